This is an optimization exercise on Yosys and OpenROAD, whose aim is a short achievable clock period and few clock cycles, not a production implementation. Function was checked by simulation only, so behaviour that the tests miss may differ from the original. Runs are listed by start time; runs that overlapped did not see each other's results, and the first one shown may already differ from the original design. Not every run is shown, and edits may drop behaviour that the tests do not exercise. Power and IR drop assume default switching activity.

**config.mk**
```make
export PLATFORM = sky130hd
export DESIGN_NAME = pipelined
export DESIGN_NICKNAME = pipelined
export VERILOG_FILES = /design/flow/design.v
export SDC_FILE = /design/flow/constraint.sdc
export NUM_CORES = 4
export LEC_CHECK = 0
export CAP_MARGIN = 20
export CELL_PAD_IN_SITES_DETAIL_PLACEMENT = 1
export CELL_PAD_IN_SITES_GLOBAL_PLACEMENT = 2
export CORE_MARGIN = 2
export CORE_UTILIZATION = 30
export PLACE_DENSITY = 0.45
export SLEW_MARGIN = 20
```
**constraint.sdc**
```tcl
create_clock -name core_clock -period 12.0 [get_ports {clk_i}]
set_input_delay 2.4000 -clock core_clock [delete_from_list [all_inputs] [get_ports {clk_i}]]
set_output_delay 2.4000 -clock core_clock [all_outputs]
set_load 0.01 [all_outputs]
```
**design.v**
```verilog
module saturated_adder #(parameter WIDTH = 4) (
  input      [WIDTH-1:0] val_i,
  input                  taken,
  output reg [WIDTH-1:0] val_o
);
  always_comb begin
    if((val_i == {WIDTH{1'd1}} & taken) | (val_i == {WIDTH{1'd0}} & ~taken)) begin
      val_o = val_i;
    end else begin
      if(taken) begin
        val_o = val_i + 'd1;
      end else begin
        val_o = val_i - 'd1;
      end
    end
  end
endmodule
module bimodal #(
  parameter WIDTH      = 2,
  parameter INDEX_BITS = 4
) (
  input        clk, reset_n ,
  input        enable, stall,
  input  [7:0] pc_share_rd, pc_share_wr,
  input        taken        ,
  output       predict_taken
);
  reg [WIDTH-1:0] bht[2**INDEX_BITS];
  wire [INDEX_BITS-1:0] bht_addr_rd, bht_addr_wr;
  wire [WIDTH-1:0] counter_val_rd, counter_val_wr;
  wire [WIDTH-1:0] next_val_counter;
  assign bht_addr_rd = pc_share_rd[INDEX_BITS-1:0];
  assign bht_addr_wr = pc_share_wr[INDEX_BITS-1:0];
  assign counter_val_rd = bht[bht_addr_rd];
  assign counter_val_wr = bht[bht_addr_wr];
  assign predict_taken  = counter_val_rd[WIDTH-1];
  saturated_adder #(WIDTH) saturated_adder (
    .val_i(counter_val_wr  ),
    .taken(taken           ),
    .val_o(next_val_counter)
  );
  always @(posedge clk or negedge reset_n) begin
    if(~reset_n) begin
      for (int i = 0; i < 2**INDEX_BITS; i = i + 1) begin
        bht[i] <= {1'b1, {(WIDTH-1){1'b0}}};   
      end
    end else begin
      if(enable & ~stall) begin
        bht[bht_addr_wr] <= next_val_counter;
      end
    end
  end
endmodule
module btb #(
  parameter IDX_BITS = 4
) (
  input                   clk      ,
  input                   reset_n  ,
  input  [IDX_BITS-1:0]   addr_rd_i, addr_wr_i,
  input  [31:0]           pc_i     ,
  input  [29-IDX_BITS:0]  tag_i    ,
  input                   enable   ,
  output [31:0]           pc_o     ,
  output [29-IDX_BITS:0]  tag_o    ,
  output                  used_o
);
  localparam ENTRIES = 2**IDX_BITS;
  reg  [59-IDX_BITS:0] buffer[ENTRIES];
  reg  [ENTRIES-1:0]   valid          ;
  wire [29:0] pc          ;
  assign pc_o = {pc, 2'd0};
  always_ff @(posedge clk) begin
    if(enable) begin
      buffer[addr_wr_i] <= {tag_i, pc_i[31:2]};
    end
  end
  always_ff @(posedge clk or negedge reset_n) begin
    if(~reset_n) begin
      valid <= {ENTRIES{1'b0}};
    end else if(enable) begin
      valid[addr_wr_i] <= 1'b1;
    end
  end
  assign {tag_o, pc} = buffer[addr_rd_i];
  assign used_o      = valid[addr_rd_i];
endmodule
module branch_prediction (
  input         clk, reset_n,
  input  [31:0] PC_i        ,
  input  [31:0] PC_ID_i, PC_EX_i, br_PC,
  input  [31:0] inst_EX_i, inst_IF_i,
  input         branch_taken,
  input         stall       ,
  output [31:0] next_pc     ,
  output        br_flush
);
  localparam BTB_IDX_BITS = 4;
  wire [29-BTB_IDX_BITS:0] PC_tag    ;
  wire [BTB_IDX_BITS-1:0]  table_addr;
  wire [31:0] predicted_pc ;
  wire [29-BTB_IDX_BITS:0] predicted_tag;
  wire        hit          ;
  wire        used         ;
  wire        predict_taken;
  wire [31:0] expected_pc, predict_new_pc;
  wire        is_br_IF, is_br_EX, is_jump_IF, is_jump_EX;
  wire [29-BTB_IDX_BITS:0] PC_EX_i_tag  ;
  wire [BTB_IDX_BITS-1:0]  table_addr_EX;
  assign PC_tag     = PC_i[31:BTB_IDX_BITS+2];
  assign table_addr = PC_i[BTB_IDX_BITS+1:2];
  assign hit = (PC_tag == predicted_tag);
  assign PC_EX_i_tag   = PC_EX_i[31:BTB_IDX_BITS+2];
  assign table_addr_EX = PC_EX_i[BTB_IDX_BITS+1:2];
  assign is_br_IF   = (inst_IF_i[6:2] == 5'b11000);
  assign is_br_EX   = (inst_EX_i[6:2] == 5'b11000);
  assign is_jump_IF = (inst_IF_i[6:2] == 5'b11011 | inst_IF_i[6:2] == 5'b11001);
  assign is_jump_EX = (inst_EX_i[6:2] == 5'b11011 | inst_EX_i[6:2] == 5'b11001);
  assign br_flush = (is_br_EX | is_jump_EX) & (PC_ID_i != expected_pc);
  assign expected_pc    = branch_taken ? br_PC : PC_EX_i + 4;
  assign predict_new_pc = (((is_br_IF & predict_taken) | is_jump_IF) & hit & used) ? predicted_pc : PC_i + 4;
  assign next_pc = br_flush ? expected_pc : predict_new_pc;
  bimodal #(.INDEX_BITS(4), .WIDTH(2)) bimodal (
    .clk          (clk          ),
    .reset_n      (reset_n      ),
    .enable       (is_br_EX     ),
    .stall        (stall        ),
    .pc_share_rd  (PC_i[9:2]    ),
    .pc_share_wr  (PC_EX_i[9:2] ),
    .taken        (branch_taken ),
    .predict_taken(predict_taken)
  );
  btb #(.IDX_BITS(BTB_IDX_BITS)) btb (
    .clk      (clk                  ),
    .reset_n  (reset_n              ),
    .addr_rd_i(table_addr           ),
    .addr_wr_i(table_addr_EX        ),
    .pc_i     (br_PC                ),
    .tag_i    (PC_EX_i_tag          ),
    .enable   (is_br_EX | is_jump_EX),
    .pc_o     (predicted_pc         ),
    .tag_o    (predicted_tag        ),
    .used_o   (used                 )
  );
endmodule
module IF (
  input         clk, reset_n, enable,
  input  [31:0] alu_out_i ,
  input  [31:0] PC_ID_i, PC_EX_i,
  input  [31:0] inst_EX_i ,
  input         branch_taken,
  input  [31:0] imem_rdata_i,
  output [31:0] PC_o      ,
  output [31:0] instr_o   ,
  output        br_flush
);
  reg  [31:0] PC     ;
  wire [31:0] next_pc;
  branch_prediction branch_prediction (
    .clk       (clk       ),
    .reset_n   (reset_n   ),
    .PC_i      (PC        ),
    .PC_EX_i   (PC_EX_i   ),
    .PC_ID_i   (PC_ID_i   ),
    .br_PC     (alu_out_i ),
    .inst_IF_i (instr_o   ),
    .inst_EX_i (inst_EX_i ),
    .stall     (1'b0   ),
    .branch_taken(branch_taken),
    .next_pc   (next_pc   ),
    .br_flush  (br_flush  )
  );
  assign instr_o = imem_rdata_i;
  assign PC_o = PC;
  always_ff @( posedge clk or negedge reset_n ) begin
    if(~reset_n) begin
      PC <= 32'd0;
    end else begin
      if(enable) begin
        PC <= next_pc;
      end else begin
        PC <= PC;
      end
    end
  end
endmodule
module IF_ID_regs (
  input             clk, reset_n, enable, flush,
  input      [31:0] PC_i, inst_i,
  output reg [31:0] PC_o, inst_o
);
  always_ff @(posedge clk or negedge reset_n) begin
    if(~reset_n) begin
      PC_o   <= 32'd0;
      inst_o <= 32'd0;
    end else if(enable & flush) begin
      PC_o   <= 32'd0;
      inst_o <= 32'd0;
    end else if(enable) begin
      PC_o   <= PC_i;
      inst_o <= inst_i;
    end
  end
endmodule
module RegFile #(parameter SP_RESET = 32'd2048) (
  input         clk_i   ,  
  input         reset_n ,
  input  [ 4:0] rsW_i, rsR1_i, rsR2_i,  
  input  [31:0] dataW_i ,  
  input         regWEn_i,
  output [31:0] dataR1_o, dataR2_o   
);
  reg [31:0] RegArray[1:31];  
  always @(negedge clk_i or negedge reset_n) begin
    if(~reset_n) begin
      for (int i = 1; i <= 31; i = i + 1) begin
        RegArray[i] <= 32'b0;
      end
      RegArray[2] <= SP_RESET;
    end else if(regWEn_i & (|rsW_i)) begin
      RegArray[rsW_i] <= dataW_i;
    end
  end
  assign dataR1_o = |rsR1_i ? RegArray[rsR1_i] : 32'b0;
  assign dataR2_o = |rsR2_i ? RegArray[rsR2_i] : 32'b0;
endmodule
module immgen (
  input  [31:7] instr  ,
  input  [ 4:0] imm_sel,
  output reg [31:0] imm
);
  logic [31:11] signxt;
  always_comb begin
    if (instr[31])
      signxt = {21{1'b1}};
    else
      signxt = 0;
    if(imm_sel[0])                                                     
      imm = {signxt[31:11],instr[30:20]};
    else if (imm_sel[1])                                               
      imm = {signxt[31:11],instr[30:25],instr[11:7]};
    else if (imm_sel[2])                                               
      imm = {signxt[31:12],instr[7],instr[30:25],instr[11:8],1'b0};
    else if(imm_sel[3])                                                
      imm = {instr[31:12],12'h0};
    else if (imm_sel[4])                                               
      imm = {signxt[31:20],instr[19:12],instr[20],instr[30:21],1'b0};
    else
      imm = 32'd0;
  end
endmodule
/*verilator lint_off UNUSEDSIGNAL*/
module control_logic (
  input  [31:0] inst_i     ,
  output [ 4:0] imm_sel_o  ,
  output [ 3:0] alu_sel_o  ,
  output        regWEn_o, BrUn_o, b_sel_o, a_sel_o, memRW_o,
  output [ 1:0] wb_sel_o   ,
  output [ 2:0] ld_st_sel_o
);
  wire [4:0] opcode = inst_i[6:2]  ;
  wire [2:0] funct3 = inst_i[14:12];
  wire       funct7 = inst_i[30]   ;
  wire Rtype, Itype, Stype, Btype, Jtype, JItype, Utype, Ltype;  
  assign Rtype  = (opcode == 5'b01100);
  assign Itype  = ({opcode[4:3], opcode[1:0]} == 4'b0000);
  assign Stype  = (opcode == 5'b01000);
  assign Btype  = (opcode == 5'b11000);
  assign Utype  = ({opcode[4], opcode[2:0]} == 4'b0101);      
  assign Jtype  = (opcode == 5'b11011);                       
  assign JItype = (opcode == 5'b11001);                       
  assign Ltype  = ~(|opcode);                                 
  assign imm_sel_o = {Jtype, Utype, Btype, Stype, Itype | JItype};
  assign BrUn_o    = funct3[1];
  assign a_sel_o   = Btype | Jtype | Utype;
  assign b_sel_o   = ~Rtype;
  assign memRW_o   = Stype;
  assign regWEn_o  = ~Btype & ~Stype;
  assign wb_sel_o  = Ltype ? 2'b00 : (Jtype | JItype) ? 2'b10 : 2'b01;
  assign ld_st_sel_o = funct3;
  assign alu_sel_o = (Rtype) ? {funct7, funct3} :
    ((Itype & ~Ltype) ? ((funct3 == 3'b101) ? {funct7, funct3} : {1'b0, funct3}) :
      ((opcode == 5'b01101) ? 4'b1001 : 4'b0000));
endmodule
/*verilator lint_on UNUSEDSIGNAL*/
module ID (
  input         clk_i, reset_n,
  input  [31:0] inst_i     ,
  input  [ 4:0] rsW_i      ,
  input  [31:0] dataW_i    ,
  input         regWEn_WB_i,
  output        a_sel_o, b_sel_o,
  output [ 3:0] alu_sel_o  ,
  output        regWEn_o   ,
  output        BrUn_o     ,
  output        memRW_o    ,
  output [ 1:0] wb_sel_o   ,
  output [ 2:0] ld_st_sel_o,
  output [31:0] dataR1_o, dataR2_o,
  output [31:0] imm_o
);
  wire [4:0] imm_sel_w;
  RegFile RegFile_module (
    .clk_i   (clk_i        ),  
    .reset_n (reset_n      ),
    .rsW_i   (rsW_i        ),
    .rsR1_i  (inst_i[19:15]),
    .rsR2_i  (inst_i[24:20]),  
    .dataW_i (dataW_i      ),  
    .regWEn_i(regWEn_WB_i  ),
    .dataR1_o(dataR1_o     ),
    .dataR2_o(dataR2_o     )   
  );
  immgen immgen_module (
    .instr  (inst_i[31:7]),
    .imm_sel(imm_sel_w   ),
    .imm    (imm_o       )
  );
  control_logic control_logic_module (
    .inst_i     (inst_i     ),
    .imm_sel_o  (imm_sel_w  ),
    .alu_sel_o  (alu_sel_o  ),
    .regWEn_o   (regWEn_o   ),
    .BrUn_o     (BrUn_o     ),
    .a_sel_o    (a_sel_o    ),
    .b_sel_o    (b_sel_o    ),
    .memRW_o    (memRW_o    ),
    .wb_sel_o   (wb_sel_o   ),
    .ld_st_sel_o(ld_st_sel_o)
  );
endmodule
module ID_EX_regs (
  input             clk, reset_n, flush,
  input      [31:0] PC_i, inst_i,
  input      [31:0] dataR1_i, dataR2_i, imm_i,
  input             a_sel_i, b_sel_i,
  input             BrUn_i     ,
  input      [ 3:0] alu_sel_i  ,
  input             regWEn_i   ,
  input             memRW_i    ,
  input      [ 1:0] wb_sel_i   ,
  input      [ 2:0] ld_st_sel_i,
  output reg [31:0] PC_o, inst_o,
  output reg [31:0] dataR1_o, dataR2_o, imm_o,
  output reg        a_sel_o, b_sel_o,
  output reg        BrUn_o     ,
  output reg [ 3:0] alu_sel_o  ,
  output reg        regWEn_o   ,
  output reg        memRW_o    ,
  output reg [ 1:0] wb_sel_o   ,
  output reg [ 2:0] ld_st_sel_o
);
  always_ff @(posedge clk or negedge reset_n) begin
    if(~reset_n) begin
      PC_o        <= 32'd0;
      inst_o      <= 32'd0;
      dataR1_o    <= 32'd0;
      dataR2_o    <= 32'd0;
      imm_o       <= 32'd0;
      a_sel_o     <= 1'd0;
      b_sel_o     <= 1'd0;
      BrUn_o      <= 1'd0;
      alu_sel_o   <= 4'd0;
      regWEn_o    <= 1'd0;
      memRW_o     <= 1'd0;
      wb_sel_o    <= 2'd0;
      ld_st_sel_o <= 3'd0;
    end else if(flush) begin
      PC_o        <= 32'd0;
      inst_o      <= 32'd0;
      dataR1_o    <= 32'd0;
      dataR2_o    <= 32'd0;
      imm_o       <= 32'd0;
      a_sel_o     <= 1'd0;
      b_sel_o     <= 1'd0;
      BrUn_o      <= 1'd0;
      alu_sel_o   <= 4'd0;
      regWEn_o    <= 1'd0;
      memRW_o     <= 1'd0;
      wb_sel_o    <= 2'd0;
      ld_st_sel_o <= 3'd0;
    end else begin
      PC_o        <= PC_i;
      inst_o      <= inst_i;
      dataR1_o    <= dataR1_i;
      dataR2_o    <= dataR2_i;
      imm_o       <= imm_i;
      a_sel_o     <= a_sel_i;
      b_sel_o     <= b_sel_i;
      BrUn_o      <= BrUn_i;
      alu_sel_o   <= alu_sel_i;
      regWEn_o    <= regWEn_i;
      memRW_o     <= memRW_i;
      wb_sel_o    <= wb_sel_i;
      ld_st_sel_o <= ld_st_sel_i;
    end
  end
endmodule
/*verilator lint_off DECLFILENAME*/
module addsub (
  input  [31:0] inA         ,
  input  [31:0] inB         ,
  input         neg_sel     ,
  input         unsigned_sel,
  output [31:0] result      ,
  output        less_than   ,
  output        equal
);
  wire [32:0] extendedA, extendedB;
  assign extendedA = unsigned_sel ? {1'b0, inA} : {1'(inA[31]), inA};
  assign extendedB = unsigned_sel ? {1'b0, inB} : {1'(inB[31]), inB};
  wire [32:0] newB;
  assign newB = neg_sel ? (~extendedB + 1'b1) : extendedB;
  assign {less_than, result} = extendedA + newB;
  assign equal = (result == 32'd0);
endmodule
/*verilator lint_on DECLFILENAME*/
module alu (
  input      [31:0] inA ,
  input      [31:0] inB ,
  input      [ 3:0] sel ,
  output reg [31:0] data
);
  wire [31:0] addsub_result;
  wire        less_than    ;
  addsub addsubcomp (
    .inA         (inA            ),
    .inB         (inB            ),
    .neg_sel     (sel[3] | sel[1]),
    .unsigned_sel(sel[0]         ),
    .result      (addsub_result  ),
    .less_than   (less_than      ),
    .equal       (               )
  );
  wire [31:0] AxorB, AorB, AandB, AsllB, AsrlB, AsraB;
  assign AxorB = inA ^ inB;
  assign AorB  = inA | inB;
  assign AandB = inA & inB;
  assign AsllB = inA << inB[4:0];
  assign AsrlB = inA >> inB[4:0];
  assign AsraB = (inA >> inB[4:0]) | ~(32'hFFFFFFFF >> (inA[31] ? inB[4:0] : 0));
  always_comb begin
    case (sel)
      4'b0000 : data =  addsub_result;
      4'b1000 : data =  addsub_result;
      4'b0010 : data = {31'd0, less_than};
      4'b0011 : data = {31'd0, less_than};
      4'b0100 : data = AxorB;
      4'b0110 : data = AorB;
      4'b0111 : data = AandB;
      4'b0001 : data = AsllB;
      4'b0101 : data = AsrlB;
      4'b1001 : data = inB;
      4'b1101 : data = AsraB;
      default : data = 0;
    endcase
  end
endmodule
/*verilator lint_off DECLFILENAME*/
module brcomp (
  input  logic [31:0] rs1_data, rs2_data,
  input  logic        br_unsigned,
  output logic        br_less, br_equal
);
  addsub addsubcomp (
    .inA         (rs1_data   ),
    .inB         (rs2_data   ),
    .neg_sel     (1'b1       ),
    .unsigned_sel(br_unsigned),
    .result      (           ),
    .less_than   (br_less    ),
    .equal       (br_equal   )
  );
endmodule
module EX (
  input  [ 3:0] alu_sel_i          ,
  input  [31:0] PC_i               ,
  input  [31:0] imm_i              ,
  input         BrUn_i             ,
  input         A_sel, B_sel       ,
  input  [31:0] rs1_data, rs2_data ,
  input  [ 1:0] forward_sel_A_i, forward_sel_B_i,
  input         pc_plus_four_selA_i, pc_plus_four_selB_i,
  input  [31:0] pc_plus_four_MEM_i, pc_plus_four_WB_i,
  input  [31:0] alu_out_MEM_i, dataW_WB,
  input  [31:0] inst_EX_i          ,
  output [31:0] forwardB_o         ,
  output [31:0] alu_out_o          ,
  output [31:0] pc_plus_four_o     ,
  output        branch_taken
);
  assign pc_plus_four_o = PC_i + 32'd4;
  wire [31:0] inA, inB;
  wire [31:0] forwardA, forwardB;
  wire [31:0] pc_plus_fourA, pc_plus_fourB;
  assign pc_plus_fourA = pc_plus_four_selA_i ? pc_plus_four_WB_i : pc_plus_four_MEM_i;
  assign pc_plus_fourB = pc_plus_four_selB_i ? pc_plus_four_WB_i : pc_plus_four_MEM_i;
  wire BrEq, BrLT;
  assign forwardA = (forward_sel_A_i == 2'b11) ? pc_plus_fourA : (forward_sel_A_i == 2'b10) ? alu_out_MEM_i : (forward_sel_A_i == 2'b01) ? dataW_WB : rs1_data;
  assign forwardB = (forward_sel_B_i == 2'b11) ? pc_plus_fourB : (forward_sel_B_i == 2'b10) ? alu_out_MEM_i : (forward_sel_B_i == 2'b01) ? dataW_WB : rs2_data;
  assign inA = A_sel ? PC_i : forwardA;
  assign inB = B_sel ? imm_i : forwardB;
  wire [2:0] funct3 = inst_EX_i[14:12];
  wire       Btype, Jtype;
  assign Btype        = (inst_EX_i[6:2] == 5'b11000);
  assign Jtype        = (inst_EX_i[6:4] == 3'b110) & inst_EX_i[2];                       
  assign branch_taken = Jtype | (Btype & ((funct3 == 3'b000 & BrEq) | (funct3 == 3'b001 & ~BrEq) | ({funct3[2], funct3[0]} == 2'b10 & BrLT) | ({funct3[2], funct3[0]} == 2'b11 & ~BrLT)));
  alu alu_module (
    .inA (inA      ),
    .inB (inB      ),
    .sel (alu_sel_i),
    .data(alu_out_o)
  );
  brcomp brcomp_module (
    .rs1_data   (forwardA),
    .rs2_data   (forwardB),
    .br_unsigned(BrUn_i  ),
    .br_less    (BrLT    ),
    .br_equal   (BrEq    )
  );
  assign forwardB_o = forwardB;
endmodule
module EX_MEM_regs (
  input             clk, reset_n  ,
  input      [31:0] PC_i, inst_i  ,
  input      [31:0] alu_out_i, dataR2_i,
  input             regWEn_i      ,
  input             memRW_i       ,
  input      [ 1:0] wb_sel_i      ,
  input      [ 2:0] ld_st_sel_i   ,
  input      [31:0] pc_plus_four_i,
  output reg [31:0] PC_o, inst_o  ,
  output reg [31:0] alu_out_o, dataR2_o,
  output reg        regWEn_o      ,
  output reg        memRW_o       ,
  output reg [ 1:0] wb_sel_o      ,
  output reg [ 2:0] ld_st_sel_o   ,
  output reg [31:0] pc_plus_four_o
);
  always_ff @(posedge clk or negedge reset_n) begin
    if(~reset_n) begin
      PC_o           <= 32'd0;
      inst_o         <= 32'd0;
      alu_out_o      <= 32'd0;
      regWEn_o       <= 1'd0;
      memRW_o        <= 1'd0;
      wb_sel_o       <= 2'd0;
      ld_st_sel_o    <= 3'd0;
      dataR2_o       <= 32'd0;
      pc_plus_four_o <= 32'd0;
    end else begin
      PC_o           <= PC_i;
      inst_o         <= inst_i;
      alu_out_o      <= alu_out_i;
      regWEn_o       <= regWEn_i;
      memRW_o        <= memRW_i;
      wb_sel_o       <= wb_sel_i;
      ld_st_sel_o    <= ld_st_sel_i;
      dataR2_o       <= dataR2_i;
      pc_plus_four_o <= pc_plus_four_i;
    end
  end
endmodule
/*verilator lint_off UNUSEDSIGNAL*/
module lsu (
  input             clk         ,
  input             reset_n     ,
  input      [31:0] addr_i      ,
  input      [31:0] st_data_i   ,
  input             st_en_i     ,
  input      [ 2:0] ld_st_sel_i ,
  input      [31:0] dmem_rdata_i,
  output     [31:0] dmem_addr_o ,
  output reg [31:0] dmem_wdata_o,
  output reg [ 3:0] dmem_be_o   ,
  output            dmem_we_o   ,
  output reg [31:0] ld_data_o
);
  wire [31:0] data_o;
  assign data_o      = dmem_rdata_i;
  assign dmem_addr_o = addr_i;
  assign dmem_we_o   = st_en_i;
  reg [31:0] lane_data;
  always_comb begin
    case (addr_i[1:0])
      2'b01   : lane_data = {8'd0, data_o[31:8]};
      2'b10   : lane_data = {16'd0, data_o[31:16]};
      2'b11   : lane_data = {24'd0, data_o[31:24]};
      default : lane_data = data_o;
    endcase
  end
  always_comb begin
    casez(ld_st_sel_i)
      3'b000  : ld_data_o = {{24{lane_data[7]}}, lane_data[7:0]};  
      3'b001  : ld_data_o = {{16{lane_data[15]}}, lane_data[15:0]};  
      3'b010  : ld_data_o = lane_data;  
      3'b100  : ld_data_o = {24'd0, lane_data[7:0]};  
      3'b101  : ld_data_o = {16'd0, lane_data[15:0]};  
      default : ld_data_o = 32'd0;
    endcase
  end
  always_comb begin
    casez(ld_st_sel_i)
      3'b000  : begin dmem_wdata_o = {4{st_data_i[7:0]}};  dmem_be_o = 4'b0001 << addr_i[1:0]; end  
      3'b001  : begin dmem_wdata_o = {2{st_data_i[15:0]}}; dmem_be_o = addr_i[1] ? 4'b1100 : 4'b0011; end  
      3'b010  : begin dmem_wdata_o = st_data_i;            dmem_be_o = 4'b1111; end  
      default : begin dmem_wdata_o = 32'd0;                dmem_be_o = 4'b0000; end
    endcase
  end
endmodule
/*verilator lint_on UNUSEDSIGNAL*/
module MEM (
  input         clk           ,
  input         reset_n       ,
  input  [31:0] addr_i        ,
  input  [31:0] rs2_i         ,
  input         st_en_i       ,
  input  [ 2:0] ld_st_sel_i   ,
  input  [31:0] PC_i          ,
  input  [31:0] dmem_rdata_i  ,
  output [31:0] dmem_addr_o   ,
  output [31:0] dmem_wdata_o  ,
  output [ 3:0] dmem_be_o     ,
  output        dmem_we_o     ,
  output [31:0] ld_data_o
);
  lsu lsu_module (
    .clk         (clk         ),
    .reset_n     (reset_n     ),
    .addr_i      (addr_i      ),
    .st_data_i   (rs2_i       ),
    .st_en_i     (st_en_i     ),
    .ld_st_sel_i (ld_st_sel_i ),
    .dmem_rdata_i(dmem_rdata_i),
    .dmem_addr_o (dmem_addr_o ),
    .dmem_wdata_o(dmem_wdata_o),
    .dmem_be_o   (dmem_be_o   ),
    .dmem_we_o   (dmem_we_o   ),
    .ld_data_o   (ld_data_o   )
  );
endmodule
module MEM_WB_regs (
  input             clk, reset_n  ,
  input      [31:0] mem_i         ,
  input      [31:0] pc_plus_four_i, inst_i,
  input      [31:0] alu_out_i     ,
  input      [ 1:0] wb_sel_i      ,
  input             regWEn_i      ,
  output reg [31:0] mem_o         ,
  output reg [31:0] pc_plus_four_o, inst_o,
  output reg [31:0] alu_out_o     ,
  output reg [ 1:0] wb_sel_o      ,
  output reg        regWEn_o
);
  always_ff @(posedge clk or negedge reset_n) begin
    if(~reset_n) begin
      mem_o          <= 32'd0;
      regWEn_o       <= 1'd0;
      pc_plus_four_o <= 32'd0;
      alu_out_o      <= 32'd0;
      wb_sel_o       <= 2'd0;
      inst_o         <= 32'd0;
    end else begin
      mem_o          <= mem_i;
      regWEn_o       <= regWEn_i;
      pc_plus_four_o <= pc_plus_four_i;
      alu_out_o      <= alu_out_i;
      wb_sel_o       <= wb_sel_i;
      inst_o         <= inst_i;
    end
  end
endmodule
module WB (
  input  [31:0] pc_plus_four_i,
  input  [31:0] alu_i         ,
  input  [31:0] mem_i         ,
  input  [ 1:0] WB_sel_i         ,
  output [31:0] dataW_o
);
  assign dataW_o = (WB_sel_i == 2'b01) ? alu_i : (WB_sel_i == 2'b10) ? pc_plus_four_i : mem_i;
endmodule
module forwarding_unit (
  input      [31:0] inst_EX_i, inst_MEM_i, inst_WB_i,
  input             regWEn_MEM_i, regWEn_WB_i,
  output reg [ 1:0] forward_sel_A_o, forward_sel_B_o,
  output reg        pc_plus_four_selA, pc_plus_four_selB
);
  wire [4:0] rs1_EX, rs2_EX, rsW_MEM, rsW_WB;
  assign rs1_EX  = inst_EX_i[19:15];
  assign rs2_EX  = inst_EX_i[24:20];
  assign rsW_MEM = inst_MEM_i[11:7];
  assign rsW_WB  = inst_WB_i[11:7];
  wire [4:0] opcode_MEM, opcode_WB;
  assign opcode_MEM = inst_MEM_i[6:2];
  assign opcode_WB  = inst_WB_i[6:2];
  wire is_jump_MEM, is_jump_WB;
  assign is_jump_MEM = (opcode_MEM == 5'b11011) | (opcode_MEM == 5'b11001);
  assign is_jump_WB  = (opcode_WB == 5'b11011) | (opcode_WB == 5'b11001);
  always_comb begin
    forward_sel_A_o   = 2'b00;
    forward_sel_B_o   = 2'b00;
    pc_plus_four_selA = 1'b0;
    pc_plus_four_selB = 1'b0;
    if(regWEn_MEM_i & (rsW_MEM != 5'd0) & (rsW_MEM == rs1_EX)) begin
      if(is_jump_MEM) begin
        forward_sel_A_o   = 2'b11;
        pc_plus_four_selA = 1'b0;
      end else begin
        forward_sel_A_o = 2'b10;
      end
    end else if(regWEn_WB_i & (rsW_WB != 5'd0) & (rsW_WB == rs1_EX)) begin
      if(is_jump_WB) begin
        forward_sel_A_o   = 2'b11;
        pc_plus_four_selA = 1'b1;
      end else begin
        forward_sel_A_o = 2'b01;
      end
    end
    if(regWEn_MEM_i & (rsW_MEM != 5'd0) & (rsW_MEM == rs2_EX)) begin
      if(is_jump_MEM) begin
        forward_sel_B_o   = 2'b11;
        pc_plus_four_selB = 1'b0;
      end else begin
        forward_sel_B_o = 2'b10;
      end
    end else if(regWEn_WB_i & (rsW_WB != 5'd0) & (rsW_WB == rs2_EX)) begin
      if(is_jump_WB) begin
        forward_sel_B_o   = 2'b11;
        pc_plus_four_selB = 1'b1;
      end else begin
        forward_sel_B_o = 2'b01;
      end
    end
  end
endmodule
module hazard_detection (
  input      [31:0] inst_ID_i, inst_EX_i,
  output reg        ID_EX_flush ,
  output reg        pc_en, IF_ID_en
);
  wire [4:0] rs1_ID, rs2_ID, rsW_EX;
  wire [4:0] opcode_EX;
  wire       isload_EX;
  assign opcode_EX = inst_EX_i[6:2];
  assign isload_EX = ~(|opcode_EX);                                 
  assign rs1_ID    = inst_ID_i[19:15];
  assign rs2_ID    = inst_ID_i[24:20];
  assign rsW_EX    = inst_EX_i[11:7];
  always_comb begin
    if(isload_EX & (rsW_EX != 5'd0) & (rsW_EX == rs1_ID | rsW_EX == rs2_ID)) begin
      ID_EX_flush = 1'b1;
      IF_ID_en    = 1'b0;
      pc_en       = 1'b0;
    end else begin
      ID_EX_flush = 1'b0;
      IF_ID_en    = 1'b1;
      pc_en       = 1'b1;
    end
  end
endmodule
module pipelined (
  input         clk_i, rst_ni,
  output [31:0] imem_addr_o ,
  input  [31:0] imem_rdata_i,
  output [31:0] dmem_addr_o ,
  output [31:0] dmem_wdata_o,
  output [ 3:0] dmem_be_o   ,
  output        dmem_we_o   ,
  input  [31:0] dmem_rdata_i
);
assign imem_addr_o = PC_IF_o;
wire [31:0] PC_IF_o, inst_IF_o;
wire [31:0] PC_ID_i, inst_ID_i;
wire [31:0] dataR1_ID_o, dataR2_ID_o;
wire [31:0] imm_ID_o      ;
wire        a_sel_ID_o, b_sel_ID_o;
wire        BrUn_ID_o     ;
wire [ 3:0] alu_sel_ID_o  ;
wire        regWEn_ID_o   ;
wire        memRW_ID_o    ;
wire [ 1:0] wb_sel_ID_o   ;
wire [ 2:0] ld_st_sel_ID_o;
wire [31:0] PC_EX_i, inst_EX_i;
wire [31:0] dataR1_EX_i, dataR2_EX_i;
wire [31:0] imm_EX_i      ;
wire        a_sel_EX_i, b_sel_EX_i;
wire        BrUn_EX_i     ;
wire [ 3:0] alu_sel_EX_i  ;
wire        regWEn_EX_i   ;
wire        memRW_EX_i    ;
wire [ 1:0] wb_sel_EX_i   ;
wire [ 2:0] ld_st_sel_EX_i;
wire [31:0] alu_out_EX_o     ;
wire [31:0] pc_plus_four_EX_o;
wire [31:0] forwardB_EX_o;
wire [31:0] alu_out_MEM_i     ;
wire [31:0] PC_MEM_i, inst_MEM_i;
wire [31:0] dataR2_MEM_i      ;
wire        regWEn_MEM_i      ;
wire        memRW_MEM_i       ;
wire [ 1:0] wb_sel_MEM_i      ;
wire [ 2:0] ld_st_sel_MEM_i   ;
wire [31:0] pc_plus_four_MEM_i;
wire [31:0] mem_MEM_o;
wire [31:0] pc_plus_four_WB_i, inst_WB_i;
wire [31:0] alu_out_WB_i     ;
wire        regWEn_WB_i      ;
wire [31:0] mem_WB_i         ;
wire [ 1:0] wb_sel_WB_i      ;
wire [31:0] dataW_WB;
wire [1:0] forward_sel_A_w, forward_sel_B_w;
wire       pc_plus_four_selA_w, pc_plus_four_selB_w;
wire       pc_en, IF_ID_en, ID_EX_flush;
wire branch_taken;
wire br_flush    ;
IF IF (
  .clk         (clk_i       ),
  .reset_n     (rst_ni      ),
  .enable      (pc_en       ),
  .alu_out_i   (alu_out_EX_o),
  .PC_ID_i     (PC_ID_i     ),
  .PC_EX_i     (PC_EX_i     ),
  .inst_EX_i   (inst_EX_i   ),
  .branch_taken(branch_taken),
  .PC_o        (PC_IF_o     ),
  .imem_rdata_i(imem_rdata_i),
  .instr_o     (inst_IF_o   ),
  .br_flush    (br_flush    )
);
IF_ID_regs IF_ID_regs (
  .clk    (clk_i    ),
  .reset_n(rst_ni   ),
  .PC_i   (PC_IF_o  ),
  .PC_o   (PC_ID_i  ),
  .inst_i (inst_IF_o),
  .inst_o (inst_ID_i),
  .enable (IF_ID_en ),
  .flush  (br_flush )
);
ID ID (
  .clk_i      (clk_i          ),
  .reset_n    (rst_ni         ),
  .inst_i     (inst_ID_i      ),
  .dataW_i    (dataW_WB       ),
  .dataR1_o   (dataR1_ID_o    ),
  .dataR2_o   (dataR2_ID_o    ),
  .imm_o      (imm_ID_o       ),
  .regWEn_WB_i(regWEn_WB_i    ),
  .BrUn_o     (BrUn_ID_o      ),
  .a_sel_o    (a_sel_ID_o     ),
  .b_sel_o    (b_sel_ID_o     ),
  .alu_sel_o  (alu_sel_ID_o   ),
  .regWEn_o   (regWEn_ID_o    ),
  .memRW_o    (memRW_ID_o     ),
  .wb_sel_o   (wb_sel_ID_o    ),
  .ld_st_sel_o(ld_st_sel_ID_o ),
  .rsW_i      (inst_WB_i[11:7])
);
ID_EX_regs ID_EX_regs (
  .clk        (clk_i                 ),
  .reset_n    (rst_ni                ),
  .PC_i       (PC_ID_i               ),
  .inst_i     (inst_ID_i             ),
  .dataR1_i   (dataR1_ID_o           ),
  .dataR2_i   (dataR2_ID_o           ),
  .imm_i      (imm_ID_o              ),
  .a_sel_i    (a_sel_ID_o            ),
  .b_sel_i    (b_sel_ID_o            ),
  .BrUn_i     (BrUn_ID_o             ),
  .alu_sel_i  (alu_sel_ID_o          ),
  .regWEn_i   (regWEn_ID_o           ),
  .memRW_i    (memRW_ID_o            ),
  .wb_sel_i   (wb_sel_ID_o           ),
  .ld_st_sel_i(ld_st_sel_ID_o        ),
  .PC_o       (PC_EX_i               ),
  .inst_o     (inst_EX_i             ),
  .dataR1_o   (dataR1_EX_i           ),
  .dataR2_o   (dataR2_EX_i           ),
  .imm_o      (imm_EX_i              ),
  .a_sel_o    (a_sel_EX_i            ),
  .b_sel_o    (b_sel_EX_i            ),
  .BrUn_o     (BrUn_EX_i             ),
  .alu_sel_o  (alu_sel_EX_i          ),
  .regWEn_o   (regWEn_EX_i           ),
  .memRW_o    (memRW_EX_i            ),
  .wb_sel_o   (wb_sel_EX_i           ),
  .ld_st_sel_o(ld_st_sel_EX_i        ),
  .flush      (br_flush | ID_EX_flush)
);
EX EX (
  .alu_sel_i          (alu_sel_EX_i       ),
  .PC_i               (PC_EX_i            ),
  .rs1_data           (dataR1_EX_i        ),
  .rs2_data           (dataR2_EX_i        ),
  .imm_i              (imm_EX_i           ),
  .BrUn_i             (BrUn_EX_i          ),
  .A_sel              (a_sel_EX_i         ),
  .B_sel              (b_sel_EX_i         ),
  .inst_EX_i          (inst_EX_i          ),
  .forward_sel_A_i    (forward_sel_A_w    ),
  .forward_sel_B_i    (forward_sel_B_w    ),
  .pc_plus_four_selA_i(pc_plus_four_selA_w),
  .pc_plus_four_selB_i(pc_plus_four_selB_w),
  .pc_plus_four_MEM_i (pc_plus_four_MEM_i ),
  .pc_plus_four_WB_i  (pc_plus_four_WB_i  ),
  .forwardB_o         (forwardB_EX_o      ),
  .alu_out_o          (alu_out_EX_o       ),
  .alu_out_MEM_i      (alu_out_MEM_i      ),
  .dataW_WB           (dataW_WB           ),
  .branch_taken       (branch_taken       ),
  .pc_plus_four_o     (pc_plus_four_EX_o  )
);
EX_MEM_regs EX_MEM_regs (
  .clk           (clk_i             ),
  .reset_n       (rst_ni            ),
  .PC_i          (PC_EX_i           ),
  .inst_i        (inst_EX_i         ),
  .alu_out_i     (alu_out_EX_o      ),
  .dataR2_i      (forwardB_EX_o     ),
  .regWEn_i      (regWEn_EX_i       ),
  .memRW_i       (memRW_EX_i        ),
  .wb_sel_i      (wb_sel_EX_i       ),
  .ld_st_sel_i   (ld_st_sel_EX_i    ),
  .pc_plus_four_i(pc_plus_four_EX_o ),
  .alu_out_o     (alu_out_MEM_i     ),
  .dataR2_o      (dataR2_MEM_i      ),
  .regWEn_o      (regWEn_MEM_i      ),
  .memRW_o       (memRW_MEM_i       ),
  .wb_sel_o      (wb_sel_MEM_i      ),
  .ld_st_sel_o   (ld_st_sel_MEM_i   ),
  .PC_o          (PC_MEM_i          ),
  .inst_o        (inst_MEM_i        ),
  .pc_plus_four_o(pc_plus_four_MEM_i)
);
MEM MEM (
  .clk        (clk_i          ),
  .reset_n    (rst_ni         ),
  .addr_i     (alu_out_MEM_i  ),
  .rs2_i      (dataR2_MEM_i   ),
  .st_en_i    (memRW_MEM_i    ),
  .ld_st_sel_i(ld_st_sel_MEM_i),
  .PC_i       (PC_MEM_i       ),
  .dmem_rdata_i(dmem_rdata_i  ),
  .dmem_addr_o(dmem_addr_o    ),
  .dmem_wdata_o(dmem_wdata_o  ),
  .dmem_be_o  (dmem_be_o      ),
  .dmem_we_o  (dmem_we_o      ),
  .ld_data_o  (mem_MEM_o      )
);
MEM_WB_regs MEM_WB_regs (
  .clk           (clk_i             ),
  .reset_n       (rst_ni            ),
  .mem_i         (mem_MEM_o         ),
  .pc_plus_four_i(pc_plus_four_MEM_i),
  .inst_i        (inst_MEM_i        ),
  .alu_out_i     (alu_out_MEM_i     ),
  .wb_sel_i      (wb_sel_MEM_i      ),
  .regWEn_i      (regWEn_MEM_i      ),
  .mem_o         (mem_WB_i          ),
  .pc_plus_four_o(pc_plus_four_WB_i ),
  .alu_out_o     (alu_out_WB_i      ),
  .wb_sel_o      (wb_sel_WB_i       ),
  .regWEn_o      (regWEn_WB_i       ),
  .inst_o        (inst_WB_i         )
);
WB WB (
  .pc_plus_four_i(pc_plus_four_WB_i),
  .alu_i         (alu_out_WB_i     ),
  .mem_i         (mem_WB_i         ),
  .WB_sel_i      (wb_sel_WB_i      ),
  .dataW_o       (dataW_WB         )
);
forwarding_unit forwarding_unit (
  .inst_EX_i        (inst_EX_i          ),
  .inst_MEM_i       (inst_MEM_i         ),
  .inst_WB_i        (inst_WB_i          ),
  .regWEn_MEM_i     (regWEn_MEM_i       ),
  .regWEn_WB_i      (regWEn_WB_i        ),
  .forward_sel_A_o  (forward_sel_A_w    ),
  .forward_sel_B_o  (forward_sel_B_w    ),
  .pc_plus_four_selA(pc_plus_four_selA_w),
  .pc_plus_four_selB(pc_plus_four_selB_w)
);
hazard_detection hazard_detection (
  .inst_ID_i  (inst_ID_i  ),
  .inst_EX_i  (inst_EX_i  ),
  .ID_EX_flush(ID_EX_flush),
  .pc_en      (pc_en      ),
  .IF_ID_en   (IF_ID_en   )
);
endmodule
```
**run.sh**
```bash
#!/bin/bash
# synth_recipe.tcl (not shown) runs the flow's synth.tcl, then flattens the netlist and writes it again
# the make line also repeats each setting of config.mk as NAME=value (left out here)
make -C /OpenROAD-flow-scripts/flow DESIGN_CONFIG=/design/flow/config.mk WORK_HOME=/design/flow/orfs CLKGATE_MAP_FILE= SYNTH_SCRIPT=/design/flow/synth_recipe.tcl finish
```
==> results of run 1 <==
-- logic make-up after synthesis --
kind of cell	after synthesis	synth area share, %
fa+ha+maj	142	1.53
simple gates	2880	11.0
xor+xnor	213	1.59
flops	2411	55.3
compound gates	3286	18.7
buf+inv	1064	3.53
mux	611	8.38
-- power by group through the flow --
| stage | Combinational [mW] | Sequential, mW | Clock, mW |
|---|---|---|---|
| after CTS | 13.7 | 13.8 | 9.36 |
| after detailed placement | 13.7 | 13.9 | 0.00104 |
| after global routing | 14.7 | 14.0 | 9.65 |
| after floorplan | 7.41 | 12.5 | 0.00104 |
| final | 13.9 | 13.8 | 9.20 |
| after global placement | 13.5 | 13.9 | 0.00104 |
-- worst max-delay path, delay by kind of cell, from the launching register on --
family	cells	cell delay (ps)
AOI/OAI and AO/OA	7	2570
xor gates and xnor gates	3	570
adders and majority gates	1	400
buffers and inverters	4	740
DFF	1	640
muxes	1	330
and+or+nand+nor	17	5570
-- cells in the mapped netlist (143+ instances only) --
cell type	count	area share, %
nor3_1	221	0.94
nor2_1	411	1.3
xnor2_1	143	1.1
edfxtp_1	896	23
a22oi_1	377	2.4
nand2_1	1505	4.8
inv_1	171	0.55
clkbuf_1	717	2.3
a21oi_1	307	1.3
nand3_1	183	0.78
mux4_2	288	5.5
a221oi_1	367	2.7
mux2i_1	232	2.0
dfrtp_1	507	11
dfrtn_1	991	21
a22o_1	325	2.4
nand4_1	180	0.96
o21ai_0	1297	5.5
-- metrics by stage --
step                hold slack (ps)  util [%]  cells
finish                          350      35.2  16100
global route                    376      35.2  16100
CTS                             349      35.2  16100
detailed placement              337      32.6  15600
global placement                341      32.6  15600
floorplan                       331         -  10600
-- worst max path at each step --
| stage | end | startpoint | slack, ps |
|---|---|---|---|
| 6_report | ID_EX_regs.dataR2_o[29] | MEM_WB_regs.inst_o[7] | 990 |
| 5_1_grt | ID_EX_regs.dataR2_o[29] | MEM_WB_regs.inst_o[7] | 510 |
| 4_1_cts | ID_EX_regs.dataR2_o[29] | MEM_WB_regs.inst_o[7] | 1080 |
| 3_5_place_dp | ID_EX_regs.dataR2_o[29] | MEM_WB_regs.inst_o[7] | 1140 |
| 3_3_place_gp | ID_EX_regs.dataR2_o[4] | MEM_WB_regs.inst_o[7] | 1200 |
| 2_1_floorplan | IF.PC[14] | MEM_WB_regs.inst_o[7] | 3540 |
-- area by class of cell --
class | count | area [um^2]
well taps | 5197 | 6500
inverters | 181 | 679
diodes | 27 | 67.6
flip-flops and latches | 2411 | 64900
repair buffers | 632 | 5470
clock buffers | 415 | 8510
fillers | 42100 | 252000
multi-input cells | 7132 | 49500
clock inverters | 132 | 1250
-- metal layers --
| metal | up-vias | share of wire, % | GRT usage [%] | routed length, um |
|---|---|---|---|---|
| met4 | 18 | 4.4 | 12.9 | 30400 |
| li1 | 40200 | - | - | - |
| met5 | - | 0.017 | 0 | 116 |
| met2 | 4404 | 42 | 49.7 | 290000 |
| met3 | 1109 | 6.8 | 5.25 | 46700 |
| met1 | 53600 | 47 | 50.3 | 322000 |
==> impl_results.md, run 1 <==
- Post-route ant nets: 0
- Flop pwr share: about 37%
- Core area: 389000 um^2
- Critical path arrival: between 10000 and 15000 ps
- First-pass GRT wire length: roughly 920 mm
- Top reg by flops: ID.RegFile_module.RegArray
- CP Max Fanout: 64
- Vias: a little under 100k
- #FFs+latches synth: 2411
- Clock-pin slew on the worst setup and hold paths: 60 ps
- Die Y: between 600 and 700 um
- Post-synth EDFFs: between 800 and 900
- Psw: approximately 16 mW
- Tmin final: between 10000 and 15000 ps
- # H-tree levels: 5
- Final period util: between 90% and 100%
- Peak supply drop: 152 uV
- Max_slew headroom: 4.74%
- Worst Hold Class: reg2reg
- Biggest regs: ID.RegFile_module.RegArray x992, IF.branch_prediction.btb.buffer x896
- Placed standard-cell area: between 100000 and 150000 um^2
- Commonest non-fill, non-tap cells in the layout: nand2_1 (1480), o21ai_0 (1294), dfrtn_1 (991), edfxtp_1 (896), dfrtp_1 (496)
- Synth Net Count: 10800
- Starting DRT DRC Count: about 12000
- Setup Viol. Count Final: 0
- Max Cap Viol: 0
- Placer Congestion: a little over 0.9
- GRT overflow: 0
- Cts-stage hold buffer count: 0
- Initial antenna violation count: between 80 and 90
- R2r worst-path depth: 33
- Required @ worst endpoint: 12770 ps
- Worst Setup End Kind: register
- Worst Clk Skew: 100 ps
- Non-Filler Cell Area, Final: approximately 140000 um^2
- Share of cells above drive strength 1: between 10% and 20%
- Fin. max-slew vios: 0
- Reg2reg setup slack: between 900 and 1000 ps
- Post-Route Setup TNS: 0 ps
- Largest net degree at the start of global routing: 155
- Fraction of registers with async set/reset: a little over three fifths
- Max reg flops: about 990
- Port Buffer Count: 164
- Cts repair resizes: 0
- Num CTS Buffers: ~300
- Fin. Hold Viols: 0
- CTS Buffer Depth: 4
- Reg2reg start: MEM_WB_regs.inst_o[7]
- Synth Flop Type: dfrtn_1
- Layout Area Growth over Synthesis: 16.7%
- Synthesized area per cell: 11.1 um^2
- Clock share of power: between 20% and 30%
- Hold path depth: 0
- Max incr delay on CP: around 760 ps
- Post-Route WL: slightly below 700 mm
- CP most frequent cell: nor3_1
- Tot Pwr: between 30 and 40 mW
- Switching share of total power: a little over two fifths
- PD cells: 269 nW/um^2
- Synth cell types: approximately 110
- Comb pwr share: roughly 38%
- # clock sinks: 2411
- Worst slew pin tran: 1390 ps
- Sequential element share of the synthesized area: 55.3%
- Residual DRC: 0
- Slowest cell on crit path: or4_1
- Pre-CTS WS: 1140 ps
- 1st-pass router iterations: 6
- Setup CP Type: reg2reg
- Final worst slack: 992 ps
- Total track usage: 34.0%
- Achievable Freq: between 90 and 100 MHz
- I/O pin total: 167
- Root buffer cell: clkbuf_16
- Worst r2r dst: ID_EX_regs.dataR2_o[29]
- Commonest non-fill, non-tap cell in the layout: nand2_1
- Clock latency (worst-skew pair): between 900 and 1000 ps
- Synth warnings: 16
- Die width: 629 um
- Post-synthesis cell count: ~11000
- Routed vias/inst: 6.16
- Post-Syn Area: approximately 120000 um^2
- Int Pwr: ~21 mW
- Worst hold endpoint: EX_MEM_regs.regWEn_o
- Hpwl dp: 455 mm
- Drt wl/cell: about 43 um
- Vias in the first global route: ~100000
- Die ar.: slightly below 400000 um^2
- Status: timing/DRC/antenna clean
- Hold Startpoint: ID_EX_regs.regWEn_o
- Std-Cell Rows: 229
- Crit path launch type: register
- CTS tree: built
- Setup repair bufs after CTS: 0
- Layout Nets: around 11000
- Initial core utilization: slightly above 30%
- RSZ-0062 raised after global routing: no
- Pleak: 53.7 nW
Testbench counts, summed over its fixed seeds: cycles 258,478.
==> run 2: changes to the inputs <==
==> design.v (replaced) <==
module pipelined (
  input         clk_i, rst_ni,
  output [31:0] imem_addr_o ,
  input  [31:0] imem_rdata_i,
  output [31:0] dmem_addr_o ,
  output [31:0] dmem_wdata_o,
  output [ 3:0] dmem_be_o   ,
  output        dmem_we_o   ,
  input  [31:0] dmem_rdata_i
);
  localparam int NB = 32;    
  localparam int NR = 4;     
  logic [31:0] pc_q;
  logic        d_valid;
  logic [31:0] d_pc, d_inst;
  logic        d_pt;                  
  logic        d_hit;                 
  logic [31:0] d_ptgt;                
  logic        e_valid;
  logic [31:0] e_a, e_b, e_s;         
  logic        e_fa, e_fb, e_fs;      
  logic [ 4:0] e_rd;
  logic        e_we, e_load, e_store, e_br, e_jal, e_jalr, e_call, e_ret;
  logic [ 2:0] e_f3;
  logic        e_sub, e_sra, e_ltu;
  logic        e_r_add, e_r_lt, e_r_xor, e_r_or, e_r_and, e_r_sll, e_r_sr, e_r_link;
  logic        e_pt;
  logic [31:0] e_alt;                 
  logic [31:0] e_exp;                 
  logic [31:0] e_link, e_bt, e_pc;
  logic        m_valid, m_we, m_load, m_store;
  logic [ 4:0] m_rd;
  logic [ 2:0] m_f3;
  logic [31:0] m_res;
  logic [31:0] m_wdata;
  logic [ 3:0] m_be;
  logic        m_redir;               
  logic [31:0] m_tgt;
  logic        u_valid, u_taken, u_cond, u_call, u_ret;
  logic [31:0] u_pc, u_tgt, u_link;
  logic [31:0][31:0] rf;
  logic [NB-1:0]            bt_v, bt_cond, bt_ret;
  logic [NB-1:0][10:0]      bt_tag, bt_tgt;
  logic [NB-1:0][3:0]       bt_h;
  logic [NB-1:0][15:0][1:0] bt_c;
  logic [4:0]               bt_ptr;    
  logic [NR-1:0][10:0]      ras;
  logic          pc_ok;
  logic [NB-1:0] hit, take;
  logic          p_taken, p_ret;
  logic [10:0]   p_btgt, p_tgt;
  logic [31:0]   pc_plus4, p_next;
  assign imem_addr_o = pc_q;
  assign pc_ok       = (pc_q[31:13] == 19'd0) & (pc_q[1:0] == 2'd0);
  always_comb begin
    p_btgt = '0;
    for (int e = 0; e < NB; e++) begin
      hit[e]  = bt_v[e] & (bt_tag[e] == pc_q[12:2]) & pc_ok;
      take[e] = hit[e] & (~bt_cond[e] | bt_c[e][bt_h[e]][1]);
      p_btgt  = p_btgt | ({11{hit[e]}} & bt_tgt[e]);
    end
  end
  assign p_taken  = |take;
  assign p_ret    = |(hit & bt_ret);
  assign p_tgt    = p_ret ? ras[0] : p_btgt;
  assign pc_plus4 = pc_q + 32'd4;
  assign p_next   = p_taken ? {19'd0, p_tgt, 2'd0} : pc_plus4;
  wire [4:0] op  = d_inst[6:2];
  wire [2:0] f3  = d_inst[14:12];
  wire       f7b = d_inst[30];
  wire [4:0] rd  = d_inst[11:7];
  wire [4:0] rs1 = d_inst[19:15];
  wire [4:0] rs2 = d_inst[24:20];
  wire is_lui   = (op == 5'b01101);
  wire is_auipc = (op == 5'b00101);
  wire is_jal   = (op == 5'b11011);
  wire is_jalr  = (op == 5'b11001);
  wire is_br    = (op == 5'b11000);
  wire is_load  = (op == 5'b00000);
  wire is_store = (op == 5'b01000);
  wire is_opimm = (op == 5'b00100);
  wire is_op    = (op == 5'b01100);
  wire writes   = is_lui | is_auipc | is_jal | is_jalr | is_load | is_opimm | is_op;
  wire d_we     = writes & (rd != 5'd0);
  wire uses_rs1 = is_jalr | is_br | is_load | is_store | is_opimm | is_op;
  wire uses_rs2 = is_br | is_store | is_op;
  wire use_imm  = ~(is_op | is_br);
  wire [31:0] imm_i = {{20{d_inst[31]}}, d_inst[31:20]};
  wire [31:0] imm_s = {{20{d_inst[31]}}, d_inst[31:25], d_inst[11:7]};
  wire [31:0] imm_b = {{19{d_inst[31]}}, d_inst[31], d_inst[7], d_inst[30:25], d_inst[11:8], 1'b0};
  wire [31:0] imm_u = {d_inst[31:12], 12'd0};
  wire [31:0] imm_j = {{11{d_inst[31]}}, d_inst[31], d_inst[19:12], d_inst[20], d_inst[30:21], 1'b0};
  logic [31:0] imm;
  always_comb begin
    if (is_store)              imm = imm_s;
    else if (is_lui | is_auipc) imm = imm_u;
    else                       imm = imm_i;
  end
  wire [31:0] d_bt   = d_pc + (is_jal ? imm_j : imm_b);
  wire [31:0] d_link = d_pc + 32'd4;
  wire [31:0] d_exp  = d_ptgt - imm_i;
  logic [31:0] ld_data, wb_res;
  wire         w_en = m_we;
  wire [31:0]  w_sel = 32'd1 << m_rd;
  wire [31:0] rf1 = (rs1 == 5'd0) ? 32'd0 : rf[rs1];
  wire [31:0] rf2 = (rs2 == 5'd0) ? 32'd0 : rf[rs2];
  wire [31:0] rv1 = (w_en & (m_rd == rs1)) ? wb_res : rf1;
  wire [31:0] rv2 = (w_en & (m_rd == rs2)) ? wb_res : rf2;
  wire ex_w   = e_valid & e_we;
  wire fwd1   = ex_w & (e_rd == rs1);
  wire fwd2   = ex_w & (e_rd == rs2);
  wire stall  = d_valid & e_valid & e_load & e_we &
                ((uses_rs1 & (e_rd == rs1)) | (uses_rs2 & (e_rd == rs2)));
  wire id_redirect = d_valid & ~stall & ~d_hit & (is_jal | (is_br & d_inst[31]));
  wire d_call = (is_jal | is_jalr) & (rd == 5'd1);
  wire d_ret  = is_jalr & (rd == 5'd0) & (rs1 == 5'd1);
  wire [31:0] A = e_fa ? m_res : e_a;
  wire [31:0] B = e_fb ? m_res : e_b;
  wire [31:0] S = e_fs ? m_res : e_s;
  wire [31:0] sum = A + (e_sub ? ~B : B) + {31'd0, e_sub};
  wire        eq  = (A == B);
  wire        lt  = ({A[31] ^ ~e_ltu, A[30:0]} < {B[31] ^ ~e_ltu, B[30:0]});
  wire [31:0] sll = A << B[4:0];
  wire [31:0] sr  = (A >> B[4:0]) | ({32{e_sra & A[31]}} & ~(32'hFFFFFFFF >> B[4:0]));
  wire [31:0] res = ({32{e_r_add }} & sum)
                  | ({32{e_r_lt  }} & {31'd0, lt})
                  | ({32{e_r_xor }} & (A ^ B))
                  | ({32{e_r_or  }} & (A | B))
                  | ({32{e_r_and }} & (A & B))
                  | ({32{e_r_sll }} & sll)
                  | ({32{e_r_sr  }} & sr)
                  | ({32{e_r_link}} & e_link);
  wire taken       = e_f3[2] ? (lt ^ e_f3[0]) : (eq ^ e_f3[0]);
  wire ex_redirect = e_valid & e_br & (taken ^ e_pt);
  wire jalr_miss   = e_valid & e_jalr & (~e_pt | (A != e_exp));
  wire ex_flush    = ex_redirect | jalr_miss;
  logic [3:0]  be;
  logic [31:0] wdata;
  always_comb begin
    case (e_f3[1:0])
      2'b00:   begin wdata = {4{S[7:0]}};  be = 4'b0001 << sum[1:0]; end
      2'b01:   begin wdata = {2{S[15:0]}}; be = sum[1] ? 4'b1100 : 4'b0011; end
      default: begin wdata = S;            be = 4'b1111; end
    endcase
  end
  assign dmem_addr_o  = m_res;
  assign dmem_wdata_o = m_wdata;
  assign dmem_be_o    = m_be;
  assign dmem_we_o    = m_store;
  wire [31:0] lane = dmem_rdata_i >> {m_res[1:0], 3'b000};
  always_comb begin
    case (m_f3)
      3'b000:  ld_data = {{24{lane[7]}}, lane[7:0]};
      3'b001:  ld_data = {{16{lane[15]}}, lane[15:0]};
      3'b100:  ld_data = {24'd0, lane[7:0]};
      3'b101:  ld_data = {16'd0, lane[15:0]};
      default: ld_data = lane;
    endcase
  end
  assign wb_res = m_load ? ld_data : m_res;
  logic [31:0] npc;
  always_comb begin
    if (m_redir)          npc = m_tgt;
    else if (ex_redirect) npc = e_alt;
    else if (id_redirect) npc = d_bt;
    else if (stall)       npc = pc_q;
    else                  npc = p_next;
  end
  always_ff @(posedge clk_i or negedge rst_ni) begin
    if (~rst_ni) pc_q <= 32'd0;
    else         pc_q <= npc;
  end
  wire kill_d = m_redir | ex_flush | id_redirect;
  wire kill_e = m_redir | ex_flush | stall;
  always_ff @(posedge clk_i or negedge rst_ni) begin
    if (~rst_ni) begin
      d_valid <= 1'b0;
      e_valid <= 1'b0;
      m_valid <= 1'b0;
      m_we    <= 1'b0;
      m_store <= 1'b0;
      m_redir <= 1'b0;
      u_valid <= 1'b0;
    end else begin
      if (kill_d)      d_valid <= 1'b0;
      else if (~stall) d_valid <= 1'b1;
      e_valid <= d_valid & ~kill_e;
      m_valid <= e_valid;
      m_we    <= e_valid & e_we;
      m_store <= e_valid & e_store;
      m_redir <= jalr_miss;
      u_valid <= e_valid & (e_br | e_jal | e_jalr);
    end
  end
  always_ff @(posedge clk_i) begin
    if (~stall) begin
      d_pc   <= pc_q;
      d_inst <= imem_rdata_i;
      d_pt   <= p_taken;
      d_hit  <= |hit;
      d_ptgt <= {19'd0, p_tgt, 2'd0};
    end
    e_a      <= is_lui ? 32'd0 : is_auipc ? d_pc : rv1;
    e_b      <= use_imm ? imm : rv2;
    e_s      <= rv2;
    e_fa     <= fwd1 & uses_rs1;
    e_fb     <= fwd2 & ~use_imm;
    e_fs     <= fwd2;
    e_rd     <= rd;
    e_we     <= d_we;
    e_load   <= is_load;
    e_store  <= is_store;
    e_br     <= is_br;
    e_jal    <= is_jal;
    e_jalr   <= is_jalr;
    e_call   <= d_call;
    e_ret    <= d_ret;
    e_f3     <= f3;
    e_sub    <= is_op & (f3 == 3'b000) & f7b;
    e_sra    <= f7b;
    e_ltu    <= (is_op | is_opimm) ? f3[0] : f3[1];
    e_r_add  <= ((is_op | is_opimm) & (f3 == 3'b000)) | is_load | is_store | is_lui | is_auipc;
    e_r_lt   <= (is_op | is_opimm) & (f3[2:1] == 2'b01);
    e_r_xor  <= (is_op | is_opimm) & (f3 == 3'b100);
    e_r_or   <= (is_op | is_opimm) & (f3 == 3'b110);
    e_r_and  <= (is_op | is_opimm) & (f3 == 3'b111);
    e_r_sll  <= (is_op | is_opimm) & (f3 == 3'b001);
    e_r_sr   <= (is_op | is_opimm) & (f3 == 3'b101);
    e_r_link <= is_jal | is_jalr;
    e_pt     <= d_pt | id_redirect;
    e_alt    <= (d_pt | id_redirect) ? d_link : d_bt;
    e_exp    <= d_exp;
    e_link   <= d_link;
    e_bt     <= d_bt;
    e_pc     <= d_pc;
    m_rd     <= e_rd;
    m_load   <= e_load;
    m_f3     <= e_f3;
    m_res    <= res;
    m_wdata  <= wdata;
    m_be     <= be;
    m_tgt    <= sum;
    u_taken  <= e_br ? taken : 1'b1;
    u_cond   <= e_br;
    u_call   <= e_call;
    u_ret    <= e_ret;
    u_pc     <= e_pc;
    u_tgt    <= e_jalr ? sum : e_bt;
    u_link   <= e_link;
  end
  always_ff @(posedge clk_i or negedge rst_ni) begin
    if (~rst_ni) begin
      for (int i = 0; i < 32; i++) rf[i] <= (i == 2) ? 32'h800 : 32'd0;
    end else begin
      for (int i = 1; i < 32; i++)
        if (w_en & w_sel[i]) rf[i] <= wb_res;
    end
  end
  wire          u_pc_ok  = (u_pc[31:13] == 19'd0);
  wire          u_tgt_ok = (u_tgt[31:13] == 19'd0) & (u_tgt[1:0] == 2'd0);
  logic [NB-1:0] um;
  always_comb
    for (int e = 0; e < NB; e++)
      um[e] = bt_v[e] & (bt_tag[e] == u_pc[12:2]) & u_pc_ok;
  wire u_any   = |um;
  wire u_alloc = u_valid & ~u_any & u_taken & u_pc_ok & u_tgt_ok;
  always_ff @(posedge clk_i or negedge rst_ni) begin
    if (~rst_ni) begin
      bt_v   <= '0;
      bt_ptr <= '0;
      ras    <= '0;
    end else begin
      if (u_alloc) begin
        bt_v[bt_ptr] <= 1'b1;
        bt_ptr       <= bt_ptr + 1'b1;
      end
      for (int e = 0; e < NB; e++)
        if (u_valid & um[e] & u_taken & ~u_tgt_ok) bt_v[e] <= 1'b0;
      if (u_valid) begin
        if (u_ret & u_call)  ras[0] <= u_link[12:2];
        else if (u_call)     ras    <= {ras[NR-2:0], u_link[12:2]};
        else if (u_ret)      ras    <= {11'd0, ras[NR-1:1]};
      end
    end
  end
  always_ff @(posedge clk_i) begin
    for (int e = 0; e < NB; e++) begin
      if (u_alloc & (bt_ptr == e)) begin
        bt_tag[e]  <= u_pc[12:2];
        bt_tgt[e]  <= u_tgt[12:2];
        bt_cond[e] <= u_cond;
        bt_ret[e]  <= u_ret;
        bt_h[e]    <= 4'd1;
        bt_c[e]    <= {16{2'b10}};
      end else if (u_valid & um[e]) begin
        if (u_taken & u_tgt_ok) bt_tgt[e] <= u_tgt[12:2];
        if (u_cond) begin
          bt_h[e] <= {bt_h[e][2:0], u_taken};
          if (u_taken & (bt_c[e][bt_h[e]] != 2'b11))  bt_c[e][bt_h[e]] <= bt_c[e][bt_h[e]] + 2'b01;
          if (~u_taken & (bt_c[e][bt_h[e]] != 2'b00)) bt_c[e][bt_h[e]] <= bt_c[e][bt_h[e]] - 2'b01;
        end
      end
    end
  end
endmodule
--- a/config.mk
+++ b/config.mk
@@ -5,10 +5,13 @@
 export SDC_FILE = /design/flow/constraint.sdc
 export NUM_CORES = 4
 export LEC_CHECK = 0
+export ABC_CLOCK_PERIOD_IN_PS = 4000
 export CAP_MARGIN = 20
 export CELL_PAD_IN_SITES_DETAIL_PLACEMENT = 1
 export CELL_PAD_IN_SITES_GLOBAL_PLACEMENT = 2
 export CORE_MARGIN = 2
 export CORE_UTILIZATION = 30
 export PLACE_DENSITY = 0.45
+export SETUP_SLACK_MARGIN = 5
 export SLEW_MARGIN = 20
+export TNS_END_PERCENT = 100
==> run 2 against run 1 <==
Against the previous run: still clean on timing, DRC and antenna; core utilization fell by 0.74 points; sequential power is 15% higher; die area is 70% higher; critical path depth shrank 13; worst hold slack lost 26 ps; first-iteration DRC count grew 46%; setup slack improved by 4500 ps; routed wire length is 54% higher; combinational power down 44%; critical endpoint is now e_alt[31].
==> impl_results.md, run 2 <==
- Post-route insts no fill: 30800 (+91%)
- Commonest non-fill, non-tap cells in the layout: nand2_1 (3277), o21ai_0 (2743), nor2_1 (1676), dfxtp_1 (1580), a21oi_1 (1182)
- Setup repair bufs after CTS: 0 (unchanged)
- Setup CP Type: reg2reg
- Crit path launch type: register
- Flop pwr share: 41.8% (+4.4 points)
- Psw: 12.6 mW (-21%)
- Fin. max-slew vios: 0 (unchanged)
- Setup Viol. Count Final: 0 (unchanged)
- Max_slew headroom: 13.6% (+8.8 points)
- Synth Net Count: 22200 (+110%)
- #FFs+latches synth: 3558 (+48%)
- Final worst slack: 5520 ps (+4520 ps)
- Vias in the first global route: 181000 (+81%)
- Fin. Hold Viols: 0 (unchanged)
- Post-Syn Area: 200000 um^2 (+70%)
- 1st-pass router iterations: 6 (unchanged)
- Max incr delay on CP: 780 ps (+20 ps)
- Fillers: 74900 (+78%)
- Residual DRC: 0 (unchanged)
- Largest area contributor in the netlist: dfxtp_1
- Synth Flop Type: dfxtp_1
- Pre-CTS WS: 5730 ps (+4580 ps)
- Die ar.: 673000 um^2 (+70%)
- Worst Setup End Kind: register
- Int Pwr: 25.3 mW (+21%)
- Biggest regs: bt_c x1024, rf x992
- Max Cap Viol: 0 (unchanged)
- Initial core utilization: 30.1% (about the same)
- Post-Route Setup TNS: 0 ps (unchanged)
- Max reg flops: 1024 (+3.2%)
- Post-route ant nets: 0 (unchanged)
- Starting DRT DRC Count: 16900 (+46%)
- Layout Nets: 22000 (+100%)
- Worst Hold Class: reg2reg
- Peak supply drop: 144 uV (-5.5%)
- Std-Cell Rows: 299 (+31%)
- Sequential element share of the synthesized area: 42.7% (-13 points)
- First-pass GRT wire length: 1480 mm (+61%)
- Root buffer cell: clkbuf_16
- Switching share of total power: 33.3% (-10 points)
- Comb pwr share: 20.6% (-17 points)
- Die Y: 820 um (+30%)
- Routed vias/inst: 5.85 (-5.1%)
- Top reg by flops: bt_c
- Worst Clk Skew: 96.3 ps (-4.12 ps)
- Die width: 820 um (+30%)
- CP most frequent cell: nand2_1
- PD cells: 166 nW/um^2 (-38%)
- Reg2reg setup slack: 5520 ps (+4520 ps)
- Pleak: 83.2 nW (+55%)
- CTS Buffer Depth: 4 (unchanged)
- RSZ-0062 raised after global routing: no
- CP Max Fanout: 41 (-36%)
- Num CTS Buffers: 449 (+49%)
- Synth warnings: 1 (-15)
- Largest net degree at the start of global routing: 142 (-8.4%)
- Achievable Freq: 154 MHz (+70%)
- Tmin final: 6480 ps (-4520 ps)
- GRT overflow: 0 (unchanged)
- Total track usage: 30.6% (-3.4 points)
- Synth top cells by count: nand2_1 (3310), o21ai_0 (2752), nor2_1 (1693)
- Drt wl/cell: 34.5 um (-19%)
- Placer Congestion: 0.897 (-2.9%)
- Clock latency (worst-skew pair): 1100 ps (+140 ps)
- Hold WS: 323 ps (-26.1 ps)
- CTS tree: built
- Clock share of power: 37.6% (+13 points)
- Post-synthesis cell count: 21700 (+100%)
- Worst slew pin tran: 1260 ps (-129 ps)
- Worst-path cell chain: buf_4 -> and3_1 -> nand2_1 -> inv_1 -> nand2_1 -> inv_1 -> nor2_1 -> a21o_1 -> ha_1 -> a21oi_1 -> nor2b_1 -> nor4_1 -> nand2_1 -> o2111ai_1 -> a21oi_1 -> o41ai_1 -> o21ai_0 -> nor2_1 -> xor2_1 -> mux2_2
- Layout Area Growth over Synthesis: 14.3%
- Status: timing/DRC/antenna clean
- Fraction of registers with async set/reset: 31.2% (-32 points)
- Clock-pin slew on the worst setup and hold paths: 60 ps (about the same)
- Hpwl dp: 761 mm (+67%)
- Cts-stage hold buffer count: 0 (unchanged)
- Initial antenna violation count: 90 (+11%)
- # clock sinks: 3558 (+48%)
- Ranking of synthesized cells by area: dfxtp_1 (16%), dfrtp_1 (14%), edfxtp_1 (13%)
- Most common cell in the netlist: nand2_1
- Port Buffer Count: 164 (unchanged)
- I/O pin total: 167 (unchanged)
- Required @ worst endpoint: 12970 ps (+200 ps)
- Critical path arrival: 7450 ps (-4330 ps)
- Share of cells above drive strength 1: 12.2% (-2.1 points)
- Final period util: 54.0% (-38 points)
- Top-area cell type share of the netlist area: 16.1% (-6.9 points)
- Synth cell types: 103 (-7.2%)
- Post-synth EDFFs: 843 (-5.9%)
- Commonest non-fill, non-tap cell in the layout: nand2_1
- Core area: 663000 um^2 (+70%)
- Slowest cell on crit path: o41ai_1
- Cell count after placement: 29900 (+92%)
- Synthesized area per cell: 9.19 um^2 (-17%)
- Post-Route WL: 1060 mm (+54%)
- # H-tree levels: 5 (unchanged)
- Vias: 180000 (+81%)
- Cts repair resizes: 0 (unchanged)
run 2: changes by cell type after synthesis, moves of 563 or more:
cell     previous run  this run
dfrtp_1           507      1110
dfxtp_1             0      1604
o21ai_0          1297      2752
a21oi_1           307      1203
nand2_1          1505      3310
mux4_2            288       852
xnor2_1           143       870
nor2_1            411      1693
dfrtn_1           991         0
nand3_1           183       746
run 2: cell families (layout without fill, tap and decap cells):
group | Yosys count | count (layout) | share of synthesized area, %
AOI/OAI and AO/OA | 6132 | 6132 | 18.3
xor gates and xnor gates | 943 | 943 | 4.13
adders and majority gates | 427 | 427 | 2.68
buffers and inverters | 1895 | 2024 | 3.71
DFF | 3558 | 3558 | 42.7
muxes | 1277 | 1277 | 11.9
other | 0 | 29 | 0
and+or+nand+nor | 7509 | 7509 | 16.7
run 2: power by group through the flow:
stage                     Clock, mW  Sequential, mW  Combinational [mW]
final                          14.3            15.9                7.83
after CTS                      14.6            15.9                7.82
after global placement            0            16.1                7.73
after global routing           15.1            16.0                8.42
after detailed placement          0            16.1                7.78
after floorplan                   0            15.0                4.81
run 2: worst paths after layout:
check | depth (start not counted) | to | from
hold / removal | 0 | u_pc[10] | e_pc[10]
setup / recovery | 20 | e_alt[31] | d_inst[5]
setup reg to reg | 20 | e_alt[31] | d_inst[5]
hold reg to reg | 0 | u_pc[10] | e_pc[10]
max in group asynchronous | 3 | rf[546] | rst_ni
min in group asynchronous | 1 | rf[106] | rst_ni
run 2: cell type report:
| cell class | instances | area, um^2 | area share (%) |
|---|---|---|---|
| multi-input cells | 16300 | 109000 | 47.6 |
| flip-flops and latches | 3558 | 85300 | 37.4 |
| clock buffers | 640 | 12900 | 5.65 |
| well taps | 8879 | 11100 | 4.86 |
| repair buffers | 800 | 6620 | 2.90 |
| clock inverters | 197 | 2280 | 1.00 |
| inverters | 387 | 1460 | 0.639 |
| diodes | 29 | 72.6 | 0.0318 |
run 2: critical path, delay by kind of cell, from the launching register on:
family	cells	cell delay [ps]
compound gates	6	2340
simple gates	8	2090
buf+inv	3	710
flops	1	370
fa+ha+maj	1	320
xor+xnor	1	310
mux	1	210
run 2: metal layers:
| layer | up-vias | GRT usage (%) | wire length (um) |
|---|---|---|---|
| li1 | 79100 | - | - |
| met1 | 94700 | 46.5 | 521000 |
| met2 | 5090 | 46.2 | 459000 |
| met3 | 960 | 4.13 | 59700 |
| met4 | 16 | 5.91 | 22500 |
| met5 | - | 0.297 | 374 |
run 2: metrics by stage:
stage | area [um^2] | util [%] | total power [mW]
finish | 228000 | 34.4 | 38.0
floorplan | 200000 | - | 19.8
CTS | 228000 | 34.4 | 38.3
detailed placement | 213000 | 32.1 | 23.9
global placement | 213000 | 32.1 | 23.8
global route | 228000 | 34.4 | 39.5
Testbench counts for the RTL of run 2, summed over its fixed seeds: cycles 237,999.
==> run 3: changes to the inputs <==
--- a/design.v
+++ b/design.v
@@ -15,10 +15,11 @@
   logic [31:0] d_pc, d_inst;
   logic        d_pt;                  
   logic        d_hit;                 
+  logic        d_jb;                  
+  logic        stall_q;               
   logic [31:0] d_ptgt;                
   logic        e_valid;
   logic [31:0] e_a, e_b, e_s;         
-  logic        e_fa, e_fb, e_fs;      
   logic [ 4:0] e_rd;
   logic        e_we, e_load, e_store, e_br, e_jal, e_jalr, e_call, e_ret;
   logic [ 2:0] e_f3;
@@ -40,6 +41,7 @@
   logic [31:0] u_pc, u_tgt, u_link;
   logic [31:0][31:0] rf;
   logic [NB-1:0]            bt_v, bt_cond, bt_ret;
+  logic [NB-1:0]            bt_p;     
   logic [NB-1:0][10:0]      bt_tag, bt_tgt;
   logic [NB-1:0][3:0]       bt_h;
   logic [NB-1:0][15:0][1:0] bt_c;
@@ -56,7 +58,7 @@
     p_btgt = '0;
     for (int e = 0; e < NB; e++) begin
       hit[e]  = bt_v[e] & (bt_tag[e] == pc_q[12:2]) & pc_ok;
-      take[e] = hit[e] & (~bt_cond[e] | bt_c[e][bt_h[e]][1]);
+      take[e] = hit[e] & bt_p[e];
       p_btgt  = p_btgt | ({11{hit[e]}} & bt_tgt[e]);
     end
   end
@@ -109,14 +111,21 @@
   wire ex_w   = e_valid & e_we;
   wire fwd1   = ex_w & (e_rd == rs1);
   wire fwd2   = ex_w & (e_rd == rs2);
-  wire stall  = d_valid & e_valid & e_load & e_we &
-                ((uses_rs1 & (e_rd == rs1)) | (uses_rs2 & (e_rd == rs2)));
-  wire id_redirect = d_valid & ~stall & ~d_hit & (is_jal | (is_br & d_inst[31]));
+  wire stall  = stall_q & d_valid & e_valid;
+  wire [4:0] f_op       = imem_rdata_i[6:2];
+  wire       f_uses_rs1 = (f_op == 5'b11001) | (f_op == 5'b11000) | (f_op == 5'b00000) |
+                          (f_op == 5'b01000) | (f_op == 5'b00100) | (f_op == 5'b01100);
+  wire       f_uses_rs2 = (f_op == 5'b11000) | (f_op == 5'b01000) | (f_op == 5'b01100);
+  wire       f_jb       = (f_op == 5'b11011) | ((f_op == 5'b11000) & imem_rdata_i[31]);
+  wire       stall_n    = ~stall & d_valid & is_load & d_we &
+                          ((f_uses_rs1 & (imem_rdata_i[19:15] == rd)) |
+                           (f_uses_rs2 & (imem_rdata_i[24:20] == rd)));
+  wire id_redirect = d_valid & ~stall & ~d_hit & d_jb;
   wire d_call = (is_jal | is_jalr) & (rd == 5'd1);
   wire d_ret  = is_jalr & (rd == 5'd0) & (rs1 == 5'd1);
-  wire [31:0] A = e_fa ? m_res : e_a;
-  wire [31:0] B = e_fb ? m_res : e_b;
-  wire [31:0] S = e_fs ? m_res : e_s;
+  wire [31:0] A = e_a;
+  wire [31:0] B = e_b;
+  wire [31:0] S = e_s;
   wire [31:0] sum = A + (e_sub ? ~B : B) + {31'd0, e_sub};
   wire        eq  = (A == B);
   wire        lt  = ({A[31] ^ ~e_ltu, A[30:0]} < {B[31] ^ ~e_ltu, B[30:0]});
@@ -160,8 +169,8 @@
   assign wb_res = m_load ? ld_data : m_res;
   logic [31:0] npc;
   always_comb begin
-    if (m_redir)          npc = m_tgt;
-    else if (ex_redirect) npc = e_alt;
+    if (ex_redirect)      npc = e_alt;
+    else if (m_redir)     npc = m_tgt;
     else if (id_redirect) npc = d_bt;
     else if (stall)       npc = pc_q;
     else                  npc = p_next;
@@ -181,7 +190,9 @@
       m_store <= 1'b0;
       m_redir <= 1'b0;
       u_valid <= 1'b0;
+      stall_q <= 1'b0;
     end else begin
+      stall_q <= stall_n;
       if (kill_d)      d_valid <= 1'b0;
       else if (~stall) d_valid <= 1'b1;
       e_valid <= d_valid & ~kill_e;
@@ -198,14 +209,12 @@
       d_inst <= imem_rdata_i;
       d_pt   <= p_taken;
       d_hit  <= |hit;
+      d_jb   <= f_jb;
       d_ptgt <= {19'd0, p_tgt, 2'd0};
     end
-    e_a      <= is_lui ? 32'd0 : is_auipc ? d_pc : rv1;
-    e_b      <= use_imm ? imm : rv2;
-    e_s      <= rv2;
-    e_fa     <= fwd1 & uses_rs1;
-    e_fb     <= fwd2 & ~use_imm;
-    e_fs     <= fwd2;
+    e_a      <= (fwd1 & uses_rs1) ? res : is_lui ? 32'd0 : is_auipc ? d_pc : rv1;
+    e_b      <= use_imm ? imm : fwd2 ? res : rv2;
+    e_s      <= fwd2 ? res : rv2;
     e_rd     <= rd;
     e_we     <= d_we;
     e_load   <= is_load;
@@ -262,20 +271,52 @@
   always_comb
     for (int e = 0; e < NB; e++)
       um[e] = bt_v[e] & (bt_tag[e] == u_pc[12:2]) & u_pc_ok;
-  wire u_any   = |um;
-  wire u_alloc = u_valid & ~u_any & u_taken & u_pc_ok & u_tgt_ok;
+  logic          w_valid, w_taken, w_cond, w_ret, w_tgt_ok;
+  logic [10:0]   w_pc, w_tgt;
+  logic [NB-1:0] w_m;
+  wire           w_alloc = w_valid & ~(|w_m) & w_taken & w_tgt_ok;
+  wire [NB-1:0]  w_new   = w_alloc ? ({{(NB-1){1'b0}}, 1'b1} << bt_ptr) : '0;
+  wire           u_same  = w_alloc & (w_pc == u_pc[12:2]) & u_pc_ok;
+  always_ff @(posedge clk_i or negedge rst_ni) begin
+    if (~rst_ni) w_valid <= 1'b0;
+    else         w_valid <= u_valid & u_pc_ok;
+  end
+  always_ff @(posedge clk_i) begin
+    w_taken  <= u_taken;
+    w_cond   <= u_cond;
+    w_ret    <= u_ret;
+    w_tgt_ok <= u_tgt_ok;
+    w_pc     <= u_pc[12:2];
+    w_tgt    <= u_tgt[12:2];
+    w_m      <= u_same ? w_new : (um & ~w_new);
+  end
+  logic [NB-1:0][15:0][1:0] c_next;
+  logic [NB-1:0]            p_next_e;
+  always_comb
+    for (int e = 0; e < NB; e++) begin
+      p_next_e[e] = 1'b0;
+      for (int k = 0; k < 16; k++) begin
+        c_next[e][k] = bt_c[e][k];
+        if (bt_h[e] == k) begin
+          if (w_taken & (bt_c[e][k] != 2'b11))  c_next[e][k] = bt_c[e][k] + 2'b01;
+          if (~w_taken & (bt_c[e][k] != 2'b00)) c_next[e][k] = bt_c[e][k] - 2'b01;
+        end
+      end
+      for (int k = 0; k < 16; k++)
+        if ({bt_h[e][2:0], w_taken} == k) p_next_e[e] = c_next[e][k][1];
+    end
   always_ff @(posedge clk_i or negedge rst_ni) begin
     if (~rst_ni) begin
       bt_v   <= '0;
       bt_ptr <= '0;
       ras    <= '0;
     end else begin
-      if (u_alloc) begin
+      if (w_alloc) begin
         bt_v[bt_ptr] <= 1'b1;
         bt_ptr       <= bt_ptr + 1'b1;
       end
       for (int e = 0; e < NB; e++)
-        if (u_valid & um[e] & u_taken & ~u_tgt_ok) bt_v[e] <= 1'b0;
+        if (w_valid & w_m[e] & w_taken & ~w_tgt_ok) bt_v[e] <= 1'b0;
       if (u_valid) begin
         if (u_ret & u_call)  ras[0] <= u_link[12:2];
         else if (u_call)     ras    <= {ras[NR-2:0], u_link[12:2]};
@@ -285,19 +326,20 @@
   end
   always_ff @(posedge clk_i) begin
     for (int e = 0; e < NB; e++) begin
-      if (u_alloc & (bt_ptr == e)) begin
-        bt_tag[e]  <= u_pc[12:2];
-        bt_tgt[e]  <= u_tgt[12:2];
-        bt_cond[e] <= u_cond;
-        bt_ret[e]  <= u_ret;
+      if (w_new[e]) begin
+        bt_tag[e]  <= w_pc;
+        bt_tgt[e]  <= w_tgt;
+        bt_cond[e] <= w_cond;
+        bt_ret[e]  <= w_ret;
         bt_h[e]    <= 4'd1;
         bt_c[e]    <= {16{2'b10}};
-      end else if (u_valid & um[e]) begin
-        if (u_taken & u_tgt_ok) bt_tgt[e] <= u_tgt[12:2];
-        if (u_cond) begin
-          bt_h[e] <= {bt_h[e][2:0], u_taken};
-          if (u_taken & (bt_c[e][bt_h[e]] != 2'b11))  bt_c[e][bt_h[e]] <= bt_c[e][bt_h[e]] + 2'b01;
-          if (~u_taken & (bt_c[e][bt_h[e]] != 2'b00)) bt_c[e][bt_h[e]] <= bt_c[e][bt_h[e]] - 2'b01;
+        bt_p[e]    <= 1'b1;
+      end else if (w_valid & w_m[e]) begin
+        if (w_taken & w_tgt_ok) bt_tgt[e] <= w_tgt;
+        if (w_cond) begin
+          bt_h[e] <= {bt_h[e][2:0], w_taken};
+          bt_p[e] <= p_next_e[e];
+          bt_c[e] <= c_next[e];
         end
       end
     end
==> flow/run.sh (new file) <==
#!/bin/bash
# The standard layout (standard.sh: the standard flow's synthesis and ORFS flow) with a larger
# setup repair margin, so that repair_timing works towards a shorter period than the
# 12 ns constraint needs. The SDC and everything else are unchanged.
set -euo pipefail
bash standard.sh SETUP_SLACK_MARGIN=7.5 finish > standard_flow.log 2>&1
==> standard.sh (new file) <==
#!/bin/bash
# synth_recipe.tcl (not shown) runs the flow's synth.tcl, then flattens the netlist and writes it again
# the make line also repeats each setting of config.mk as NAME=value (left out here)
make -C /OpenROAD-flow-scripts/flow DESIGN_CONFIG=/design/flow/config.mk WORK_HOME=/design/flow/orfs CLKGATE_MAP_FILE= SYNTH_SCRIPT=/design/flow/synth_recipe.tcl "${@:-finish}"
--- a/config.mk
+++ b/config.mk
@@ -12,6 +12,5 @@
 export CORE_MARGIN = 2
 export CORE_UTILIZATION = 30
 export PLACE_DENSITY = 0.45
-export SETUP_SLACK_MARGIN = 5
 export SLEW_MARGIN = 20
 export TNS_END_PERCENT = 100
removed: run.sh
==> run 3 against run 2 <==
Against the previous run: total power grew 4.3%; synthesized area grew 5.9%; core utilization shrank 0.092 points; worst hold slack lost 4.8 ps; clock skew shrank 6.4 ps; sequential share of layout area shrank 1.6 points; non-clock buffer count shrank 66; flip-flop and latch count grew 58; final area grew 5.7%; first-iteration DRC count shrank 32%; die area grew 5.8%; largest cell class unchanged.
==> impl_results.md, run 3 <==
- Tot Pwr: 39.6 mW (+4.3%)
- Clock-pin slew on the worst setup and hold paths: 60 ps (about the same)
- Post-synth EDFFs: 812 (-3.7%)
- CP Max Fanout: 3 (-93%)
- Max reg flops: 1024 (unchanged)
- Post-Route Setup TNS: 0 ps (unchanged)
- Vias in the first global route: 176000 (-2.8%)
- Share of cells above drive strength 1: 11.4% (-0.82 points)
- Starting DRT DRC Count: 11500 (-32%)
- Synth Net Count: 23800 (+7.2%)
- Fraction of registers with async set/reset: 30.8% (-0.45 points)
- Die ar.: 712000 um^2 (+5.8%)
- Die width: 844 um (+2.9%)
- Std-Cell Rows: 308 (+3.0%)
- Layout Utilization: 34.3% (-0.092 points)
- Synth Flop Type: dfxtp_1
- Crit path launch type: register
- Xor-xnor portion of the synthesized cell area: 5.83% (+1.7 points)
- Cell count after placement: 31100 (+3.8%)
- Routed vias/inst: 5.36 (-8.3%)
- Num CTS Buffers: 466 (+3.8%)
- Core area: 703000 um^2 (+6.0%)
- Status: timing/DRC/antenna clean
- Critical path arrival: 2150 ps (-5300 ps)
- Port Buffer Count: 164 (unchanged)
- Tmin final: 4550 ps (-1930 ps)
- Post-route insts no fill: 32000 (+4.0%)
- Die Y: 844 um (+2.9%)
- Peak supply drop: 171 uV (+19%)
- # clock sinks: 3616 (+1.6%)
- RSZ-0062 raised after global routing: yes
- Root buffer cell: clkbuf_16
- Ranking of synthesized cells by area: dfxtp_1 (16%), dfrtp_1 (13%), edfxtp_1 (12%)
- Layout Area Growth over Synthesis: 14.1%
- 1st-pass router iterations: 5 (-1)
- Placed standard-cell area: 224000 um^2 (+5.0%)
- Top delay family on crit path: flip-flops
- Critical path buffers and inverters: 1 (-2)
- Setup CP Type: reg2out
- Mux cell area share after synthesis: 10.7% (-1.2 points)
- #FFs+latches synth: 3616 (+1.6%)
- Initial antenna violation count: 71 (-21%)
- CTS Buffer Depth: 4 (unchanged)
- First-pass GRT wire length: 1270 mm (-15%)
- Most common cell in the netlist: nand2_1
- Layout Nets: 23600 (+7.2%)
- Placer Congestion: 0.830 (-7.4%)
- Clock latency (worst-skew pair): 1100 ps (about the same)
- I/O pin total: 167 (unchanged)
- Hpwl dp: 570 mm (-25%)
- Max_slew headroom: 19.6% (+6.0 points)
- Top-area cell type share of the netlist area: 16.0% (-0.067 points)
- Largest area contributor in the netlist: dfxtp_1
- Fillers: 79300 (+5.8%)
- Setup Viol. Count Final: 0 (unchanged)
- Worst-path cell chain: dlygate4sd2_1
- Post-Route WL: 869 mm (-18%)
- Post-Syn Area: 212000 um^2 (+5.9%)
- Met2 Usage GRT: 38.0% (-8.2 points)
- Worst Hold Class: reg2reg
- Slowest cell on crit path: dfxtp_1
- Simple-Gate Fraction of Synth Area: 15.0% (-1.6 points)
- Top reg by flops: bt_c
- CTS tree: built
- Achievable Freq: 220 MHz (+42%)
- Biggest regs: bt_c x1024, rf x992
- Gr busiest metal: met2
- Synth Area in Compound Gates: 15.1% (-3.1 points)
- Post-synthesis cell count: 22600 (+3.7%)
- PD cells: 164 nW/um^2 (-1.3%)
- Vias: 171000 (-4.7%)
- Total track usage: 23.7% (-6.8 points)
- Commonest non-fill, non-tap cell in the layout: nand2_1
- Hold WS: 319 ps (-4.81 ps)
- Routing usage on met1: 34.3% (-12 points)
- GRT overflow: 0 (unchanged)
- Pleak: 96.8 nW (+16%)
- Residual DRC: 0 (unchanged)
- Sequential element share of the synthesized area: 40.7% (-2.0 points)
- Post-route ant nets: 0 (unchanged)
- Max incr delay on CP: 670 ps (-110 ps)
- Worst slew pin tran: 1200 ps (-67.0 ps)
- Largest net degree at the start of global routing: 143 (+0.70%)
- Fin. Hold Viols: 0 (unchanged)
- Non-Filler Cell Area, Final: 241000 um^2 (+5.7%)
- Synth cell types: 111 (+7.8%)
- Met3 Use GR: 2.92% (-1.2 points)
- Final period util: 38.0% (-16 points)
- Post-synthesis adder-cell area fraction: 7.15% (+4.5 points)
- Synthesized area per cell: 9.38 um^2 (+2.1%)
- Cts-stage hold buffer count: 0 (unchanged)
- Reg2reg setup slack: 7560 ps (+2040 ps)
- Worst Setup End Kind: primary output
- Required @ worst endpoint: 9600 ps (-3370 ps)
- Max Cap Viol: 0 (unchanged)
- Worst Clk Skew: 89.9 ps (-6.37 ps)
- Synth warnings: 1 (unchanged)
- Initial core utilization: 30.1% (about the same)
- Synth top cells by count: nand2_1 (2829), nor2_1 (1724), o21ai_0 (1713)
- Main combinational cell family by area after synthesis: compound AO/OA/AOI/OAI gates
- Final worst slack: 7450 ps (+1930 ps)
- Commonest non-fill, non-tap cells in the layout: nand2_1 (2793), nor2_1 (1709), o21ai_0 (1708), dfxtp_1 (1628), inv_1 (1406)
- Pre-CTS WS: 5560 ps (-170 ps)
- Drt wl/cell: 27.1 um (-21%)
- Fin. max-slew vios: 0 (unchanged)
- # H-tree levels: 5 (unchanged)
==> run 3: cell types whose count changed after synthesis, sizes merged, moves of 137 or more <==
cell	delta
nor4	+167
mux2i	+296
o21ai	-1059
inv	+1061
nor3b	+137
xnor2	+453
nand2	-481
nor2b	+148
nand3	-331
mux4	-194
a211oi	+142
o211ai	+169
ha	+781
==> run 3: kinds of logic (layout without fill, tap and decap cells) <==
logic type                 count (synthesis)  in the layout
xor gates and xnor gates                1408           1408
DFF                                     3616           3616
buffers and inverters                   2904           3031
muxes                                   1408           1408
AOI/OAI and AO/OA                       5072           5075
and+or+nand+nor                         6938           6938
adders and majority gates               1208           1208
other                                      0             21
==> run 3: what timing repair did <==
action                     CTS  global route
pin swaps                    7            14
buffers inserted            51            12
cloned                       6             2
hold endpoints to repair     0             0
setup endpoints to repair  337           148
gates resized for setup    332            99
==> run 3: area by class of cell <==
class	instances	area [um^2]	area share, %
clock buffers	684	13700	5.67
inverters	1438	5430	2.25
multi-input cells	16000	116000	47.9
flip-flops and latches	3616	86300	35.8
repair buffers	734	6770	2.81
well taps	9300	11600	4.82
diodes	21	52.6	0.0218
clock inverters	175	1820	0.752
==> run 3: where the power goes <==
part           internal (mW)  switching (mW)
clock                   8.42            6.09
sequential              14.3            1.63
combinational           3.48            5.71
total                   26.2            13.4
==> run 3: worst paths after layout <==
| kind | start | end | depth (start not counted) |
|---|---|---|---|
| min | u_tgt[7] | w_tgt[5] | 0 |
| min reg2reg | u_tgt[7] | w_tgt[5] | 0 |
| max reg2reg | pc_q[9] | pc_q[11] | 12 |
| max | m_res[31] | dmem_addr_o[31] | 1 |
| min in group asynchronous | rst_ni | pc_q[27] | 1 |
| max in group asynchronous | rst_ni | rf[844] | 3 |
==> run 3: routing by layer <==
metal | part of all wire (%) | vias to the layer above
met2 | 45 | 3043
met3 | 4.3 | 906
met4 | 2.5 | 12
met5 | 0.0096 | -
li1 | - | 79900
met1 | 48 | 87600
Testbench counts for the RTL of run 3, summed over its fixed seeds: cycles 238,037.
==> run 4: changes to the inputs <==
--- a/design.v
+++ b/design.v
@@ -11,15 +11,20 @@
   localparam int NB = 32;    
   localparam int NR = 4;     
   logic [31:0] pc_q;
+  logic [31:0] pc_o;                  
+  logic [31:0] pc_c;                  
   logic        d_valid;
   logic [31:0] d_pc, d_inst;
+  logic [31:0] d_rs1oh, d_rs2oh;      
   logic        d_pt;                  
   logic        d_hit;                 
   logic        d_jb;                  
   logic        stall_q;               
+  logic [31:0] d_bimm;                
   logic [31:0] d_ptgt;                
   logic        e_valid;
   logic [31:0] e_a, e_b, e_s;         
+  logic        e_sl;                  
   logic [ 4:0] e_rd;
   logic        e_we, e_load, e_store, e_br, e_jal, e_jalr, e_call, e_ret;
   logic [ 2:0] e_f3;
@@ -33,6 +38,7 @@
   logic [ 4:0] m_rd;
   logic [ 2:0] m_f3;
   logic [31:0] m_res;
+  logic [31:0] m_addr;                
   logic [31:0] m_wdata;
   logic [ 3:0] m_be;
   logic        m_redir;               
@@ -45,28 +51,28 @@
   logic [NB-1:0][10:0]      bt_tag, bt_tgt;
   logic [NB-1:0][3:0]       bt_h;
   logic [NB-1:0][15:0][1:0] bt_c;
-  logic [4:0]               bt_ptr;    
+  logic [NB-1:0]            bt_poh;    
   logic [NR-1:0][10:0]      ras;
   logic          pc_ok;
   logic [NB-1:0] hit, take;
-  logic          p_taken, p_ret;
-  logic [10:0]   p_btgt, p_tgt;
+  logic          p_taken;
+  logic [10:0]   p_tgt;
   logic [31:0]   pc_plus4, p_next;
-  assign imem_addr_o = pc_q;
-  assign pc_ok       = (pc_q[31:13] == 19'd0) & (pc_q[1:0] == 2'd0);
+  assign imem_addr_o = pc_o;
+  assign pc_ok       = (pc_c[31:13] == 19'd0) & (pc_c[1:0] == 2'd0);
   always_comb begin
-    p_btgt = '0;
+    p_tgt = '0;
     for (int e = 0; e < NB; e++) begin
-      hit[e]  = bt_v[e] & (bt_tag[e] == pc_q[12:2]) & pc_ok;
+      hit[e]  = bt_v[e] & (bt_tag[e] == pc_c[12:2]) & pc_ok;
       take[e] = hit[e] & bt_p[e];
-      p_btgt  = p_btgt | ({11{hit[e]}} & bt_tgt[e]);
+      p_tgt   = p_tgt | ({11{take[e]}} & (bt_ret[e] ? ras[0] : bt_tgt[e]));
     end
   end
   assign p_taken  = |take;
-  assign p_ret    = |(hit & bt_ret);
-  assign p_tgt    = p_ret ? ras[0] : p_btgt;
   assign pc_plus4 = pc_q + 32'd4;
-  assign p_next   = p_taken ? {19'd0, p_tgt, 2'd0} : pc_plus4;
+  assign p_next   = {{19{~p_taken}} & pc_plus4[31:13],
+                     p_tgt | ({11{~p_taken}} & pc_plus4[12:2]),
+                     pc_plus4[1:0]};
   wire [4:0] op  = d_inst[6:2];
   wire [2:0] f3  = d_inst[14:12];
   wire       f7b = d_inst[30];
@@ -89,23 +95,28 @@
   wire use_imm  = ~(is_op | is_br);
   wire [31:0] imm_i = {{20{d_inst[31]}}, d_inst[31:20]};
   wire [31:0] imm_s = {{20{d_inst[31]}}, d_inst[31:25], d_inst[11:7]};
-  wire [31:0] imm_b = {{19{d_inst[31]}}, d_inst[31], d_inst[7], d_inst[30:25], d_inst[11:8], 1'b0};
   wire [31:0] imm_u = {d_inst[31:12], 12'd0};
-  wire [31:0] imm_j = {{11{d_inst[31]}}, d_inst[31], d_inst[19:12], d_inst[20], d_inst[30:21], 1'b0};
   logic [31:0] imm;
   always_comb begin
     if (is_store)              imm = imm_s;
     else if (is_lui | is_auipc) imm = imm_u;
     else                       imm = imm_i;
   end
-  wire [31:0] d_bt   = d_pc + (is_jal ? imm_j : imm_b);
+  wire [31:0] d_bt   = d_pc + d_bimm;
   wire [31:0] d_link = d_pc + 32'd4;
   wire [31:0] d_exp  = d_ptgt - imm_i;
   logic [31:0] ld_data, wb_res;
   wire         w_en = m_we;
   wire [31:0]  w_sel = 32'd1 << m_rd;
-  wire [31:0] rf1 = (rs1 == 5'd0) ? 32'd0 : rf[rs1];
-  wire [31:0] rf2 = (rs2 == 5'd0) ? 32'd0 : rf[rs2];
+  logic [31:0] rf1, rf2;
+  always_comb begin
+    rf1 = 32'd0;
+    rf2 = 32'd0;
+    for (int i = 1; i < 32; i++) begin
+      rf1 = rf1 | ({32{d_rs1oh[i]}} & rf[i]);
+      rf2 = rf2 | ({32{d_rs2oh[i]}} & rf[i]);
+    end
+  end
   wire [31:0] rv1 = (w_en & (m_rd == rs1)) ? wb_res : rf1;
   wire [31:0] rv2 = (w_en & (m_rd == rs2)) ? wb_res : rf2;
   wire ex_w   = e_valid & e_we;
@@ -115,8 +126,11 @@
   wire [4:0] f_op       = imem_rdata_i[6:2];
   wire       f_uses_rs1 = (f_op == 5'b11001) | (f_op == 5'b11000) | (f_op == 5'b00000) |
                           (f_op == 5'b01000) | (f_op == 5'b00100) | (f_op == 5'b01100);
-  wire       f_uses_rs2 = (f_op == 5'b11000) | (f_op == 5'b01000) | (f_op == 5'b01100);
+  wire       f_uses_rs2 = (f_op == 5'b11000) | (f_op == 5'b01100);
   wire       f_jb       = (f_op == 5'b11011) | ((f_op == 5'b11000) & imem_rdata_i[31]);
+  wire [31:0] f_bimm    = (f_op == 5'b11011) ?
+      {{11{imem_rdata_i[31]}}, imem_rdata_i[31], imem_rdata_i[19:12], imem_rdata_i[20], imem_rdata_i[30:21], 1'b0} :
+      {{19{imem_rdata_i[31]}}, imem_rdata_i[31], imem_rdata_i[7], imem_rdata_i[30:25], imem_rdata_i[11:8], 1'b0};
   wire       stall_n    = ~stall & d_valid & is_load & d_we &
                           ((f_uses_rs1 & (imem_rdata_i[19:15] == rd)) |
                            (f_uses_rs2 & (imem_rdata_i[24:20] == rd)));
@@ -125,7 +139,7 @@
   wire d_ret  = is_jalr & (rd == 5'd0) & (rs1 == 5'd1);
   wire [31:0] A = e_a;
   wire [31:0] B = e_b;
-  wire [31:0] S = e_s;
+  wire [31:0] S = e_sl ? wb_res : e_s;
   wire [31:0] sum = A + (e_sub ? ~B : B) + {31'd0, e_sub};
   wire        eq  = (A == B);
   wire        lt  = ({A[31] ^ ~e_ltu, A[30:0]} < {B[31] ^ ~e_ltu, B[30:0]});
@@ -152,7 +166,7 @@
       default: begin wdata = S;            be = 4'b1111; end
     endcase
   end
-  assign dmem_addr_o  = m_res;
+  assign dmem_addr_o  = m_addr;
   assign dmem_wdata_o = m_wdata;
   assign dmem_be_o    = m_be;
   assign dmem_we_o    = m_store;
@@ -175,10 +189,31 @@
     else if (stall)       npc = pc_q;
     else                  npc = p_next;
   end
+  logic [31:0] npc_o, npc_c;
+  always_comb begin
+    if (m_redir)          npc_o = m_tgt;
+    else if (ex_redirect) npc_o = e_alt;
+    else if (id_redirect) npc_o = d_bt;
+    else if (stall)       npc_o = pc_o;
+    else                  npc_o = p_next;
+  end
+  always_comb begin
+    if (stall & ~ex_redirect & ~m_redir) npc_c = pc_c;
+    else if (ex_redirect)                npc_c = e_alt;
+    else if (m_redir)                    npc_c = m_tgt;
+    else if (id_redirect)                npc_c = d_bt;
+    else                                 npc_c = p_next;
+  end
   always_ff @(posedge clk_i or negedge rst_ni) begin
-    if (~rst_ni) pc_q <= 32'd0;
-    else         pc_q <= npc;
+    if (~rst_ni) begin
+      pc_q <= 32'd0;
+      pc_c <= 32'd0;
+    end else begin
+      pc_q <= npc;
+      pc_c <= npc_c;
+    end
   end
+  always_ff @(posedge clk_i) pc_o <= rst_ni ? npc_o : 32'd0;
   wire kill_d = m_redir | ex_flush | id_redirect;
   wire kill_e = m_redir | ex_flush | stall;
   always_ff @(posedge clk_i or negedge rst_ni) begin
@@ -187,7 +222,6 @@
       e_valid <= 1'b0;
       m_valid <= 1'b0;
       m_we    <= 1'b0;
-      m_store <= 1'b0;
       m_redir <= 1'b0;
       u_valid <= 1'b0;
       stall_q <= 1'b0;
@@ -198,7 +232,6 @@
       e_valid <= d_valid & ~kill_e;
       m_valid <= e_valid;
       m_we    <= e_valid & e_we;
-      m_store <= e_valid & e_store;
       m_redir <= jalr_miss;
       u_valid <= e_valid & (e_br | e_jal | e_jalr);
     end
@@ -207,14 +240,18 @@
     if (~stall) begin
       d_pc   <= pc_q;
       d_inst <= imem_rdata_i;
+      d_rs1oh <= (32'd1 << imem_rdata_i[19:15]) & ~32'd1;
+      d_rs2oh <= (32'd1 << imem_rdata_i[24:20]) & ~32'd1;
       d_pt   <= p_taken;
       d_hit  <= |hit;
       d_jb   <= f_jb;
+      d_bimm <= f_bimm;
       d_ptgt <= {19'd0, p_tgt, 2'd0};
     end
     e_a      <= (fwd1 & uses_rs1) ? res : is_lui ? 32'd0 : is_auipc ? d_pc : rv1;
     e_b      <= use_imm ? imm : fwd2 ? res : rv2;
     e_s      <= fwd2 ? res : rv2;
+    e_sl     <= fwd2 & e_load;
     e_rd     <= rd;
     e_we     <= d_we;
     e_load   <= is_load;
@@ -245,10 +282,12 @@
     m_rd     <= e_rd;
     m_load   <= e_load;
     m_f3     <= e_f3;
+    m_store  <= rst_ni & e_valid & e_store;    
     m_res    <= res;
+    m_addr   <= sum;
     m_wdata  <= wdata;
     m_be     <= be;
-    m_tgt    <= sum;
+    if (e_jalr) m_tgt <= sum;
     u_taken  <= e_br ? taken : 1'b1;
     u_cond   <= e_br;
     u_call   <= e_call;
@@ -274,8 +313,9 @@
   logic          w_valid, w_taken, w_cond, w_ret, w_tgt_ok;
   logic [10:0]   w_pc, w_tgt;
   logic [NB-1:0] w_m;
-  wire           w_alloc = w_valid & ~(|w_m) & w_taken & w_tgt_ok;
-  wire [NB-1:0]  w_new   = w_alloc ? ({{(NB-1){1'b0}}, 1'b1} << bt_ptr) : '0;
+  logic          w_any;                 
+  wire           w_alloc = w_valid & ~w_any & w_taken & w_tgt_ok;
+  wire [NB-1:0]  w_new   = w_alloc ? bt_poh : '0;
   wire           u_same  = w_alloc & (w_pc == u_pc[12:2]) & u_pc_ok;
   always_ff @(posedge clk_i or negedge rst_ni) begin
     if (~rst_ni) w_valid <= 1'b0;
@@ -289,6 +329,7 @@
     w_pc     <= u_pc[12:2];
     w_tgt    <= u_tgt[12:2];
     w_m      <= u_same ? w_new : (um & ~w_new);
+    w_any    <= u_same | (|(um & ~w_new));
   end
   logic [NB-1:0][15:0][1:0] c_next;
   logic [NB-1:0]            p_next_e;
@@ -308,13 +349,11 @@
   always_ff @(posedge clk_i or negedge rst_ni) begin
     if (~rst_ni) begin
       bt_v   <= '0;
-      bt_ptr <= '0;
+      bt_poh <= {{(NB-1){1'b0}}, 1'b1};
       ras    <= '0;
     end else begin
-      if (w_alloc) begin
-        bt_v[bt_ptr] <= 1'b1;
-        bt_ptr       <= bt_ptr + 1'b1;
-      end
+      if (w_alloc) bt_poh <= {bt_poh[NB-2:0], bt_poh[NB-1]};
+      bt_v <= bt_v | w_new;
       for (int e = 0; e < NB; e++)
         if (w_valid & w_m[e] & w_taken & ~w_tgt_ok) bt_v[e] <= 1'b0;
       if (u_valid) begin
==> flow/run.sh (replaced) <==
#!/bin/bash
# The standard layout (standard.sh: the standard flow's synthesis and ORFS flow) with two changes
# to how the layout is made; the SDC and everything else are unchanged:
# - a larger setup repair margin, so that repair_timing works towards a shorter
#   period than the 12 ns constraint needs;
# - every input and output port is still buffered, but with buf_4 instead of the
#   slow delay buffer that buffer_ports picks by default.
set -euo pipefail
export BUFFER_PORTS_ARGS="-buffer_cell sky130_fd_sc_hd__buf_4"
bash standard.sh SETUP_SLACK_MARGIN=8 finish > standard_flow.log 2>&1
==> run 4 against run 3 <==
Against the previous run: synthesized cell count up 5.0%; core utilization up 1.1 points; maximum frequency up 6.3%; largest cell class unchanged; first-iteration DRC count up 34%; flip-flop and latch count up 200; sequential power up 13%; die area up 1.8%; total power up 10%; via count up 11%; non-clock buffer count up 363; count of clock-buffer cells in the layout up 89.
==> impl_results.md, run 4 <==
- RSZ-0062 raised after global routing: yes
- R2r worst-path depth: 15 (+3)
- Switching share of total power: 34.9% (+0.98 points)
- PD cells: 172 nW/um^2 (+4.9%)
- Num CTS Buffers: 522 (+12%)
- Vias: 190000 (+11%)
- Layout Nets: 25000 (+6.0%)
- Residual DRC: 0 (unchanged)
- # H-tree levels: 6 (+1)
- Area occupied by multi-input gates: 116000 um^2 (+0.36%)
- Status: timing/DRC/antenna clean
- Initial antenna violation count: 72 (+1.4%)
- Worst slew pin tran: 1280 ps (+83.3 ps)
- Hold WS: 255 ps (-63.9 ps)
- Worst Hold Class: reg2reg
- Fin. Hold Viols: 0 (unchanged)
- Synthesized area per cell: 9.09 um^2 (-3.0%)
- Share of cells above drive strength 1: 12.3% (+0.88 points)
- Post-synth EDFFs: 919 (+13%)
- Clock latency (worst-skew pair): 1140 ps (+40 ps)
- Root buffer cell: clkbuf_16
- Largest area contributor in the netlist: dfxtp_1
- Peak supply drop: 149 uV (-13%)
- Comb pwr share: 22.4% (-0.8 points)
- Drt wl/cell: 31.1 um (+15%)
- Fillers: 80800 (+1.9%)
- Die width: 851 um (+0.88%)
- Routed vias/inst: 5.63 (+5.0%)
- Non-Filler Cell Area, Final: 254000 um^2 (+5.0%)
- Synth cell types: 105 (-5.4%)
- Post-Syn Area: 215000 um^2 (+1.8%)
- Most common cell in the netlist: nand2_1
- Commonest non-fill, non-tap cells in the layout: nand2_1 (2618), o21ai_0 (1749), nor2_1 (1629), dfxtp_1 (1548), inv_1 (1334)
- Critical path arrival: 5300 ps (+3150 ps)
- CTS tree: built
- Pleak: 103 nW (+6.6%)
- Fin. max-slew vios: 0 (unchanged)
- Achievable Freq: 233 MHz (+6.3%)
- Post-Route Setup TNS: 0 ps (unchanged)
- Setup Viol. Count Final: 0 (unchanged)
- 1st-pass router iterations: 8 (+3)
- Fraction of registers with async set/reset: 30.7% (-0.093 points)
- Vias in the first global route: 191000 (+8.9%)
- Layout Area Growth over Synthesis: 17.8%
- Die ar.: 724000 um^2 (+1.8%)
- Top reg by flops: bt_c
- Flop pwr share: 41.0% (+0.8 points)
- Placer Congestion: 0.894 (+7.6%)
- Std-Cell Rows: 311 (+0.97%)
- Synth Net Count: 24900 (+4.7%)
- Hold path depth: 0 (unchanged)
- Tmin final: 4280 ps (-271 ps)
- Starting DRT DRC Count: 15400 (+34%)
- Post-Route WL: 1050 mm (+21%)
- #FFs+latches synth: 3816 (+5.5%)
- Die Y: 851 um (+0.88%)
- Final period util: 35.7% (-2.3 points)
- Max_slew headroom: 14.7% (-4.9 points)
- Synth top cells by count: nand2_1 (2658), o21ai_0 (1767), dfxtp_1 (1726)
- Total track usage: 27.9% (+4.2 points)
- First-pass GRT wire length: 1480 mm (+17%)
- Synth Flop Type: dfxtp_1
- Clock share of power: 36.6% (about the same)
- # clock sinks: 3816 (+5.5%)
- Register area: 91900 um^2 (+6.5%)
- Top-area cell type share of the netlist area: 16.1% (+0.048 points)
- CTS Buffer Depth: 4 (unchanged)
- Crit path launch type: register
- Max Cap Viol: 0 (unchanged)
- Clock-pin slew on the worst setup and hold paths: 60 ps (about the same)
- Worst Setup End Kind: register
- Psw: 15.2 mW (+13%)
- Biggest regs: bt_c x1024, rf x992
- Post-route ant nets: 0 (unchanged)
- Post-synthesis cell count: 23700 (+5.0%)
- Reg2reg setup slack: 7720 ps (+160 ps)
- Commonest non-fill, non-tap cell in the layout: nand2_1
- Worst r2r dst: pc_q[17]
- Port Buffer Count: 164 (unchanged)
- Largest net degree at the start of global routing: 128 (-10%)
- Setup CP Type: reg2reg
- Placed standard-cell area: 228000 um^2 (+2.1%)
- Sequential element share of the synthesized area: 42.5% (+1.8 points)
- Hpwl dp: 682 mm (+20%)
- Hold Startpoint: e_pc[6]
- Worst hold endpoint: u_pc[6]
- Max reg flops: 1024 (unchanged)
- Worst Clk Skew: 93.4 ps (+3.49 ps)
- GRT overflow: 0 (unchanged)
- Core area: 716000 um^2 (+1.9%)
- Int Pwr: 28.4 mW (+8.6%)
- CP Max Fanout: 4 (+1)
- Cts-stage hold buffer count: 0 (unchanged)
- Reg2reg start: pc_c[10]
- Required @ worst endpoint: 13020 ps (+3420 ps)
- Synth warnings: 1 (unchanged)
- Initial core utilization: 30.1% (about the same)
- I/O pin total: 167 (unchanged)
- Ranking of synthesized cells by area: dfxtp_1 (16%), dfrtp_1 (14%), edfxtp_1 (13%)
run 4: cell types whose count changed after synthesis, moves of 227 or more:
cell,previous run,this run
xor2_1,85,313
nor3_1,371,717
a221oi_1,213,440
xnor2_1,1322,1069
a22oi_1,222,460
mux4_2,669,86
run 4: worst max-delay path by stage:
stage | from | endpoint | slack, ps
2_1_floorplan | dmem_rdata_i[31] | e_b[18] | 7880
3_3_place_gp | e_a[31] | pc_q[16] | 4690
3_5_place_dp | e_a[31] | pc_q[2] | 5140
4_1_cts | pc_o[11] | imem_addr_o[11] | 7730
5_1_grt | pc_c[2] | pc_q[17] | 7670
6_report | pc_c[10] | pc_q[17] | 7720
run 4: routing by layer:
layer	vias to the layer above	routed length, um	track usage (%)
met1	97300	469000	37.6
met3	1641	55300	3.63
met2	5251	477000	45.5
met4	18	48000	10.8
li1	85500	-	-
met5	-	144	0
run 4: what timing repair did:
item	in CTS	in global routing
endpoints found under the setup margin	936	299
setup buffers	193	93
gates resized for setup	777	292
pin swaps	99	111
cloned	20	11
run 4: cell type report:
type	count	area share, %
Tap cell	9546	4.71
Clock inverter	156	0.668
Antenna cell	41	0.0405
Timing Repair Buffer	1097	4.33
Clock buffer	773	6.12
Sequential cell	3816	36.3
Inverter	1376	2.07
Multi-Input combinational cell	16900	45.8
run 4: stage by stage:
stage                     setup WS [ps]  utilization [%]  power (mW)  instances
after floorplan                    7880                -        21.7      23700
after global placement             4690             31.9        26.4      32400
after detailed placement           5140             31.9        26.5      32400
after CTS                          7730             35.1        43.7      33600
after global routing               7670             35.4        45.3      33700
final                              7720             35.4        43.7      33700
run 4: power by group through the flow:
| stage | Sequential [mW] | Combinational (mW) | Clock, mW |
|---|---|---|---|
| 2_1_floorplan | 16.6 | 5.09 | 0 |
| 3_3_place_gp | 18.1 | 8.28 | 0 |
| 3_5_place_dp | 18.2 | 8.32 | 0 |
| 4_1_cts | 17.8 | 9.38 | 16.4 |
| 5_1_grt | 18.0 | 10.4 | 16.9 |
| 6_report | 17.9 | 9.78 | 16.0 |
run 4: kinds of logic (layout without fill, tap and decap cells):
group / after synthesis / after routing / share of synthesized area (%)
AO/OA/AOI/OAI: 6068 / 6068 / 18.7
flip-flops: 3816 / 3816 / 42.5
adder cells (fa/ha/maj): 1199 / 1199 / 6.98
other: 0 / 41 / 0
AND/OR/NAND/NOR: 7343 / 7351 / 16.0
multiplexers: 898 / 898 / 4.79
XOR/XNOR: 1382 / 1382 / 5.62
buffers and inverters: 2966 / 3402 / 5.43
run 4: critical path, stage by stage, from the launching register on:
cell	delay, ps
dfrtp_4	560
buf_12	170
xnor2_2	170
nand4_1	190
nor4_4	1000
a2111oi_4	20
buf_4	220
nand4_1	350
nor4_4	70
buf_12	170
buf_6	110
o21ai_4	130
buf_12	180
o221ai_4	130
a221o_1	450
a21boi_1	160
Testbench counts for the RTL of run 4, summed over its fixed seeds: cycles 237,169.
==> run 5: changes to the inputs <==
--- a/design.v
+++ b/design.v
@@ -70,7 +70,8 @@
   end
   assign p_taken  = |take;
   assign pc_plus4 = pc_q + 32'd4;
-  assign p_next   = {{19{~p_taken}} & pc_plus4[31:13],
+  assign p_next   = {pc_plus4[31:14],
+                     pc_plus4[13] & ~p_taken,
                      p_tgt | ({11{~p_taken}} & pc_plus4[12:2]),
                      pc_plus4[1:0]};
   wire [4:0] op  = d_inst[6:2];
@@ -181,39 +182,21 @@
     endcase
   end
   assign wb_res = m_load ? ld_data : m_res;
-  logic [31:0] npc;
-  always_comb begin
-    if (ex_redirect)      npc = e_alt;
-    else if (m_redir)     npc = m_tgt;
-    else if (id_redirect) npc = d_bt;
-    else if (stall)       npc = pc_q;
-    else                  npc = p_next;
-  end
-  logic [31:0] npc_o, npc_c;
-  always_comb begin
-    if (m_redir)          npc_o = m_tgt;
-    else if (ex_redirect) npc_o = e_alt;
-    else if (id_redirect) npc_o = d_bt;
-    else if (stall)       npc_o = pc_o;
-    else                  npc_o = p_next;
-  end
-  always_comb begin
-    if (stall & ~ex_redirect & ~m_redir) npc_c = pc_c;
-    else if (ex_redirect)                npc_c = e_alt;
-    else if (m_redir)                    npc_c = m_tgt;
-    else if (id_redirect)                npc_c = d_bt;
-    else                                 npc_c = p_next;
-  end
+  wire s_m  = m_redir;
+  wire s_id = id_redirect & ~m_redir;
+  wire s_st = stall & ~m_redir;
+  wire s_p  = ~(m_redir | id_redirect | stall);
+  wire [31:0] npc_move = ({32{s_m}} & m_tgt) | ({32{s_id}} & d_bt) | ({32{s_p}} & p_next);
+  wire [31:0] npc   = ex_redirect ? e_alt : (npc_move | ({32{s_st}} & pc_q));
+  wire [31:0] npc_c = ex_redirect ? e_alt : (npc_move | ({32{s_st}} & pc_c));
   always_ff @(posedge clk_i or negedge rst_ni) begin
-    if (~rst_ni) begin
-      pc_q <= 32'd0;
-      pc_c <= 32'd0;
-    end else begin
-      pc_q <= npc;
-      pc_c <= npc_c;
-    end
+    if (~rst_ni) pc_q <= 32'd0;
+    else         pc_q <= npc;
+  end
+  always_ff @(posedge clk_i) begin
+    pc_c <= rst_ni ? npc_c : 32'd0;
+    pc_o <= rst_ni ? npc   : 32'd0;
   end
-  always_ff @(posedge clk_i) pc_o <= rst_ni ? npc_o : 32'd0;
   wire kill_d = m_redir | ex_flush | id_redirect;
   wire kill_e = m_redir | ex_flush | stall;
   always_ff @(posedge clk_i or negedge rst_ni) begin
==> run 5 against run 4 <==
Against the previous run: still clean on timing, DRC and antenna; core utilization is 0.48 points lower; final cell count is 1.3% lower; synthesized area is 1.0% lower; flip-flop and latch count stayed put; total power is 3.3% lower; worst hold slack better by 68 ps; combinational power is 8.8% lower; synthesized cell count is 0.98% lower; non-clock buffer count is 173 lower; clock power hardly changed; sequential share of layout area is 0.84 points higher.
==> impl_results.md, run 5 <==
- Status: timing/DRC/antenna clean
- Commonest non-fill, non-tap cells in the layout: nand2_1 (2685), o21ai_0 (1791), nor2_1 (1617), dfxtp_1 (1574), inv_1 (1349)
- GRT overflow: 0 (unchanged)
- Commonest non-fill, non-tap cell in the layout: nand2_1
- Starting DRT DRC Count: 14400 (-6.8%)
- Drt wl/cell: 30.3 um (-2.5%)
- Post-Route Setup TNS: 0 ps (unchanged)
- CTS tree: built
- Total track usage: 27.1% (-0.80 points)
- #FFs+latches synth: 3816 (unchanged)
- Setup CP Type: reg2reg
- Max Cap Viol: 0 (unchanged)
- Num CTS Buffers: 518 (-0.77%)
- Final worst slack: 7820 ps (+108 ps)
- Hold WS: 323 ps (+67.9 ps)
- Layout Nets: 24600 (-1.5%)
- I/O pin total: 167 (unchanged)
- Core area: 708000 um^2 (-1.1%)
- Initial antenna violation count: 58 (-19%)
- Top-area cell type share of the netlist area: 16.5% (+0.46 points)
- Worst slew pin tran: 1300 ps (+19.9 ps)
- Top reg by flops: bt_c
- Hpwl dp: 652 mm (-4.4%)
- Post-synthesis cell count: 23400 (-0.98%)
- Achievable Freq: 240 MHz (+2.6%)
- Placer Congestion: 0.843 (-5.7%)
- Flop pwr share: 41.2% (+0.2 points)
- Main combinational cell family by area after synthesis: compound AO/OA/AOI/OAI gates
- Post-route ant nets: 0 (unchanged)
- PD cells: 171 nW/um^2 (-0.82%)
- Die ar.: 717000 um^2 (-0.99%)
- Critical path arrival: 5150 ps (-150 ps)
- CTS Buffer Depth: 4 (unchanged)
- Max reg flops: 1024 (unchanged)
- CP most frequent cell: buf_4
- Int Pwr: 27.9 mW (-2.1%)
- Vias: 185000 (-2.2%)
- RSZ-0062 raised after global routing: yes
- Top delay family on crit path: simple AND/OR/NAND/NOR gates
- Fin. max-slew vios: 0 (unchanged)
- Pre-CTS WS: 6140 ps (+998 ps)
- Vias in the first global route: 187000 (-2.1%)
- Synthesized area per cell: 9.09 um^2 (about the same)
- Post-synth EDFFs: 919 (unchanged)
- Worst Setup End Kind: register
- Routed vias/inst: 5.57 (-0.99%)
- Largest area contributor in the netlist: dfxtp_1
- Reg2reg setup slack: 7820 ps (+110 ps)
- Mux cell area share after synthesis: 4.80% (+0.0078 points)
- Synth top cells by count: nand2_1 (2725), o21ai_0 (1844), dfxtp_1 (1758)
- 1st-pass router iterations: 10 (+2)
- Clock share of power: 37.7% (+1.1 points)
- Switching share of total power: 34.1% (-0.81 points)
- Residual DRC: 0 (unchanged)
- Psw: 14.4 mW (-5.5%)
- Simple-Gate Fraction of Synth Area: 15.5% (-0.54 points)
- Tmin final: 4180 ps (-108 ps)
- Post-Route WL: 1010 mm (-3.8%)
- Port Buffer Count: 164 (unchanged)
- Largest net degree at the start of global routing: 153 (+20%)
- Sequential element share of the synthesized area: 42.8% (+0.35 points)
- Layout Utilization: 34.9% (-0.48 points)
- Xor-xnor portion of the synthesized cell area: 5.76% (+0.14 points)
- Synth Net Count: 24700 (-0.93%)
- Fin. Hold Viols: 0 (unchanged)
- Share of cells above drive strength 1: 10.9% (-1.4 points)
- Initial core utilization: 30.1% (+0.040 points)
- Post-synthesis adder-cell area fraction: 7.05% (+0.070 points)
- Worst Hold Class: reg2reg
- Worst hold endpoint: u_pc[22]
- Root buffer cell: clkbuf_16
- Final period util: 34.8% (-0.90 points)
- Layout Area Growth over Synthesis: 16.0%
- Max incr delay on CP: 1000 ps (about the same)
- Worst r2r dst: e_a[1]
- Synth Flop Type: dfxtp_1
- Comb pwr share: 21.1% (-1.3 points)
- Pleak: 100 nW (-2.6%)
- Crit path launch type: register
- Synth cell types: 104 (-0.95%)
- Hold Startpoint: e_pc[22]
- # clock sinks: 3816 (unchanged)
- Worst-path cell chain: buf_4 -> buf_4 -> a22o_1 -> a221oi_1 -> nand4_1 -> nor3_2 -> mux2i_1 -> a211oi_1 -> a21oi_1
- # H-tree levels: 6 (unchanged)
- Clock-pin slew on the worst setup and hold paths: 60 ps (about the same)
- Synth warnings: 1 (unchanged)
- Fillers: 80100 (-0.82%)
- Tot Pwr: 42.3 mW (-3.3%)
- Biggest regs: bt_c x1024, rf x992
- Die width: 847 um (-0.50%)
- Required @ worst endpoint: 12980 ps (-40 ps)
- Peak supply drop: 171 uV (+15%)
- Std-Cell Rows: 309 (-0.64%)
- Ranking of synthesized cells by area: dfxtp_1 (17%), dfrtp_1 (13%), edfxtp_1 (13%)
- Max_slew headroom: 12.6% (-2.1 points)
- Clock latency (worst-skew pair): 1130 ps (about the same)
- Slowest cell on crit path: nor3_2
- First-pass GRT wire length: 1430 mm (-3.5%)
- Cts-stage hold buffer count: 0 (unchanged)
- Synth Area in Compound Gates: 18.7% (+0.075 points)
- Critical path buffers and inverters: 2 (-3)
- Worst Clk Skew: 66.2 ps (-27.3 ps)
- Die Y: 847 um (-0.50%)
- Reg2reg start: d_rs1oh[14]
- Hold path depth: 0 (unchanged)
- Fraction of registers with async set/reset: 29.8% (-0.84 points)
- Setup Viol. Count Final: 0 (unchanged)
- Post-Syn Area: 213000 um^2 (-1.0%)
- R2r worst-path depth: 9 (-6)
- Most common cell in the netlist: nand2_1
- CP Max Fanout: 17 (+13)
## run 5: cell count changes after synthesis, sizes merged, moves of 46 or more
cell | previous run | this run
a22oi | 460 | 283
o21ai | 1782 | 1861
o22ai | 92 | 168
xor2 | 313 | 129
a221oi | 440 | 538
xnor2 | 1069 | 1270
nor4 | 256 | 182
nor4b | 55 | 9
buf | 340 | 290
nand4 | 398 | 505
nor3 | 720 | 620
a22o | 291 | 381
nand2 | 2660 | 2725
## run 5: power by group through the flow
stage | clock (mW) | sequential [mW] | combinational [mW]
finish | 15.9 | 17.4 | 8.92
global route | 16.9 | 17.6 | 9.50
CTS | 16.4 | 17.4 | 8.59
detailed placement | 0 | 17.7 | 8.02
global placement | 0 | 17.7 | 7.97
floorplan | 0 | 16.5 | 4.73
## run 5: kinds of logic (layout without fill, tap and decap cells)
group	after synthesis	count (layout)
AO/OA/AOI/OAI	6037	6040
AND/OR/NAND/NOR	7138	7141
flip-flops	3816	3816
adder cells (fa/ha/maj)	1199	1199
multiplexers	898	898
other	0	57
buffers and inverters	2953	3245
XOR/XNOR	1400	1400
## run 5: area by class of cell
class                      instances  area (um^2)  share of cell area (%)
tap                             9485        11900                    4.80
antenna                           57          143                  0.0577
multi-input combinational      16700       113000                    45.6
sequential                      3816        91700                    37.1
clock inverter                   172         1880                   0.762
timing repair buffer             924         8550                    3.46
clock buffer                     756        15200                    6.15
inverter                        1393         5250                    2.12
## run 5: per-stage QoR
stage / area (um^2) / std cells
after floorplan: 213000 / 23400
after global placement: 226000 / 32100
after detailed placement: 226000 / 32100
after CTS: 246000 / 33100
after global routing: 247000 / 33200
final: 247000 / 33300
## run 5: layer usage
metal  global-route usage (%)  vias up  wire, um
met4                     10.9       26     47600
li1                         -    84200         -
met2                     44.4     4937    463000
met5                        0        -       178
met3                     3.46     1606     50000
met1                     36.2    94600    449000
## run 5: how the worst max path moves through the flow
stage                     depth (start not counted)   startpoint  slack [ps]              to
final                                             9  d_rs1oh[14]        7820          e_a[1]
after global routing                              1      pc_o[4]        7890  imem_addr_o[4]
after CTS                                         1      pc_o[4]        7850  imem_addr_o[4]
after detailed placement                         14        e_sub        6140         e_s[28]
after global placement                           14        e_sub        6190         e_s[30]
after floorplan                                   7      e_valid        7850         pc_q[8]
## run 5: worst reg2reg max path, stage by stage, from the launching register on
cell,delay [ps]
edfxtp_1,720
buf_4,380
buf_4,420
a22o_1,340
a221oi_1,260
nand4_1,150
nor3_2,1000
mux2i_1,370
a211oi_1,340
a21oi_1,70
## run 5: timing repair
item | CTS | global route
setup buffers | 65 | 73
gates resized for setup | 504 | 170
setup endpoints to repair | 583 | 283
gates cloned | 8 | 14
pin swaps | 25 | 31
Testbench counts for the RTL of run 5, summed over its fixed seeds: cycles 237,169.
==> run 6: changes to the inputs <==
--- a/design.v
+++ b/design.v
@@ -31,6 +31,7 @@
   logic        e_sub, e_sra, e_ltu;
   logic        e_r_add, e_r_lt, e_r_xor, e_r_or, e_r_and, e_r_sll, e_r_sr, e_r_link;
   logic        e_pt;
+  logic        e_beq, e_blt, e_binv;  
   logic [31:0] e_alt;                 
   logic [31:0] e_exp;                 
   logic [31:0] e_link, e_bt, e_pc;
@@ -136,6 +137,10 @@
                           ((f_uses_rs1 & (imem_rdata_i[19:15] == rd)) |
                            (f_uses_rs2 & (imem_rdata_i[24:20] == rd)));
   wire id_redirect = d_valid & ~stall & ~d_hit & d_jb;
+  wire        f_ret   = (imem_rdata_i[6:0] == 7'b1100111) & (imem_rdata_i[11:7] == 5'd0) &
+                        (imem_rdata_i[19:15] == 5'd1) & (imem_rdata_i[31:20] == 12'd0);
+  wire        f_sret  = ~(|hit) & f_ret;
+  wire [31:0] p_next2 = f_sret ? {19'd0, ras[0], 2'd0} : p_next;
   wire d_call = (is_jal | is_jalr) & (rd == 5'd1);
   wire d_ret  = is_jalr & (rd == 5'd0) & (rs1 == 5'd1);
   wire [31:0] A = e_a;
@@ -155,7 +160,7 @@
                   | ({32{e_r_sr  }} & sr)
                   | ({32{e_r_link}} & e_link);
   wire taken       = e_f3[2] ? (lt ^ e_f3[0]) : (eq ^ e_f3[0]);
-  wire ex_redirect = e_valid & e_br & (taken ^ e_pt);
+  wire ex_redirect = e_valid & ((e_beq & (eq ^ e_binv)) | (e_blt & (lt ^ e_binv)));
   wire jalr_miss   = e_valid & e_jalr & (~e_pt | (A != e_exp));
   wire ex_flush    = ex_redirect | jalr_miss;
   logic [3:0]  be;
@@ -186,7 +191,7 @@
   wire s_id = id_redirect & ~m_redir;
   wire s_st = stall & ~m_redir;
   wire s_p  = ~(m_redir | id_redirect | stall);
-  wire [31:0] npc_move = ({32{s_m}} & m_tgt) | ({32{s_id}} & d_bt) | ({32{s_p}} & p_next);
+  wire [31:0] npc_move = ({32{s_m}} & m_tgt) | ({32{s_id}} & d_bt) | ({32{s_p}} & p_next2);
   wire [31:0] npc   = ex_redirect ? e_alt : (npc_move | ({32{s_st}} & pc_q));
   wire [31:0] npc_c = ex_redirect ? e_alt : (npc_move | ({32{s_st}} & pc_c));
   always_ff @(posedge clk_i or negedge rst_ni) begin
@@ -225,11 +230,11 @@
       d_inst <= imem_rdata_i;
       d_rs1oh <= (32'd1 << imem_rdata_i[19:15]) & ~32'd1;
       d_rs2oh <= (32'd1 << imem_rdata_i[24:20]) & ~32'd1;
-      d_pt   <= p_taken;
+      d_pt   <= p_taken | f_sret;
       d_hit  <= |hit;
       d_jb   <= f_jb;
       d_bimm <= f_bimm;
-      d_ptgt <= {19'd0, p_tgt, 2'd0};
+      d_ptgt <= {19'd0, f_sret ? ras[0] : p_tgt, 2'd0};
     end
     e_a      <= (fwd1 & uses_rs1) ? res : is_lui ? 32'd0 : is_auipc ? d_pc : rv1;
     e_b      <= use_imm ? imm : fwd2 ? res : rv2;
@@ -257,6 +262,9 @@
     e_r_sr   <= (is_op | is_opimm) & (f3 == 3'b101);
     e_r_link <= is_jal | is_jalr;
     e_pt     <= d_pt | id_redirect;
+    e_beq    <= is_br & ~f3[2];
+    e_blt    <= is_br & f3[2];
+    e_binv   <= f3[0] ^ (d_pt | id_redirect);
     e_alt    <= (d_pt | id_redirect) ? d_link : d_bt;
     e_exp    <= d_exp;
     e_link   <= d_link;
==> run 6 against run 5 <==
Against the previous run: sequential share of layout area is 0.47 points lower; combinational power shrank 4.0%; clock skew up 16 ps; first-iteration DRC count rose by 29%; via count is 5.3% higher; critical path type is now reg2out; setup slack got worse by 50 ps; maximum frequency decreased by 1.2%; largest cell class unchanged; register-to-register slack improved by 40 ps; global-route usage rose by 2.2 points; sequential power hardly changed.
==> impl_results.md, run 6 <==
- Synth cell types: 100 (-3.8%)
- Synth Net Count: 25300 (+2.6%)
- Routed vias/inst: 5.75 (+3.2%)
- Clock latency (worst-skew pair): 1140 ps (about the same)
- R2r worst-path depth: 11 (+2)
- Root buffer cell: clkbuf_16
- Largest area contributor in the netlist: dfxtp_1
- Worst Setup End Kind: primary output
- Post-route insts no fill: 34000 (+2.1%)
- Post-synth EDFFs: 919 (unchanged)
- Top-area cell type share of the netlist area: 16.2% (-0.27 points)
- Met3 Use GR: 5.01% (+1.5 points)
- Final period util: 35.2% (+0.42 points)
- Cell count after placement: 32800 (+2.2%)
- Cell count along the critical path: 1 (-8)
- Post-route ant nets: 0 (unchanged)
- Hpwl dp: 752 mm (+15%)
- Setup CP Type: reg2out
- Achievable Freq: 237 MHz (-1.2%)
- PD cells: 165 nW/um^2 (-3.5%)
- CP Max Fanout: 1 (-16)
- Worst slew pin tran: 1390 ps (+89.1 ps)
- Synth warnings: 1 (unchanged)
- I/O pin total: 167 (unchanged)
- Ranking of synthesized cells by area: dfxtp_1 (16%), dfrtp_1 (13%), edfxtp_1 (13%)
- Layout Nets: 25200 (+2.3%)
- Fin. Hold Viols: 0 (unchanged)
- Vias in the first global route: 194000 (+3.6%)
- # H-tree levels: 5 (-1)
- Hold path depth: 0 (unchanged)
- Synth Flop Type: dfxtp_1
- CTS Buffer Depth: 4 (unchanged)
- Most common cell in the netlist: nand2_1
- Max_slew headroom: 6.70% (-5.9 points)
- Worst Hold Class: reg2reg
- Critical path arrival: 1830 ps (-3320 ps)
- Residual DRC: 0 (unchanged)
- Fin. max-slew vios: 0 (unchanged)
- Die width: 855 um (+0.91%)
- Clock-pin slew on the worst setup and hold paths: 60 ps (about the same)
- Post-Syn Area: 217000 um^2 (+1.8%)
- Max Cap Viol: 0 (unchanged)
- Biggest regs: bt_c x1024, rf x992
- 1st-pass router iterations: 9 (-1)
- Max reg flops: 1024 (unchanged)
- Met2 Usage GRT: 45.1% (+0.70 points)
- Cts-stage hold buffer count: 0 (unchanged)
- Fraction of registers with async set/reset: 29.8% (about the same)
- Synthesized area per cell: 9.01 um^2 (-0.85%)
- Placed standard-cell area: 230000 um^2 (+2.0%)
- Crit path launch type: register
- Die ar.: 730000 um^2 (+1.8%)
- Routing usage on met1: 40.5% (+4.3 points)
- Post-Route WL: 1110 mm (+10%)
- Non-Filler Cell Area, Final: 251000 um^2 (+1.4%)
- Std-Cell Rows: 312 (+0.97%)
- Share of cells above drive strength 1: 10.8% (-0.091 points)
- Commonest non-fill, non-tap cells in the layout: nand2_1 (2654), o21ai_0 (1825), nor2_1 (1805), dfxtp_1 (1587), inv_1 (1403)
- Port Buffer Count: 166 (+1.2%)
- Peak supply drop: 147 uV (-14%)
- Setup Viol. Count Final: 0 (unchanged)
- Tmin final: 4230 ps (+50.5 ps)
- Commonest non-fill, non-tap cell in the layout: nand2_1
- #FFs+latches synth: 3819 (+0.079%)
- Top delay family on crit path: flip-flops
- Initial antenna violation count: 110 (+90%)
- Gr busiest metal: met2
- Starting DRT DRC Count: 18600 (+29%)
- CTS tree: built
- Placer Congestion: 0.981 (+16%)
- Layout Area Growth over Synthesis: 15.6%
- Initial core utilization: 30.1% (about the same)
- # clock sinks: 3819 (+0.079%)
- Status: timing/DRC/antenna clean
- Die Y: 855 um (+0.91%)
- Top reg by flops: bt_c
- GRT overflow: 0 (unchanged)
- RSZ-0062 raised after global routing: yes
- Drt wl/cell: 32.7 um (+7.7%)
- Required @ worst endpoint: 9600 ps (-3380 ps)
- Sequential element share of the synthesized area: 42.1% (-0.75 points)
- Total track usage: 29.3% (+2.2 points)
- Synth top cells by count: nand2_1 (2712), o21ai_0 (1862), nor2_1 (1810)
- Critical path buffers and inverters: 1 (-1)
- First-pass GRT wire length: 1550 mm (+8.3%)
- Max incr delay on CP: 520 ps (-480 ps)
- Slowest cell on crit path: dfxtp_4
- Worst-path cell chain: buf_6
- Num CTS Buffers: 485 (-6.4%)
- Post-Route Setup TNS: 0 ps (unchanged)
- Pleak: 101 nW (+0.83%)
- Core area: 721000 um^2 (+1.9%)
- Worst Clk Skew: 82.2 ps (+16.1 ps)
- Vias: 195000 (+5.3%)
- Largest net degree at the start of global routing: 146 (-4.6%)
- Post-synthesis cell count: 24100 (+2.7%)
## run 6: cell types whose count changed after synthesis, moves of 50 or more
cell	delta
mux2i_1	+84
a21oi_1	-86
o22ai_1	+123
a22o_1	-74
a211oi_1	-68
nor2_1	+180
a22oi_1	+203
inv_1	+50
## run 6: timing repair
item / in CTS / in global routing
cloned: 11 / 4
pin swaps: 25 / 23
setup buffers: 61 / 71
endpoints found under the setup margin: 698 / 270
resized for setup: 546 / 138
## run 6: routing by layer
layer	vias to the layer above	wire length (um)
met5	-	282
met3	2085	74100
met4	38	56600
li1	86700	-
met2	6753	479000
met1	99800	500000
## run 6: logic make-up (layout without fill, tap and decap cells)
| kind of cell | Yosys count | after routing | synth area share [%] |
|---|---|---|---|
| and+or+nand+nor | 7490 | 7493 | 16.1 |
| AOI/OAI and AO/OA | 6181 | 6187 | 18.8 |
| DFF | 3819 | 3819 | 42.1 |
| buffers and inverters | 3044 | 3288 | 5.43 |
| xor gates and xnor gates | 1374 | 1374 | 5.54 |
| adders and majority gates | 1199 | 1199 | 6.92 |
| muxes | 970 | 970 | 5.14 |
| other | 0 | 61 | 0 |
## run 6: path summary, 6_finish.rpt
| kind | startpoint | end | slack [ps] |
|---|---|---|---|
| max | pc_o[2] | imem_addr_o[2] | 7770 |
| max in group asynchronous | rst_ni | rf[771] | 8310 |
| max reg2reg | pc_c[8] | d_ptgt[11] | 7860 |
| min reg2reg | e_pc[10] | u_pc[10] | 280 |
| min in group asynchronous | rst_ni | rf[829] | 1210 |
| min | e_pc[10] | u_pc[10] | 280 |
## run 6: where the power goes
| group | total (mW) | leakage (nW) | switching [mW] | internal (mW) |
|---|---|---|---|---|
| combinational | 8.56 | 58.3 | 5.53 | 3.03 |
| clock | 15.3 | 7.96 | 6.48 | 8.79 |
| sequential | 17.5 | 35.0 | 2.29 | 15.2 |
| total | 41.4 | 101 | 14.3 | 27.1 |
## run 6: worst register-to-register path, stage by stage, from the launching register on
cell and delay [ps]:
dfxtp_4 700, buf_6 500, xnor2_1 170, nand4_1 110, nor3_1 80, buf_4 190
nand3_2 370, o22ai_1 170, nor2_1 310, nand2_1 120, a2111oi_1 890, a41oi_1 210
## run 6: layout make-up
cell class,instances,area (um^2)
antenna,61,153
multi-input combinational,17200,117000
timing repair inverter,1,5.00
fill,81900,471000
clock inverter,186,2040
sequential,3819,91900
timing repair buffer,925,8410
tap,9577,12000
inverter,1443,5450
clock buffer,733,14200
## run 6: metrics by stage
step                utilization, %  total power, mW  worst slack [ps]  hold slack (ps)
finish                        34.8             41.4              7770              279
global route                  34.8             42.8              7740              288
CTS                           34.6             41.5              7650              266
detailed placement            31.9             25.6              6000              313
global placement              31.9             25.6              6000              310
floorplan                        -             21.0              7300              310
Testbench counts for the RTL of run 6, summed over its fixed seeds: cycles 236,680.
==> run 7: changes to the inputs <==
--- a/design.v
+++ b/design.v
@@ -109,7 +109,10 @@
   wire [31:0] d_exp  = d_ptgt - imm_i;
   logic [31:0] ld_data, wb_res;
   wire         w_en = m_we;
-  wire [31:0]  w_sel = 32'd1 << m_rd;
+  logic        x_we;
+  logic [4:0]  x_rd;
+  logic [31:0] x_res;
+  wire  [31:0] x_sel = 32'd1 << x_rd;
   logic [31:0] rf1, rf2;
   always_comb begin
     rf1 = 32'd0;
@@ -119,8 +122,10 @@
       rf2 = rf2 | ({32{d_rs2oh[i]}} & rf[i]);
     end
   end
-  wire [31:0] rv1 = (w_en & (m_rd == rs1)) ? wb_res : rf1;
-  wire [31:0] rv2 = (w_en & (m_rd == rs2)) ? wb_res : rf2;
+  wire [31:0] rf1x = (x_we & (x_rd == rs1)) ? x_res : rf1;
+  wire [31:0] rf2x = (x_we & (x_rd == rs2)) ? x_res : rf2;
+  wire [31:0] rv1  = (w_en & (m_rd == rs1)) ? wb_res : rf1x;
+  wire [31:0] rv2  = (w_en & (m_rd == rs2)) ? wb_res : rf2x;
   wire ex_w   = e_valid & e_we;
   wire fwd1   = ex_w & (e_rd == rs1);
   wire fwd2   = ex_w & (e_rd == rs2);
@@ -236,8 +241,12 @@
       d_bimm <= f_bimm;
       d_ptgt <= {19'd0, f_sret ? ras[0] : p_tgt, 2'd0};
     end
-    e_a      <= (fwd1 & uses_rs1) ? res : is_lui ? 32'd0 : is_auipc ? d_pc : rv1;
-    e_b      <= use_imm ? imm : fwd2 ? res : rv2;
+    e_a      <= (fwd1 & uses_rs1) ? res :
+                (w_en & (m_rd == rs1) & ~is_lui & ~is_auipc) ? wb_res :
+                is_lui ? 32'd0 : is_auipc ? d_pc : rf1x;
+    e_b      <= (fwd2 & ~use_imm) ? res :
+                (w_en & (m_rd == rs2) & ~use_imm) ? wb_res :
+                use_imm ? imm : rf2x;
     e_s      <= fwd2 ? res : rv2;
     e_sl     <= fwd2 & e_load;
     e_rd     <= rd;
@@ -288,11 +297,19 @@
     u_link   <= e_link;
   end
   always_ff @(posedge clk_i or negedge rst_ni) begin
+    if (~rst_ni) x_we <= 1'b0;
+    else         x_we <= w_en;
+  end
+  always_ff @(posedge clk_i) begin
+    x_rd  <= m_rd;
+    x_res <= wb_res;
+  end
+  always_ff @(posedge clk_i or negedge rst_ni) begin
     if (~rst_ni) begin
       for (int i = 0; i < 32; i++) rf[i] <= (i == 2) ? 32'h800 : 32'd0;
     end else begin
       for (int i = 1; i < 32; i++)
-        if (w_en & w_sel[i]) rf[i] <= wb_res;
+        if (x_we & x_sel[i]) rf[i] <= x_res;
     end
   end
   wire          u_pc_ok  = (u_pc[31:13] == 19'd0);
==> run 7 against run 6 <==
Against the previous run: non-clock buffer count decreased by 48; maximum frequency increased by 2.9%; flip-flop and latch count rose by 38; synthesized cell count is 6.2% lower; synthesized area is essentially flat; routed wire length down 5.2%; clock power is 5% higher; global-route usage shrank 1.5 points; sequential share of layout area grew 0.28 points; highest routed layer unchanged.
==> impl_results.md, run 7 <==
- Status: timing/DRC/antenna clean
- Post-route insts no fill: 32500 (-4.2%)
- Final period util: 34.2% (-0.98 points)
- First-pass GRT wire length: 1480 mm (-4.4%)
- Pre-CTS WS: 6100 ps (+92.6 ps)
- Ranking of synthesized cells by area: dfxtp_1 (17%), dfrtp_1 (13%), edfxtp_1 (13%)
- Reg2reg start: e_sub
- Num CTS Buffers: 521 (+7.4%)
- GRT overflow: 0 (unchanged)
- Max Cap Viol: 0 (unchanged)
- Final worst slack: 7890 ps (+118 ps)
- Post-synthesis cell count: 22600 (-6.2%)
- Placed standard-cell area: 230000 um^2 (about the same)
- Worst Clk Skew: 79.2 ps (-3.05 ps)
- Post-Route WL: 1050 mm (-5.2%)
- Die ar.: 730000 um^2 (about the same)
- R2r worst-path depth: 15 (+4)
- Sequential element share of the synthesized area: 42.4% (+0.34 points)
- Commonest non-fill, non-tap cell in the layout: nand2_1
- Top reg by flops: bt_c
- Cell count after placement: 31500 (-4.2%)
- Max reg flops: 1024 (unchanged)
- Synth cell types: 104 (+4.0%)
- Biggest regs: bt_c x1024, rf x992
- Initial core utilization: 30.1% (about the same)
- Area occupied by multi-input gates: 116000 um^2 (-1.0%)
- Layout Area Growth over Synthesis: 15.5% (about the same)
- Largest area contributor in the netlist: dfxtp_1
- Worst Hold Class: reg2reg
- Max_slew headroom: 16.3% (+9.6 points)
- Cts-stage hold buffer count: 0 (unchanged)
- CP Max Fanout: 1 (unchanged)
- Setup Viol. Count Final: 0 (unchanged)
- Top delay family on crit path: flip-flops
- Setup CP Type: reg2out
- Synthesized area per cell: 9.61 um^2 (+6.6%)
- Tmin final: 4110 ps (-118 ps)
- Fin. Hold Viols: 0 (unchanged)
- Fillers: 80300 (-1.9%)
- RSZ-0062 raised after global routing: yes
- Fin. max-slew vios: 0 (unchanged)
- CTS Buffer Depth: 4 (unchanged)
- #FFs+latches synth: 3857 (+1.0%)
- Post-synth EDFFs: 919 (unchanged)
- Crit path launch type: register
- Post-Syn Area: 217000 um^2 (about the same)
- Synth warnings: 1 (unchanged)
- Starting DRT DRC Count: 15700 (-16%)
- Worst r2r dst: e_b[31]
- Peak supply drop: 165 uV (+12%)
- Critical path arrival: 1710 ps (-120 ps)
- Vias: 185000 (-5.4%)
- I/O pin total: 167 (unchanged)
- Clock latency (worst-skew pair): 1120 ps (-20 ps)
- Synth Net Count: 23900 (-5.9%)
- Max incr delay on CP: 470 ps (-50 ps)
- Hpwl dp: 707 mm (-6.1%)
- Synth Flop Type: dfxtp_1
- # clock sinks: 3857 (+1.0%)
- Die width: 855 um (about the same)
- Register area: 92600 um^2 (+0.75%)
- Worst Setup End Kind: primary output
- Residual DRC: 0 (unchanged)
- Synth top cells by count: dfxtp_1 (1798), nand2_1 (1729), nor2_1 (1716)
- Commonest non-fill, non-tap cells in the layout: nand2_1 (1697), nor2_1 (1695), dfxtp_1 (1634), inv_1 (1370), xnor2_1 (1281)
- Post-Route Setup TNS: 0 ps (unchanged)
- Required @ worst endpoint: 9600 ps (about the same)
- Top-area cell type share of the netlist area: 16.6% (+0.34 points)
- Core area: 721000 um^2 (unchanged)
- Critical path buffers and inverters: 1 (unchanged)
- CTS tree: built
- Fraction of registers with async set/reset: 29.6% (-0.27 points)
- PD cells: 156 nW/um^2 (-5.3%)
- CP Capture Point: imem_addr_o[4]
- Most common cell in the netlist: dfxtp_1
- Worst slew pin tran: 1250 ps (-136 ps)
- 1st-pass router iterations: 7 (-2)
- Clock-pin slew on the worst setup and hold paths: 60 ps (about the same)
- Placer Congestion: 0.902 (-8.0%)
- Crit. Startpoint: pc_o[4]
- Routed vias/inst: 5.68 (-1.2%)
- Die Y: 855 um (about the same)
- Vias in the first global route: 187000 (-3.9%)
- Initial antenna violation count: 76 (-31%)
- Std-Cell Rows: 312 (unchanged)
- Drt wl/cell: 32.4 um (-0.98%)
- Post-route ant nets: 0 (unchanged)
- # H-tree levels: 6 (+1)
- Total track usage: 27.8% (-1.5 points)
- Largest net degree at the start of global routing: 164 (+12%)
- Worst-path cell chain: buf_6
- Root buffer cell: clkbuf_16
- Pleak: 103 nW (+1.4%)
- Port Buffer Count: 166 (unchanged)
- Share of cells above drive strength 1: 15.1% (+4.3 points)
- Cell count along the critical path: 1 (unchanged)
- Slowest cell on crit path: dfxtp_4
- Layout Nets: 23800 (-5.6%)
- Achievable Freq: 243 MHz (+2.9%)
- Reg2reg setup slack: 7990 ps (+130 ps)
- Non-Filler Cell Area, Final: 251000 um^2 (about the same)
-- run 7: routing by layer --
metal / track usage, % / wire length, um / up-vias / share of wire [%]
met3: 3.96 / 57000 / 1770 / 5.4
li1: - / - / 82100 / -
met1: 37.3 / 467000 / 95400 / 44
met4: 10.8 / 48900 / 20 / 4.6
met2: 45.3 / 480000 / 5475 / 46
met5: 0 / 138 / - / 0.013
-- run 7: where the power goes --
part | total (mW) | leakage, nW | internal [mW] | switching [mW]
logic | 6.69 | 55.2 | 2.38 | 4.31
registers | 16.4 | 39.1 | 14.8 | 1.62
clock network | 16.1 | 8.43 | 9.48 | 6.60
-- run 7: how the worst min path moves through the flow --
stage	to	slack [ps]	from	cells past startpoint
2_1_floorplan	u_call	310	e_call	0
3_3_place_gp	u_pc[12]	310	e_pc[12]	0
3_5_place_dp	u_pc[4]	310	e_pc[4]	0
4_1_cts	u_pc[12]	300	e_pc[12]	0
5_1_grt	u_pc[12]	310	e_pc[12]	0
6_report	u_pc[12]	310	e_pc[12]	0
-- run 7: logic make-up after synthesis --
family | Yosys count | synth area share [%]
AND/OR/NAND/NOR | 6261 | 13.7
adder cells (fa/ha/maj) | 1199 | 6.92
AO/OA/AOI/OAI | 5083 | 16.2
buffers and inverters | 2905 | 5.21
multiplexers | 1882 | 9.90
XOR/XNOR | 1403 | 5.66
flip-flops | 3857 | 42.4
-- run 7: repair_timing --
item / in CTS / in global routing
setup buffers: 62 / 24
pin swaps: 19 / 23
resized for setup: 439 / 112
gates cloned: 8 / 4
setup endpoints to repair: 494 / 204
-- run 7: cell type report --
class                      count  area share [%]
clock inverter               165           0.709
clock buffer                 777            6.15
inverter                    1411            2.12
sequential                  3857            36.9
tap                         9577            4.78
timing repair buffer         877            3.23
multi-input combinational  15800            46.1
antenna                       35          0.0349
-- run 7: metrics by stage --
stage	hold WS, ps	total power [mW]	util [%]
after floorplan	310	19.4	-
after CTS	304	39.5	34.6
after global placement	309	22.9	31.9
after detailed placement	313	22.9	31.9
after global routing	312	40.5	34.8
final	309	39.2	34.8
Testbench counts for the RTL of run 7, summed over its fixed seeds: cycles 236,680.
==> run 8: changes to the inputs <==
--- a/design.v
+++ b/design.v
@@ -8,7 +8,7 @@
   output        dmem_we_o   ,
   input  [31:0] dmem_rdata_i
 );
-  localparam int NB = 32;    
+  localparam int NB = 16;    
   localparam int NR = 4;     
   logic [31:0] pc_q;
   logic [31:0] pc_o;                  
==> run 8 against run 7 <==
Against the previous run: final cell count fell by 31%; clock skew increased by 37 ps; largest cell class unchanged; register-to-register slack worse by 50 ps; synthesized area down 29%; critical endpoint is now pc_o[7].
==> impl_results.md, run 8 <==
- Status: timing/DRC/antenna clean
- Pleak: 73.6 nW (-28%)
- Peak supply drop: 135 uV (-18%)
- Root buffer cell: clkbuf_16
- Achievable Freq: 242 MHz (-0.61%)
- Xor-xnor portion of the synthesized cell area: 4.66% (-1.0 points)
- Non-Filler Cell Area, Final: 179000 um^2 (-29%)
- Die ar.: 522000 um^2 (-29%)
- Synth Area in Compound Gates: 16.5% (+0.37 points)
- Synth Net Count: 16200 (-32%)
- Mux cell area share after synthesis: 12.2% (+2.3 points)
- Fin. max-slew vios: 0 (unchanged)
- Vias in the first global route: 137000 (-27%)
- Final worst slack: 7870 ps (-25.4 ps)
- Synth Flop Type: dfxtp_1
- Required @ worst endpoint: 12880 ps (+3280 ps)
- I/O pin total: 167 (unchanged)
- Fraction of registers with async set/reset: 38.9% (+9.3 points)
- Most common cell in the netlist: nand2_1
- # H-tree levels: 5 (-1)
- Fin. Hold Viols: 0 (unchanged)
- Worst slew pin tran: 1220 ps (-30.3 ps)
- Largest net degree at the start of global routing: 163 (-0.61%)
- Die Y: 722 um (-15%)
- Commonest non-fill, non-tap cells in the layout: nand2_1 (1215), mux2_2 (1184), dfxtp_1 (1106), dfrtp_1 (1104), nor2_1 (1051)
- 1st-pass router iterations: 9 (+2)
- Max reg flops: 992 (-3.1%)
- Critical path arrival: 5010 ps (+3300 ps)
- Post-synthesis cell count: 15500 (-31%)
- Die width: 722 um (-15%)
- Initial antenna violation count: 55 (-28%)
- Top reg by flops: rf
- Post-synth EDFFs: 551 (-40%)
- Simple-Gate Fraction of Synth Area: 12.3% (-1.4 points)
- Hpwl dp: 505 mm (-29%)
- Post-Route Setup TNS: 0 ps (unchanged)
- Tmin final: 4130 ps (+25.4 ps)
- Final period util: 34.4% (+0.21 points)
- Main combinational cell family by area after synthesis: compound AO/OA/AOI/OAI gates
- Biggest regs: rf x992, bt_c x512
- Ranking of synthesized cells by area: dfrtp_1 (18%), dfxtp_1 (15%), edfxtp_1 (11%)
- Synthesized area per cell: 9.99 um^2 (+4.0%)
- Residual DRC: 0 (unchanged)
- Vias: 132000 (-29%)
- Worst Hold Class: reg2reg
- Max Cap Viol: 0 (unchanged)
- Setup Viol. Count Final: 0 (unchanged)
- Total track usage: 28.9% (+1.1 points)
- CTS tree: built
- Core area: 513000 um^2 (-29%)
- Hold WS: 312 ps (+3.07 ps)
- Std-Cell Rows: 263 (-16%)
- Top-area cell type share of the netlist area: 17.9% (+1.3 points)
- Port Buffer Count: 166 (unchanged)
- R2r worst-path depth: 9 (-6)
- RSZ-0062 raised after global routing: yes
- Share of cells above drive strength 1: 18.7% (+3.6 points)
- Commonest non-fill, non-tap cell in the layout: nand2_1
- Synth top cells by count: nand2_1 (1237), dfxtp_1 (1190), mux2_2 (1190)
- Layout Area Growth over Synthesis: 15.4%
- Layout Utilization: 34.8% (about the same)
- Hold path depth: 0 (unchanged)
- Layout Nets: 16200 (-32%)
- Initial core utilization: 30.1% (+0.054 points)
- Cell count after placement: 21700 (-31%)
- Drt wl/cell: 34.6 um (+7.0%)
- PD cells: 160 nW/um^2 (+2.5%)
- Placer Congestion: 0.888 (-1.6%)
- Post-route insts no fill: 22500 (-31%)
- GRT overflow: 0 (unchanged)
- Starting DRT DRC Count: 11800 (-24%)
- Largest area contributor in the netlist: dfrtp_1
- Synth warnings: 1 (unchanged)
- Pre-CTS WS: 6220 ps (+125 ps)
- Worst Clk Skew: 116 ps (+36.9 ps)
- Clock latency (worst-skew pair): 1050 ps (-70 ps)
- # clock sinks: 2849 (-26%)
- Tot Pwr: 28.6 mW (-27%)
- Worst Setup End Kind: register
- Crit path launch type: input pin
- Num CTS Buffers: 365 (-30%)
- Cts-stage hold buffer count: 0 (unchanged)
- First-pass GRT wire length: 1090 mm (-26%)
- Post-route ant nets: 0 (unchanged)
- CTS Buffer Depth: 4 (unchanged)
- #FFs+latches synth: 2849 (-26%)
- Setup CP Type: in2reg
- Post-Syn Area: 155000 um^2 (-29%)
- Routed vias/inst: 5.86 (+3.2%)
- Clock-pin slew on the worst setup and hold paths: 60 ps (about the same)
- Synth cell types: 113 (+8.7%)
- Post-synthesis adder-cell area fraction: 5.56% (-1.4 points)
- CP Max Fanout: 5 (+4)
- Placed standard-cell area: 164000 um^2 (-29%)
- Post-Route WL: 779 mm (-26%)
- Sequential element share of the synthesized area: 44.0% (+1.6 points)
- Max_slew headroom: 18.5% (+2.2 points)
==> run 8: report_power, final <==
group / total [mW] / leakage (nW) / internal (mW) / switching (mW)
sequential: 12.1 / 30.4 / 10.9 / 1.17
clock: 11.6 / 6.04 / 6.81 / 4.79
combinational: 4.89 / 37.1 / 1.67 / 3.22
total: 28.6 / 73.6 / 19.4 / 9.17
==> run 8: critical path: stages <==
cell and delay, ps:
buf_6 90, or4_4 520, or4_4 590, nor4_4 180
buf_6 190, buf_12 150, buf_8 110, mux2_4 310
nand2_4 70, o2111ai_4 120, o221a_1 250
==> run 8: path summary, 6_finish.rpt <==
check,startpoint,to,slack (ps)
min in group asynchronous,rst_ni,rf[498],1390
worst min-delay path,e_pc[4],u_pc[4],310
worst min register to register,e_pc[4],u_pc[4],310
max in group asynchronous,rst_ni,bt_v[15],8170
worst max-delay path,imem_rdata_i[30],pc_o[7],7870
worst max register to register,d_inst[20],e_b[25],7940
==> run 8: area by class of cell <==
class | instances | area (um^2)
diodes | 19 | 47.5
repair buffers | 679 | 5730
flip-flops and latches | 2849 | 68300
well taps | 6757 | 8450
clock inverters | 119 | 1580
inverters | 763 | 2890
fillers | 56200 | 335000
multi-input cells | 10800 | 80900
clock buffers | 552 | 10800
==> run 8: timing repair <==
| item | CTS | global route |
|---|---|---|
| setup endpoints to repair | 322 | 139 |
| gates resized for setup | 245 | 106 |
| cloned | 7 | 1 |
| pin swaps | 26 | 28 |
| setup buffers | 41 | 22 |
==> run 8: metal layers <==
metal | vias to the layer above | GRT usage (%) | share of wire [%]
li1 | 56700 | - | -
met1 | 69400 | 38.6 | 44
met2 | 4377 | 47.2 | 46
met3 | 1409 | 3.41 | 5.1
met4 | 8 | 12.4 | 5.2
met5 | - | 0 | 0.0071
==> run 8: kinds of logic (layout without fill, tap and decap cells) <==
logic type | Yosys count | count (layout)
simple gates | 4010 | 4012
compound gates | 3615 | 3615
flops | 2849 | 2849
buf+inv | 1880 | 2113
mux | 1621 | 1621
xor+xnor | 822 | 822
fa+ha+maj | 687 | 687
other cells | 0 | 19
Testbench counts for the RTL of run 8, summed over its fixed seeds: cycles 237,447.
==> run 9: changes to the inputs <==
--- a/design.v
+++ b/design.v
@@ -8,7 +8,7 @@
   output        dmem_we_o   ,
   input  [31:0] dmem_rdata_i
 );
-  localparam int NB = 16;    
+  localparam int NB = 32;    
   localparam int NR = 4;     
   logic [31:0] pc_q;
   logic [31:0] pc_o;                  
@@ -50,8 +50,8 @@
   logic [NB-1:0]            bt_v, bt_cond, bt_ret;
   logic [NB-1:0]            bt_p;     
   logic [NB-1:0][10:0]      bt_tag, bt_tgt;
-  logic [NB-1:0][3:0]       bt_h;
-  logic [NB-1:0][15:0][1:0] bt_c;
+  logic [NB-1:0][4:0]       bt_h;
+  logic [NB-1:0][31:0][1:0] bt_c;
   logic [NB-1:0]            bt_poh;    
   logic [NR-1:0][10:0]      ras;
   logic          pc_ok;
@@ -143,9 +143,8 @@
                            (f_uses_rs2 & (imem_rdata_i[24:20] == rd)));
   wire id_redirect = d_valid & ~stall & ~d_hit & d_jb;
   wire        f_ret   = (imem_rdata_i[6:0] == 7'b1100111) & (imem_rdata_i[11:7] == 5'd0) &
-                        (imem_rdata_i[19:15] == 5'd1) & (imem_rdata_i[31:20] == 12'd0);
-  wire        f_sret  = ~(|hit) & f_ret;
-  wire [31:0] p_next2 = f_sret ? {19'd0, ras[0], 2'd0} : p_next;
+                        (imem_rdata_i[19:15] == 5'd1);
+  wire [31:0] p_next2 = f_ret ? {19'd0, ras[0], 2'd0} : p_next;
   wire d_call = (is_jal | is_jalr) & (rd == 5'd1);
   wire d_ret  = is_jalr & (rd == 5'd0) & (rs1 == 5'd1);
   wire [31:0] A = e_a;
@@ -235,11 +234,11 @@
       d_inst <= imem_rdata_i;
       d_rs1oh <= (32'd1 << imem_rdata_i[19:15]) & ~32'd1;
       d_rs2oh <= (32'd1 << imem_rdata_i[24:20]) & ~32'd1;
-      d_pt   <= p_taken | f_sret;
+      d_pt   <= p_taken | f_ret;
       d_hit  <= |hit;
       d_jb   <= f_jb;
       d_bimm <= f_bimm;
-      d_ptgt <= {19'd0, f_sret ? ras[0] : p_tgt, 2'd0};
+      d_ptgt <= {19'd0, f_ret ? ras[0] : p_tgt, 2'd0};
     end
     e_a      <= (fwd1 & uses_rs1) ? res :
                 (w_en & (m_rd == rs1) & ~is_lui & ~is_auipc) ? wb_res :
@@ -339,20 +338,20 @@
     w_m      <= u_same ? w_new : (um & ~w_new);
     w_any    <= u_same | (|(um & ~w_new));
   end
-  logic [NB-1:0][15:0][1:0] c_next;
+  logic [NB-1:0][31:0][1:0] c_next;
   logic [NB-1:0]            p_next_e;
   always_comb
     for (int e = 0; e < NB; e++) begin
       p_next_e[e] = 1'b0;
-      for (int k = 0; k < 16; k++) begin
+      for (int k = 0; k < 32; k++) begin
         c_next[e][k] = bt_c[e][k];
         if (bt_h[e] == k) begin
           if (w_taken & (bt_c[e][k] != 2'b11))  c_next[e][k] = bt_c[e][k] + 2'b01;
           if (~w_taken & (bt_c[e][k] != 2'b00)) c_next[e][k] = bt_c[e][k] - 2'b01;
         end
       end
-      for (int k = 0; k < 16; k++)
-        if ({bt_h[e][2:0], w_taken} == k) p_next_e[e] = c_next[e][k][1];
+      for (int k = 0; k < 32; k++)
+        if ({bt_h[e][3:0], w_taken} == k) p_next_e[e] = c_next[e][k][1];
     end
   always_ff @(posedge clk_i or negedge rst_ni) begin
     if (~rst_ni) begin
@@ -378,13 +377,13 @@
         bt_tgt[e]  <= w_tgt;
         bt_cond[e] <= w_cond;
         bt_ret[e]  <= w_ret;
-        bt_h[e]    <= 4'd1;
-        bt_c[e]    <= {16{2'b10}};
+        bt_h[e]    <= 5'd1;
+        bt_c[e]    <= {32{2'b10}};
         bt_p[e]    <= 1'b1;
       end else if (w_valid & w_m[e]) begin
         if (w_taken & w_tgt_ok) bt_tgt[e] <= w_tgt;
         if (w_cond) begin
-          bt_h[e] <= {bt_h[e][2:0], w_taken};
+          bt_h[e] <= {bt_h[e][3:0], w_taken};
           bt_p[e] <= p_next_e[e];
           bt_c[e] <= c_next[e];
         end
==> run 9 against run 8 <==
Against the previous run: still clean on timing, DRC and antenna; clock skew is 12 ps higher; register-to-register slack lost 100 ps; synthesized area increased by 98%; setup slack worse by 200 ps; synthesized cell count up 130%; sequential share of layout area is 5.8 points lower; count of clock-buffer cells in the layout is 428 higher; worst hold slack better by 4.0 ps.
==> impl_results.md, run 9 <==
- Status: timing/DRC/antenna clean
- Psw: 14.6 mW (+59%)
- 1st-pass router iterations: 9 (unchanged)
- Synth warnings: 1 (unchanged)
- Synth top cells by count: nor2_1 (3159), nand2_1 (2928), dfxtp_1 (2854)
- Worst-path cell chain: buf_6
- Std-Cell Rows: 371 (+41%)
- Initial core utilization: 30.1% (-0.089 points)
- GRT overflow: 0 (unchanged)
- Worst Clk Skew: 128 ps (+12.2 ps)
- Die ar.: 1030000 um^2 (+97%)
- Placed standard-cell area: 323000 um^2 (+97%)
- Layout Utilization: 34.4% (-0.40 points)
- Commonest non-fill, non-tap cell in the layout: nor2_1
- Die width: 1.01 mm (+40%)
- Port Buffer Count: 166 (unchanged)
- CTS Buffer Depth: 5 (+1)
- Max_slew headroom: 11.9% (-6.6 points)
- Slowest cell on crit path: dfxtp_4
- Required @ worst endpoint: 9600 ps (-3280 ps)
- Worst Hold Class: reg2reg
- Ranking of synthesized cells by area: dfxtp_1 (19%), dfrtp_1 (9.3%), ha_1 (9.1%)
- Tmin final: 4340 ps (+204 ps)
- Crit path launch type: register
- CTS tree: built
- RSZ-0062 raised after global routing: yes
- I/O pin total: 167 (unchanged)
- Hpwl dp: 926 mm (+83%)
- Share of cells above drive strength 1: 11.7% (-7.0 points)
- Final period util: 36.1% (+1.7 points)
- Pleak: 141 nW (+91%)
- Post-synthesis cell count: 34900 (+130%)
- Top-area cell type share of the netlist area: 18.6% (+0.76 points)
- Sequential element share of the synthesized area: 37.0% (-7.0 points)
- Vias: 273000 (+110%)
- Routed vias/inst: 5.61 (-4.3%)
- Synth Flop Type: dfxtp_1
- Setup CP Type: reg2out
- Starting DRT DRC Count: 19600 (+65%)
- Top reg by flops: bt_c
- Clock-pin slew on the worst setup and hold paths: 60 ps (about the same)
- Layout Nets: 36800 (+130%)
- Critical path arrival: 1940 ps (-3070 ps)
- # H-tree levels: 6 (+1)
- PD cells: 136 nW/um^2 (-15%)
- Setup Viol. Count Final: 0 (unchanged)
- Non-Filler Cell Area, Final: 351000 um^2 (+96%)
- Residual DRC: 0 (unchanged)
- Post-Route Setup TNS: 0 ps (unchanged)
- Peak supply drop: 162 uV (+19%)
- Post-route ant nets: 0 (unchanged)
- Synth Net Count: 37200 (+130%)
- Max reg flops: 2048 (+110%)
- Placer Congestion: 0.880 (-0.91%)
- Post-Route WL: 1410 mm (+81%)
- Top delay family on crit path: flip-flops
- # clock sinks: 4913 (+72%)
- CP Max Fanout: 1 (-4)
- #FFs+latches synth: 4913 (+72%)
- First-pass GRT wire length: 2020 mm (+85%)
- Core area: 1020000 um^2 (+99%)
- Int Pwr: 33.2 mW (+71%)
- Synth cell types: 98 (-13%)
- Max incr delay on CP: 550 ps (-40 ps)
- Fin. max-slew vios: 0 (unchanged)
- Switching share of total power: 30.6% (-1.5 points)
- Num CTS Buffers: 673 (+84%)
- Max Cap Viol: 0 (unchanged)
- Largest net degree at the start of global routing: 162 (-0.61%)
- Achievable Freq: 231 MHz (-4.7%)
- Flop pwr share: 41.8% (-0.5 points)
- Clock latency (worst-skew pair): 1190 ps (+140 ps)
- Biggest regs: bt_c x2048, rf x992
- Drt wl/cell: 28.9 um (-17%)
- Commonest non-fill, non-tap cells in the layout: nor2_1 (3129), nand2_1 (2878), dfxtp_1 (2666), inv_1 (2514), ha_1 (2215)
- Post-Syn Area: 306000 um^2 (+98%)
- Clock share of power: 44.4% (+3.8 points)
- Comb pwr share: 13.9% (-3.2 points)
- Critical path buffers and inverters: 1 (-3)
- Die Y: 1.01 mm (+40%)
- Root buffer cell: clkbuf_16
- Fraction of registers with async set/reset: 23.2% (-16 points)
- Synthesized area per cell: 8.77 um^2 (-12%)
- Worst Setup End Kind: primary output
- Post-synth EDFFs: 919 (+67%)
- Most common cell in the netlist: nor2_1
- Fin. Hold Viols: 0 (unchanged)
- Largest area contributor in the netlist: dfxtp_1
- Total track usage: 26.1% (-2.8 points)
- Worst slew pin tran: 1310 ps (+86.5 ps)
- Layout Area Growth over Synthesis: 14.4%
- Vias in the first global route: 278000 (+100%)
- Initial antenna violation count: 86 (+56%)
- Cts-stage hold buffer count: 0 (unchanged)
## run 9: cell types whose count changed after synthesis, sizes merged, moves of 1177 or more
| cell | previous run | this run |
|---|---|---|
| nor2 | 1079 | 3159 |
| a21oi | 671 | 1925 |
| dfxtp | 1190 | 2854 |
| ha | 685 | 2221 |
| o21ai | 545 | 1722 |
| inv | 759 | 2540 |
| nand2 | 1237 | 2928 |
## run 9: cell families (layout without fill, tap and decap cells)
| logic type | count (synthesis) | count (layout) | synth area share, % |
|---|---|---|---|
| simple gates | 10400 | 10400 | 15.9 |
| compound gates | 8398 | 8398 | 18.5 |
| fa+ha+maj | 2223 | 2223 | 9.08 |
| other cells | 0 | 70 | 0 |
| flops | 4913 | 4913 | 37.0 |
| buf+inv | 4850 | 4918 | 6.15 |
| mux | 2170 | 2170 | 7.82 |
| xor+xnor | 1941 | 1941 | 5.55 |
## run 9: what timing repair did
action / 4_1_cts / 5_1_grt
endpoints found under the setup margin: 1458 / 342
setup buffers: 34 / 80
pin swaps: 19 / 31
gates resized for setup: 540 / 197
gates cloned: 10 / 14
## run 9: power by group through the flow
| stage | logic, mW | clock network [mW] | registers [mW] |
|---|---|---|---|
| after floorplan | 3.56 | 0 | 19.2 |
| after global placement | 6.01 | 0 | 20.3 |
| after detailed placement | 6.04 | 0 | 20.3 |
| after CTS | 6.25 | 21.8 | 19.9 |
| after global routing | 6.95 | 22.4 | 20.0 |
| final | 6.63 | 21.2 | 19.9 |
## run 9: metal layers
metal  global-route usage [%]  vias to the layer above  wire (um)
met5                        0                        -        163
met4                     7.45                       26      46000
met3                     4.07                     1968      79500
met2                     42.1                     6828     631000
met1                     36.1                   140000     651000
li1                         -                   125000          -
## run 9: path summary, 6_finish.rpt
kind | start | to | slack (ps) | depth (start not counted)
worst max-delay path | pc_o[5] | imem_addr_o[5] | 7660 | 1
worst min-delay path | e_pc[31] | u_pc[31] | 320 | 0
worst max register to register | d_inst[15] | e_a[28] | 7840 | 9
worst min register to register | e_pc[31] | u_pc[31] | 320 | 0
max in group asynchronous | rst_ni | rf[392] | 8270 | 4
min in group asynchronous | rst_ni | rf[639] | 1230 | 1
## run 9: stage by stage
step / hold WS (ps) / cells / setup slack, ps / power, mW
CTS: 310 / 48500 / 7590 / 48.0
global route: 320 / 48600 / 7630 / 49.3
global placement: 310 / 47300 / 5830 / 26.3
floorplan: 310 / 34900 / 7420 / 22.8
finish: 316 / 48700 / 7660 / 47.7
detailed placement: 313 / 47300 / 5860 / 26.3
## run 9: area by class of cell
type                            instances  area, um^2
Clock inverter                        224        2920
Antenna cell                           70         175
Tap cell                            13600       17000
Multi-Input combinational cell      25200      176000
Fill cell                          116000      669000
Sequential cell                      4913      114000
Inverter                             2558        9660
Timing Repair Buffer                 1156       10900
Clock buffer                          980       19700
Testbench counts for the RTL of run 9, summed over its fixed seeds: cycles 236,218.
==> run 10: changes to the inputs <==
--- a/design.v
+++ b/design.v
@@ -122,13 +122,13 @@
       rf2 = rf2 | ({32{d_rs2oh[i]}} & rf[i]);
     end
   end
-  wire [31:0] rf1x = (x_we & (x_rd == rs1)) ? x_res : rf1;
-  wire [31:0] rf2x = (x_we & (x_rd == rs2)) ? x_res : rf2;
-  wire [31:0] rv1  = (w_en & (m_rd == rs1)) ? wb_res : rf1x;
-  wire [31:0] rv2  = (w_en & (m_rd == rs2)) ? wb_res : rf2x;
-  wire ex_w   = e_valid & e_we;
-  wire fwd1   = ex_w & (e_rd == rs1);
-  wire fwd2   = ex_w & (e_rd == rs2);
+  logic        s_e1, s_e2, s_m1, s_m2, s_x1, s_x2;
+  wire  [31:0] rf1x = s_x1 ? x_res : rf1;
+  wire  [31:0] rf2x = s_x2 ? x_res : rf2;
+  wire  [31:0] rv1  = s_m1 ? wb_res : rf1x;
+  wire  [31:0] rv2  = s_m2 ? wb_res : rf2x;
+  wire         fwd1 = s_e1;
+  wire         fwd2 = s_e2;
   wire stall  = stall_q & d_valid & e_valid;
   wire [4:0] f_op       = imem_rdata_i[6:2];
   wire       f_uses_rs1 = (f_op == 5'b11001) | (f_op == 5'b11000) | (f_op == 5'b00000) |
@@ -138,6 +138,8 @@
   wire [31:0] f_bimm    = (f_op == 5'b11011) ?
       {{11{imem_rdata_i[31]}}, imem_rdata_i[31], imem_rdata_i[19:12], imem_rdata_i[20], imem_rdata_i[30:21], 1'b0} :
       {{19{imem_rdata_i[31]}}, imem_rdata_i[31], imem_rdata_i[7], imem_rdata_i[30:25], imem_rdata_i[11:8], 1'b0};
+  wire [4:0] n_rs1      = stall ? rs1 : imem_rdata_i[19:15];
+  wire [4:0] n_rs2      = stall ? rs2 : imem_rdata_i[24:20];
   wire       stall_n    = ~stall & d_valid & is_load & d_we &
                           ((f_uses_rs1 & (imem_rdata_i[19:15] == rd)) |
                            (f_uses_rs2 & (imem_rdata_i[24:20] == rd)));
@@ -217,8 +219,20 @@
       m_redir <= 1'b0;
       u_valid <= 1'b0;
       stall_q <= 1'b0;
+      s_e1    <= 1'b0;
+      s_e2    <= 1'b0;
+      s_m1    <= 1'b0;
+      s_m2    <= 1'b0;
+      s_x1    <= 1'b0;
+      s_x2    <= 1'b0;
     end else begin
       stall_q <= stall_n;
+      s_e1    <= d_valid & ~stall & d_we & (rd == n_rs1);
+      s_e2    <= d_valid & ~stall & d_we & (rd == n_rs2);
+      s_m1    <= e_valid & e_we & (e_rd == n_rs1);
+      s_m2    <= e_valid & e_we & (e_rd == n_rs2);
+      s_x1    <= m_we & (m_rd == n_rs1);
+      s_x2    <= m_we & (m_rd == n_rs2);
       if (kill_d)      d_valid <= 1'b0;
       else if (~stall) d_valid <= 1'b1;
       e_valid <= d_valid & ~kill_e;
@@ -241,10 +255,10 @@
       d_ptgt <= {19'd0, f_ret ? ras[0] : p_tgt, 2'd0};
     end
     e_a      <= (fwd1 & uses_rs1) ? res :
-                (w_en & (m_rd == rs1) & ~is_lui & ~is_auipc) ? wb_res :
+                (s_m1 & ~is_lui & ~is_auipc) ? wb_res :
                 is_lui ? 32'd0 : is_auipc ? d_pc : rf1x;
     e_b      <= (fwd2 & ~use_imm) ? res :
-                (w_en & (m_rd == rs2) & ~use_imm) ? wb_res :
+                (s_m2 & ~use_imm) ? wb_res :
                 use_imm ? imm : rf2x;
     e_s      <= fwd2 ? res : rv2;
     e_sl     <= fwd2 & e_load;
==> run 10 against run 9 <==
Against the previous run: synthesized cell count is essentially flat; first-iteration DRC count rose by 1.5%; via count is 0.33% higher; count of clock-buffer cells in the layout up 14; die area rose by 0.23%; clock skew rose by 6.6 ps; combinational power fell by 0.6%; total power shrank 1.1%.
==> impl_results.md, run 10 <==
- Status: timing/DRC/antenna clean
- Slowest cell on crit path: dfxtp_4
- Fraction of registers with async set/reset: 23.3% (+0.094 points)
- Crit. Startpoint: pc_o[11]
- Post-synth EDFFs: 919 (unchanged)
- Synthesized area per cell: 8.79 um^2 (+0.23%)
- Cell count along the critical path: 1 (unchanged)
- Reg2reg setup slack: 7910 ps (+70 ps)
- Final period util: 34.8% (-1.3 points)
- Commonest non-fill, non-tap cells in the layout: nor2_1 (3184), dfxtp_1 (2681), nand2_1 (2613), inv_1 (2530), ha_1 (2207)
- Die width: 1.02 mm (+0.11%)
- Largest net degree at the start of global routing: 153 (-5.6%)
- Worst r2r dst: e_a[6]
- Setup Viol. Count Final: 0 (unchanged)
- Die Y: 1.02 mm (+0.11%)
- Fillers: 117000 (+0.29%)
- First-pass GRT wire length: 2040 mm (+0.99%)
- Xor-xnor portion of the synthesized cell area: 5.52% (-0.024 points)
- Root buffer cell: clkbuf_16
- Required @ worst endpoint: 9600 ps (about the same)
- PD cells: 135 nW/um^2 (-1.2%)
- I/O pin total: 167 (unchanged)
- Pre-CTS WS: 5860 ps (+0.610 ps)
- Most common cell in the netlist: nor2_1
- Core area: 1020000 um^2 (about the same)
- Clock latency (worst-skew pair): 1190 ps (about the same)
- Layout Nets: 36800 (+0.13%)
- Reg2reg start: d_rs1oh[20]
- Pleak: 142 nW (+0.64%)
- Post-synthesis cell count: 34900 (-0.0029%)
- Critical path buffers and inverters: 1 (unchanged)
- #FFs+latches synth: 4919 (+0.12%)
- Achievable Freq: 239 MHz (+3.8%)
- Std-Cell Rows: 371 (unchanged)
- CTS tree: built
- Hpwl dp: 924 mm (-0.20%)
- Synth Net Count: 37200 (-0.0027%)
- Top reg by flops: bt_c
- Num CTS Buffers: 669 (-0.59%)
- Worst Clk Skew: 135 ps (+6.63 ps)
- Vias: 274000 (+0.33%)
- Commonest non-fill, non-tap cell in the layout: nor2_1
- Initial core utilization: 30.1% (+0.041 points)
- Fin. max-slew vios: 0 (unchanged)
- Sequential element share of the synthesized area: 36.9% (about the same)
- Area occupied by multi-input gates: 177000 um^2 (+0.19%)
- Worst-path cell chain: buf_6
- Vias in the first global route: 281000 (+1.1%)
- Biggest regs: bt_c x2048, rf x992
- Max incr delay on CP: 460 ps (-90 ps)
- Top-area cell type share of the netlist area: 18.6% (-0.042 points)
- Worst slew pin tran: 1390 ps (+78.4 ps)
- Mux cell area share after synthesis: 7.80% (-0.025 points)
- Initial antenna violation count: 94 (+9.3%)
- Synth top cells by count: nor2_1 (3217), dfxtp_1 (2854), nand2_1 (2663)
- Starting DRT DRC Count: 19900 (+1.5%)
- Die ar.: 1030000 um^2 (+0.23%)
- Fin. Hold Viols: 0 (unchanged)
- Post-Syn Area: 307000 um^2 (+0.23%)
- Register area: 114000 um^2 (about the same)
- Max Cap Viol: 0 (unchanged)
- Max_slew headroom: 7.21% (-4.7 points)
- Worst Setup End Kind: primary output
- Post-route ant nets: 0 (unchanged)
- Drt wl/cell: 29.0 um (+0.27%)
- Max reg flops: 2048 (unchanged)
- Ranking of synthesized cells by area: dfxtp_1 (19%), dfrtp_1 (9.3%), ha_1 (9.1%)
- Post-route insts no fill: 48700 (+0.070%)
- CTS Buffer Depth: 5 (unchanged)
- GRT overflow: 0 (unchanged)
- Main combinational cell family by area after synthesis: compound AO/OA/AOI/OAI gates
- Crit path launch type: register
- Synth Flop Type: dfxtp_1
- Simple-Gate Fraction of Synth Area: 15.9% (+0.027 points)
- Final worst slack: 7820 ps (+158 ps)
- Largest area contributor in the netlist: dfxtp_1
- Top delay family on crit path: flip-flops
- Residual DRC: 0 (unchanged)
- Synth warnings: 1 (unchanged)
- CP Max Fanout: 1 (unchanged)
- Clock-pin slew on the worst setup and hold paths: 60 ps (about the same)
- Post-Route WL: 1410 mm (+0.34%)
- Layout Area Growth over Synthesis: 14.3%
- Peak supply drop: 110 uV (-32%)
- Cts-stage hold buffer count: 0 (unchanged)
- Placer Congestion: 0.893 (+1.5%)
- Synth cell types: 117 (+19%)
- 1st-pass router iterations: 6 (-3)
- Port Buffer Count: 166 (unchanged)
- Worst Hold Class: reg2reg
- Critical path arrival: 1780 ps (-160 ps)
- # clock sinks: 4919 (+0.12%)
- Post-Route Setup TNS: 0 ps (unchanged)
- R2r worst-path depth: 9 (unchanged)
- Cell count after placement: 47300 (+0.097%)
- Total track usage: 26.3% (+0.19 points)
- Tmin final: 4180 ps (-158 ps)
- RSZ-0062 raised after global routing: yes
- Post-synthesis adder-cell area fraction: 9.06% (-0.021 points)
- Synth Area in Compound Gates: 18.6% (+0.048 points)
- # H-tree levels: 6 (unchanged)
- Share of cells above drive strength 1: 11.6% (-0.095 points)
- CP Capture Point: imem_addr_o[11]
- Routed vias/inst: 5.62 (+0.26%)
- Setup CP Type: reg2out
==> run 10: cell types whose count changed in the layout (fill, tap and decap cells not counted), moves of 91 or more <==
| cell | previous run | this run |
|---|---|---|
| o21ai_0 | 1672 | 1581 |
| a22oi_1 | 440 | 638 |
| nand3_1 | 847 | 946 |
| a211oi_1 | 480 | 612 |
| o211ai_1 | 580 | 456 |
| nand2_1 | 2878 | 2613 |
==> run 10: cells by family after synthesis <==
| logic type | after synthesis |
|---|---|
| and+or+nand+nor | 10400 |
| xor gates and xnor gates | 1937 |
| muxes | 2171 |
| adders and majority gates | 2223 |
| buffers and inverters | 4861 |
| AOI/OAI and AO/OA | 8465 |
| DFF | 4919 |
==> run 10: timing repair <==
action | CTS | global route
cloned | 16 | 8
setup endpoints to repair | 683 | 309
setup buffers | 72 | 48
pin swaps | 28 | 22
resized for setup | 539 | 143
==> run 10: metrics by stage <==
step | hold slack [ps] | power, mW | area, um^2 | util (%)
after floorplan | 310 | 22.9 | 307000 | -
after global placement | 310 | 26.2 | 324000 | 31.8
after detailed placement | 313 | 26.2 | 324000 | 31.8
after CTS | 297 | 47.7 | 350000 | 34.3
after global routing | 318 | 48.9 | 351000 | 34.4
final | 296 | 47.2 | 351000 | 34.4
==> run 10: final cells by class <==
| type | instances | share of cell area (%) |
|---|---|---|
| multi-input combinational | 25200 | 50.4 |
| inverter | 2577 | 2.78 |
| antenna | 34 | 0.0242 |
| timing repair buffer | 1201 | 3.16 |
| clock inverter | 228 | 0.755 |
| sequential | 4919 | 32.5 |
| tap | 13600 | 4.85 |
| clock buffer | 994 | 5.60 |
==> run 10: report_power, final <==
| part | leakage (nW) | switching (mW) | total [mW] | internal, mW |
|---|---|---|---|---|
| sequential | 47.7 | 1.51 | 19.8 | 18.3 |
| clock | 10.9 | 8.64 | 20.8 | 12.2 |
| combinational | 82.9 | 4.26 | 6.59 | 2.33 |
==> run 10: how the worst min path moves through the flow <==
| stage | startpoint | endpoint | slack [ps] | cells past startpoint |
|---|---|---|---|---|
| floorplan | e_call | u_call | 310 | 0 |
| global placement | e_pc[28] | u_pc[28] | 310 | 0 |
| detailed placement | e_pc[12] | u_pc[12] | 310 | 0 |
| CTS | e_pc[22] | u_pc[22] | 300 | 0 |
| global route | e_pc[22] | u_pc[22] | 320 | 0 |
| finish | e_pc[22] | u_pc[22] | 300 | 0 |
==> run 10: per-layer routing <==
metal  vias up  wire length [um]  global-route usage (%)
li1     125000                 -                       -
met1    140000            643000                    35.5
met2      6724            643000                    43.0
met3      2157             76300                    4.09
met4        36             50300                    8.45
met5         -               247                       0
Testbench counts for the RTL of run 10, summed over its fixed seeds: cycles 236,218.
==> run 11: changes to the inputs <==
--- a/design.v
+++ b/design.v
@@ -246,14 +246,14 @@
     if (~stall) begin
       d_pc   <= pc_q;
       d_inst <= imem_rdata_i;
-      d_rs1oh <= (32'd1 << imem_rdata_i[19:15]) & ~32'd1;
-      d_rs2oh <= (32'd1 << imem_rdata_i[24:20]) & ~32'd1;
       d_pt   <= p_taken | f_ret;
       d_hit  <= |hit;
       d_jb   <= f_jb;
       d_bimm <= f_bimm;
       d_ptgt <= {19'd0, f_ret ? ras[0] : p_tgt, 2'd0};
     end
+    d_rs1oh  <= (32'd1 << n_rs1) & ~32'd1;
+    d_rs2oh  <= (32'd1 << n_rs2) & ~32'd1;
     e_a      <= (fwd1 & uses_rs1) ? res :
                 (s_m1 & ~is_lui & ~is_auipc) ? wb_res :
                 is_lui ? 32'd0 : is_auipc ? d_pc : rf1x;
==> run 11 against run 10 <==
Against the previous run: die area grew 0.69%; global-route usage shrank 0.19 points; critical endpoint is now imem_addr_o[2]; via count grew 1.1%; count of clock-buffer cells in the layout grew 21; first-iteration DRC count shrank 5.1%; sequential power is essentially flat; critical path type unchanged.
==> impl_results.md, run 11 <==
- Hold Startpoint: e_pc[5]
- # clock sinks: 4919 (unchanged)
- Worst Clk Skew: 94.8 ps (-40.1 ps)
- Cts-stage hold buffer count: 0 (unchanged)
- Commonest non-fill, non-tap cells in the layout: nor2_1 (3229), dfxtp_1 (2674), nand2_1 (2601), inv_1 (2480), ha_1 (2214)
- Clock-pin slew on the worst setup and hold paths: 70 ps (about the same)
- 1st-pass router iterations: 8 (+2)
- Fin. max-slew vios: 0 (unchanged)
- Max reg flops: 2048 (unchanged)
- Max Cap Viol: 0 (unchanged)
- Drt wl/cell: 28.7 um (-1.1%)
- Worst Setup End Kind: primary output
- Met3 Use GR: 3.40% (-0.69 points)
- Placer Congestion: 0.862 (-3.5%)
- Post-synthesis cell count: 35400 (+1.2%)
- Vias: 277000 (+1.1%)
- Starting DRT DRC Count: 18900 (-5.1%)
- Worst r2r dst: e_b[4]
- Top-area cell type share of the netlist area: 18.9% (+0.27 points)
- Synth top cells by count: nor2_1 (3274), dfxtp_1 (2916), nand2_1 (2652)
- PD cells: 135 nW/um^2 (+0.17%)
- Status: timing/DRC/antenna clean
- Most common cell in the netlist: nor2_1
- CTS tree: built
- Achievable Freq: 242 MHz (+1.3%)
- Residual DRC: 0 (unchanged)
- R2r worst-path depth: 10 (+1)
- Gr busiest metal: met2
- CP Max Fanout: 1 (unchanged)
- Top delay family on crit path: flip-flops
- Worst Hold Class: reg2reg
- Max_slew headroom: 12.7% (+5.5 points)
- Setup Viol. Count Final: 0 (unchanged)
- Critical path buffers and inverters: 1 (unchanged)
- Post-route ant nets: 0 (unchanged)
- Core area: 1030000 um^2 (+0.63%)
- First-pass GRT wire length: 2040 mm (+0.12%)
- Slowest cell on crit path: dfxtp_4
- Placed standard-cell area: 327000 um^2 (+0.86%)
- Routed vias/inst: 5.63 (+0.19%)
- Initial antenna violation count: 84 (-11%)
- Layout Area Growth over Synthesis: 14.4% (about the same)
- Fraction of registers with async set/reset: 23.3% (unchanged)
- Clock latency (worst-skew pair): 1180 ps (about the same)
- Worst-path cell chain: buf_6
- RSZ-0062 raised after global routing: yes
- Reg2reg setup slack: 7920 ps (about the same)
- Worst slew pin tran: 1300 ps (-89.6 ps)
- Total track usage: 26.1% (-0.19 points)
- Synth cell types: 101 (-14%)
- Cell count after placement: 47800 (+0.95%)
- GRT overflow: 0 (unchanged)
- Synth Net Count: 37700 (+1.1%)
- Tmin final: 4130 ps (-51.8 ps)
- Post-Syn Area: 309000 um^2 (+0.69%)
- Post-Route Setup TNS: 0 ps (unchanged)
- Hpwl dp: 924 mm (about the same)
- Tot Pwr: 47.7 mW (+0.96%)
- Fin. Hold Viols: 0 (unchanged)
- Layout Nets: 37200 (+1.1%)
- Required @ worst endpoint: 9600 ps (about the same)
- #FFs+latches synth: 4919 (unchanged)
- Initial core utilization: 30.1% (about the same)
- Commonest non-fill, non-tap cell in the layout: nor2_1
- Post-route insts no fill: 49200 (+0.91%)
- CTS Buffer Depth: 5 (unchanged)
- I/O pin total: 167 (unchanged)
- Crit path launch type: register
- Worst hold endpoint: u_pc[5]
- Post-Route WL: 1410 mm (-0.17%)
- Hold path depth: 0 (unchanged)
- Share of cells above drive strength 1: 12.0% (+0.41 points)
- Post-synth EDFFs: 857 (-6.7%)
- Pleak: 143 nW (+1.2%)
- Synth warnings: 1 (unchanged)
- Root buffer cell: clkbuf_16
- Die width: 1.02 mm (+0.35%)
- Routing usage on met1: 35.1% (-0.43 points)
- Peak supply drop: 129 uV (+17%)
- Die Y: 1.02 mm (+0.35%)
- Critical path arrival: 1730 ps (-50 ps)
- # H-tree levels: 6 (unchanged)
- Die ar.: 1040000 um^2 (+0.69%)
- Final period util: 34.4% (-0.43 points)
- Reg2reg start: d_rs2oh[29]
- Port Buffer Count: 166 (unchanged)
- Num CTS Buffers: 678 (+1.3%)
- Synth Flop Type: dfxtp_1
- Std-Cell Rows: 372 (+0.27%)
- Met2 Usage GRT: 42.8% (-0.15 points)
- Top reg by flops: bt_c
- Sequential element share of the synthesized area: 36.5% (-0.46 points)
- Setup CP Type: reg2out
- Max incr delay on CP: 410 ps (-50 ps)
- Fillers: 117000 (+0.51%)
- Biggest regs: bt_c x2048, rf x992
- Vias in the first global route: 284000 (+1.2%)
- Largest net degree at the start of global routing: 161 (+5.2%)
- Synthesized area per cell: 8.74 um^2 (-0.52%)
- Ranking of synthesized cells by area: dfxtp_1 (19%), dfrtp_1 (9.3%), ha_1 (9.0%)
- Non-Filler Cell Area, Final: 354000 um^2 (+0.79%)
- Largest area contributor in the netlist: dfxtp_1
[run 11: cells by family (layout without fill, tap and decap cells)]
kind of cell | after synthesis | after routing | share of synthesized area, %
adders and majority gates | 2223 | 2223 | 9.00
other | 0 | 29 | 0
muxes | 2371 | 2371 | 8.40
buffers and inverters | 4849 | 4972 | 6.04
AOI/OAI and AO/OA | 8455 | 8455 | 18.4
DFF | 4919 | 4919 | 36.5
and+or+nand+nor | 10600 | 10600 | 16.3
xor gates and xnor gates | 1904 | 1904 | 5.39
[run 11: how the worst max path moves through the flow]
stage | from | end | cells past startpoint
after floorplan | imem_rdata_i[10] | pc_c[7] | 9
after global placement | e_b[1] | pc_o[4] | 14
after detailed placement | e_b[1] | pc_o[10] | 14
after CTS | pc_o[6] | imem_addr_o[6] | 1
after global routing | pc_o[6] | imem_addr_o[6] | 1
final | pc_o[2] | imem_addr_o[2] | 1
[run 11: cell type report]
class | count | area (um^2) | share of cell area [%]
multi-input combinational | 25600 | 180000 | 50.8
timing repair buffer | 1202 | 11100 | 3.13
clock inverter | 227 | 2570 | 0.727
antenna | 29 | 72.6 | 0.0205
inverter | 2527 | 9540 | 2.70
sequential | 4919 | 113000 | 32.0
tap | 13700 | 17100 | 4.83
timing repair inverter | 1 | 5.00 | 0.00142
clock buffer | 1015 | 20200 | 5.71
[run 11: power breakdown]
part,internal (mW),switching [mW]
clock network,12.5,8.71
logic,2.35,4.23
registers,18.2,1.66
total,33.1,14.6
[run 11: timing repair]
item	in CTS	in global routing
resized for setup	490	138
gates cloned	9	11
endpoints found under the setup margin	2577	303
setup buffers	72	29
pin swaps	7	18
[run 11: metrics by stage]
stage / setup slack [ps] / utilization [%] / hold slack (ps)
3_5_place_dp: 5800 / 31.8 / 313
4_1_cts: 7770 / 34.3 / 303
2_1_floorplan: 7490 / - / 310
6_report: 7870 / 34.4 / 300
3_3_place_gp: 5810 / 31.8 / 311
5_1_grt: 7800 / 34.4 / 312
[run 11: per-layer routing]
metal | part of all wire, % | vias to the layer above
li1 | - | 127000
met1 | 46 | 142000
met2 | 46 | 6444
met3 | 4.6 | 2219
met4 | 4.2 | 20
met5 | 0.0099 | -
Testbench counts for the RTL of run 11, summed over its fixed seeds: cycles 236,218.
==> run 12: changes to the inputs <==
--- a/design.v
+++ b/design.v
@@ -50,8 +50,8 @@
   logic [NB-1:0]            bt_v, bt_cond, bt_ret;
   logic [NB-1:0]            bt_p;     
   logic [NB-1:0][10:0]      bt_tag, bt_tgt;
-  logic [NB-1:0][4:0]       bt_h;
-  logic [NB-1:0][31:0][1:0] bt_c;
+  logic [NB-1:0][3:0]       bt_h;
+  logic [NB-1:0][15:0][1:0] bt_c;
   logic [NB-1:0]            bt_poh;    
   logic [NR-1:0][10:0]      ras;
   logic          pc_ok;
@@ -352,20 +352,20 @@
     w_m      <= u_same ? w_new : (um & ~w_new);
     w_any    <= u_same | (|(um & ~w_new));
   end
-  logic [NB-1:0][31:0][1:0] c_next;
+  logic [NB-1:0][15:0][1:0] c_next;
   logic [NB-1:0]            p_next_e;
   always_comb
     for (int e = 0; e < NB; e++) begin
       p_next_e[e] = 1'b0;
-      for (int k = 0; k < 32; k++) begin
+      for (int k = 0; k < 16; k++) begin
         c_next[e][k] = bt_c[e][k];
         if (bt_h[e] == k) begin
           if (w_taken & (bt_c[e][k] != 2'b11))  c_next[e][k] = bt_c[e][k] + 2'b01;
           if (~w_taken & (bt_c[e][k] != 2'b00)) c_next[e][k] = bt_c[e][k] - 2'b01;
         end
       end
-      for (int k = 0; k < 32; k++)
-        if ({bt_h[e][3:0], w_taken} == k) p_next_e[e] = c_next[e][k][1];
+      for (int k = 0; k < 16; k++)
+        if ({bt_h[e][2:0], w_taken} == k) p_next_e[e] = c_next[e][k][1];
     end
   always_ff @(posedge clk_i or negedge rst_ni) begin
     if (~rst_ni) begin
@@ -391,13 +391,13 @@
         bt_tgt[e]  <= w_tgt;
         bt_cond[e] <= w_cond;
         bt_ret[e]  <= w_ret;
-        bt_h[e]    <= 5'd1;
-        bt_c[e]    <= {32{2'b10}};
+        bt_h[e]    <= 4'd1;
+        bt_c[e]    <= {16{2'b10}};
         bt_p[e]    <= 1'b1;
       end else if (w_valid & w_m[e]) begin
         if (w_taken & w_tgt_ok) bt_tgt[e] <= w_tgt;
         if (w_cond) begin
-          bt_h[e] <= {bt_h[e][3:0], w_taken};
+          bt_h[e] <= {bt_h[e][2:0], w_taken};
           bt_p[e] <= p_next_e[e];
           bt_c[e] <= c_next[e];
         end
==> run 12 against run 11 <==
Against the previous run: largest power group is now registers; worst hold slack got worse by 1.5 ps; setup slack improved by 70 ps; critical path type unchanged; sequential share of layout area increased by 4.6 points; final cell count decreased by 33%; clock power decreased by 24%; largest cell class unchanged; still clean on timing, DRC and antenna.
==> impl_results.md, run 12 <==
- Worst slew pin tran: 1340 ps (+38.1 ps)
- Std-Cell Rows: 313 (-16%)
- Final worst slack: 7940 ps (+70.2 ps)
- Top reg by flops: bt_c
- 1st-pass router iterations: 6 (-2)
- PD cells: 157 nW/um^2 (+16%)
- Post-Route WL: 1060 mm (-25%)
- Fin. Hold Viols: 0 (unchanged)
- R2r worst-path depth: 10 (unchanged)
- Gr busiest metal: met2
- Clock-pin slew on the worst setup and hold paths: 60 ps (about the same)
- Synth warnings: 1 (unchanged)
- Status: timing/DRC/antenna clean
- I/O pin total: 167 (unchanged)
- Post-synthesis cell count: 22800 (-35%)
- Largest area contributor in the netlist: dfxtp_1
- Die width: 858 um (-16%)
- Biggest regs: bt_c x1024, rf x992
- Worst Setup End Kind: primary output
- Die Y: 858 um (-16%)
- Final period util: 33.8% (-0.59 points)
- Vias: 187000 (-32%)
- Met2 Usage GRT: 43.6% (+0.75 points)
- Setup Viol. Count Final: 0 (unchanged)
- Synth Flop Type: dfxtp_1
- Worst Hold Class: reg2reg
- Hold Startpoint: e_pc[3]
- Synthesized area per cell: 9.58 um^2 (+9.6%)
- Post-Syn Area: 219000 um^2 (-29%)
- Fillers: 81100 (-31%)
- Max_slew headroom: 10.9% (-1.7 points)
- Synth top cells by count: dfxtp_1 (1860), nor2_1 (1640), nand2_1 (1630)
- Total track usage: 27.7% (+1.6 points)
- Pre-CTS WS: 6400 ps (+599 ps)
- First-pass GRT wire length: 1490 mm (-27%)
- Max reg flops: 1024 (-50%)
- CP Max Fanout: 1 (unchanged)
- Port Buffer Count: 166 (unchanged)
- Setup CP Type: reg2out
- GRT overflow: 0 (unchanged)
- Worst hold endpoint: u_pc[3]
- #FFs+latches synth: 3863 (-21%)
- Slowest cell on crit path: dfxtp_4
- Clock latency (worst-skew pair): 1160 ps (-20 ps)
- Worst-path cell chain: buf_6
- Met3 Use GR: 3.97% (+0.57 points)
- Reg2reg start: pc_c[11]
- Commonest non-fill, non-tap cell in the layout: nor2_1
- Fraction of registers with async set/reset: 29.7% (+6.4 points)
- Top-area cell type share of the netlist area: 17.0% (-1.9 points)
- Initial core utilization: 30.1% (about the same)
- Cts-stage hold buffer count: 0 (unchanged)
- Tmin final: 4060 ps (-70.2 ps)
- Post-Route Setup TNS: 0 ps (unchanged)
- Placer Congestion: 0.927 (+7.5%)
- Num CTS Buffers: 523 (-23%)
- Layout Nets: 23900 (-36%)
- Worst Clk Skew: 92.1 ps (-2.65 ps)
- Ranking of synthesized cells by area: dfxtp_1 (17%), dfrtp_1 (13%), edfxtp_1 (12%)
- Share of cells above drive strength 1: 15.5% (+3.4 points)
- Die ar.: 736000 um^2 (-29%)
- Hpwl dp: 705 mm (-24%)
- Max Cap Viol: 0 (unchanged)
- Initial antenna violation count: 79 (-6.0%)
- Core area: 727000 um^2 (-29%)
- Synth cell types: 107 (+5.9%)
- Pleak: 102 nW (-28%)
- # clock sinks: 3863 (-21%)
- Reg2reg setup slack: 7950 ps (+30 ps)
- Required @ worst endpoint: 9600 ps (about the same)
- Synth Net Count: 24100 (-36%)
- CTS tree: built
- Max incr delay on CP: 430 ps (+20 ps)
- Drt wl/cell: 32.4 um (+13%)
- Hold path depth: 0 (unchanged)
- Vias in the first global route: 188000 (-34%)
- Achievable Freq: 247 MHz (+1.7%)
- Routed vias/inst: 5.72 (+1.6%)
- # H-tree levels: 6 (unchanged)
- Routing usage on met1: 38.5% (+3.4 points)
- Layout Area Growth over Synthesis: 15.1%
- Post-synth EDFFs: 857 (unchanged)
- Critical path buffers and inverters: 1 (unchanged)
- Critical path arrival: 1660 ps (-70 ps)
- Largest net degree at the start of global routing: 149 (-7.5%)
- CTS Buffer Depth: 4 (-1)
- Fin. max-slew vios: 0 (unchanged)
- Starting DRT DRC Count: 16200 (-14%)
- Commonest non-fill, non-tap cells in the layout: nor2_1 (1616), dfxtp_1 (1615), nand2_1 (1600), inv_1 (1385), xnor2_1 (1286)
- Residual DRC: 0 (unchanged)
- Post-route ant nets: 0 (unchanged)
- Peak supply drop: 156 uV (+21%)
- Sequential element share of the synthesized area: 41.9% (+5.4 points)
- Top delay family on crit path: flip-flops
- Crit path launch type: register
- RSZ-0062 raised after global routing: yes
- Most common cell in the netlist: dfxtp_1
- Root buffer cell: clkbuf_16
- Hold WS: 299 ps (-1.51 ps)
- Worst r2r dst: d_pt
run 12: cell types whose count changed after synthesis, sizes merged, moves of 530 or more:
cell and delta:
xnor2 -530, o21ai -713, ha -1024, nand3 -589, inv -1094, clkbuf -662, nand2 -1022, mux2i -551
nor2 -1633, a21oi -800, dfxtp -1056
run 12: logic make-up (layout without fill, tap and decap cells):
logic type      after synthesis  in the layout  synth area share [%]
simple gates               6378           6379                  14.2
flops                      3863           3863                  41.9
fa+ha+maj                  1199           1199                  6.86
xor+xnor                   1381           1381                  5.53
compound gates             5184           5184                  16.3
other cells                   0             26                     0
buf+inv                    2924           3185                  5.20
mux                        1904           1904                  9.98
run 12: what timing repair did:
action	CTS	global route
pin swaps	7	17
gates resized for setup	404	127
setup buffers	24	27
gates cloned	6	4
endpoints found under the setup margin	927	300
run 12: final cells by class:
cell class	count	area, um^2	share of cell area (%)
inverter	1426	5390	2.14
timing repair buffer	810	7430	2.95
sequential	3863	92200	36.6
clock buffer	758	15300	6.09
antenna	26	65.1	0.0258
clock inverter	191	2040	0.811
tap	9607	12000	4.77
multi-input combinational	16000	117000	46.6
run 12: how the worst max path moves through the flow:
| stage | from | end | slack, ps | depth (start not counted) |
|---|---|---|---|---|
| after global placement | imem_rdata_i[16] | pc_o[8] | 5960 | 10 |
| after global routing | w_taken | bt_p[20] | 7840 | 14 |
| final | pc_o[4] | imem_addr_o[4] | 7940 | 1 |
| after CTS | w_taken | w_any | 7730 | 13 |
| after floorplan | imem_rdata_i[19] | pc_q[8] | 7640 | 8 |
| after detailed placement | w_taken | w_any | 6400 | 11 |
run 12: stage by stage:
step / cell area (um^2) / cells / total power, mW / util, %
global placement: 232000 / 31700 / 23.2 / 31.9
global route: 252000 / 32700 / 40.9 / 34.6
detailed placement: 232000 / 31700 / 23.2 / 31.9
CTS: 251000 / 32700 / 39.8 / 34.5
floorplan: 219000 / 22800 / 19.5 / -
finish: 252000 / 32700 / 39.5 / 34.6
run 12: metal layers:
metal / vias up / part of all wire, % / routed length [um]
met5: - / 0.020 / 211
met4: 24 / 4.6 / 48300
met1: 96800 / 45 / 480000
met2: 5827 / 44 / 468000
met3: 1690 / 6.1 / 64700
li1: 83000 / - / -
run 12: power breakdown:
group          leakage (nW)  total (mW)  internal, mW  switching, mW
combinational          55.1        6.64          2.36           4.28
clock                  8.54        16.2          9.47           6.69
sequential             38.9        16.7          14.8           1.92
Testbench counts for the RTL of run 12, summed over its fixed seeds: cycles 236,680.

-- what the ideal ports hide --
Ports are ideal in the flow. The routed layouts listed here were re-timed in OpenROAD.
Step 1 sets driving cells, clkbuf_16 on the clock port and buf_2 on the other inputs (assumed; they add their load-dependent delay and slew).
Step 2 moves the port delays by t, midway between the first and last clock arrival at a register: inputs arrive t later, outputs are due t later. That takes back most of the time a late clock gives input paths.
Three values: ideal ports, drivers, drivers and shift; two values: the first two.
run | t, ns | slack for setup (ns) | slew at the worst register clock pin (ns)
run 2 | 1.179 | 5.517 / 5.517 / 5.517 | 0.08 / 0.08
run 3 | 1.178 | 7.446 / 7.319 / 6.505 | 0.07 / 0.07
run 4 | 1.257 | 7.717 / 7.625 / 6.879 | 0.07 / 0.07
run 5 | 1.251 | 7.825 / 7.818 / 6.716 | 0.07 / 0.07
run 6 | 1.232 | 7.774 / 7.642 / 6.831 | 0.08 / 0.08
run 7 | 1.223 | 7.892 / 7.750 / 6.894 | 0.07 / 0.07
run 8 | 1.115 | 7.867 / 7.921 / 6.841 | 0.07 / 0.07
run 9 | 1.281 | 7.663 / 7.512 / 6.591 | 0.07 / 0.07
run 10 | 1.278 | 7.821 / 7.677 / 6.885 | 0.07 / 0.07
run 11 | 1.298 | 7.873 / 7.715 / 6.768 | 0.07 / 0.07
run 12 | 1.255 | 7.943 / 7.802 / 6.845 | 0.08 / 0.08
After both steps setup and hold are still met in every run listed. The setup slack of run 5, which loses most, moves by -0.007 ns with the drivers and by -1.109 ns with both steps.
